From an optimization exercise on the open Yosys and OpenROAD flow, aimed at small area, a short achievable clock period and few clock cycles; shortcuts taken in it are not production practice. Function was checked by simulation only, so behaviour that the tests miss may differ from the original. Order is by start time. A run may have started before the one above it ended, and the first run may already hold edits. Not every run is shown, and edits may drop behaviour that the tests do not exercise.

$ cat flow/config.mk
export PLATFORM = sky130hd
export DESIGN_NAME = MatrixMulEngine
export DESIGN_NICKNAME = MatrixMulEngine
export VERILOG_FILES = /design/flow/design.v
export SDC_FILE = /design/flow/constraint.sdc
export NUM_CORES = 4
export LEC_CHECK = 0
export CAP_MARGIN = 20
export CORE_MARGIN = 2
export CORE_UTILIZATION = 35
export SLEW_MARGIN = 20
$ cat flow/constraint.sdc
create_clock -name core_clock -period 33.0 [get_ports {clk}]
set_input_delay 6.6000 -clock core_clock [delete_from_list [all_inputs] [get_ports {clk}]]
set_output_delay 6.6000 -clock core_clock [all_outputs]
set_load 0.01 [all_outputs]
$ cat flow/design.v
module FullAdder(
    input augend_i,
    input addend_i,
    input carry_i,
    output sum_o,
    output carry_o);
    assign sum_o = augend_i ^ addend_i ^ carry_i;
    assign carry_o = (augend_i & addend_i) || (addend_i & carry_i) || (carry_i & augend_i);
endmodule
module Compressor32 #(
    parameter XLEN = 49
) (
    input [XLEN - 1 : 0] A_i,
    input [XLEN - 1 : 0] B_i,
    input [XLEN - 1 : 0] C_i,
    output [XLEN - 1 : 0] Sum_o,
    output [XLEN - 1 : 0] Carry_o
);
    generate
        genvar j;
        for(j = 0; j < XLEN; j = j+1)begin
            FullAdder FA(
                .augend_i(A_i[j]),
                .addend_i(B_i[j]),
                .carry_i(C_i[j]),
                .sum_o(Sum_o[j]),
                .carry_o(Carry_o[j])
            );
        end
    endgenerate
endmodule
module Compressor42 #(
    parameter XLEN = 49
) (
    input [XLEN - 1 : 0] A_i,
    input [XLEN - 1 : 0] B_i,
    input [XLEN - 1 : 0] C_i,
    input [XLEN - 1 : 0] D_i,
    output [XLEN - 1 : 0] Sum_o,
    output [XLEN - 1 : 0] Carry_o,
    output hidden_carry_msb);
    wire [XLEN - 1: 0] top_sum;
    wire [XLEN - 1: 0] top_carry;
    Compressor32 top32(
        .A_i(A_i),
        .B_i(B_i),
        .C_i(C_i),
        .Sum_o(top_sum),
        .Carry_o(top_carry)
    );
    Compressor32 down32(
        .A_i(top_sum),
        .B_i({top_carry<<1}),
        .C_i(D_i),
        .Sum_o(Sum_o),
        .Carry_o(Carry_o)
    );
    assign hidden_carry_msb = top_carry[XLEN - 1];
endmodule
module R4Booth #(
    parameter PARM_MANT = 23
) (
    input [PARM_MANT : 0] MantA_i,  
    input [PARM_MANT : 0] MantB_i,
    output [2*PARM_MANT + 2 : 0] pp_00_o,  
    output [2*PARM_MANT + 2 : 0] pp_01_o,
    output [2*PARM_MANT + 2 : 0] pp_02_o,
    output [2*PARM_MANT + 2 : 0] pp_03_o,
    output [2*PARM_MANT + 2 : 0] pp_04_o,
    output [2*PARM_MANT + 2 : 0] pp_05_o,
    output [2*PARM_MANT + 2 : 0] pp_06_o,
    output [2*PARM_MANT + 2 : 0] pp_07_o,
    output [2*PARM_MANT + 2 : 0] pp_08_o,
    output [2*PARM_MANT + 2 : 0] pp_09_o,
    output [2*PARM_MANT + 2 : 0] pp_10_o,
    output [2*PARM_MANT + 2 : 0] pp_11_o,
    output [2*PARM_MANT + 1 : 0] pp_12_o
);
    parameter PARM_PP = ((PARM_MANT+1)+1+1)/2;  
    wire [PARM_MANT + 3 : 0] mant_B_Padding = {2'd0, MantB_i, 1'd0};
    wire [PARM_PP - 1 : 0] mul1x;  
    wire [PARM_PP - 1 : 0] mul2x;  
    wire [PARM_PP - 1 : 0] mulsign;  
    generate
        genvar j;
        for (j = 0; j < 13; j = j+1) begin
            assign mul1x[j] =  mant_B_Padding[j*2] ^ mant_B_Padding[j*2 + 1];
            assign mul2x[j] =   ((~mant_B_Padding[j*2]) & (~mant_B_Padding[j*2 + 1]) & (mant_B_Padding[j*2 + 2])) ||
                                ((mant_B_Padding[j*2]) & (mant_B_Padding[j*2+1]) & (~mant_B_Padding[j*2+2]));
            assign mulsign[j] = mant_B_Padding[j*2 + 2];
        end
    endgenerate
    reg [PARM_MANT + 1 : 0] booth_PP_tmp [PARM_PP - 1: 0];
    wire [PARM_MANT + 1 : 0] booth_PP [PARM_PP - 1: 0];
    integer idx;
    always @(*) begin
        for (idx = 0; idx < PARM_PP; idx = idx + 1) begin
            if(mul1x[idx]) booth_PP_tmp[idx] = MantA_i;
            else if(mul2x[idx]) booth_PP_tmp[idx] = MantA_i << 1;
            else booth_PP_tmp[idx] = 0;
        end
    end
    generate
        genvar k;
        for(k = 0; k < PARM_PP; k = k + 1)begin
            assign booth_PP[k] = (mulsign[k])? ~booth_PP_tmp[k] : booth_PP_tmp[k];
        end
    endgenerate 
    assign pp_00_o = {21'd0, ~mulsign[ 0],{2{mulsign[0]}},booth_PP[0]}; 
    assign pp_01_o = {21'd1, ~mulsign[ 1], booth_PP[ 1], 1'b0, mulsign[ 0]};
    assign pp_02_o = {19'd1, ~mulsign[ 2], booth_PP[ 2], 1'b0, mulsign[ 1],  2'd0};
    assign pp_03_o = {17'd1, ~mulsign[ 3], booth_PP[ 3], 1'b0, mulsign[ 2],  4'd0};
    assign pp_04_o = {15'd1, ~mulsign[ 4], booth_PP[ 4], 1'b0, mulsign[ 3],  6'd0};
    assign pp_05_o = {13'd1, ~mulsign[ 5], booth_PP[ 5], 1'b0, mulsign[ 4],  8'd0};
    assign pp_06_o = {11'd1, ~mulsign[ 6], booth_PP[ 6], 1'b0, mulsign[ 5], 10'd0};
    assign pp_07_o = { 9'd1, ~mulsign[ 7], booth_PP[ 7], 1'b0, mulsign[ 6], 12'd0};
    assign pp_08_o = { 7'd1, ~mulsign[ 8], booth_PP[ 8], 1'b0, mulsign[ 7], 14'd0};
    assign pp_09_o = { 5'd1, ~mulsign[ 9], booth_PP[ 9], 1'b0, mulsign[ 8], 16'd0};
    assign pp_10_o = { 3'd1, ~mulsign[10], booth_PP[10], 1'b0, mulsign[ 9], 18'd0};
    assign pp_11_o = { 1'd1, ~mulsign[11], booth_PP[11], 1'b0, mulsign[10], 20'd0};
    assign pp_12_o = {booth_PP[12][PARM_MANT : 0], 1'b0, mulsign[11], 22'd0};  
endmodule
module WallaceTree #(
    parameter PARM_MANT = 23
) (
    input [2*PARM_MANT + 2 : 0] pp_00_i,
    input [2*PARM_MANT + 2 : 0] pp_01_i,
    input [2*PARM_MANT + 2 : 0] pp_02_i,
    input [2*PARM_MANT + 2 : 0] pp_03_i,
    input [2*PARM_MANT + 2 : 0] pp_04_i,
    input [2*PARM_MANT + 2 : 0] pp_05_i,
    input [2*PARM_MANT + 2 : 0] pp_06_i,
    input [2*PARM_MANT + 2 : 0] pp_07_i,
    input [2*PARM_MANT + 2 : 0] pp_08_i,
    input [2*PARM_MANT + 2 : 0] pp_09_i,
    input [2*PARM_MANT + 2 : 0] pp_10_i,
    input [2*PARM_MANT + 2 : 0] pp_11_i,
    input [2*PARM_MANT + 1 : 0] pp_12_i,
    output [2*PARM_MANT + 2 : 0] wallace_sum_o,
    output [2*PARM_MANT + 2 : 0] wallace_carry_o,
    output suppression_sign_extension_o);
    wire  [2*PARM_MANT + 2 : 0] csa_sum [9 - 1: 0];
    wire  [2*PARM_MANT + 2 : 0] csa_carry [9 - 1: 0];
    wire  [2*PARM_MANT + 2 : 0] csa_shcy [9 - 1: 0];
    wire  [9 : 3] sign_extension;
    generate
        genvar i;
        for(i = 3; i < 9; i = i+1)begin
            assign sign_extension[i] = csa_carry[i][2*PARM_MANT + 2];
        end
    endgenerate
    generate
        genvar j;
        for(j = 0; j < 9; j = j+1)begin
            assign csa_shcy[j] = csa_carry[j] << 1;
        end
    endgenerate
    Compressor32 #(2*PARM_MANT + 3) LV1_0 (.A_i(pp_00_i),.B_i(pp_01_i),.C_i(pp_02_i),.Sum_o(csa_sum[0]),.Carry_o(csa_carry[0]));
    Compressor32 #(2*PARM_MANT + 3) LV1_1 (.A_i(pp_03_i),.B_i(pp_04_i),.C_i(pp_05_i),.Sum_o(csa_sum[1]),.Carry_o(csa_carry[1]));
    Compressor32 #(2*PARM_MANT + 3) LV1_2 (.A_i(pp_06_i),.B_i(pp_07_i),.C_i(pp_08_i),.Sum_o(csa_sum[2]),.Carry_o(csa_carry[2]));
    Compressor32 #(2*PARM_MANT + 3) LV1_3 (.A_i(pp_09_i),.B_i(pp_10_i),.C_i(pp_11_i),.Sum_o(csa_sum[3]),.Carry_o(csa_carry[3]));
    Compressor32 #(2*PARM_MANT + 3) LV2_0 (.A_i(csa_sum[0] ),.B_i(csa_shcy[0]),.C_i(csa_sum[1] ),.Sum_o(csa_sum[4]),.Carry_o(csa_carry[4]));
    Compressor32 #(2*PARM_MANT + 3) LV2_1 (.A_i(csa_shcy[1]),.B_i(csa_sum[2] ),.C_i(csa_shcy[2]),.Sum_o(csa_sum[5]),.Carry_o(csa_carry[5]));
    Compressor32 #(2*PARM_MANT + 3) LV2_2 (.A_i(csa_sum[3] ),.B_i(csa_shcy[3]),.C_i({1'd0, pp_12_i}),.Sum_o(csa_sum[6]),.Carry_o(csa_carry[6]));
    Compressor32 #(2*PARM_MANT + 3) LV3_0 (.A_i(csa_sum[4] ),.B_i(csa_shcy[4]),.C_i(csa_sum[5] ),.Sum_o(csa_sum[7]),.Carry_o(csa_carry[7]));
    Compressor32 #(2*PARM_MANT + 3) LV3_1 (.A_i(csa_shcy[5]),.B_i(csa_sum[6] ),.C_i(csa_shcy[6]),.Sum_o(csa_sum[8]),.Carry_o(csa_carry[8]));
    Compressor42 #(2*PARM_MANT + 3)
        LV4_Final (
            .A_i(csa_sum[7]),
            .B_i(csa_shcy[7]),
            .C_i(csa_sum[8]),
            .D_i(csa_shcy[8]),
            .Sum_o(wallace_sum_o),
            .Carry_o(wallace_carry_o),
            .hidden_carry_msb(sign_extension[9])
        );
    assign suppression_sign_extension_o = |sign_extension;
endmodule
module SpecialCaseDetector #(
    parameter PARM_XLEN         = 32,
    parameter PARM_EXP          = 8,
    parameter PARM_MANT         = 23
) (
    input [PARM_XLEN - 1 : 0] A_i,
    input [PARM_XLEN - 1 : 0] B_i,
    input [PARM_XLEN - 1 : 0] C_i,
    input A_Leadingbit_i,
    input B_Leadingbit_i,
    input C_Leadingbit_i,
    output A_Inf_o,
    output B_Inf_o,
    output C_Inf_o,
    output A_Zero_o,
    output B_Zero_o,
    output C_Zero_o,
    output A_NaN_o,
    output B_NaN_o,
    output C_NaN_o,
    output A_DeN_o,
    output B_DeN_o,
    output C_DeN_o);
    wire [PARM_EXP - 1: 0] Exp_Fullone = {PARM_EXP{1'b1}};  
    wire A_ExpZero = ~A_Leadingbit_i;
    wire B_ExpZero = ~B_Leadingbit_i;
    wire C_ExpZero = ~C_Leadingbit_i;
    wire A_ExpFull = (A_i[PARM_XLEN - 2 : PARM_MANT] == Exp_Fullone);
    wire B_ExpFull = (B_i[PARM_XLEN - 2 : PARM_MANT] == Exp_Fullone);
    wire C_ExpFull = (C_i[PARM_XLEN - 2 : PARM_MANT] == Exp_Fullone);
    wire A_MantZero = (A_i[PARM_MANT - 1 : 0] == 0);
    wire B_MantZero = (B_i[PARM_MANT - 1 : 0] == 0);
    wire C_MantZero = (C_i[PARM_MANT - 1 : 0] == 0);
    assign A_Zero_o = A_ExpZero & A_MantZero;
    assign B_Zero_o = B_ExpZero & B_MantZero;
    assign C_Zero_o = C_ExpZero & C_MantZero;
    assign A_Inf_o = A_ExpFull & A_MantZero;
    assign B_Inf_o = B_ExpFull & B_MantZero;
    assign C_Inf_o = C_ExpFull & C_MantZero;
    assign A_NaN_o = A_ExpFull & (~A_MantZero);
    assign B_NaN_o = B_ExpFull & (~B_MantZero);
    assign C_NaN_o = C_ExpFull & (~C_MantZero);
    assign A_DeN_o  = A_ExpZero & (~A_MantZero);
    assign B_DeN_o  = B_ExpZero & (~B_MantZero);
    assign C_DeN_o  = C_ExpZero & (~C_MantZero);
endmodule
module PreNormalizer #(
    parameter PARM_EXP  = 8,
    parameter PARM_MANT = 23,
    parameter PARM_BIAS = 127
) (
    input A_sign_i,
    input B_sign_i,
    input C_sign_i,
    input Sub_Sign_i,
    input [PARM_EXP - 1 : 0] A_Exp_i,
    input [PARM_EXP - 1 : 0] B_Exp_i,
    input [PARM_EXP - 1 : 0] C_Exp_i,
    input [PARM_MANT : 0] A_Mant_i,
    input Sign_flip_i, 
    input Mv_halt_i,
    input [PARM_EXP + 1 : 0] Exp_mv_i,
    input Exp_mv_sign_i,
    output Sign_aligned_o,
    output [PARM_EXP + 1: 0] Exp_aligned_o,
    output reg [74 : 0] A_Mant_aligned_o,
    output reg Mant_sticky_sht_out_o
    );
    wire [73 : 0] A_Mant_aligned;
    wire [PARM_MANT : 0] Drop_bits;
    assign {A_Mant_aligned, Drop_bits} = {A_Mant_i, 74'd0} >> (Mv_halt_i ? 0 : Exp_mv_i);
    assign Sign_aligned_o = (Exp_mv_sign_i)? A_sign_i : B_sign_i ^ C_sign_i;
    assign Exp_aligned_o = (Exp_mv_sign_i)? A_Exp_i : (B_Exp_i + C_Exp_i - PARM_BIAS + 27);  
    always @(*) begin
        if(Exp_mv_sign_i)
            A_Mant_aligned_o = (A_Mant_i << 50);
        else if(~Mv_halt_i)
            A_Mant_aligned_o = {Sub_Sign_i, {74{Sub_Sign_i}}^A_Mant_aligned};
        else 
            A_Mant_aligned_o = 0;
    end
    wire [PARM_MANT : 0] A_Mant_2compelemnt = (~A_Mant_i) + 1;  
    wire [PARM_MANT : 0] Drop_bits_2complement = (~Drop_bits) + 1;  
    always @(*) begin
        if(Sub_Sign_i & (~Sign_flip_i))
            Mant_sticky_sht_out_o = (Mv_halt_i)? (|A_Mant_2compelemnt) : (|Drop_bits_2complement);
        else
            Mant_sticky_sht_out_o = (Mv_halt_i)? (|A_Mant_i) : (|Drop_bits);
    end
endmodule
module EACAdder #(
    parameter PARM_MANT = 23
) (
    input [2*PARM_MANT + 1 : 0] CSA_sum_i,
    input [2*PARM_MANT + 1 : 0] CSA_carry_i,
    input Carry_postcor_i,
    input Sub_Sign_i,
    input A_Zero_i,    
    output [2*PARM_MANT + 1 : 0] low_sum_o,
    output low_carry_o,
    output [2*PARM_MANT + 1 : 0] low_sum_inv_o,
    output low_carry_inv_o);
    wire end_round_carry = Sub_Sign_i & (~A_Zero_i);
    assign {low_carry_o, low_sum_o} =  CSA_sum_i + {Carry_postcor_i, CSA_carry_i[2*PARM_MANT : 0], end_round_carry};
    assign {low_carry_inv_o, low_sum_inv_o} = 2'b10 + {1'b1, ~CSA_sum_i} + {~Carry_postcor_i, ~CSA_carry_i[2*PARM_MANT : 0], ~end_round_carry};
endmodule
module MSBIncrementer #(
    parameter PARM_MANT = 23
) (
    input low_carry_i,
    input low_carry_inv_i,
    input [PARM_MANT + 3 : 0]   A_Mant_aligned_high_i, 
    output [PARM_MANT + 3 : 0]  high_sum_o,
    output [PARM_MANT + 3 : 0]  high_sum_inv_o
);
    wire high_carry;         
    wire high_carry_inv;     
    assign {high_carry, high_sum_o} = (low_carry_i)? A_Mant_aligned_high_i + 1 : A_Mant_aligned_high_i;
    assign {high_carry_inv, high_sum_inv_o} = (low_carry_inv_i)? ~A_Mant_aligned_high_i : ~A_Mant_aligned_high_i - 1;
endmodule
module ZeroDetector_Base #(
    parameter XLEN = 8
) (
    input [XLEN - 1: 0] base_data_i,
    output zero_o );
    assign zero_o = (base_data_i == 0);
endmodule
module ZeroDetector_Group #(
    parameter XLEN = 2
) (
    input [XLEN - 1 : 0] group_data_i,
    output group_zero_o );
    assign group_zero_o = &group_data_i;
endmodule
module LeadingOneDetector_Top #(
    parameter X_LEN = 74,
    parameter PARM_SHIFTZERO = $clog2(X_LEN)
) (
    input  [X_LEN - 1 : 0] data_i,
    output reg [PARM_SHIFTZERO - 1 : 0] shift_num_o,
    output allzero_o );
    wire [7:0] base_zeros;
    generate
        genvar i;
        for(i = 0; i < 8; i = i+1)begin
            ZeroDetector_Base #(8) lzd_base(
                .base_data_i(data_i[(72 - i*8) -: 8]),
                .zero_o(base_zeros[i])
            );
        end
    endgenerate
    wire [3:0] lv1_zeros;
    generate
        genvar j;
        for (j = 0; j < 4; j = j+1) begin
            ZeroDetector_Group #(2) lzd_grouplv1(
                .group_data_i(base_zeros[j*2 +:2]),
                .group_zero_o(lv1_zeros[j])
            );
        end
    endgenerate
    wire [1:0] lv2_zeros;
    ZeroDetector_Group #(2) lzd_grouplv2_0(
        .group_data_i(lv1_zeros[1:0]),
        .group_zero_o(lv2_zeros[0])
    );
    ZeroDetector_Group #(2) lzd_grouplv2_1(
        .group_data_i(lv1_zeros[3:2]),
        .group_zero_o(lv2_zeros[1])
    );
    wire lv3_zeros;
    ZeroDetector_Group #(2) lzd_grouplv3(
        .group_data_i(lv2_zeros),
        .group_zero_o(lv3_zeros)
    );
    wire left_zero = (data_i[8:0] == 9'd0);
    assign allzero_o = lv3_zeros & left_zero;
    always @(*) begin
        if(lv3_zeros)begin
            if(data_i[8])  shift_num_o = 64;
            else if(data_i[7]) shift_num_o = 65;
            else if(data_i[6]) shift_num_o = 66;
            else if(data_i[5]) shift_num_o = 67;
            else if(data_i[4]) shift_num_o = 68;
            else if(data_i[3]) shift_num_o = 69;
            else if(data_i[2]) shift_num_o = 70;
            else if(data_i[1]) shift_num_o = 71;
            else shift_num_o = 72;  
        end
        else begin  
            if(lv2_zeros[0])begin  
                if(lv1_zeros[2])begin  
                    if(base_zeros[6])begin  
                        if(data_i[16]) shift_num_o = 56;
                        else if(data_i[15]) shift_num_o = 57;
                        else if(data_i[14]) shift_num_o = 58;
                        else if(data_i[13]) shift_num_o = 59;
                        else if(data_i[12]) shift_num_o = 60;
                        else if(data_i[11]) shift_num_o = 61;
                        else if(data_i[10]) shift_num_o = 62;
                        else  shift_num_o = 63;  
                    end
                    else begin  
                        if(data_i[24]) shift_num_o = 48;
                        else if(data_i[23]) shift_num_o = 49;
                        else if(data_i[22]) shift_num_o = 50;
                        else if(data_i[21]) shift_num_o = 51;
                        else if(data_i[20]) shift_num_o = 52;
                        else if(data_i[19]) shift_num_o = 53;
                        else if(data_i[18]) shift_num_o = 54;
                        else  shift_num_o = 55;  
                    end
                end
                else begin  
                    if(base_zeros[4])begin  
                        if(data_i[32]) shift_num_o = 40;
                        else if(data_i[31]) shift_num_o = 41;
                        else if(data_i[30]) shift_num_o = 42;
                        else if(data_i[29]) shift_num_o = 43;
                        else if(data_i[28]) shift_num_o = 44;
                        else if(data_i[27]) shift_num_o = 45;
                        else if(data_i[26]) shift_num_o = 46;
                        else  shift_num_o = 47;  
                    end
                    else begin  
                        if(data_i[40]) shift_num_o = 32;
                        else if(data_i[39]) shift_num_o = 33;
                        else if(data_i[38]) shift_num_o = 34;
                        else if(data_i[37]) shift_num_o = 35;
                        else if(data_i[36]) shift_num_o = 36;
                        else if(data_i[35]) shift_num_o = 37;
                        else if(data_i[34]) shift_num_o = 38;
                        else  shift_num_o = 39;  
                    end
                end
            end
            else begin  
                if(lv1_zeros[0])begin   
                    if(base_zeros[2])begin  
                        if(data_i[48]) shift_num_o = 24;
                        else if(data_i[47]) shift_num_o = 25;
                        else if(data_i[46]) shift_num_o = 26;
                        else if(data_i[45]) shift_num_o = 27;
                        else if(data_i[44]) shift_num_o = 28;
                        else if(data_i[43]) shift_num_o = 29;
                        else if(data_i[42]) shift_num_o = 30;
                        else shift_num_o = 31;  
                    end
                    else begin  
                        if(data_i[56]) shift_num_o = 16;
                        else if(data_i[55]) shift_num_o = 17;
                        else if(data_i[54]) shift_num_o = 18;
                        else if(data_i[53]) shift_num_o = 19;
                        else if(data_i[52]) shift_num_o = 20;
                        else if(data_i[51]) shift_num_o = 21;
                        else if(data_i[50]) shift_num_o = 22;
                        else shift_num_o = 23;  
                    end
                end
                else begin  
                    if(base_zeros[0])begin  
                        if(data_i[64]) shift_num_o = 8;
                        else if(data_i[63]) shift_num_o = 9;
                        else if(data_i[62]) shift_num_o = 10;
                        else if(data_i[61]) shift_num_o = 11;
                        else if(data_i[60]) shift_num_o = 12;
                        else if(data_i[59]) shift_num_o = 13;
                        else if(data_i[58]) shift_num_o = 14;
                        else shift_num_o = 15;  
                    end
                    else begin  
                        if(data_i[72]) shift_num_o = 0;
                        else if(data_i[71]) shift_num_o = 1;
                        else if(data_i[70]) shift_num_o = 2;
                        else if(data_i[69]) shift_num_o = 3;
                        else if(data_i[68]) shift_num_o = 4;
                        else if(data_i[67]) shift_num_o = 5;
                        else if(data_i[66]) shift_num_o = 6;
                        else shift_num_o = 7;  
                    end
                end
            end
        end
    end
endmodule
module Normalizer#(
    parameter PARM_EXP              = 8,
    parameter PARM_MANT             = 23,
    parameter PARM_LEADONE_WIDTH    = 7
) (
    input [3*PARM_MANT + 4 : 0]Mant_i,
    input [PARM_EXP + 1 : 0]Exp_i,
    input [PARM_LEADONE_WIDTH - 1 : 0] Shift_num_i,
    input Exp_mv_sign_i,
    output [3*PARM_MANT + 4 : 0] Mant_norm_o,
    output reg [PARM_EXP + 1 : 0] Exp_norm_o,
    output [PARM_EXP + 1 : 0] Exp_norm_mone_o,
    output [PARM_EXP + 1 : 0] Exp_max_rs_o,
    output [3*PARM_MANT + 6 : 0] Rs_Mant_o
    );
    wire [PARM_LEADONE_WIDTH - 1 : 0] Shift_num = (Exp_mv_sign_i | Mant_i[3*PARM_MANT + 4])? 0 : Shift_num_i;  
    reg [PARM_EXP : 0] norm_amt;
    always @(*) begin
        if(Exp_i[PARM_EXP + 1]) 
            norm_amt = 0;  
        else if(Exp_i > Shift_num) 
            norm_amt = Shift_num;  
        else 
            norm_amt =  Exp_i[PARM_EXP : 0] - 1;  
    end
    assign Mant_norm_o = Mant_i << norm_amt;
    always @(*) begin
        if(Exp_i[PARM_EXP + 1]) 
            Exp_norm_o = 0;  
        else if(Exp_i > Shift_num) 
            Exp_norm_o = Exp_i - Shift_num;  
        else 
            Exp_norm_o = 1;  
    end
    assign Exp_norm_mone_o = Exp_i - Shift_num - 1;
    assign Exp_max_rs_o = Exp_i[PARM_EXP : 0] + 74;
    wire [PARM_EXP + 1 : 0] Rs_count = (~Exp_i + 1) + 1;  
    assign Rs_Mant_o = {Mant_i, 2'd0} >> Rs_count;
endmodule
module Rounder #(
    parameter PARM_EXP              = 8,
    parameter PARM_MANT             = 23
) (
    input [PARM_EXP + 1 : 0]Exp_i,
    input Sign_i,
    input Allzero_i,
    input Exp_mv_sign_i,
    input Sub_Sign_i,
    input [PARM_EXP - 1 : 0] A_Exp_raw_i,
    input [PARM_MANT : 0] A_Mant_i,
    input A_Sign_i,
    input B_Sign_i,
    input C_Sign_i,
    input A_DeN_i,
    input A_Inf_i,
    input B_Inf_i,
    input C_Inf_i,
    input A_Zero_i,
    input B_Zero_i,
    input C_Zero_i,
    input A_NaN_i,
    input B_NaN_i,
    input C_NaN_i,
    input Mant_sticky_sht_out_i,
    input Minus_sticky_bit_i,
    input [3*PARM_MANT + 4 : 0] Mant_norm_i,
    input [PARM_EXP + 1 : 0] Exp_norm_i,
    input [PARM_EXP + 1 : 0] Exp_norm_mone_i,
    input [PARM_EXP + 1 : 0] Exp_max_rs_i,
    input [3*PARM_MANT + 6 : 0] Rs_Mant_i,
    output reg Sign_result_o,
    output reg [PARM_EXP - 1 : 0] Exp_result_o,
    output reg [PARM_MANT - 1 : 0] Mant_result_o);
    reg [2*PARM_MANT + 1 : 0] Mant_sticky_changed;
    always @(*) begin
        if(Exp_norm_i[PARM_EXP + 1]) 
            Mant_sticky_changed = Rs_Mant_i [2*PARM_MANT + 3 : 2];
        else if(Exp_norm_i == 0) 
            Mant_sticky_changed = Mant_norm_i[2*PARM_MANT + 2 : 1];
        else if(Mant_norm_i[3*PARM_MANT + 4]) 
            Mant_sticky_changed = Mant_norm_i[2*PARM_MANT + 1 : 0];
        else 
            Mant_sticky_changed = {Mant_norm_i[2*PARM_MANT : 0], 1'b0};
    end
    wire Sticky_one = (|Mant_sticky_changed) || Mant_sticky_sht_out_i || Minus_sticky_bit_i;
    reg Mant_sticky;
    reg [PARM_MANT : 0] Mant_result_norm;  
    reg [PARM_EXP - 1 : 0] Exp_result_norm;  
    reg [1 : 0] Mant_lower;
    always @(*) begin
        Mant_result_norm = 0;
        Exp_result_norm = 0;
        Mant_lower = 2'b00;
        Sign_result_o = 1'b0;
        Mant_sticky = 1'b0;
        if(A_Inf_i | B_Inf_i | C_Inf_i)begin
            Exp_result_norm = 8'b1111_1111;
            if(A_Inf_i) Sign_result_o = A_Sign_i;
            else Sign_result_o = B_Sign_i ^ C_Sign_i; 
        end
        else if(B_Zero_i | C_Zero_i)begin 
            Mant_result_norm = A_Mant_i;
            Exp_result_norm = A_Exp_raw_i;
            Sign_result_o = A_Sign_i;
        end
        else if(Exp_mv_sign_i)begin
            Mant_result_norm = A_Mant_i;
            Exp_result_norm = A_Exp_raw_i;
            Sign_result_o = A_Sign_i;
            Mant_sticky = Sticky_one;
        end
        else if(Allzero_i)begin
            Sign_result_o = Sign_i;
        end
        else if(Exp_i[PARM_EXP + 1])begin 
            if(~Exp_max_rs_i[PARM_EXP + 1])begin
                Sign_result_o = Sign_i;
            end
            else begin 
                Mant_result_norm = {1'b0, Rs_Mant_i[3*PARM_MANT + 6 : 2*PARM_MANT + 6]};
                Mant_lower = Rs_Mant_i[2*PARM_MANT + 5 : 2*PARM_MANT + 4];
                Sign_result_o = Sign_i;
                Mant_sticky = Sticky_one;
            end
        end
        else if(Exp_norm_i[PARM_EXP - 1 : 0] == 8'b1111_1111)begin
            if(Mant_norm_i[3*PARM_MANT + 4] || (Mant_norm_i[3*PARM_MANT + 4 : 2*PARM_MANT + 4] == 0))begin 
                Sign_result_o = Sign_i;
            end
            else begin 
                Exp_result_norm = 8'b1111_1110;  
                Sign_result_o = Sign_i;
                Mant_result_norm  = Mant_norm_i [3*PARM_MANT + 2 : 2*PARM_MANT + 3];
                Mant_lower = Mant_norm_i[2*PARM_MANT + 2 : 2*PARM_MANT + 1];
                Mant_sticky = Sticky_one;
            end
        end
        else if(Exp_norm_i[PARM_EXP])begin 
            Sign_result_o = Sign_i;
        end
        else if(Exp_norm_i == 10'd0)begin 
            Mant_result_norm = {1'b0, Mant_norm_i[3*PARM_MANT + 4 : 2*PARM_MANT + 5]};
            Mant_lower = Mant_norm_i[2*PARM_MANT + 4 : 2*PARM_MANT + 3];
            Sign_result_o = Sign_i;
            Mant_sticky = Sticky_one;
        end
        else if(Exp_norm_i == 10'd1)begin
            if(Mant_norm_i[3*PARM_MANT + 4])begin 
                Mant_result_norm = Mant_norm_i[3*PARM_MANT + 4 : 2*PARM_MANT + 4];
                Exp_result_norm = 1;
                Mant_lower = Mant_norm_i[2*PARM_MANT + 3 : 2*PARM_MANT + 2];
                Sign_result_o = Sign_i;
                Mant_sticky = Sticky_one;
            end
            else begin 
                Mant_result_norm = Mant_norm_i[3*PARM_MANT + 4: 2*PARM_MANT + 4];
                Mant_lower = Mant_norm_i[2*PARM_MANT + 3 : 2*PARM_MANT + 2];
                Sign_result_o = Sign_i;
                Mant_sticky = Sticky_one;
            end
        end
        else if(~Mant_norm_i[3*PARM_MANT + 4])begin 
            Mant_result_norm = Mant_norm_i[3*PARM_MANT + 3 : 2*PARM_MANT + 3];
            Exp_result_norm = Exp_norm_mone_i[PARM_EXP - 1 : 0];
            Mant_lower = Mant_norm_i[2*PARM_MANT + 2 : 2*PARM_MANT + 1];
            Sign_result_o = Sign_i;
            Mant_sticky = Sticky_one;
        end
        else begin 
            Mant_result_norm = Mant_norm_i[3*PARM_MANT + 4 : 2*PARM_MANT + 4];
            Exp_result_norm = Exp_norm_i[PARM_EXP - 1 : 0];
            Mant_lower = Mant_norm_i[2*PARM_MANT + 3 : 2*PARM_MANT + 2];
            Sign_result_o = Sign_i;
            Mant_sticky = Sticky_one;
        end
    end
    wire GRSbits = (|Mant_lower) || Mant_sticky; 
    reg Mant_roundup;
    always @(*) begin
        Mant_roundup = GRSbits & (~Sign_i);  
    end
    wire [PARM_MANT + 1 : 0] Mant_upper_rounded = Mant_result_norm + Mant_roundup;
    wire Mant_renormalize = Mant_upper_rounded[PARM_MANT + 1];
    always @(*) begin
        if(Mant_renormalize)
            Mant_result_o = Mant_upper_rounded[PARM_MANT : 1];
        else 
            Mant_result_o = Mant_upper_rounded[PARM_MANT - 1 : 0];
    end
    always@(*)begin
        Exp_result_o = Exp_result_norm + Mant_renormalize;
    end
endmodule
module MAC32_top #(
    parameter PARM_XLEN     = 32,
    parameter PARM_EXP      = 8,
    parameter PARM_MANT     = 23,
    parameter PARM_BIAS     = 127
) (
    input clk,
    input rst_n,
    input [PARM_XLEN - 1 : 0] A_i,
    input [PARM_XLEN - 1 : 0] B_i,
    input [PARM_XLEN - 1 : 0] C_i,
    output reg [PARM_XLEN - 1 : 0] Result  
    );
    parameter PARM_LEADONE_WIDTH = 7;
    parameter PARM_EXP_ONE      = 8'h01; 
    wire A_Leadingbit = | A_i[PARM_XLEN - 2 : PARM_MANT]; 
    wire B_Leadingbit = | B_i[PARM_XLEN - 2 : PARM_MANT];
    wire C_Leadingbit = | C_i[PARM_XLEN - 2 : PARM_MANT];
    wire A_Inf, B_Inf, C_Inf;
    wire A_Zero, B_Zero, C_Zero;
    wire A_NaN, B_NaN, C_NaN;
    wire A_DeN, B_DeN, C_DeN;
    wire [PARM_XLEN - 1 : 0] Result_o;
    always @(posedge clk or negedge rst_n) begin
        if (!rst_n) begin
            Result <= 0;
        end else begin
            Result <= Result_o;
        end
    end
    SpecialCaseDetector #(
        .PARM_XLEN(PARM_XLEN),
        .PARM_EXP(PARM_EXP),
        .PARM_MANT(PARM_MANT)
    ) SpecialCaseDetector (
        .A_i(A_i),
        .B_i(B_i),
        .C_i(C_i),
        .A_Leadingbit_i(A_Leadingbit),
        .B_Leadingbit_i(B_Leadingbit),
        .C_Leadingbit_i(C_Leadingbit),
        .A_Inf_o(A_Inf),
        .B_Inf_o(B_Inf),
        .C_Inf_o(C_Inf),
        .A_Zero_o(A_Zero),
        .B_Zero_o(B_Zero),
        .C_Zero_o(C_Zero),
        .A_NaN_o(A_NaN),
        .B_NaN_o(B_NaN),
        .C_NaN_o(C_NaN),
        .A_DeN_o(A_DeN),
        .B_DeN_o(B_DeN),
        .C_DeN_o(C_DeN)
    );
    wire A_Sign = A_i[PARM_XLEN - 1];
    wire B_Sign = B_i[PARM_XLEN - 1];
    wire C_Sign = C_i[PARM_XLEN - 1];
    wire Sub_Sign = A_Sign ^ B_Sign ^ C_Sign;  
    wire [PARM_EXP - 1: 0] A_Exp = A_DeN ? PARM_EXP_ONE : A_i[PARM_XLEN - 2 : PARM_MANT];
    wire [PARM_EXP - 1: 0] B_Exp = B_DeN ? PARM_EXP_ONE : B_i[PARM_XLEN - 2 : PARM_MANT];
    wire [PARM_EXP - 1: 0] C_Exp = C_DeN ? PARM_EXP_ONE : C_i[PARM_XLEN - 2 : PARM_MANT];
    wire [PARM_MANT : 0] A_Mant = {A_Leadingbit, A_i[PARM_MANT - 1 : 0]};
    wire [PARM_MANT : 0] B_Mant = {B_Leadingbit, B_i[PARM_MANT - 1 : 0]};
    wire [PARM_MANT : 0] C_Mant = {C_Leadingbit, C_i[PARM_MANT - 1 : 0]};
    wire [2*PARM_MANT + 2 : 0] booth_PP [12 - 1: 0];
    wire [2*PARM_MANT + 1 : 0] booth_PP_13;
    R4Booth #(
        .PARM_MANT(PARM_MANT)
    ) R4Booth (
        .MantA_i(B_Mant),
        .MantB_i(C_Mant),
        .pp_00_o(booth_PP[ 0]),
        .pp_01_o(booth_PP[ 1]),
        .pp_02_o(booth_PP[ 2]),
        .pp_03_o(booth_PP[ 3]),
        .pp_04_o(booth_PP[ 4]),
        .pp_05_o(booth_PP[ 5]),
        .pp_06_o(booth_PP[ 6]),
        .pp_07_o(booth_PP[ 7]),
        .pp_08_o(booth_PP[ 8]),
        .pp_09_o(booth_PP[ 9]),
        .pp_10_o(booth_PP[10]),
        .pp_11_o(booth_PP[11]),
        .pp_12_o(booth_PP_13)
    );
    wire [2*PARM_MANT + 2 : 0] Wallace_sum;
    wire [2*PARM_MANT + 2 : 0] Wallace_carry;
    wire Wallace_suppression_sign_extension;
    WallaceTree #(
        .PARM_MANT(PARM_MANT)
    ) WallaceTree (
        .pp_00_i(booth_PP[ 0]),
        .pp_01_i(booth_PP[ 1]),
        .pp_02_i(booth_PP[ 2]),
        .pp_03_i(booth_PP[ 3]),
        .pp_04_i(booth_PP[ 4]),
        .pp_05_i(booth_PP[ 5]),
        .pp_06_i(booth_PP[ 6]),
        .pp_07_i(booth_PP[ 7]),
        .pp_08_i(booth_PP[ 8]),
        .pp_09_i(booth_PP[ 9]),
        .pp_10_i(booth_PP[10]),
        .pp_11_i(booth_PP[11]),
        .pp_12_i(booth_PP_13),
        .wallace_sum_o(Wallace_sum),
        .wallace_carry_o(Wallace_carry),
        .suppression_sign_extension_o(Wallace_suppression_sign_extension)
    );
    wire Sign_aligned;
    wire Exp_mv_sign;
    wire Mv_halt;
    wire [PARM_EXP + 1 : 0] Exp_mv = 27 - A_Exp + B_Exp + C_Exp - PARM_BIAS; 
    wire [PARM_EXP + 1 : 0] Exp_mv_neg = -27 + A_Exp - B_Exp - C_Exp + PARM_BIAS;
    assign Exp_mv_sign = Exp_mv[PARM_EXP + 1];
    assign Mv_halt = ((~Exp_mv_sign) & (Exp_mv[PARM_EXP : 0] > 73)) || A_Zero; 
    wire SignFlip_ADD_PRN;
    wire [3*PARM_MANT + 5 : 0] A_Mant_aligned;
    wire [PARM_MANT + 3 : 0] A_Mant_aligned_high = A_Mant_aligned[3*PARM_MANT + 5 : 2*PARM_MANT + 2];
    wire [2*PARM_MANT + 1 : 0] A_Mant_aligned_low = A_Mant_aligned[2*PARM_MANT + 1 : 0];
    wire signed [PARM_EXP + 1 : 0] Exp_aligned;
    wire Mant_sticky_sht_out;
    PreNormalizer #(
        .PARM_EXP(PARM_EXP),
        .PARM_MANT(PARM_MANT),
        .PARM_BIAS(PARM_BIAS)
    ) PreNormalizer (
        .A_sign_i(A_Sign),
        .B_sign_i(B_Sign),
        .C_sign_i(C_Sign),
        .Sub_Sign_i(Sub_Sign),
        .A_Exp_i(A_Exp),
        .B_Exp_i(B_Exp),
        .C_Exp_i(C_Exp),
        .A_Mant_i(A_Mant),
        .Sign_flip_i(SignFlip_ADD_PRN), 
        .Mv_halt_i(Mv_halt),
        .Exp_mv_i(Exp_mv),
        .Exp_mv_sign_i(Exp_mv_sign),
        .A_Mant_aligned_o(A_Mant_aligned),
        .Exp_aligned_o(Exp_aligned),
        .Sign_aligned_o(Sign_aligned),
        .Mant_sticky_sht_out_o(Mant_sticky_sht_out)
    );
    wire [2*PARM_MANT + 2 : 0] Wallace_sum_adjusted;
    wire [2*PARM_MANT + 2 : 0] Wallace_carry_adjusted;
    assign Wallace_sum_adjusted = (Exp_mv_sign) ? 0 : Wallace_sum;
    assign Wallace_carry_adjusted = (Exp_mv_sign) ? 0 : Wallace_carry;
    wire [2*PARM_MANT + 1 : 0] CSA_sum;
    wire [2*PARM_MANT + 1 : 0] CSA_carry;
    Compressor32 #(
        .XLEN(2*PARM_MANT + 2)
    ) CarrySaveAdder (
        .A_i(A_Mant_aligned_low),
        .B_i(Wallace_sum_adjusted[2*PARM_MANT + 1 : 0]),
        .C_i({Wallace_carry_adjusted[2*PARM_MANT : 0], 1'b0}),
        .Sum_o(CSA_sum),
        .Carry_o(CSA_carry)
    );
    reg [73 : 0] PosSum;
    wire Minus_sticky_bit;
    wire Adder_sign;
    wire wallace_msb_G = Wallace_sum_adjusted[2*PARM_MANT + 2] & Wallace_carry_adjusted[2*PARM_MANT + 1];
    wire adder_Correlated_sign = Wallace_suppression_sign_extension | Wallace_carry_adjusted[2*PARM_MANT + 2] | wallace_msb_G;
    wire Carry_postcor = (~Exp_mv_sign) & ((~adder_Correlated_sign) ^ CSA_carry[2*PARM_MANT + 1]);
    wire [2*PARM_MANT + 1 : 0] low_sum;
    wire low_carry;
    wire [2*PARM_MANT + 1 : 0] low_sum_inv;
    wire low_carry_inv;
    EACAdder #(
        .PARM_MANT(PARM_MANT)
    ) EACAdder (
        .CSA_sum_i(CSA_sum),
        .CSA_carry_i(CSA_carry),
        .Carry_postcor_i(Carry_postcor),
        .Sub_Sign_i(Sub_Sign),
        .A_Zero_i(A_Zero),
        .low_sum_o(low_sum),
        .low_carry_o(low_carry),
        .low_sum_inv_o(low_sum_inv),
        .low_carry_inv_o(low_carry_inv)
    );
    wire [PARM_MANT + 3 : 0] high_sum;
    wire [PARM_MANT + 3 : 0] high_sum_inv;
    MSBIncrementer #(
        .PARM_MANT(PARM_MANT)
    ) MSBIncrementer (
        .low_carry_i(low_carry),
        .low_carry_inv_i(low_carry_inv),
        .A_Mant_aligned_high_i(A_Mant_aligned_high), 
        .high_sum_o(high_sum),
        .high_sum_inv_o(high_sum_inv)
    );
    wire bc_not_strange = ~(B_Inf | C_Inf | B_Zero | C_Zero | B_NaN | C_NaN);
    wire [3*PARM_MANT + 4 : 0] sub_minus = {{A_Mant_aligned_high[PARM_MANT+2 : 0], 1'b0} - bc_not_strange, 47'd0};
    assign SignFlip_ADD_PRN = high_sum[PARM_MANT + 3];
    assign Adder_sign = Exp_mv_sign ? Sign_aligned : (SignFlip_ADD_PRN ^ Sign_aligned);
    always @(*) begin
        if (Mv_halt)
            PosSum = {{26'd0}, low_sum};  
        else if (Exp_mv_sign)
            PosSum = Sub_Sign ? sub_minus : {A_Mant_aligned_high[PARM_MANT+2 : 0], 48'd0};  
        else if (SignFlip_ADD_PRN)
            PosSum = {high_sum_inv[PARM_MANT + 2 : 0], low_sum_inv};  
        else
            PosSum = {high_sum[PARM_MANT + 2 : 0], low_sum};  
    end
    assign Minus_sticky_bit = Exp_mv_sign && (bc_not_strange);
    wire [PARM_LEADONE_WIDTH - 1 : 0] shift_num;
    wire allzero;
    LeadingOneDetector_Top #(
        .X_LEN(74)
    ) LeadingOneDetector (
        .data_i(PosSum),
        .shift_num_o(shift_num),
        .allzero_o(allzero)
    );
    wire [3*PARM_MANT + 4 : 0] Mant_norm;
    wire [PARM_EXP + 1 : 0] Exp_norm;
    wire [PARM_EXP + 1 : 0] Exp_norm_mone;
    wire [PARM_EXP + 1 : 0] Exp_max_rs;
    wire [3*PARM_MANT + 6 : 0] Rs_Mant;
    Normalizer #(
        .PARM_EXP(PARM_EXP),
        .PARM_MANT(PARM_MANT),
        .PARM_LEADONE_WIDTH(PARM_LEADONE_WIDTH)
    ) Normalizer (
        .Mant_i(PosSum),
        .Exp_i(Exp_aligned),
        .Shift_num_i(shift_num),
        .Exp_mv_sign_i(Exp_mv_sign),
        .Mant_norm_o(Mant_norm),
        .Exp_norm_o(Exp_norm),
        .Exp_norm_mone_o(Exp_norm_mone),
        .Exp_max_rs_o(Exp_max_rs),
        .Rs_Mant_o(Rs_Mant)
    );
    wire Sign_result;
    wire [PARM_EXP - 1 : 0] Exp_result;
    wire [PARM_MANT - 1 : 0] Mant_result;
    assign Result_o = {Sign_result, Exp_result, Mant_result};
    Rounder #(
        .PARM_EXP(PARM_EXP),          
        .PARM_MANT(PARM_MANT)
    ) Rounder (
        .Exp_i(Exp_aligned),
        .Sign_i(Adder_sign),
        .Allzero_i(allzero),
        .Exp_mv_sign_i(Exp_mv_sign),
        .Sub_Sign_i(Sub_Sign),
        .A_Exp_raw_i(A_i[PARM_XLEN - 2 : PARM_MANT]),
        .A_Mant_i(A_Mant),
        .A_Sign_i(A_Sign),
        .B_Sign_i(B_Sign),
        .C_Sign_i(C_Sign),
        .A_DeN_i(A_DeN),
        .A_Inf_i(A_Inf),
        .B_Inf_i(B_Inf),
        .C_Inf_i(C_Inf),
        .A_Zero_i(A_Zero),
        .B_Zero_i(B_Zero),
        .C_Zero_i(C_Zero),
        .A_NaN_i(A_NaN),
        .B_NaN_i(B_NaN),
        .C_NaN_i(C_NaN),
        .Mant_sticky_sht_out_i(Mant_sticky_sht_out),
        .Minus_sticky_bit_i(Minus_sticky_bit),
        .Mant_norm_i(Mant_norm),
        .Exp_norm_i(Exp_norm),
        .Exp_norm_mone_i(Exp_norm_mone),
        .Exp_max_rs_i(Exp_max_rs),
        .Rs_Mant_i(Rs_Mant),
        .Sign_result_o(Sign_result),
        .Exp_result_o(Exp_result),
        .Mant_result_o(Mant_result)
    );
endmodule
module DotProductEngine #(
    parameter DATA_WIDTH = 32,
    parameter ADDR_WIDTH = 10
)(
    input wire clk,
    input wire rst_n,
    input wire start,
    input wire [ADDR_WIDTH-1:0] vec_length,
    input wire [DATA_WIDTH-1:0] patch_data,
    input wire [DATA_WIDTH-1:0] filter_data,
    output reg done,
    output reg [DATA_WIDTH-1:0] result,
    output reg [ADDR_WIDTH-1:0] patch_addr,
    output reg [ADDR_WIDTH-1:0] filter_addr
);
    reg [1:0] state, next_state;
    parameter IDLE = 2'b00;
    parameter RUN  = 2'b01;
    parameter WAIT_RESULT = 2'b10;
    parameter DONE = 2'b11;
    reg [ADDR_WIDTH-1:0] counter;
    reg [DATA_WIDTH-1:0] acc;
    wire [DATA_WIDTH-1:0] mac_result;
    MAC32_top u_mac (
        .clk(clk),
        .rst_n(rst_n),
        .A_i(acc),
        .B_i(patch_data),
        .C_i(filter_data),
        .Result(mac_result)
    );
    always @(posedge clk or negedge rst_n) begin
        if (!rst_n)
            state <= IDLE;
        else
            state <= next_state;
    end
    always @(*) begin
        case (state)
            IDLE: next_state = (start) ? RUN : IDLE;
            RUN: next_state = WAIT_RESULT;
            WAIT_RESULT: next_state = (counter == vec_length) ? DONE : RUN;
            DONE: next_state = IDLE;
            default: next_state = IDLE;
        endcase
    end
    always @(posedge clk or negedge rst_n) begin
        if (!rst_n) begin
            counter <= 0;
            acc <= 0;
            patch_addr <= 0;
            filter_addr <= 0;
            done <= 0;
            result <= 0;
        end else begin
            case (state)
                IDLE: begin
                    counter <= 0;
                    acc <= 32'b0;
                    patch_addr <= 0;
                    filter_addr <= 0;
                    done <= 0;
                end
                RUN: begin
                    patch_addr <= patch_addr + 1;
                    filter_addr <= filter_addr + 1;
                    counter <= counter + 1;
                end
                WAIT_RESULT: begin
                    acc <= mac_result;   
                end
                DONE: begin
                    result <= acc;
                    done <= 1;
                end
            endcase
        end
    end
endmodule
`timescale 1ns/1ps
module MatrixMulEngine #(
    parameter MAX_M = 4,
    parameter MAX_K = 4,
    parameter MAX_N = 4,
    parameter ADDR_M_BITS = $clog2(MAX_M),
    parameter ADDR_K_BITS = $clog2(MAX_K),
    parameter ADDR_N_BITS = $clog2(MAX_N),
    parameter ADDR_A_BITS = $clog2(MAX_M * MAX_K),
    parameter ADDR_B_BITS = $clog2(MAX_K * MAX_N),
    parameter ADDR_C_BITS = $clog2(MAX_M * MAX_N),
    parameter ADDR_WIDTH = $clog2((MAX_M > MAX_K ? (MAX_M > MAX_N ? MAX_M : MAX_N) : (MAX_K > MAX_N ? MAX_K : MAX_N)))
)(
    input wire clk,
    input wire rst_n,
    input wire start,
    output reg done,
    input [ADDR_M_BITS:0] M_val,
    input [ADDR_K_BITS:0] K_val,
    input [ADDR_N_BITS:0] N_val,
    input  wire [32*MAX_M*MAX_K-1:0] matrix_A,
    input  wire [32*MAX_K*MAX_N-1:0] matrix_B,
    output reg  [32*MAX_M*MAX_N-1:0] matrix_C
);
    reg [1:0] state;
    localparam IDLE = 2'b00,
               WAIT_DPE = 2'b01,
               STORE = 2'b10;
    integer i;
    reg [ADDR_M_BITS-1:0] row_idx;
    reg [ADDR_N_BITS-1:0] col_idx;
    reg  dpe_start;
    wire dpe_done;
    wire [31:0] dpe_result;
    wire [ADDR_WIDTH-1:0] dpe_patch_addr, dpe_filter_addr;
    wire [31:0] dpe_patch_data, dpe_filter_data;
    wire [ADDR_A_BITS-1:0] a_index = row_idx * K_val + dpe_patch_addr;
    wire [ADDR_B_BITS-1:0] b_index = dpe_filter_addr * N_val + col_idx;
    wire [ADDR_C_BITS-1:0] c_index = row_idx * N_val + col_idx;
    wire [ADDR_WIDTH-1:0] vec_len_ext = K_val;
    DotProductEngine #(
        .ADDR_WIDTH(ADDR_WIDTH)
    ) dpe_inst (
        .clk(clk),
        .rst_n(rst_n),
        .start(dpe_start),
        .vec_length(vec_len_ext),
        .patch_data(dpe_patch_data),
        .filter_data(dpe_filter_data),
        .done(dpe_done),
        .result(dpe_result),
        .patch_addr(dpe_patch_addr),
        .filter_addr(dpe_filter_addr)
    );
    assign dpe_patch_data  = matrix_A[a_index*32 +: 32];
    assign dpe_filter_data = matrix_B[b_index*32 +: 32];
    always @(posedge clk) begin
        if (rst_n && state == STORE)
            matrix_C[c_index*32 +: 32] <= dpe_result;
    end
    always @(posedge clk or negedge rst_n) begin
        if (!rst_n) begin
            state <= IDLE;
            row_idx <= 0;
            col_idx <= 0;
            dpe_start <= 0;
            done <= 0;
        end else begin
            case (state)
                IDLE: begin
                    done <= 0;
                    if (start) begin
                        row_idx <= 0;
                        col_idx <= 0;
                        dpe_start <= 1;
                        state <= WAIT_DPE;
                    end
                end
                WAIT_DPE: begin
                    dpe_start <= 0;
                    if (dpe_done) begin
                        state <= STORE;
                    end
                end
                STORE: begin
                    if (col_idx < N_val - 1) begin
                        col_idx <= col_idx + 1;
                        dpe_start <= 1;
                        state <= WAIT_DPE;
                    end else if (row_idx < M_val - 1) begin
                        row_idx <= row_idx + 1;
                        col_idx <= 0;
                        dpe_start <= 1;
                        state <= WAIT_DPE;
                    end else begin
                        done <= 1;
                        state <= IDLE;
                    end
                end
            endcase
        end
    end
endmodule
$ cat flow/run.sh
#!/bin/bash
# synth_recipe.tcl (not shown) runs the flow's synth.tcl, then flattens the netlist and writes it again
# the make line also repeats each setting of config.mk as NAME=value (left out here)
make -C /OpenROAD-flow-scripts/flow DESIGN_CONFIG=/design/flow/config.mk WORK_HOME=/design/flow/orfs CLKGATE_MAP_FILE= SYNTH_SCRIPT=/design/flow/synth_recipe.tcl finish
==> summary.txt, run 1 <==
status=no timing/DRC/antenna violations; Post-CTS Hold Fix Bufs=0; Post-synth EDFFs=512; Die Y=488 um; Post-Syn Area per Cell=9.27 sq um; initial cell density of the core=35.2%; final WL=590,000 um; yosys warns=10; WS Path Type=input port to register; Seq/Total Area, Yosys=22.2%; H-Tree Depth=2; worst path required time=33.52 ns; Max Root-Sink Buffers=3; crit end category=register; Row Count=177; RSZ-0062 raised after global routing=no; Worst Max-Slew Pin Slew=1.32 ns; top sig layer=met5; crit path DAT=32.53 ns; first-pass GRT wire length=782,000 um; DRT antenna net count=0; Final setup viols=0; vias in the first global route=89,800; register bit total from synthesis=625; Max Slew Vio Count=0; Core ar.=0.233 sq mm; fillers=22,100; hpwl dp=496,000 um; DRT Pass-1 Iters=10; final worst-path cycle share=97.0%; CP max-delay cell=ha_4; Num CTS Buffers=53; Netlist Area Pre-Place=0.0819 sq mm; WL/cell=38.8 um; clk_skew=0.0508 ns; IO Port Bufs=1,548; die width=488 um; fmax=31.2 MHz; syn_nets=10,500; Total GRT Usage=47.8%; Sum Neg Setup Slack=0 ns; synthesized instance count=8,841; Cell variety after synth=147; Tmin final=32.01 ns; Slew Limit Headroom=11.8%; # DRC=0; Area Growth Syn to Fin=41.4%; Max Cap Violations=0; wire length on met2=243,000 um; endpoints failing hold=0; Clock Latency Late Sink=0.65 ns; Final Wtd Congestion=1.19; vias per cell=6.22; Initial DRC Count=13,100; largest net degree at the start of global routing=134; CTS tree=done; Via Count=94,800; Root Driver=clkbuf_16; Net count, final=13,200; clk sinks=625; full die area=0.238 sq mm; most used cell, CP=buf_4; gr ovfl total=0; CP Launch Type=input port; clk slew on worst S/H paths=0.07 ns; slowest stage delay, CP=0.72 ns; HP Class=register to register; Max FO, Critical Path=50; top_reg_cell synth=edfxtp_1; IO Pins=1,549; layout cell share with drive strength beyond 1=26.3%; antenna violations before repair=207; Async S/R FF share, synth=18.1%; met3 WL=66,500 um; wire length on met1=212,000 um
==> sequential cells by signal, indices dropped and copies added, names as in the netlist, 2 cells and up <==
signal	flops
matrix_C	512
dpe_inst.acc	32
dpe_inst.result	32
dpe_inst.u_mac.Result	32
col_idx	2
dpe_inst.counter	2
dpe_inst.filter_addr	2
dpe_inst.patch_addr	2
dpe_inst.state	2
row_idx	2
state	2
==> area by class of cell <==
cell class | instances | area, sq um | share of cell area [%]
antenna | 555 | 1390 | 1.20
clock buffer | 67 | 1420 | 1.22
clock inverter | 33 | 369 | 0.319
inverter | 510 | 1910 | 1.65
multi-input combinational | 6970 | 58900 | 50.8
sequential | 625 | 18200 | 15.7
tap | 3132 | 3920 | 3.38
timing repair buffer | 3343 | 29700 | 25.7
==> final timing paths <==
kind,from,end,slack [ns],cells after the start
max in group asynchronous,rst_n,dpe_inst.result[8]$_DFFE_PN0P_,25.68,2
min in group asynchronous,rst_n,dpe_start$_DFFE_PN0P_,6.04,1
worst min register to register,dpe_inst.u_mac.Result[1]$_DFF_PN0_,dpe_inst.acc[1]$_DFFE_PN0P_,0.42,2
worst min-delay path,dpe_inst.u_mac.Result[1]$_DFF_PN0_,dpe_inst.acc[1]$_DFFE_PN0P_,0.42,2
worst max register to register,row_idx[1]$_DFFE_PN0P_,dpe_inst.u_mac.Result[29]$_DFF_PN0_,6.95,109
worst max-delay path,K_val[0],dpe_inst.u_mac.Result[29]$_DFF_PN0_,0.99,110
==> through the flow <==
stage	cell area [sq um]	cells	setup slack [ns]	utilization (%)	hold WS [ns]
2_1_floorplan	81900	8841	3.60	-	0.428
3_3_place_gp	113000	14600	0.209	48.3	0.436
3_5_place_dp	113000	14600	0.299	48.3	0.446
4_1_cts	114000	14700	0.782	49.1	0.415
5_1_grt	116000	15100	0.0127	49.7	0.480
6_report	116000	15200	0.990	49.8	0.418
==> cells in the final DEF, fill, tap and decap left out, drive strengths merged, types with 84 or more instances in the layout <==
cell type	n
a211oi	94
a21o	98
a21oi	449
a22oi	323
a31oi	84
and2	95
buf	1796
clkdlybuf4s50	1547
dfrtp	113
diode	555
edfxtp	512
fa	319
ha	311
inv	503
mux2	606
mux2i	164
mux4	320
nand2	773
nand2b	113
nand3	192
nand4	90
nor2	614
nor3	179
o211ai	128
o21ai	384
o22ai	104
xnor2	430
==> critical path: cells and delay by family <==
family,cells,cell delay (ns)
buffers and inverters,23,4.29
XOR/XNOR,3,0.46
AO/OA/AOI/OAI,36,8.54
multiplexers,3,1.45
AND/OR/NAND/NOR,31,6.28
adder cells (fa/ha/maj),14,4.70
==> logic make-up after synthesis <==
group	synth area share (%)
flops	22.2
xor+xnor	5.57
buf+inv	6.33
simple gates	14.3
mux	19.1
compound gates	19.9
fa+ha+maj	12.6
==> layer usage <==
layer  global-route usage [%]  up-vias
met1                     56.0    47100
li1                         -    39000
met2                     67.4     7087
met3                     14.9     1591
met4                     48.3       50
met5                     1.31        -
==> Yosys cell counts (all sizes together), types with 84 or more instances <==
master	instances	area, sq um
inv	500	1880
o21ai	384	1960
dfrtp	113	2830
a211oi	94	731
nor2	614	2350
ha	311	3890
nand2	773	2930
fa	319	6390
mux2	606	6830
mux2i	164	1650
xnor2	430	3830
mux4	320	7210
nand4	90	576
nand2b	113	707
and2	95	594
a21oi	449	2280
a22oi	323	2430
nor3	179	968
clkbuf	430	1620
o22ai	104	657
edfxtp	512	15400
buf	306	1650
o211ai	128	998
a21o	98	736
a31oi	84	541
nand3	192	983
==> what timing repair did <==
action	CTS	global route
gates resized for setup	0	5
setup buffers	0	7
endpoints found under the setup margin	0	17
Testbench counts, summed over its fixed seeds: cycles 10,704.
Power of run 1 is left out: the tool's default activity adds up to more than one toggle a clock period on the data nets, which glitch-free logic cannot reach.
==> inputs of run 2 (changes only) <==
--- a/flow/design.v
+++ b/flow/design.v
@@ -931,4 +931,196 @@
     );
 endmodule
+module FMAPipe (
+    input clk,
+    input [31:0] b_i,           
+    input [31:0] c_i,           
+    input acc_zero_i,           
+    output [31:0] result_o      
+);
+    localparam PARM_XLEN = 32, PARM_EXP = 8, PARM_MANT = 23, PARM_BIAS = 127;
+    localparam PARM_EXP_ONE = 8'h01;
+    reg [31:0] B_i, C_i;
+    always @(posedge clk) begin
+        B_i <= b_i;
+        C_i <= c_i;
+    end
+    wire B_Leadingbit = | B_i[PARM_XLEN - 2 : PARM_MANT];
+    wire C_Leadingbit = | C_i[PARM_XLEN - 2 : PARM_MANT];
+    wire B_ExpFull = (B_i[30:23] == 8'hff);
+    wire C_ExpFull = (C_i[30:23] == 8'hff);
+    wire B_MantZero = (B_i[22:0] == 0);
+    wire C_MantZero = (C_i[22:0] == 0);
+    wire B_Zero = ~B_Leadingbit & B_MantZero;
+    wire C_Zero = ~C_Leadingbit & C_MantZero;
+    wire B_Inf = B_ExpFull & B_MantZero;
+    wire C_Inf = C_ExpFull & C_MantZero;
+    wire B_NaN = B_ExpFull & ~B_MantZero;
+    wire C_NaN = C_ExpFull & ~C_MantZero;
+    wire B_DeN = ~B_Leadingbit & ~B_MantZero;
+    wire C_DeN = ~C_Leadingbit & ~C_MantZero;
+    wire [PARM_EXP - 1: 0] B_Exp = B_DeN ? PARM_EXP_ONE : B_i[PARM_XLEN - 2 : PARM_MANT];
+    wire [PARM_EXP - 1: 0] C_Exp = C_DeN ? PARM_EXP_ONE : C_i[PARM_XLEN - 2 : PARM_MANT];
+    wire [PARM_MANT : 0] B_Mant = {B_Leadingbit, B_i[PARM_MANT - 1 : 0]};
+    wire [PARM_MANT : 0] C_Mant = {C_Leadingbit, C_i[PARM_MANT - 1 : 0]};
+    wire [2*PARM_MANT + 2 : 0] booth_PP [12 - 1: 0];
+    wire [2*PARM_MANT + 1 : 0] booth_PP_13;
+    R4Booth #(.PARM_MANT(PARM_MANT)) R4Booth (
+        .MantA_i(B_Mant), .MantB_i(C_Mant),
+        .pp_00_o(booth_PP[ 0]), .pp_01_o(booth_PP[ 1]), .pp_02_o(booth_PP[ 2]),
+        .pp_03_o(booth_PP[ 3]), .pp_04_o(booth_PP[ 4]), .pp_05_o(booth_PP[ 5]),
+        .pp_06_o(booth_PP[ 6]), .pp_07_o(booth_PP[ 7]), .pp_08_o(booth_PP[ 8]),
+        .pp_09_o(booth_PP[ 9]), .pp_10_o(booth_PP[10]), .pp_11_o(booth_PP[11]),
+        .pp_12_o(booth_PP_13)
+    );
+    wire [2*PARM_MANT + 2 : 0] Wallace_sum_d, Wallace_carry_d;
+    wire Wallace_supp_d;
+    WallaceTree #(.PARM_MANT(PARM_MANT)) WallaceTree (
+        .pp_00_i(booth_PP[ 0]), .pp_01_i(booth_PP[ 1]), .pp_02_i(booth_PP[ 2]),
+        .pp_03_i(booth_PP[ 3]), .pp_04_i(booth_PP[ 4]), .pp_05_i(booth_PP[ 5]),
+        .pp_06_i(booth_PP[ 6]), .pp_07_i(booth_PP[ 7]), .pp_08_i(booth_PP[ 8]),
+        .pp_09_i(booth_PP[ 9]), .pp_10_i(booth_PP[10]), .pp_11_i(booth_PP[11]),
+        .pp_12_i(booth_PP_13),
+        .wallace_sum_o(Wallace_sum_d), .wallace_carry_o(Wallace_carry_d),
+        .suppression_sign_extension_o(Wallace_supp_d)
+    );
+    wire [PARM_EXP + 1 : 0] BC_Exp_d = B_Exp + C_Exp - PARM_BIAS + 27;
+    reg [2*PARM_MANT + 2 : 0] Wallace_sum, Wallace_carry;
+    reg Wallace_suppression_sign_extension;
+    reg [PARM_EXP + 1 : 0] BC_Exp;
+    reg BC_Sign, BC_Inf, BC_Zero, bc_not_strange;
+    always @(posedge clk) begin
+        Wallace_sum <= Wallace_sum_d;
+        Wallace_carry <= Wallace_carry_d;
+        Wallace_suppression_sign_extension <= Wallace_supp_d;
+        BC_Exp <= BC_Exp_d;
+        BC_Sign <= B_i[31] ^ C_i[31];
+        BC_Inf <= B_Inf | C_Inf;
+        BC_Zero <= B_Zero | C_Zero;
+        bc_not_strange <= ~(B_Inf | C_Inf | B_Zero | C_Zero | B_NaN | C_NaN);
+    end
+    reg [31:0] acc_q;
+    wire [31:0] A_i = acc_zero_i ? 32'd0 : acc_q;
+    wire A_Leadingbit = | A_i[PARM_XLEN - 2 : PARM_MANT];
+    wire A_ExpFull = (A_i[30:23] == 8'hff);
+    wire A_MantZero = (A_i[22:0] == 0);
+    wire A_Zero = ~A_Leadingbit & A_MantZero;
+    wire A_Inf = A_ExpFull & A_MantZero;
+    wire A_DeN = ~A_Leadingbit & ~A_MantZero;
+    wire A_Sign = A_i[PARM_XLEN - 1];
+    wire Sub_Sign = A_Sign ^ BC_Sign;
+    wire [PARM_EXP - 1: 0] A_Exp = A_DeN ? PARM_EXP_ONE : A_i[PARM_XLEN - 2 : PARM_MANT];
+    wire [PARM_MANT : 0] A_Mant = {A_Leadingbit, A_i[PARM_MANT - 1 : 0]};
+    wire [PARM_EXP + 1 : 0] Exp_mv = BC_Exp - A_Exp;
+    wire Exp_mv_sign = Exp_mv[PARM_EXP + 1];
+    wire Mv_halt = ((~Exp_mv_sign) & (Exp_mv[PARM_EXP : 0] > 73)) || A_Zero;
+    wire SignFlip_ADD_PRN;
+    wire Sign_aligned;
+    wire [3*PARM_MANT + 5 : 0] A_Mant_aligned;
+    wire [PARM_MANT + 3 : 0] A_Mant_aligned_high = A_Mant_aligned[3*PARM_MANT + 5 : 2*PARM_MANT + 2];
+    wire [2*PARM_MANT + 1 : 0] A_Mant_aligned_low = A_Mant_aligned[2*PARM_MANT + 1 : 0];
+    wire [PARM_EXP + 1 : 0] Exp_aligned_pn;
+    wire Mant_sticky_sht_out;
+    PreNormalizer #(.PARM_EXP(PARM_EXP), .PARM_MANT(PARM_MANT), .PARM_BIAS(PARM_BIAS)) PreNormalizer (
+        .A_sign_i(A_Sign), .B_sign_i(BC_Sign), .C_sign_i(1'b0), .Sub_Sign_i(Sub_Sign),
+        .A_Exp_i(A_Exp), .B_Exp_i(8'd0), .C_Exp_i(8'd0), .A_Mant_i(A_Mant),
+        .Sign_flip_i(SignFlip_ADD_PRN), .Mv_halt_i(Mv_halt), .Exp_mv_i(Exp_mv), .Exp_mv_sign_i(Exp_mv_sign),
+        .A_Mant_aligned_o(A_Mant_aligned), .Exp_aligned_o(Exp_aligned_pn),
+        .Sign_aligned_o(Sign_aligned), .Mant_sticky_sht_out_o(Mant_sticky_sht_out)
+    );
+    wire [PARM_EXP + 1 : 0] Exp_aligned = Exp_mv_sign ? {2'b00, A_Exp} : BC_Exp;
+    wire [2*PARM_MANT + 2 : 0] Wallace_sum_adjusted = Exp_mv_sign ? 0 : Wallace_sum;
+    wire [2*PARM_MANT + 2 : 0] Wallace_carry_adjusted = Exp_mv_sign ? 0 : Wallace_carry;
+    wire [2*PARM_MANT + 1 : 0] CSA_sum, CSA_carry;
+    Compressor32 #(.XLEN(2*PARM_MANT + 2)) CarrySaveAdder (
+        .A_i(A_Mant_aligned_low),
+        .B_i(Wallace_sum_adjusted[2*PARM_MANT + 1 : 0]),
+        .C_i({Wallace_carry_adjusted[2*PARM_MANT : 0], 1'b0}),
+        .Sum_o(CSA_sum), .Carry_o(CSA_carry)
+    );
+    wire wallace_msb_G = Wallace_sum_adjusted[2*PARM_MANT + 2] & Wallace_carry_adjusted[2*PARM_MANT + 1];
+    wire adder_Correlated_sign = Wallace_suppression_sign_extension | Wallace_carry_adjusted[2*PARM_MANT + 2] | wallace_msb_G;
+    wire Carry_postcor = (~Exp_mv_sign) & ((~adder_Correlated_sign) ^ CSA_carry[2*PARM_MANT + 1]);
+    wire [2*PARM_MANT + 1 : 0] low_sum, low_sum_inv;
+    wire low_carry, low_carry_inv;
+    EACAdder #(.PARM_MANT(PARM_MANT)) EACAdder (
+        .CSA_sum_i(CSA_sum), .CSA_carry_i(CSA_carry), .Carry_postcor_i(Carry_postcor),
+        .Sub_Sign_i(Sub_Sign), .A_Zero_i(A_Zero),
+        .low_sum_o(low_sum), .low_carry_o(low_carry),
+        .low_sum_inv_o(low_sum_inv), .low_carry_inv_o(low_carry_inv)
+    );
+    wire [PARM_MANT + 3 : 0] high_sum, high_sum_inv;
+    MSBIncrementer #(.PARM_MANT(PARM_MANT)) MSBIncrementer (
+        .low_carry_i(low_carry), .low_carry_inv_i(low_carry_inv),
+        .A_Mant_aligned_high_i(A_Mant_aligned_high),
+        .high_sum_o(high_sum), .high_sum_inv_o(high_sum_inv)
+    );
+    wire [3*PARM_MANT + 4 : 0] sub_minus = {{A_Mant_aligned_high[PARM_MANT+2 : 0], 1'b0} - bc_not_strange, 47'd0};
+    assign SignFlip_ADD_PRN = high_sum[PARM_MANT + 3];
+    wire Adder_sign = Exp_mv_sign ? Sign_aligned : (SignFlip_ADD_PRN ^ Sign_aligned);
+    reg [73 : 0] PosSum_d;
+    always @(*) begin
+        if (Mv_halt)
+            PosSum_d = {{26'd0}, low_sum};
+        else if (Exp_mv_sign)
+            PosSum_d = Sub_Sign ? sub_minus : {A_Mant_aligned_high[PARM_MANT+2 : 0], 48'd0};
+        else if (SignFlip_ADD_PRN)
+            PosSum_d = {high_sum_inv[PARM_MANT + 2 : 0], low_sum_inv};
+        else
+            PosSum_d = {high_sum[PARM_MANT + 2 : 0], low_sum};
+    end
+    wire Minus_sticky_bit_d = Exp_mv_sign && bc_not_strange;
+    reg [73:0] PosSum;
+    reg [PARM_EXP + 1 : 0] Exp_aligned_q;
+    reg Adder_sign_q, Exp_mv_sign_q, A_Sign_q, A_Inf_q, BC_Inf_q, BC_Zero_q, BC_Sign_q;
+    reg Mant_sticky_sht_out_q, Minus_sticky_bit_q;
+    reg [PARM_EXP - 1 : 0] A_Exp_raw_q;
+    reg [PARM_MANT : 0] A_Mant_q;
+    always @(posedge clk) begin
+        PosSum <= PosSum_d;
+        Exp_aligned_q <= Exp_aligned;
+        Adder_sign_q <= Adder_sign;
+        Exp_mv_sign_q <= Exp_mv_sign;
+        A_Sign_q <= A_Sign;
+        A_Inf_q <= A_Inf;
+        BC_Inf_q <= BC_Inf;
+        BC_Zero_q <= BC_Zero;
+        BC_Sign_q <= BC_Sign;
+        Mant_sticky_sht_out_q <= Mant_sticky_sht_out;
+        Minus_sticky_bit_q <= Minus_sticky_bit_d;
+        A_Exp_raw_q <= A_i[PARM_XLEN - 2 : PARM_MANT];
+        A_Mant_q <= A_Mant;
+    end
+    wire [6 : 0] shift_num;
+    wire allzero;
+    LeadingOneDetector_Top #(.X_LEN(74)) LeadingOneDetector (
+        .data_i(PosSum), .shift_num_o(shift_num), .allzero_o(allzero)
+    );
+    wire [3*PARM_MANT + 4 : 0] Mant_norm;
+    wire [PARM_EXP + 1 : 0] Exp_norm, Exp_norm_mone, Exp_max_rs;
+    wire [3*PARM_MANT + 6 : 0] Rs_Mant;
+    Normalizer #(.PARM_EXP(PARM_EXP), .PARM_MANT(PARM_MANT), .PARM_LEADONE_WIDTH(7)) Normalizer (
+        .Mant_i(PosSum), .Exp_i(Exp_aligned_q), .Shift_num_i(shift_num), .Exp_mv_sign_i(Exp_mv_sign_q),
+        .Mant_norm_o(Mant_norm), .Exp_norm_o(Exp_norm), .Exp_norm_mone_o(Exp_norm_mone),
+        .Exp_max_rs_o(Exp_max_rs), .Rs_Mant_o(Rs_Mant)
+    );
+    wire Sign_result;
+    wire [PARM_EXP - 1 : 0] Exp_result;
+    wire [PARM_MANT - 1 : 0] Mant_result;
+    Rounder #(.PARM_EXP(PARM_EXP), .PARM_MANT(PARM_MANT)) Rounder (
+        .Exp_i(Exp_aligned_q), .Sign_i(Adder_sign_q), .Allzero_i(allzero), .Exp_mv_sign_i(Exp_mv_sign_q),
+        .Sub_Sign_i(1'b0), .A_Exp_raw_i(A_Exp_raw_q), .A_Mant_i(A_Mant_q),
+        .A_Sign_i(A_Sign_q), .B_Sign_i(BC_Sign_q), .C_Sign_i(1'b0),
+        .A_DeN_i(1'b0), .A_Inf_i(A_Inf_q), .B_Inf_i(BC_Inf_q), .C_Inf_i(1'b0),
+        .A_Zero_i(1'b0), .B_Zero_i(BC_Zero_q), .C_Zero_i(1'b0),
+        .A_NaN_i(1'b0), .B_NaN_i(1'b0), .C_NaN_i(1'b0),
+        .Mant_sticky_sht_out_i(Mant_sticky_sht_out_q), .Minus_sticky_bit_i(Minus_sticky_bit_q),
+        .Mant_norm_i(Mant_norm), .Exp_norm_i(Exp_norm), .Exp_norm_mone_i(Exp_norm_mone),
+        .Exp_max_rs_i(Exp_max_rs), .Rs_Mant_i(Rs_Mant),
+        .Sign_result_o(Sign_result), .Exp_result_o(Exp_result), .Mant_result_o(Mant_result)
+    );
+    assign result_o = {Sign_result, Exp_result, Mant_result};
+    always @(posedge clk)
+        acc_q <= result_o;
+endmodule
 module DotProductEngine #(
     parameter DATA_WIDTH = 32,
@@ -1014,12 +1206,5 @@
     parameter MAX_M = 4,
     parameter MAX_K = 4,
-    parameter MAX_N = 4,
-    parameter ADDR_M_BITS = $clog2(MAX_M),
-    parameter ADDR_K_BITS = $clog2(MAX_K),
-    parameter ADDR_N_BITS = $clog2(MAX_N),
-    parameter ADDR_A_BITS = $clog2(MAX_M * MAX_K),
-    parameter ADDR_B_BITS = $clog2(MAX_K * MAX_N),
-    parameter ADDR_C_BITS = $clog2(MAX_M * MAX_N),
-    parameter ADDR_WIDTH = $clog2((MAX_M > MAX_K ? (MAX_M > MAX_N ? MAX_M : MAX_N) : (MAX_K > MAX_N ? MAX_K : MAX_N)))
+    parameter MAX_N = 4
 )(
     input wire clk,
@@ -1027,88 +1212,101 @@
     input wire start,
     output reg done,
-    input [ADDR_M_BITS:0] M_val,
-    input [ADDR_K_BITS:0] K_val,
-    input [ADDR_N_BITS:0] N_val,
+    input [2:0] M_val,
+    input [2:0] K_val,
+    input [2:0] N_val,
     input  wire [32*MAX_M*MAX_K-1:0] matrix_A,
     input  wire [32*MAX_K*MAX_N-1:0] matrix_B,
     output reg  [32*MAX_M*MAX_N-1:0] matrix_C
 );
-    reg [1:0] state;
-    localparam IDLE = 2'b00,
-               WAIT_DPE = 2'b01,
-               STORE = 2'b10;
-    integer i;
-    reg [ADDR_M_BITS-1:0] row_idx;
-    reg [ADDR_N_BITS-1:0] col_idx;
-    reg  dpe_start;
-    wire dpe_done;
-    wire [31:0] dpe_result;
-    wire [ADDR_WIDTH-1:0] dpe_patch_addr, dpe_filter_addr;
-    wire [31:0] dpe_patch_data, dpe_filter_data;
-    wire [ADDR_A_BITS-1:0] a_index = row_idx * K_val + dpe_patch_addr;
-    wire [ADDR_B_BITS-1:0] b_index = dpe_filter_addr * N_val + col_idx;
-    wire [ADDR_C_BITS-1:0] c_index = row_idx * N_val + col_idx;
-    wire [ADDR_WIDTH-1:0] vec_len_ext = K_val;
-    DotProductEngine #(
-        .ADDR_WIDTH(ADDR_WIDTH)
-    ) dpe_inst (
-        .clk(clk),
-        .rst_n(rst_n),
-        .start(dpe_start),
-        .vec_length(vec_len_ext),
-        .patch_data(dpe_patch_data),
-        .filter_data(dpe_filter_data),
-        .done(dpe_done),
-        .result(dpe_result),
-        .patch_addr(dpe_patch_addr),
-        .filter_addr(dpe_filter_addr)
-    );
-    assign dpe_patch_data  = matrix_A[a_index*32 +: 32];
-    assign dpe_filter_data = matrix_B[b_index*32 +: 32];
-    always @(posedge clk) begin
-        if (rst_n && state == STORE)
-            matrix_C[c_index*32 +: 32] <= dpe_result;
-    end
+    reg       busy;
+    reg       slot;               
+    reg [1:0] k;
+    reg [3:0] kN;                 
+    reg [1:0] i0, j0, i1, j1;     
+    reg [3:0] e0;                 
+    wire issue = start | busy;
+    wire [4:0] E = M_val * N_val;
+    wire last_k = ({1'b0, k} == K_val - 3'd1);
+    wire last_pair = ({1'b0, e0} + 5'd2 >= E);
+    wire [1:0] ic = slot ? i1 : i0;
+    wire [1:0] jc = slot ? j1 : j0;
+    wire       n0_wrap = ({1'b0, j0} == N_val - 3'd1);
+    wire [1:0] n0_i = n0_wrap ? i0 + 2'd1 : i0;
+    wire [1:0] n0_j = n0_wrap ? 2'd0 : j0 + 2'd1;
+    wire       n1_wrap = ({1'b0, j1} == N_val - 3'd1);
+    wire [1:0] n1_i = n1_wrap ? i1 + 2'd1 : i1;
+    wire [1:0] n1_j = n1_wrap ? 2'd0 : j1 + 2'd1;
+    wire [3:0] a_idx = ic * K_val[2:0] + k;
+    wire [3:0] b_idx = kN + jc;
     always @(posedge clk or negedge rst_n) begin
         if (!rst_n) begin
-            state <= IDLE;
-            row_idx <= 0;
-            col_idx <= 0;
-            dpe_start <= 0;
-            done <= 0;
-        end else begin
-            case (state)
-                IDLE: begin
-                    done <= 0;
-                    if (start) begin
-                        row_idx <= 0;
-                        col_idx <= 0;
-                        dpe_start <= 1;
-                        state <= WAIT_DPE;
-                    end
-                end
-                WAIT_DPE: begin
-                    dpe_start <= 0;
-                    if (dpe_done) begin
-                        state <= STORE;
-                    end
-                end
-                STORE: begin
-                    if (col_idx < N_val - 1) begin
-                        col_idx <= col_idx + 1;
-                        dpe_start <= 1;
-                        state <= WAIT_DPE;
-                    end else if (row_idx < M_val - 1) begin
-                        row_idx <= row_idx + 1;
-                        col_idx <= 0;
-                        dpe_start <= 1;
-                        state <= WAIT_DPE;
+            busy <= 1'b0;
+            slot <= 1'b0;
+            k <= 2'd0;
+            kN <= 4'd0;
+            i0 <= 2'd0; j0 <= 2'd0;
+            i1 <= 2'd0; j1 <= 2'd0;
+            e0 <= 4'd0;
+        end else if (issue) begin
+            busy <= 1'b1;
+            if (!slot) begin
+                slot <= 1'b1;
+                i1 <= n0_i;
+                j1 <= n0_j;
+            end else begin
+                slot <= 1'b0;
+                if (!last_k) begin
+                    k <= k + 2'd1;
+                    kN <= kN + {1'b0, N_val};
+                end else begin
+                    k <= 2'd0;
+                    kN <= 4'd0;
+                    if (last_pair) begin
+                        busy <= 1'b0;
+                        i0 <= 2'd0; j0 <= 2'd0;
+                        e0 <= 4'd0;
                     end else begin
-                        done <= 1;
-                        state <= IDLE;
+                        i0 <= n1_i;
+                        j0 <= n1_j;
+                        e0 <= e0 + 4'd2;
                     end
                 end
-            endcase
+            end
         end
     end
+    reg       v0, v1, v2;
+    reg       f0, f1;
+    reg       l0, l1, l2;
+    reg [3:0] x0, x1, x2;
+    always @(posedge clk or negedge rst_n) begin
+        if (!rst_n) begin
+            v0 <= 1'b0; v1 <= 1'b0; v2 <= 1'b0;
+            l0 <= 1'b0; l1 <= 1'b0; l2 <= 1'b0;
+            done <= 1'b0;
+        end else begin
+            v0 <= issue;
+            l0 <= issue & slot & last_k & last_pair;
+            v1 <= v0; l1 <= l0;
+            v2 <= v1; l2 <= l1;
+            done <= v2 & l2;
+        end
+    end
+    always @(posedge clk) begin
+        f0 <= (k == 2'd0);
+        x0 <= e0 + {3'd0, slot};
+        f1 <= f0; x1 <= x0;
+        x2 <= x1;
+    end
+    wire [31:0] result;
+    FMAPipe u_fma (
+        .clk(clk),
+        .b_i(matrix_A[a_idx*32 +: 32]),
+        .c_i(matrix_B[b_idx*32 +: 32]),
+        .acc_zero_i(f1),
+        .result_o(result)
+    );
+    always @(posedge clk) begin
+        if (v2)
+            matrix_C[x2*32 +: 32] <= result;
+    end
 endmodule
==> summary.txt, run 2 <==
Final Wtd Congestion=1.15 (-3.8%); Netlist Area Pre-Place=0.0811 sq mm (-0.95%); initial cell density of the core=35.2% (about the same); hpwl dp=447,000 um (-9.8%); endpoints failing hold=0 (unchanged); worst path required time=33.57 ns (+0.05 ns); Via Count=86,500 (-8.7%); most numerous cell in the Yosys netlist=nand2_1; Cell variety after synth=128 (-13%); final worst-path cycle share=49.4% (-48 points); largest family of logic cells by synthesized area=compound AO/OA/AOI/OAI gates; full die area=0.236 sq mm (-0.94%); IO Pins=1,549 (unchanged); DRT Pass-1 Iters=8 (-2); top flop regs=matrix_C: 512 flops, u_fma.PosSum: 74 flops, u_fma.Wallace_sum: 49 flops; gr ovfl total=0 (unchanged); Most flops, register=matrix_C; syn_nets=10,600 (+0.73%); Post-CTS Setup Bufs=0 (unchanged); CP max-delay cell=o32ai_1; largest net degree at the start of global routing=150 (+12%); Placed Area=0.100 sq mm (-11%); top cells by count, synth=1,237 x nand2_1, 643 x o21ai_0, 597 x clkbuf_1; Total GRT Usage=45.3% (-2.5 points); post-CTS sizing=0 (unchanged); Fin Hold WS=0.326 ns (-0.0925 ns); CTS tree=done; Die Y=486 um (-0.47%); Sum Neg Setup Slack=0 ns (unchanged); Post-Synth XOR/XNOR Area=5.51% (-0.055 points); most used cell, CP=buf_4; Tmin final=16.31 ns (-15.70 ns); Core ar.=0.230 sq mm (-1.0%); # DRC=0 (unchanged); H-Tree Depth=3 (+1); Async S/R FF share, synth=2.95% (-15 points); antenna violations before repair=191 (-7.7%); vias per cell=6.40 (+3.0%); Synth area leader=edfxtp_1; RSZ-0062 raised after global routing=no; first-pass GRT wire length=734,000 um (-6.1%); yosys warns=9 (-1); Root Driver=clkbuf_16; WS Path Type=register to register; Adder-Cell Fraction of Synth Area=12.4% (-0.19 points); post-synthesis compound-gate area fraction=19.2% (-0.72 points); Post-synth EDFFs=512 (unchanged); fmax=61.3 MHz (+96%); register bit total from synthesis=881 (+41%); top cells by area, synth=edfxtp_1 19%, mux4_2 9.8%, dfxtp_1 8.5%, fa_1 7.7%, nand2_1 5.7%; synthesized instance count=8,931 (+1.0%); clk slew on worst S/H paths=0.06 ns (about the same); DRT antenna net count=0 (unchanged); Max Root-Sink Buffers=3 (unchanged); simple-gate share of the synthesized area=14.9% (+0.64 points); Num CTS Buffers=104 (+96%); clk_skew=0.0910 ns (+0.0403 ns); IO Port Bufs=1,548 (unchanged); Largest register FFs=512 (unchanged); WL/cell=41.0 um (+5.8%); Max Slew Vio Count=0 (unchanged); Net count, final=11,800 (-10%); top_reg_cell synth=edfxtp_1; mux contribution to synthesized area=13.8% (-5.4 points); vias in the first global route=81,800 (-9.0%); Post-CTS Hold Fix Bufs=0 (unchanged); Worst Max-Slew Pin Slew=1.31 ns (-0.0116 ns); status=no timing/DRC/antenna violations; clk sinks=881 (+41%); final instance area=0.105 sq mm (-9.6%); HP Class=register to register; Max Cap Violations=0 (unchanged); Row Count=176 (-0.56%); Seq/Total Area, Yosys=28.2% (+6.0 points); crit path DAT=16.88 ns (-15.65 ns); Post-Syn Area per Cell=9.09 sq um (-1.9%); die width=486 um (-0.47%); Final setup viols=0 (unchanged); final WL=554,000 um (-6.1%); commonest non-fill, non-tap cell in the layout=clkdlybuf4s50_1; Max FO, Critical Path=39 (-22%); fillers=22,200 (+0.25%); commonest cells after routing, fill and taps aside=1,548 x clkdlybuf4s50_1, 1,219 x nand2_1, 636 x o21ai_0, 512 x edfxtp_1, 497 x inv_1; Area Growth Syn to Fin=29.0%; top cell type's share of synthesized area=18.9% (+0.18 points); layout cell share with drive strength beyond 1=11.4% (-15 points); CP Launch Type=register; crit end category=register; Clock Latency Late Sink=0.86 ns (+0.21 ns); Initial DRC Count=12,500 (-4.9%); Slew Limit Headroom=12.5% (+0.72 points); slowest stage delay, CP=1.15 ns (+0.43 ns)
run 2: final timing paths:
path                                         start                       end  slack [ns]  cells after the start
setup / recovery           u_fma.acc_q[17]$_DFF_P_  u_fma.PosSum[25]$_DFF_P_       16.69                     46
hold / removal                       x1[0]$_DFF_P_             x2[0]$_DFF_P_        0.33                      0
setup reg to reg           u_fma.acc_q[17]$_DFF_P_  u_fma.PosSum[25]$_DFF_P_       16.69                     46
hold reg to reg                      x1[0]$_DFF_P_             x2[0]$_DFF_P_        0.33                      0
max in group asynchronous                    rst_n              v2$_DFF_PN0_       26.18                      2
min in group asynchronous                    rst_n            done$_DFF_PN0_        6.32                      2
run 2: through the flow:
stage	setup slack (ns)	util (%)	std cells
floorplan	21.41	-	8931
global placement	16.90	43.6	13100
detailed placement	17.43	43.6	13100
CTS	17.38	45.1	13300
global route	16.55	45.3	13400
finish	16.69	45.4	13500
run 2: final cells by class:
class / count / area (sq um) / area share, %
clock inverter: 52 / 619 / 0.592
antenna: 258 / 646 / 0.617
tap: 3026 / 3790 / 3.62
inverter: 509 / 1910 / 1.83
timing repair buffer: 1849 / 17800 / 17.0
multi-input combinational: 6798 / 54100 / 51.7
sequential: 881 / 22900 / 21.9
clock buffer: 141 / 2880 / 2.76
run 2: logic make-up after synthesis:
| group | Yosys count |
|---|---|
| simple gates | 2627 |
| compound gates | 2384 |
| flops | 881 |
| xor+xnor | 510 |
| buf+inv | 1252 |
| fa+ha+maj | 617 |
| mux | 660 |
run 2: metal layers:
layer | vias up | wire, um | global-route usage (%)
met5 | - | 560 | 0.0408
met4 | 70 | 60300 | 41.9
met3 | 1686 | 60500 | 14.4
met2 | 6395 | 244000 | 68.8
met1 | 43000 | 189000 | 50.6
li1 | 35300 | - | -
run 2: critical path: cells and delay by family (launching register included):
| family | cells | cell delay (ns) |
|---|---|---|
| simple gates | 12 | 2.21 |
| mux | 1 | 0.51 |
| flops | 1 | 0.32 |
| compound gates | 20 | 7.72 |
| xor+xnor | 3 | 1.85 |
| fa+ha+maj | 4 | 1.61 |
| buf+inv | 6 | 1.74 |
Testbench counts for the RTL of run 2, summed over its fixed seeds: cycles 3,684.
Power of run 2 is left out for the same reason.
==> inputs of run 3 (changes only) <==
--- a/flow/design.v
+++ b/flow/design.v
@@ -933,32 +933,32 @@
 module FMAPipe (
     input clk,
+    input [31:0] a_i,           
     input [31:0] b_i,           
     input [31:0] c_i,           
-    input acc_zero_i,           
     output [31:0] result_o      
 );
     localparam PARM_XLEN = 32, PARM_EXP = 8, PARM_MANT = 23, PARM_BIAS = 127;
     localparam PARM_EXP_ONE = 8'h01;
-    reg [31:0] B_i, C_i;
-    always @(posedge clk) begin
-        B_i <= b_i;
-        C_i <= c_i;
-    end
+    wire [31:0] A_i = a_i, B_i = b_i, C_i = c_i;
+    wire A_Leadingbit = | A_i[PARM_XLEN - 2 : PARM_MANT];
     wire B_Leadingbit = | B_i[PARM_XLEN - 2 : PARM_MANT];
     wire C_Leadingbit = | C_i[PARM_XLEN - 2 : PARM_MANT];
-    wire B_ExpFull = (B_i[30:23] == 8'hff);
-    wire C_ExpFull = (C_i[30:23] == 8'hff);
-    wire B_MantZero = (B_i[22:0] == 0);
-    wire C_MantZero = (C_i[22:0] == 0);
-    wire B_Zero = ~B_Leadingbit & B_MantZero;
-    wire C_Zero = ~C_Leadingbit & C_MantZero;
-    wire B_Inf = B_ExpFull & B_MantZero;
-    wire C_Inf = C_ExpFull & C_MantZero;
-    wire B_NaN = B_ExpFull & ~B_MantZero;
-    wire C_NaN = C_ExpFull & ~C_MantZero;
-    wire B_DeN = ~B_Leadingbit & ~B_MantZero;
-    wire C_DeN = ~C_Leadingbit & ~C_MantZero;
+    wire A_Inf, B_Inf, C_Inf, A_Zero, B_Zero, C_Zero, A_NaN, B_NaN, C_NaN, A_DeN, B_DeN, C_DeN;
+    SpecialCaseDetector #(.PARM_XLEN(PARM_XLEN), .PARM_EXP(PARM_EXP), .PARM_MANT(PARM_MANT)) SpecialCaseDetector (
+        .A_i(A_i), .B_i(B_i), .C_i(C_i),
+        .A_Leadingbit_i(A_Leadingbit), .B_Leadingbit_i(B_Leadingbit), .C_Leadingbit_i(C_Leadingbit),
+        .A_Inf_o(A_Inf), .B_Inf_o(B_Inf), .C_Inf_o(C_Inf),
+        .A_Zero_o(A_Zero), .B_Zero_o(B_Zero), .C_Zero_o(C_Zero),
+        .A_NaN_o(A_NaN), .B_NaN_o(B_NaN), .C_NaN_o(C_NaN),
+        .A_DeN_o(A_DeN), .B_DeN_o(B_DeN), .C_DeN_o(C_DeN)
+    );
+    wire A_Sign = A_i[PARM_XLEN - 1];
+    wire B_Sign = B_i[PARM_XLEN - 1];
+    wire C_Sign = C_i[PARM_XLEN - 1];
+    wire Sub_Sign = A_Sign ^ B_Sign ^ C_Sign;
+    wire [PARM_EXP - 1: 0] A_Exp = A_DeN ? PARM_EXP_ONE : A_i[PARM_XLEN - 2 : PARM_MANT];
     wire [PARM_EXP - 1: 0] B_Exp = B_DeN ? PARM_EXP_ONE : B_i[PARM_XLEN - 2 : PARM_MANT];
     wire [PARM_EXP - 1: 0] C_Exp = C_DeN ? PARM_EXP_ONE : C_i[PARM_XLEN - 2 : PARM_MANT];
+    wire [PARM_MANT : 0] A_Mant = {A_Leadingbit, A_i[PARM_MANT - 1 : 0]};
     wire [PARM_MANT : 0] B_Mant = {B_Leadingbit, B_i[PARM_MANT - 1 : 0]};
     wire [PARM_MANT : 0] C_Mant = {C_Leadingbit, C_i[PARM_MANT - 1 : 0]};
@@ -973,6 +973,6 @@
         .pp_12_o(booth_PP_13)
     );
-    wire [2*PARM_MANT + 2 : 0] Wallace_sum_d, Wallace_carry_d;
-    wire Wallace_supp_d;
+    wire [2*PARM_MANT + 2 : 0] Wallace_sum, Wallace_carry;
+    wire Wallace_suppression_sign_extension;
     WallaceTree #(.PARM_MANT(PARM_MANT)) WallaceTree (
         .pp_00_i(booth_PP[ 0]), .pp_01_i(booth_PP[ 1]), .pp_02_i(booth_PP[ 2]),
@@ -981,52 +981,27 @@
         .pp_09_i(booth_PP[ 9]), .pp_10_i(booth_PP[10]), .pp_11_i(booth_PP[11]),
         .pp_12_i(booth_PP_13),
-        .wallace_sum_o(Wallace_sum_d), .wallace_carry_o(Wallace_carry_d),
-        .suppression_sign_extension_o(Wallace_supp_d)
+        .wallace_sum_o(Wallace_sum), .wallace_carry_o(Wallace_carry),
+        .suppression_sign_extension_o(Wallace_suppression_sign_extension)
     );
-    wire [PARM_EXP + 1 : 0] BC_Exp_d = B_Exp + C_Exp - PARM_BIAS + 27;
-    reg [2*PARM_MANT + 2 : 0] Wallace_sum, Wallace_carry;
-    reg Wallace_suppression_sign_extension;
-    reg [PARM_EXP + 1 : 0] BC_Exp;
-    reg BC_Sign, BC_Inf, BC_Zero, bc_not_strange;
-    always @(posedge clk) begin
-        Wallace_sum <= Wallace_sum_d;
-        Wallace_carry <= Wallace_carry_d;
-        Wallace_suppression_sign_extension <= Wallace_supp_d;
-        BC_Exp <= BC_Exp_d;
-        BC_Sign <= B_i[31] ^ C_i[31];
-        BC_Inf <= B_Inf | C_Inf;
-        BC_Zero <= B_Zero | C_Zero;
-        bc_not_strange <= ~(B_Inf | C_Inf | B_Zero | C_Zero | B_NaN | C_NaN);
-    end
-    reg [31:0] acc_q;
-    wire [31:0] A_i = acc_zero_i ? 32'd0 : acc_q;
-    wire A_Leadingbit = | A_i[PARM_XLEN - 2 : PARM_MANT];
-    wire A_ExpFull = (A_i[30:23] == 8'hff);
-    wire A_MantZero = (A_i[22:0] == 0);
-    wire A_Zero = ~A_Leadingbit & A_MantZero;
-    wire A_Inf = A_ExpFull & A_MantZero;
-    wire A_DeN = ~A_Leadingbit & ~A_MantZero;
-    wire A_Sign = A_i[PARM_XLEN - 1];
-    wire Sub_Sign = A_Sign ^ BC_Sign;
-    wire [PARM_EXP - 1: 0] A_Exp = A_DeN ? PARM_EXP_ONE : A_i[PARM_XLEN - 2 : PARM_MANT];
-    wire [PARM_MANT : 0] A_Mant = {A_Leadingbit, A_i[PARM_MANT - 1 : 0]};
-    wire [PARM_EXP + 1 : 0] Exp_mv = BC_Exp - A_Exp;
+    wire [PARM_EXP + 1 : 0] Exp_mv = 27 - A_Exp + B_Exp + C_Exp - PARM_BIAS;
     wire Exp_mv_sign = Exp_mv[PARM_EXP + 1];
     wire Mv_halt = ((~Exp_mv_sign) & (Exp_mv[PARM_EXP : 0] > 73)) || A_Zero;
-    wire SignFlip_ADD_PRN;
-    wire Sign_aligned;
-    wire [3*PARM_MANT + 5 : 0] A_Mant_aligned;
+    wire [97 : 0] A_Mant_shifted = {A_Mant, 74'd0} >> Exp_mv[6:0];
+    wire [73 : 0] A_Mant_shifted_high = A_Mant_shifted[97 : PARM_MANT + 1];
+    wire [PARM_MANT : 0] Drop_bits = A_Mant_shifted[PARM_MANT : 0];
+    wire Sign_aligned = Exp_mv_sign ? A_Sign : B_Sign ^ C_Sign;
+    wire [PARM_EXP + 1 : 0] Exp_aligned = Exp_mv_sign ? {2'b00, A_Exp} : (B_Exp + C_Exp - PARM_BIAS + 27);
+    reg [3*PARM_MANT + 5 : 0] A_Mant_aligned;
+    always @(*) begin
+        if (Exp_mv_sign)
+            A_Mant_aligned = A_Mant << 50;
+        else if (~Mv_halt)
+            A_Mant_aligned = {Sub_Sign, {74{Sub_Sign}} ^ A_Mant_shifted_high};
+        else
+            A_Mant_aligned = 0;
+    end
+    wire Mant_sticky_sht_out = Mv_halt ? (|A_Mant) : (~Exp_mv_sign & (|Drop_bits));
     wire [PARM_MANT + 3 : 0] A_Mant_aligned_high = A_Mant_aligned[3*PARM_MANT + 5 : 2*PARM_MANT + 2];
     wire [2*PARM_MANT + 1 : 0] A_Mant_aligned_low = A_Mant_aligned[2*PARM_MANT + 1 : 0];
-    wire [PARM_EXP + 1 : 0] Exp_aligned_pn;
-    wire Mant_sticky_sht_out;
-    PreNormalizer #(.PARM_EXP(PARM_EXP), .PARM_MANT(PARM_MANT), .PARM_BIAS(PARM_BIAS)) PreNormalizer (
-        .A_sign_i(A_Sign), .B_sign_i(BC_Sign), .C_sign_i(1'b0), .Sub_Sign_i(Sub_Sign),
-        .A_Exp_i(A_Exp), .B_Exp_i(8'd0), .C_Exp_i(8'd0), .A_Mant_i(A_Mant),
-        .Sign_flip_i(SignFlip_ADD_PRN), .Mv_halt_i(Mv_halt), .Exp_mv_i(Exp_mv), .Exp_mv_sign_i(Exp_mv_sign),
-        .A_Mant_aligned_o(A_Mant_aligned), .Exp_aligned_o(Exp_aligned_pn),
-        .Sign_aligned_o(Sign_aligned), .Mant_sticky_sht_out_o(Mant_sticky_sht_out)
-    );
-    wire [PARM_EXP + 1 : 0] Exp_aligned = Exp_mv_sign ? {2'b00, A_Exp} : BC_Exp;
     wire [2*PARM_MANT + 2 : 0] Wallace_sum_adjusted = Exp_mv_sign ? 0 : Wallace_sum;
     wire [2*PARM_MANT + 2 : 0] Wallace_carry_adjusted = Exp_mv_sign ? 0 : Wallace_carry;
@@ -1041,9 +1016,38 @@
     wire adder_Correlated_sign = Wallace_suppression_sign_extension | Wallace_carry_adjusted[2*PARM_MANT + 2] | wallace_msb_G;
     wire Carry_postcor = (~Exp_mv_sign) & ((~adder_Correlated_sign) ^ CSA_carry[2*PARM_MANT + 1]);
+    wire bc_not_strange = ~(B_Inf | C_Inf | B_Zero | C_Zero | B_NaN | C_NaN);
+    reg [2*PARM_MANT + 1 : 0] p1_CSA_sum;
+    reg [2*PARM_MANT : 0]     p1_CSA_carry;
+    reg p1_Carry_postcor, p1_Sub_Sign, p1_A_Zero;
+    reg [PARM_MANT + 3 : 0] p1_A_Mant_aligned_high;
+    reg p1_bc_not_strange, p1_Mv_halt, p1_Exp_mv_sign, p1_Sign_aligned;
+    reg [PARM_EXP + 1 : 0] p1_Exp_aligned;
+    reg p1_Mant_sticky_sht_out;
+    reg [31:0] p1_A;
+    reg p1_A_Inf, p1_BC_Inf, p1_BC_Zero, p1_BC_Sign;
+    always @(posedge clk) begin
+        p1_CSA_sum <= CSA_sum;
+        p1_CSA_carry <= CSA_carry[2*PARM_MANT : 0];
+        p1_Carry_postcor <= Carry_postcor;
+        p1_Sub_Sign <= Sub_Sign;
+        p1_A_Zero <= A_Zero;
+        p1_A_Mant_aligned_high <= A_Mant_aligned_high;
+        p1_bc_not_strange <= bc_not_strange;
+        p1_Mv_halt <= Mv_halt;
+        p1_Exp_mv_sign <= Exp_mv_sign;
+        p1_Sign_aligned <= Sign_aligned;
+        p1_Exp_aligned <= Exp_aligned;
+        p1_Mant_sticky_sht_out <= Mant_sticky_sht_out;
+        p1_A <= A_i;
+        p1_A_Inf <= A_Inf;
+        p1_BC_Inf <= B_Inf | C_Inf;
+        p1_BC_Zero <= B_Zero | C_Zero;
+        p1_BC_Sign <= B_Sign ^ C_Sign;
+    end
     wire [2*PARM_MANT + 1 : 0] low_sum, low_sum_inv;
     wire low_carry, low_carry_inv;
     EACAdder #(.PARM_MANT(PARM_MANT)) EACAdder (
-        .CSA_sum_i(CSA_sum), .CSA_carry_i(CSA_carry), .Carry_postcor_i(Carry_postcor),
-        .Sub_Sign_i(Sub_Sign), .A_Zero_i(A_Zero),
+        .CSA_sum_i(p1_CSA_sum), .CSA_carry_i({1'b0, p1_CSA_carry}), .Carry_postcor_i(p1_Carry_postcor),
+        .Sub_Sign_i(p1_Sub_Sign), .A_Zero_i(p1_A_Zero),
         .low_sum_o(low_sum), .low_carry_o(low_carry),
         .low_sum_inv_o(low_sum_inv), .low_carry_inv_o(low_carry_inv)
@@ -1052,74 +1056,113 @@
     MSBIncrementer #(.PARM_MANT(PARM_MANT)) MSBIncrementer (
         .low_carry_i(low_carry), .low_carry_inv_i(low_carry_inv),
-        .A_Mant_aligned_high_i(A_Mant_aligned_high),
+        .A_Mant_aligned_high_i(p1_A_Mant_aligned_high),
         .high_sum_o(high_sum), .high_sum_inv_o(high_sum_inv)
     );
-    wire [3*PARM_MANT + 4 : 0] sub_minus = {{A_Mant_aligned_high[PARM_MANT+2 : 0], 1'b0} - bc_not_strange, 47'd0};
-    assign SignFlip_ADD_PRN = high_sum[PARM_MANT + 3];
-    wire Adder_sign = Exp_mv_sign ? Sign_aligned : (SignFlip_ADD_PRN ^ Sign_aligned);
-    reg [73 : 0] PosSum_d;
+    wire [3*PARM_MANT + 4 : 0] sub_minus = {{p1_A_Mant_aligned_high[PARM_MANT+2 : 0], 1'b0} - p1_bc_not_strange, 47'd0};
+    wire SignFlip_ADD_PRN = high_sum[PARM_MANT + 3];
+    wire Adder_sign = p1_Exp_mv_sign ? p1_Sign_aligned : (SignFlip_ADD_PRN ^ p1_Sign_aligned);
+    reg [73 : 0] PosSum;
     always @(*) begin
-        if (Mv_halt)
-            PosSum_d = {{26'd0}, low_sum};
-        else if (Exp_mv_sign)
-            PosSum_d = Sub_Sign ? sub_minus : {A_Mant_aligned_high[PARM_MANT+2 : 0], 48'd0};
+        if (p1_Mv_halt)
+            PosSum = {{26'd0}, low_sum};
+        else if (p1_Exp_mv_sign)
+            PosSum = p1_Sub_Sign ? sub_minus : {p1_A_Mant_aligned_high[PARM_MANT+2 : 0], 48'd0};
         else if (SignFlip_ADD_PRN)
-            PosSum_d = {high_sum_inv[PARM_MANT + 2 : 0], low_sum_inv};
+            PosSum = {high_sum_inv[PARM_MANT + 2 : 0], low_sum_inv};
         else
-            PosSum_d = {high_sum[PARM_MANT + 2 : 0], low_sum};
+            PosSum = {high_sum[PARM_MANT + 2 : 0], low_sum};
     end
-    wire Minus_sticky_bit_d = Exp_mv_sign && bc_not_strange;
-    reg [73:0] PosSum;
-    reg [PARM_EXP + 1 : 0] Exp_aligned_q;
-    reg Adder_sign_q, Exp_mv_sign_q, A_Sign_q, A_Inf_q, BC_Inf_q, BC_Zero_q, BC_Sign_q;
-    reg Mant_sticky_sht_out_q, Minus_sticky_bit_q;
-    reg [PARM_EXP - 1 : 0] A_Exp_raw_q;
-    reg [PARM_MANT : 0] A_Mant_q;
+    wire Minus_sticky_bit = p1_Exp_mv_sign && p1_bc_not_strange;
+    reg [73:0] p2_PosSum;
+    reg [PARM_EXP + 1 : 0] p2_Exp_aligned;
+    reg p2_Adder_sign, p2_Exp_mv_sign, p2_Mant_sticky_sht_out, p2_Minus_sticky_bit;
+    reg [31:0] p2_A;
+    reg p2_A_Inf, p2_BC_Inf, p2_BC_Zero, p2_BC_Sign;
     always @(posedge clk) begin
-        PosSum <= PosSum_d;
-        Exp_aligned_q <= Exp_aligned;
-        Adder_sign_q <= Adder_sign;
-        Exp_mv_sign_q <= Exp_mv_sign;
-        A_Sign_q <= A_Sign;
-        A_Inf_q <= A_Inf;
-        BC_Inf_q <= BC_Inf;
-        BC_Zero_q <= BC_Zero;
-        BC_Sign_q <= BC_Sign;
-        Mant_sticky_sht_out_q <= Mant_sticky_sht_out;
-        Minus_sticky_bit_q <= Minus_sticky_bit_d;
-        A_Exp_raw_q <= A_i[PARM_XLEN - 2 : PARM_MANT];
-        A_Mant_q <= A_Mant;
+        p2_PosSum <= PosSum;
+        p2_Exp_aligned <= p1_Exp_aligned;
+        p2_Adder_sign <= Adder_sign;
+        p2_Exp_mv_sign <= p1_Exp_mv_sign;
+        p2_Mant_sticky_sht_out <= p1_Mant_sticky_sht_out;
+        p2_Minus_sticky_bit <= Minus_sticky_bit;
+        p2_A <= p1_A;
+        p2_A_Inf <= p1_A_Inf;
+        p2_BC_Inf <= p1_BC_Inf;
+        p2_BC_Zero <= p1_BC_Zero;
+        p2_BC_Sign <= p1_BC_Sign;
     end
     wire [6 : 0] shift_num;
     wire allzero;
     LeadingOneDetector_Top #(.X_LEN(74)) LeadingOneDetector (
-        .data_i(PosSum), .shift_num_o(shift_num), .allzero_o(allzero)
-    );
-    wire [3*PARM_MANT + 4 : 0] Mant_norm;
-    wire [PARM_EXP + 1 : 0] Exp_norm, Exp_norm_mone, Exp_max_rs;
-    wire [3*PARM_MANT + 6 : 0] Rs_Mant;
-    Normalizer #(.PARM_EXP(PARM_EXP), .PARM_MANT(PARM_MANT), .PARM_LEADONE_WIDTH(7)) Normalizer (
-        .Mant_i(PosSum), .Exp_i(Exp_aligned_q), .Shift_num_i(shift_num), .Exp_mv_sign_i(Exp_mv_sign_q),
-        .Mant_norm_o(Mant_norm), .Exp_norm_o(Exp_norm), .Exp_norm_mone_o(Exp_norm_mone),
-        .Exp_max_rs_o(Exp_max_rs), .Rs_Mant_o(Rs_Mant)
+        .data_i(p2_PosSum), .shift_num_o(shift_num), .allzero_o(allzero)
     );
+    wire [73 : 0] Mant_i = p2_PosSum;
+    wire [PARM_EXP + 1 : 0] Exp_i = p2_Exp_aligned;
+    wire [6 : 0] Shift_num = (p2_Exp_mv_sign | Mant_i[73]) ? 7'd0 : shift_num;
+    wire norm_gt = (Exp_i > {3'd0, Shift_num});
+    wire [6 : 0] norm_amt = Exp_i[PARM_EXP + 1] ? 7'd0 : (norm_gt ? Shift_num : Exp_i[6:0] - 7'd1);
+    wire [73 : 0] Mant_norm = (Exp_i == 10'd0) ? 74'd0 : (Mant_i << norm_amt);
+    reg [PARM_EXP + 1 : 0] Exp_norm;
+    always @(*) begin
+        if (Exp_i[PARM_EXP + 1])
+            Exp_norm = 0;
+        else if (norm_gt)
+            Exp_norm = Exp_i - Shift_num;
+        else
+            Exp_norm = 1;
+    end
+    wire [PARM_EXP + 1 : 0] Exp_norm_mone = Exp_i - Shift_num - 1;
+    wire [PARM_EXP + 1 : 0] Exp_max_rs = Exp_i[PARM_EXP : 0] + 74;
+    wire [PARM_EXP + 1 : 0] Rs_count = (~Exp_i + 1) + 1;
+    wire [3*PARM_MANT + 6 : 0] Rs_Mant = {Mant_i, 2'd0} >> Rs_count;
+    reg [3*PARM_MANT + 4 : 2*PARM_MANT + 1] p3_Mant_norm_high;    
+    reg p3_or_46_1, p3_b0;
+    reg [PARM_EXP : 0] p3_Exp_norm;
+    reg [PARM_EXP - 1 : 0] p3_Exp_norm_mone;
+    reg p3_Exp_max_rs_sign, p3_Exp_sign;
+    reg [3*PARM_MANT + 6 : 2*PARM_MANT + 5] p3_Rs_Mant_high;      
+    reg p3_allzero, p3_Adder_sign, p3_Exp_mv_sign, p3_Mant_sticky_sht_out, p3_Minus_sticky_bit;
+    reg [31:0] p3_A;
+    reg p3_A_Inf, p3_BC_Inf, p3_BC_Zero, p3_BC_Sign;
+    always @(posedge clk) begin
+        p3_Mant_norm_high <= Mant_norm[3*PARM_MANT + 4 : 2*PARM_MANT + 1];
+        p3_or_46_1 <= |Mant_norm[2*PARM_MANT : 1];
+        p3_b0 <= Mant_norm[0];
+        p3_Exp_norm <= Exp_norm[PARM_EXP : 0];
+        p3_Exp_norm_mone <= Exp_norm_mone[PARM_EXP - 1 : 0];
+        p3_Exp_max_rs_sign <= Exp_max_rs[PARM_EXP + 1];
+        p3_Exp_sign <= p2_Exp_aligned[PARM_EXP + 1];
+        p3_Rs_Mant_high <= Rs_Mant[3*PARM_MANT + 6 : 2*PARM_MANT + 5];
+        p3_allzero <= allzero;
+        p3_Adder_sign <= p2_Adder_sign;
+        p3_Exp_mv_sign <= p2_Exp_mv_sign;
+        p3_Mant_sticky_sht_out <= p2_Mant_sticky_sht_out;
+        p3_Minus_sticky_bit <= p2_Minus_sticky_bit;
+        p3_A <= p2_A;
+        p3_A_Inf <= p2_A_Inf;
+        p3_BC_Inf <= p2_BC_Inf;
+        p3_BC_Zero <= p2_BC_Zero;
+        p3_BC_Sign <= p2_BC_Sign;
+    end
+    wire [3*PARM_MANT + 4 : 0] Mant_norm_r = {p3_Mant_norm_high, 45'd0, p3_or_46_1, p3_b0};
+    wire [3*PARM_MANT + 6 : 0] Rs_Mant_r = {p3_Rs_Mant_high, 51'd0};
+    wire A_Leadingbit_r = | p3_A[PARM_XLEN - 2 : PARM_MANT];
     wire Sign_result;
     wire [PARM_EXP - 1 : 0] Exp_result;
     wire [PARM_MANT - 1 : 0] Mant_result;
     Rounder #(.PARM_EXP(PARM_EXP), .PARM_MANT(PARM_MANT)) Rounder (
-        .Exp_i(Exp_aligned_q), .Sign_i(Adder_sign_q), .Allzero_i(allzero), .Exp_mv_sign_i(Exp_mv_sign_q),
-        .Sub_Sign_i(1'b0), .A_Exp_raw_i(A_Exp_raw_q), .A_Mant_i(A_Mant_q),
-        .A_Sign_i(A_Sign_q), .B_Sign_i(BC_Sign_q), .C_Sign_i(1'b0),
-        .A_DeN_i(1'b0), .A_Inf_i(A_Inf_q), .B_Inf_i(BC_Inf_q), .C_Inf_i(1'b0),
-        .A_Zero_i(1'b0), .B_Zero_i(BC_Zero_q), .C_Zero_i(1'b0),
+        .Exp_i({p3_Exp_sign, 9'd0}), .Sign_i(p3_Adder_sign), .Allzero_i(p3_allzero), .Exp_mv_sign_i(p3_Exp_mv_sign),
+        .Sub_Sign_i(1'b0), .A_Exp_raw_i(p3_A[PARM_XLEN - 2 : PARM_MANT]),
+        .A_Mant_i({A_Leadingbit_r, p3_A[PARM_MANT - 1 : 0]}),
+        .A_Sign_i(p3_A[PARM_XLEN - 1]), .B_Sign_i(p3_BC_Sign), .C_Sign_i(1'b0),
+        .A_DeN_i(1'b0), .A_Inf_i(p3_A_Inf), .B_Inf_i(p3_BC_Inf), .C_Inf_i(1'b0),
+        .A_Zero_i(1'b0), .B_Zero_i(p3_BC_Zero), .C_Zero_i(1'b0),
         .A_NaN_i(1'b0), .B_NaN_i(1'b0), .C_NaN_i(1'b0),
-        .Mant_sticky_sht_out_i(Mant_sticky_sht_out_q), .Minus_sticky_bit_i(Minus_sticky_bit_q),
-        .Mant_norm_i(Mant_norm), .Exp_norm_i(Exp_norm), .Exp_norm_mone_i(Exp_norm_mone),
-        .Exp_max_rs_i(Exp_max_rs), .Rs_Mant_i(Rs_Mant),
+        .Mant_sticky_sht_out_i(p3_Mant_sticky_sht_out), .Minus_sticky_bit_i(p3_Minus_sticky_bit),
+        .Mant_norm_i(Mant_norm_r), .Exp_norm_i({1'b0, p3_Exp_norm}), .Exp_norm_mone_i({2'b00, p3_Exp_norm_mone}),
+        .Exp_max_rs_i({p3_Exp_max_rs_sign, 9'd0}), .Rs_Mant_i(Rs_Mant_r),
         .Sign_result_o(Sign_result), .Exp_result_o(Exp_result), .Mant_result_o(Mant_result)
     );
     assign result_o = {Sign_result, Exp_result, Mant_result};
-    always @(posedge clk)
-        acc_q <= result_o;
 endmodule
 module DotProductEngine #(
@@ -1220,93 +1263,118 @@
 );
     reg       busy;
-    reg       slot;               
+    reg [1:0] slot;               
     reg [1:0] k;
     reg [3:0] kN;                 
-    reg [1:0] i0, j0, i1, j1;     
+    reg [1:0] ic, jc;             
+    reg [1:0] ig, jg;             
     reg [3:0] e0;                 
+    reg [3:0] a_idx, b_idx;       
+    reg [2:0] Kq, Nq;
+    reg [4:0] Eq;                 
     wire issue = start | busy;
-    wire [4:0] E = M_val * N_val;
-    wire last_k = ({1'b0, k} == K_val - 3'd1);
-    wire last_pair = ({1'b0, e0} + 5'd2 >= E);
-    wire [1:0] ic = slot ? i1 : i0;
-    wire [1:0] jc = slot ? j1 : j0;
-    wire       n0_wrap = ({1'b0, j0} == N_val - 3'd1);
-    wire [1:0] n0_i = n0_wrap ? i0 + 2'd1 : i0;
-    wire [1:0] n0_j = n0_wrap ? 2'd0 : j0 + 2'd1;
-    wire       n1_wrap = ({1'b0, j1} == N_val - 3'd1);
-    wire [1:0] n1_i = n1_wrap ? i1 + 2'd1 : i1;
-    wire [1:0] n1_j = n1_wrap ? 2'd0 : j1 + 2'd1;
-    wire [3:0] a_idx = ic * K_val[2:0] + k;
-    wire [3:0] b_idx = kN + jc;
+    wire last_k = ({1'b0, k} == Kq - 3'd1);
+    wire last_group = ({1'b0, e0} + 5'd4 >= Eq);
+    wire       n_wrap = ({1'b0, jc} == Nq - 3'd1);
+    wire [1:0] n_i = n_wrap ? ic + 2'd1 : ic;
+    wire [1:0] n_j = n_wrap ? 2'd0 : jc + 2'd1;
+    function [3:0] a_index(input [1:0] i, input [2:0] kk, input [2:0] K);
+        a_index = i * K + {1'b0, kk};
+    endfunction
     always @(posedge clk or negedge rst_n) begin
         if (!rst_n) begin
             busy <= 1'b0;
-            slot <= 1'b0;
+            slot <= 2'd0;
             k <= 2'd0;
             kN <= 4'd0;
-            i0 <= 2'd0; j0 <= 2'd0;
-            i1 <= 2'd0; j1 <= 2'd0;
+            ic <= 2'd0; jc <= 2'd0;
+            ig <= 2'd0; jg <= 2'd0;
             e0 <= 4'd0;
-        end else if (issue) begin
+            a_idx <= 4'd0; b_idx <= 4'd0;
+            Kq <= 3'd1; Nq <= 3'd1; Eq <= 5'd1;
+        end else if (start) begin
             busy <= 1'b1;
-            if (!slot) begin
-                slot <= 1'b1;
-                i1 <= n0_i;
-                j1 <= n0_j;
+            slot <= 2'd1;
+            Kq <= K_val; Nq <= N_val; Eq <= M_val * N_val;
+            if (N_val == 3'd1) begin
+                ic <= 2'd1; jc <= 2'd0;
+                a_idx <= {1'b0, K_val}; b_idx <= 4'd0;
             end else begin
-                slot <= 1'b0;
-                if (!last_k) begin
-                    k <= k + 2'd1;
-                    kN <= kN + {1'b0, N_val};
+                ic <= 2'd0; jc <= 2'd1;
+                a_idx <= 4'd0; b_idx <= 4'd1;
+            end
+        end else if (busy) begin
+            slot <= slot + 2'd1;
+            if (slot != 2'd3) begin
+                ic <= n_i;
+                jc <= n_j;
+                a_idx <= a_index(n_i, {1'b0, k}, Kq);
+                b_idx <= kN + {2'd0, n_j};
+            end else if (!last_k) begin
+                k <= k + 2'd1;
+                kN <= kN + {1'b0, Nq};
+                ic <= ig;
+                jc <= jg;
+                a_idx <= a_index(ig, {1'b0, k} + 3'd1, Kq);
+                b_idx <= kN + {1'b0, Nq} + {2'd0, jg};
+            end else begin
+                k <= 2'd0;
+                kN <= 4'd0;
+                if (last_group) begin
+                    busy <= 1'b0;
+                    ic <= 2'd0; jc <= 2'd0;
+                    ig <= 2'd0; jg <= 2'd0;
+                    e0 <= 4'd0;
+                    a_idx <= 4'd0; b_idx <= 4'd0;
                 end else begin
-                    k <= 2'd0;
-                    kN <= 4'd0;
-                    if (last_pair) begin
-                        busy <= 1'b0;
-                        i0 <= 2'd0; j0 <= 2'd0;
-                        e0 <= 4'd0;
-                    end else begin
-                        i0 <= n1_i;
-                        j0 <= n1_j;
-                        e0 <= e0 + 4'd2;
-                    end
+                    ic <= n_i; jc <= n_j;
+                    ig <= n_i; jg <= n_j;
+                    e0 <= e0 + 4'd4;
+                    a_idx <= a_index(n_i, 3'd0, Kq);
+                    b_idx <= {2'd0, n_j};
                 end
             end
         end
     end
-    reg       v0, v1, v2;
-    reg       f0, f1;
-    reg       l0, l1, l2;
-    reg [3:0] x0, x1, x2;
+    reg       v0, v1, v2, v3;
+    reg       l0, l1, l2, l3;
+    reg       f0;
+    reg [3:0] x0, x1, x2, x3;
     always @(posedge clk or negedge rst_n) begin
         if (!rst_n) begin
-            v0 <= 1'b0; v1 <= 1'b0; v2 <= 1'b0;
-            l0 <= 1'b0; l1 <= 1'b0; l2 <= 1'b0;
+            v0 <= 1'b0; v1 <= 1'b0; v2 <= 1'b0; v3 <= 1'b0;
+            l0 <= 1'b0; l1 <= 1'b0; l2 <= 1'b0; l3 <= 1'b0;
             done <= 1'b0;
         end else begin
             v0 <= issue;
-            l0 <= issue & slot & last_k & last_pair;
+            l0 <= issue & (slot == 2'd3) & last_k & last_group;
             v1 <= v0; l1 <= l0;
             v2 <= v1; l2 <= l1;
-            done <= v2 & l2;
+            v3 <= v2; l3 <= l2;
+            done <= v3 & l3;
         end
     end
     always @(posedge clk) begin
         f0 <= (k == 2'd0);
-        x0 <= e0 + {3'd0, slot};
-        f1 <= f0; x1 <= x0;
-        x2 <= x1;
+        x0 <= e0 + {2'd0, slot};
+        x1 <= x0; x2 <= x1; x3 <= x2;
     end
+    reg  [31:0] op_a, op_b;       
     wire [31:0] result;
+    reg  [31:0] acc;              
+    always @(posedge clk) begin
+        op_a <= matrix_A[a_idx*32 +: 32];
+        op_b <= matrix_B[b_idx*32 +: 32];
+        acc <= result;
+    end
     FMAPipe u_fma (
         .clk(clk),
-        .b_i(matrix_A[a_idx*32 +: 32]),
-        .c_i(matrix_B[b_idx*32 +: 32]),
-        .acc_zero_i(f1),
+        .a_i(f0 ? 32'd0 : acc),
+        .b_i(op_a),
+        .c_i(op_b),
         .result_o(result)
     );
     always @(posedge clk) begin
-        if (v2)
-            matrix_C[x2*32 +: 32] <= result;
+        if (v3)
+            matrix_C[x3*32 +: 32] <= result;
     end
 endmodule
==> summary.txt, run 3 <==
status=no timing/DRC/antenna violations; Seq/Total Area, Yosys=33.5% (+5.3 points); Max FO, Critical Path=72 (+85%); Largest register FFs=512 (unchanged); commonest non-fill, non-tap cell in the layout=clkdlybuf4s50_1; Tmin final=9.11 ns (-7.21 ns); area of the multi-input gates=0.0495 sq mm (-8.4%); Most flops, register=matrix_C; Clock Latency Late Sink=0.83 ns (-0.03 ns); DRT Pass-1 Iters=7 (-1); fillers=21,800 (-1.5%); family with the most delay on the worst path=compound AO/OA/AOI/OAI gates; fmax=110 MHz (+79%); Async S/R FF share, synth=4.33% (+1.4 points); vias in the first global route=72,500 (-11%); Post-Syn Area per Cell=9.93 sq um (+9.3%); register bit total from synthesis=1,086 (+23%); vias per cell=5.92 (-7.5%); reg2reg start=u_fma.p2_PosSum[33]$_DFF_P_; CP max-delay cell=a222oi_1; Root Driver=clkbuf_16; Post-CTS Setup Bufs=0 (unchanged); Area Growth Syn to Fin=29.3%; WS Path Type=register to register; die width=485 um (-0.11%); Final Wtd Congestion=1.08 (-6.1%); Num CTS Buffers=132 (+27%); path length in cells of the critical path=24 (-48%); Initial DRC Count=8,864 (-29%); Total GRT Usage=37.2% (-8.1 points); Final Instance Count excl. Fillers=12,700 (-6.2%); flop-to-flop setup slack=23.89 ns (+7.21 ns); clk slew on worst S/H paths=0.06 ns (about the same); # DRC=0 (unchanged); most numerous cell in the Yosys netlist=nand2_1; dpl cells=12,300 (-6.1%); H-Tree Depth=4 (+1); IO Port Bufs=1,548 (unchanged); Worst Max-Slew Pin Slew=1.26 ns (-0.0503 ns); layout cell share with drive strength beyond 1=10.3% (-1.0 points); clk sinks=1,086 (+23%); synthesized instance count=8,152 (-8.7%); top cells by count, synth=847 x nand2_1, 602 x inv_1, 527 x dfxtp_1; WP buf/inv=4 (-2); Netlist Area Pre-Place=0.0810 sq mm (-0.22%); worst flop-to-flop path endpoint=u_fma.p3_or_46_1$_DFF_P_; slowest stage delay, CP=0.94 ns (-0.21 ns); hpwl dp=369,000 um (-18%); largest net degree at the start of global routing=170 (+13%); antenna violations before repair=140 (-27%); yosys warns=7 (-2); Post-CTS Hold Fix Bufs=0 (unchanged); Row Count=176 (unchanged); WL/cell=35.7 um (-13%); Reg2Reg Depth=24 (-48%); CTS tree=done; syn_nets=9,836 (-7.1%); Max Slew Vio Count=0 (unchanged); initial cell density of the core=35.2% (about the same); clk_skew=0.0781 ns (-0.0129 ns); HP Class=register to register; Max Cap Violations=0 (unchanged); Storage cell area=0.0271 sq mm (+19%); CP cell instances=nor4_1 > nand2_1 > o41ai_1 > a31oi_1 > or3_1 > inv_1 > ha_1 > inv_1 > fa_1 > a21oi_1 > o2111ai_1 > nand3_1 > buf_4 > mux2i_1 > a211o_2 > buf_4 > mux2_2 > a222oi_1 > nand3_1 > a211oi_1 > a22oi_1 > nor4_1 > nand4_1 > and3_1; endpoints failing hold=0 (unchanged); Synth area leader=edfxtp_1; worst path required time=33.69 ns (+0.12 ns); first-pass GRT wire length=612,000 um (-17%); Die Y=485 um (-0.11%); final WL=452,000 um (-18%); top flop regs=matrix_C: 512 flops, u_fma.p2_PosSum: 74 flops, u_fma.p1_CSA_sum: 48 flops; gr ovfl total=0 (unchanged); top_reg_cell synth=dfxtp_1; Post-synth EDFFs=512 (unchanged); worst setup path end=u_fma.p3_or_46_1$_DFF_P_; Slew Limit Headroom=15.9% (+3.4 points); IO Pins=1,549 (unchanged); Core ar.=0.230 sq mm (-0.19%); Net count, final=11,100 (-6.3%); Final setup viols=0 (unchanged); full die area=0.235 sq mm (-0.22%); crit end category=register; Via Count=75,100 (-13%); top cell type's share of synthesized area=19.0% (+0.041 points); Max Root-Sink Buffers=3 (unchanged); final worst-path cycle share=27.6% (-22 points); Fin Hold WS=0.316 ns (-0.00952 ns); CP Launch Type=register; commonest cells after routing, fill and taps aside=1,546 x clkdlybuf4s50_1, 837 x nand2_1, 602 x inv_1, 517 x dfxtp_1, 512 x edfxtp_1; post-CTS sizing=0 (unchanged); RSZ-0062 raised after global routing=no; crit path DAT=9.80 ns (-7.08 ns); Critical Path Start=u_fma.p2_PosSum[33]$_DFF_P_; DRT antenna net count=0 (unchanged); Cell variety after synth=97 (-24%); Sum Neg Setup Slack=0 ns (unchanged); top cells by area, synth=edfxtp_1 19%, dfxtp_1 13%, mux4_2 9.2%, fa_1 8.0%, ha_1 5.0%
==> run 3: cell families (layout without fill, tap and decap cells) <==
group | after synthesis | in the layout | synth area share [%]
AOI/OAI and AO/OA | 1977 | 1977 | 16.9
xor gates and xnor gates | 577 | 577 | 6.24
adders and majority gates | 648 | 648 | 13.0
buffers and inverters | 1260 | 2590 | 5.93
DFF | 1086 | 1086 | 33.5
muxes | 672 | 672 | 13.6
other | 0 | 169 | 0
and+or+nand+nor | 1932 | 1932 | 10.9
==> run 3: per-stage QoR <==
stage	util [%]	setup WS (ns)	area, sq um
5_1_grt	45.5	23.43	105000
3_3_place_gp	43.3	24.01	99600
2_1_floorplan	-	21.41	81000
6_report	45.5	23.89	105000
3_5_place_dp	43.4	23.99	99700
4_1_cts	45.3	24.16	104000
==> run 3: worst min-delay path by stage <==
stage / start / to / slack (ns) / cells after the start
4_1_cts: u_fma.p2_A[6]$_DFF_P_ / u_fma.p3_A[6]$_DFF_P_ / 0.31 / 0
3_3_place_gp: u_fma.p1_Exp_aligned[9]$_SDFF_PN0_ / u_fma.p2_Exp_aligned[9]$_DFF_P_ / 0.31 / 0
3_5_place_dp: u_fma.p1_A[6]$_DFF_P_ / u_fma.p2_A[6]$_DFF_P_ / 0.31 / 0
5_1_grt: x2[1]$_DFF_P_ / x3[1]$_DFF_P_ / 0.32 / 0
2_1_floorplan: u_fma.p1_A[0]$_DFF_P_ / u_fma.p2_A[0]$_DFF_P_ / 0.31 / 0
6_report: u_fma.p1_Exp_aligned[4]$_DFF_P_ / u_fma.p2_Exp_aligned[4]$_DFF_P_ / 0.32 / 0
==> run 3: per-layer routing <==
metal	track usage [%]	vias up	part of all wire, %
met3	7.48	837	8.0
met5	0	-	0.065
met2	59.1	4200	46
met1	45.7	37900	38
li1	-	32100	-
met4	25.0	44	7.9
==> run 3: cell type report <==
cell class | count | share of cell area (%)
Inverter | 614 | 2.20
Multi-Input combinational cell | 5806 | 47.3
Antenna cell | 169 | 0.404
Clock inverter | 73 | 0.936
Tap cell | 3026 | 3.62
Sequential cell | 1086 | 25.9
Clock buffer | 170 | 3.42
Timing Repair Buffer | 1733 | 16.2
Testbench counts for the RTL of run 3, summed over its fixed seeds: cycles 3,772.
Power of run 3 is left out for the same reason.
==> inputs of run 4 (changes only) <==
--- a/flow/design.v
+++ b/flow/design.v
@@ -1116,4 +1116,16 @@
     wire [PARM_EXP + 1 : 0] Rs_count = (~Exp_i + 1) + 1;
     wire [3*PARM_MANT + 6 : 0] Rs_Mant = {Mant_i, 2'd0} >> Rs_count;
+    wire [73 : 0] prefix;
+    genvar gp;
+    generate
+        for (gp = 0; gp < 74; gp = gp + 1) begin : g_prefix
+            assign prefix[gp] = |Mant_i[gp : 0];
+        end
+    endgenerate
+    wire [6 : 0] sticky_pos = 7'd46 - norm_amt;
+    wire or_46_1 = (Exp_i == 10'd0) ? 1'b0 :
+                   (norm_amt == 7'd0) ? (|Mant_i[46 : 1]) :
+                   (norm_amt <= 7'd46) ? prefix[sticky_pos] : 1'b0;
+    wire b0 = (Exp_i != 10'd0) & (norm_amt == 7'd0) & Mant_i[0];
     reg [3*PARM_MANT + 4 : 2*PARM_MANT + 1] p3_Mant_norm_high;    
     reg p3_or_46_1, p3_b0;
@@ -1127,6 +1139,6 @@
     always @(posedge clk) begin
         p3_Mant_norm_high <= Mant_norm[3*PARM_MANT + 4 : 2*PARM_MANT + 1];
-        p3_or_46_1 <= |Mant_norm[2*PARM_MANT : 1];
-        p3_b0 <= Mant_norm[0];
+        p3_or_46_1 <= or_46_1;
+        p3_b0 <= b0;
         p3_Exp_norm <= Exp_norm[PARM_EXP : 0];
         p3_Exp_norm_mone <= Exp_norm_mone[PARM_EXP - 1 : 0];
@@ -1270,6 +1282,6 @@
     reg [3:0] e0;                 
     reg [3:0] a_idx, b_idx;       
-    reg [2:0] Kq, Nq;
-    reg [4:0] Eq;                 
+    reg [2:0] Mq, Kq, Nq;
+    wire [4:0] Eq = Mq * Nq;
     wire issue = start | busy;
     wire last_k = ({1'b0, k} == Kq - 3'd1);
@@ -1291,9 +1303,9 @@
             e0 <= 4'd0;
             a_idx <= 4'd0; b_idx <= 4'd0;
-            Kq <= 3'd1; Nq <= 3'd1; Eq <= 5'd1;
+            Mq <= 3'd1; Kq <= 3'd1; Nq <= 3'd1;
         end else if (start) begin
             busy <= 1'b1;
             slot <= 2'd1;
-            Kq <= K_val; Nq <= N_val; Eq <= M_val * N_val;
+            Mq <= M_val; Kq <= K_val; Nq <= N_val;
             if (N_val == 3'd1) begin
                 ic <= 2'd1; jc <= 2'd0;
@@ -1336,12 +1348,12 @@
         end
     end
-    reg       v0, v1, v2, v3;
-    reg       l0, l1, l2, l3;
+    reg       v0, v1, v2, v3, v4;
+    reg       l0, l1, l2, l3, l4;
     reg       f0;
-    reg [3:0] x0, x1, x2, x3;
+    reg [3:0] x0, x1, x2, x3, x4;
     always @(posedge clk or negedge rst_n) begin
         if (!rst_n) begin
-            v0 <= 1'b0; v1 <= 1'b0; v2 <= 1'b0; v3 <= 1'b0;
-            l0 <= 1'b0; l1 <= 1'b0; l2 <= 1'b0; l3 <= 1'b0;
+            v0 <= 1'b0; v1 <= 1'b0; v2 <= 1'b0; v3 <= 1'b0; v4 <= 1'b0;
+            l0 <= 1'b0; l1 <= 1'b0; l2 <= 1'b0; l3 <= 1'b0; l4 <= 1'b0;
             done <= 1'b0;
         end else begin
@@ -1351,5 +1363,6 @@
             v2 <= v1; l2 <= l1;
             v3 <= v2; l3 <= l2;
-            done <= v3 & l3;
+            v4 <= v3; l4 <= l3;
+            done <= v4 & l4;
         end
     end
@@ -1357,5 +1370,5 @@
         f0 <= (k == 2'd0);
         x0 <= e0 + {2'd0, slot};
-        x1 <= x0; x2 <= x1; x3 <= x2;
+        x1 <= x0; x2 <= x1; x3 <= x2; x4 <= x3;
     end
     reg  [31:0] op_a, op_b;       
@@ -1375,6 +1388,6 @@
     );
     always @(posedge clk) begin
-        if (v3)
-            matrix_C[x3*32 +: 32] <= result;
+        if (v4)
+            matrix_C[x4*32 +: 32] <= acc;
     end
 endmodule
==> flow/flow/run.sh (new file) <==
#!/bin/bash
# Layout flow: the standard flow (standard.sh, synthesis unchanged) with two
# settings changed for the steps after synthesis:
#  - BUFFER_PORTS_ARGS: the port buffers are sky130_fd_sc_hd__buf_1, the
#    smallest buffer (timing repair upsizes the ones on critical paths).
# Each tool's output is in orfs/logs/ (one log per step); standard.sh's own
# output is in standard.log.
export SETUP_SLACK_MARGIN=25
export BUFFER_PORTS_ARGS="-buffer_cell sky130_fd_sc_hd__buf_1"
bash standard.sh > standard.log 2>&1
status=$?
cp standard.sh standard_sh.txt 2>/dev/null
exit $status
==> flow/standard.sh (new file) <==
#!/bin/bash
# synth_recipe.tcl (not shown) runs the flow's synth.tcl, then flattens the netlist and writes it again
# the make line also repeats each setting of config.mk as NAME=value (left out here)
make -C /OpenROAD-flow-scripts/flow DESIGN_CONFIG=/design/flow/config.mk WORK_HOME=/design/flow/orfs CLKGATE_MAP_FILE= SYNTH_SCRIPT=/design/flow/synth_recipe.tcl "${@:-finish}"
removed: flow/run.sh
==> summary.txt, run 4 <==
vias in the first global route=70,200 (-3.2%); syn_nets=9,583 (-2.6%); DRT Pass-1 Iters=6 (-1); met2 track demand over resource=54.9% (-4.2 points); Worst Max-Slew Pin Slew=1.29 ns (+0.0309 ns); fillers=22,600 (+3.5%); RSZ-0062 raised after global routing=yes; initial cell density of the core=35.2% (about the same); fmax=123 MHz (+12%); WL/cell=35.4 um (-0.73%); Cell variety after synth=100 (+3.1%); clk slew on worst S/H paths=0.06 ns (about the same); synthesized instance count=7,902 (-3.1%); WS Path Type=register to primary output; Seq/Total Area, Yosys=33.2% (-0.27 points); IO Pins=1,549 (unchanged); CP max-delay cell=edfxtp_1; commonest cells after routing, fill and taps aside=1,087 x buf_1, 646 x nand2_1, 559 x inv_1, 551 x mux2_2, 524 x dfxtp_1; layout cell share with drive strength beyond 1=21.7% (+11 points); Max Cap Violations=0 (unchanged); most numerous cell in the Yosys netlist=nand2_1; Tmin final=8.10 ns (-1.01 ns); Netlist Area Pre-Place=0.0819 sq mm (+1.1%); Clock Latency Late Sink=0.86 ns (+0.03 ns); Core ar.=0.233 sq mm (+1.1%); Post-Syn Area per Cell=10.4 sq um (+4.3%); HP Class=register to register; Net count, final=11,000 (-0.43%); final worst-path cycle share=24.5% (-3.1 points); worst path required time=26.40 ns (-7.29 ns); crit path DAT=1.50 ns (-8.30 ns); DRT antenna net count=0 (unchanged); die width=488 um (+0.55%); crit end category=primary output; Final setup viols=0 (unchanged); antenna violations before repair=218 (+56%); Slew Limit Headroom=14.1% (-1.8 points); Initial DRC Count=8,668 (-2.2%); simple-gate share of the synthesized area=10.0% (-0.87 points); Num CTS Buffers=134 (+1.5%); Row Count=177 (+0.57%); top_reg_cell synth=dfxtp_1; largest net degree at the start of global routing=90 (-47%); top flop regs=matrix_C: 512 flops, u_fma.p2_PosSum: 74 flops, u_fma.p1_CSA_sum: 48 flops; Root Driver=clkbuf_16; Adder-Cell Fraction of Synth Area=12.8% (-0.19 points); hpwl dp=368,000 um (-0.27%); final worst setup slack=24.90 ns (+1.01 ns); register bit total from synthesis=1,090 (+0.37%); Area Growth Syn to Fin=21.8%; commonest non-fill, non-tap cell in the layout=buf_1; Final Wtd Congestion=1.09 (+1.2%); IO Port Bufs=1,548 (unchanged); top cells by area, synth=edfxtp_1 19%, dfxtp_1 13%, mux4_2 9.4%, fa_1 7.9%, mux2_2 7.6%; top cell type's share of synthesized area=18.8% (-0.21 points); vias per cell=5.80 (-2.1%); WP buf/inv=1 (-3); status=no timing/DRC/antenna violations; H-Tree Depth=4 (unchanged); final WL=459,000 um (+1.5%); first-pass GRT wire length=604,000 um (-1.4%); clk sinks=1,090 (+0.37%); family with the most delay on the worst path=flip-flops; slowest stage delay, CP=0.47 ns (-0.47 ns); largest family of logic cells by synthesized area=multiplexers; Sum Neg Setup Slack=0 ns (unchanged); endpoints failing hold=0 (unchanged); Max Slew Vio Count=0 (unchanged); gr ovfl total=0 (unchanged); Async S/R FF share, synth=4.31% (-0.016 points); Largest register FFs=512 (unchanged); Storage cell area=0.0272 sq mm (+0.30%); Max Root-Sink Buffers=3 (unchanged); Total GRT Usage=37.0% (-0.22 points); Most flops, register=matrix_C; clk_skew=0.0558 ns (-0.0223 ns); CTS tree=done; GR peak layer=met2; Via Count=75,200 (+0.12%); Synth area leader=edfxtp_1; Max FO, Critical Path=2 (-97%); worst slack at placement=24.43 ns (+0.443 ns); yosys warns=7 (unchanged); area of the multi-input gates=0.0502 sq mm (+1.4%); full die area=0.238 sq mm (+1.1%); Post-Synth XOR/XNOR Area=6.02% (-0.22 points); mux contribution to synthesized area=20.1% (+6.5 points); # DRC=0 (unchanged); post-synthesis compound-gate area fraction=12.1% (-4.8 points); top cells by count, synth=652 x nand2_1, 559 x inv_1, 551 x mux2_2; Die Y=488 um (+0.55%); met3 usage=12.7% (+5.2 points); CP cell instances=buf_6; Post-synth EDFFs=512 (unchanged); CP Launch Type=register; met1 usage=43.4% (-2.3 points)
[run 4: path summary, 6_finish.rpt]
path                            cells past startpoint  slack [ns]                                endpoint                            from
worst max-delay path                                1       24.90                           matrix_C[158]         matrix_C[158]$_DFFE_PP_
worst min-delay path                                0        0.30                           x4[1]$_DFF_P_                   x3[1]$_DFF_P_
worst max register to register                     21       25.37  u_fma.p3_Mant_norm_high[61]$_SDFF_PP0_  u_fma.p2_PosSum[64]$_SDFF_PP0_
worst min register to register                      0        0.30                           x4[1]$_DFF_P_                   x3[1]$_DFF_P_
max in group asynchronous                           2       26.22                            v4$_DFF_PN0_                           rst_n
min in group asynchronous                           2        6.01                    a_idx[3]$_DFFE_PN0N_                           rst_n
[run 4: cell type report]
cell class / count / area share (%)
Antenna cell: 485 / 1.22
Clock buffer: 169 / 3.61
Clock inverter: 74 / 1.08
Inverter: 575 / 2.17
Multi-Input combinational cell: 5593 / 50.4
Sequential cell: 1090 / 27.3
Tap cell: 3043 / 3.82
Timing Repair Buffer: 1935 / 10.4
[run 4: cell families after synthesis]
family | after synthesis
muxes | 1151
xor gates and xnor gates | 563
adders and majority gates | 645
buffers and inverters | 1219
AOI/OAI and AO/OA | 1489
and+or+nand+nor | 1745
DFF | 1090
[run 4: what timing repair did]
action,4_1_cts,5_1_grt
setup buffers,109,81
gates resized for setup,451,302
hold buffers,0,0
endpoints found under the setup margin,409,492
[run 4: metal layers]
layer | part of all wire, % | vias up
li1 | - | 31900
met1 | 37 | 37500
met2 | 44 | 4778
met3 | 11 | 1002
met4 | 8.7 | 76
met5 | 0.14 | -
[run 4: through the flow]
step                      std cells  hold WS [ns]  cell area, sq um  util (%)
after global placement        12000         0.311             90600      39.0
final                         13000         0.295             99700      42.9
after CTS                     12400         0.288             97200      41.8
after detailed placement      12000         0.312             90700      39.0
after global routing          12900         0.292             99500      42.8
after floorplan                7902         0.310             81900         -
Testbench counts for the RTL of run 4, summed over its fixed seeds: cycles 3,844.
Power of run 4 is left out for the same reason.
==> inputs of run 5 (changes only) <==
--- a/flow/design.v
+++ b/flow/design.v
@@ -1281,5 +1281,5 @@
     reg [1:0] ig, jg;             
     reg [3:0] e0;                 
-    reg [3:0] a_idx, b_idx;       
+    reg [15:0] a_sel, b_sel;      
     reg [2:0] Mq, Kq, Nq;
     wire [4:0] Eq = Mq * Nq;
@@ -1293,4 +1293,7 @@
         a_index = i * K + {1'b0, kk};
     endfunction
+    function [15:0] onehot(input [3:0] idx);
+        onehot = 16'd1 << idx;
+    endfunction
     always @(posedge clk or negedge rst_n) begin
         if (!rst_n) begin
@@ -1302,5 +1305,5 @@
             ig <= 2'd0; jg <= 2'd0;
             e0 <= 4'd0;
-            a_idx <= 4'd0; b_idx <= 4'd0;
+            a_sel <= 16'd1; b_sel <= 16'd1;
             Mq <= 3'd1; Kq <= 3'd1; Nq <= 3'd1;
         end else if (start) begin
@@ -1310,8 +1313,8 @@
             if (N_val == 3'd1) begin
                 ic <= 2'd1; jc <= 2'd0;
-                a_idx <= {1'b0, K_val}; b_idx <= 4'd0;
+                a_sel <= onehot({1'b0, K_val}); b_sel <= 16'd1;
             end else begin
                 ic <= 2'd0; jc <= 2'd1;
-                a_idx <= 4'd0; b_idx <= 4'd1;
+                a_sel <= 16'd1; b_sel <= 16'd2;
             end
         end else if (busy) begin
@@ -1320,6 +1323,6 @@
                 ic <= n_i;
                 jc <= n_j;
-                a_idx <= a_index(n_i, {1'b0, k}, Kq);
-                b_idx <= kN + {2'd0, n_j};
+                a_sel <= onehot(a_index(n_i, {1'b0, k}, Kq));
+                b_sel <= onehot(kN + {2'd0, n_j});
             end else if (!last_k) begin
                 k <= k + 2'd1;
@@ -1327,6 +1330,6 @@
                 ic <= ig;
                 jc <= jg;
-                a_idx <= a_index(ig, {1'b0, k} + 3'd1, Kq);
-                b_idx <= kN + {1'b0, Nq} + {2'd0, jg};
+                a_sel <= onehot(a_index(ig, {1'b0, k} + 3'd1, Kq));
+                b_sel <= onehot(kN + {1'b0, Nq} + {2'd0, jg});
             end else begin
                 k <= 2'd0;
@@ -1337,23 +1340,23 @@
                     ig <= 2'd0; jg <= 2'd0;
                     e0 <= 4'd0;
-                    a_idx <= 4'd0; b_idx <= 4'd0;
+                    a_sel <= 16'd1; b_sel <= 16'd1;
                 end else begin
                     ic <= n_i; jc <= n_j;
                     ig <= n_i; jg <= n_j;
                     e0 <= e0 + 4'd4;
-                    a_idx <= a_index(n_i, 3'd0, Kq);
-                    b_idx <= {2'd0, n_j};
+                    a_sel <= onehot(a_index(n_i, 3'd0, Kq));
+                    b_sel <= onehot({2'd0, n_j});
                 end
             end
         end
     end
-    reg       v0, v1, v2, v3, v4;
-    reg       l0, l1, l2, l3, l4;
+    reg       v0, v1, v2, v3;
+    reg       l0, l1, l2, l3;
     reg       f0;
-    reg [3:0] x0, x1, x2, x3, x4;
+    reg [3:0] x0, x1, x2, x3;
     always @(posedge clk or negedge rst_n) begin
         if (!rst_n) begin
-            v0 <= 1'b0; v1 <= 1'b0; v2 <= 1'b0; v3 <= 1'b0; v4 <= 1'b0;
-            l0 <= 1'b0; l1 <= 1'b0; l2 <= 1'b0; l3 <= 1'b0; l4 <= 1'b0;
+            v0 <= 1'b0; v1 <= 1'b0; v2 <= 1'b0; v3 <= 1'b0;
+            l0 <= 1'b0; l1 <= 1'b0; l2 <= 1'b0; l3 <= 1'b0;
             done <= 1'b0;
         end else begin
@@ -1363,6 +1366,5 @@
             v2 <= v1; l2 <= l1;
             v3 <= v2; l3 <= l2;
-            v4 <= v3; l4 <= l3;
-            done <= v4 & l4;
+            done <= v3 & l3;
         end
     end
@@ -1370,12 +1372,22 @@
         f0 <= (k == 2'd0);
         x0 <= e0 + {2'd0, slot};
-        x1 <= x0; x2 <= x1; x3 <= x2; x4 <= x3;
+        x1 <= x0; x2 <= x1; x3 <= x2;
     end
     reg  [31:0] op_a, op_b;       
     wire [31:0] result;
     reg  [31:0] acc;              
+    reg  [31:0] op_a_d, op_b_d;
+    integer e;
+    always @(*) begin
+        op_a_d = 32'd0;
+        op_b_d = 32'd0;
+        for (e = 0; e < 16; e = e + 1) begin
+            op_a_d = op_a_d | (matrix_A[32*e +: 32] & {32{a_sel[e]}});
+            op_b_d = op_b_d | (matrix_B[32*e +: 32] & {32{b_sel[e]}});
+        end
+    end
     always @(posedge clk) begin
-        op_a <= matrix_A[a_idx*32 +: 32];
-        op_b <= matrix_B[b_idx*32 +: 32];
+        op_a <= op_a_d;
+        op_b <= op_b_d;
         acc <= result;
     end
@@ -1388,6 +1400,6 @@
     );
     always @(posedge clk) begin
-        if (v4)
-            matrix_C[x4*32 +: 32] <= acc;
+        if (v3)
+            matrix_C[x3*32 +: 32] <= result;
     end
 endmodule
--- a/flow/config.mk
+++ b/flow/config.mk
@@ -8,4 +8,4 @@
 export CAP_MARGIN = 20
 export CORE_MARGIN = 2
-export CORE_UTILIZATION = 35
+export CORE_UTILIZATION = 42
 export SLEW_MARGIN = 20
==> summary.txt, run 5 <==
DRT antenna net count=1 (+1); Root Driver=clkbuf_16; Net count, final=12,000 (+8.5%); IO Port Bufs=1,548 (unchanged); final instance area=0.0954 sq mm (-4.3%); antenna violations before repair=143 (-34%); final worst setup slack=24.93 ns (+0.0281 ns); Most flops, register=matrix_C; CP max-delay cell=edfxtp_1; WP buf/inv=1 (unchanged); path length in cells of the critical path=1 (unchanged); full die area=0.195 sq mm (-18%); CP cell instances=clkbuf_2; clk sinks=1,108 (+1.7%); clk slew on worst S/H paths=0.07 ns (about the same); DRT Pass-1 Iters=12 (+6); WL/cell=39.1 um (+10%); Via Count=84,000 (+12%); RSZ-0062 raised after global routing=yes; Netlist Area Pre-Place=0.0803 sq mm (-1.9%); Core ar.=0.190 sq mm (-18%); worst path required time=26.40 ns (about the same); worst slack at placement=24.31 ns (-0.121 ns); Final setup viols=0 (unchanged); gr ovfl total=0 (unchanged); CP Launch Type=register; register bit total from synthesis=1,108 (+1.7%); Async S/R FF share, synth=6.23% (+1.9 points); WS Path Type=register to primary output; CTS tree=done; status=complete, but fails checks; Synth area leader=edfxtp_1; yosys warns=7 (unchanged); Worst Max-Slew Pin Slew=1.38 ns (+0.0904 ns); most numerous cell in the Yosys netlist=nand2_1; initial cell density of the core=42.2% (+7.0 points); slowest stage delay, CP=0.45 ns (-0.02 ns); top cells by area, synth=edfxtp_1 19%, dfxtp_1 13%, fa_1 8.0%, nand2_1 5.1%, ha_1 5.1%; family with the most delay on the worst path=flip-flops; Layout Check Fails=antenna rules; top_reg_cell synth=dfxtp_1; Seq/Total Area, Yosys=34.4% (+1.2 points); largest net degree at the start of global routing=88 (-2.2%); Row Count=160 (-9.6%); hpwl dp=406,000 um (+10%); Initial DRC Count=11,600 (+34%); Cell variety after synth=97 (-3.0%); Final Wtd Congestion=1.17 (+7.1%); Sum Neg Setup Slack=0 ns (unchanged); crit end category=primary output; Largest register FFs=512 (unchanged); crit path DAT=1.47 ns (-0.03 ns); Num CTS Buffers=117 (-13%); vias per cell=6.47 (+12%); Post-synth EDFFs=512 (unchanged); Tmin final=8.07 ns (-0.0281 ns); # DRC=0 (unchanged); fillers=17,800 (-21%); die width=441 um (-9.5%); commonest non-fill, non-tap cell in the layout=buf_1; IO Pins=1,549 (unchanged); top cell type's share of synthesized area=19.1% (+0.36 points); Hold Path Depth=0 (unchanged); fmax=124 MHz (+0.35%); Max Cap Violations=0 (unchanged); Max Root-Sink Buffers=3 (unchanged); Clock Latency Late Sink=0.85 ns (about the same); Area Growth Syn to Fin=18.8%; vias in the first global route=76,700 (+9.3%); layout cell share with drive strength beyond 1=11.3% (-10 points); Max FO, Critical Path=2 (unchanged); Die Y=441 um (-9.5%); Placed Area=0.0885 sq mm (-2.5%); Post-Syn Area per Cell=9.02 sq um (-13%); commonest cells after routing, fill and taps aside=1,297 x buf_1, 1,074 x nand2_1, 619 x inv_1, 535 x o21ai_0, 525 x dfxtp_1; Max Slew Vio Count=0 (unchanged); syn_nets=10,600 (+11%); top cells by count, synth=1,091 x nand2_1, 620 x clkbuf_1, 620 x inv_1; top flop regs=matrix_C: 512 flops, u_fma.p2_PosSum: 74 flops, u_fma.p1_CSA_sum: 48 flops; clk_skew=0.0755 ns (+0.0197 ns); HP Class=register to register; endpoints failing hold=0 (unchanged); H-Tree Depth=3 (-1); Reg2Reg Depth=21 (unchanged); synthesized instance count=8,905 (+13%); Total GRT Usage=49.7% (+13 points); final WL=508,000 um (+11%); final worst-path cycle share=24.5% (-0.085 points); first-pass GRT wire length=661,000 um (+9.6%); Slew Limit Headroom=8.11% (-6.0 points)
==> run 5: cell families after synthesis <==
group                      Yosys count  synth area share (%)
AOI/OAI and AO/OA                 2494                  21.2
and+or+nand+nor                   2306                  13.0
buffers and inverters             1371                  6.55
DFF                               1108                  34.4
adders and majority gates          649                  13.1
xor gates and xnor gates           591                  6.44
muxes                              386                  5.24
==> run 5: metrics by stage <==
step / std cells / hold slack, ns / utilization (%)
after floorplan: 8905 / 0.310 / -
after global placement: 12400 / 0.313 / 46.5
after detailed placement: 12400 / 0.312 / 46.5
after CTS: 12800 / 0.297 / 49.4
after global routing: 12900 / 0.291 / 50.1
final: 13000 / 0.289 / 50.2
==> run 5: area by class of cell <==
cell class              instances  area [sq um]  share of cell area, %
multi-input cells            6426         47900                   50.2
diodes                        105           263                  0.275
repair buffers               1975         10000                   10.5
clock buffers                 143          3170                   3.33
flip-flops and latches       1108         27700                   29.0
well taps                    2511          3140                   3.29
clock inverters                79           823                  0.863
inverters                     638          2400                   2.51
==> run 5: per-layer routing <==
metal  part of all wire (%)  vias up  routed length [um]  track usage (%)
met2                     42     6413              215000             72.2
met1                     32    40900              164000             52.2
li1                       -    34700                   -                -
met3                     11     1857               56600             17.2
met4                     14       76               71200             58.7
met5                   0.21        -                1080             2.64
==> run 5: repair_timing <==
| action | CTS | global route |
|---|---|---|
| hold endpoints to repair | 0 | 0 |
| endpoints found under the setup margin | 294 | 322 |
| resized for setup | 290 | 155 |
| hold buffers | 0 | 0 |
| cloned | 0 | 0 |
| setup buffers | 117 | 93 |
| pin swaps | 0 | 0 |
==> run 5: path summary, 6_finish.rpt <==
| kind | start | endpoint | slack, ns |
|---|---|---|---|
| setup / recovery | matrix_C[283]$_DFFE_PP_ | matrix_C[283] | 24.93 |
| setup reg to reg | f0$_DFF_P_ | u_fma.p1_CSA_sum[13]$_DFF_P_ | 25.25 |
| hold / removal | u_fma.p1_A[20]$_DFF_P_ | u_fma.p2_A[20]$_DFF_P_ | 0.29 |
| max in group asynchronous | rst_n | a_sel[0]$_DFFE_PN1N_ | 26.60 |
| hold reg to reg | u_fma.p1_A[20]$_DFF_P_ | u_fma.p2_A[20]$_DFF_P_ | 0.29 |
| min in group asynchronous | rst_n | kN[3]$_DFFE_PN0P_ | 5.74 |
Testbench counts for the RTL of run 5, summed over its fixed seeds: cycles 3,772.
Power of run 5 is left out for the same reason.
==> inputs of run 6 (changes only) <==
--- a/flow/design.v
+++ b/flow/design.v
@@ -1280,14 +1280,12 @@
     reg [1:0] ic, jc;             
     reg [1:0] ig, jg;             
-    reg [3:0] e0;                 
+    reg [3:0] cnt;                
     reg [15:0] a_sel, b_sel;      
+    wire [15:0] b_sel1 = {b_sel[14:0], 1'b0};    
     reg [2:0] Mq, Kq, Nq;
-    wire [4:0] Eq = Mq * Nq;
+    wire [4:0] E0 = Mq * ((Nq + 3'd1) >> 1);    
     wire issue = start | busy;
     wire last_k = ({1'b0, k} == Kq - 3'd1);
-    wire last_group = ({1'b0, e0} + 5'd4 >= Eq);
-    wire       n_wrap = ({1'b0, jc} == Nq - 3'd1);
-    wire [1:0] n_i = n_wrap ? ic + 2'd1 : ic;
-    wire [1:0] n_j = n_wrap ? 2'd0 : jc + 2'd1;
+    wire last_group = ({1'b0, cnt} + 5'd4 >= E0);
     function [3:0] a_index(input [1:0] i, input [2:0] kk, input [2:0] K);
         a_index = i * K + {1'b0, kk};
@@ -1296,4 +1294,6 @@
         onehot = 16'd1 << idx;
     endfunction
+    wire [1:0] n_i = ({1'b0, jc} + 3'd2 < Nq) ? ic : ic + 2'd1;
+    wire [1:0] n_j = ({1'b0, jc} + 3'd2 < Nq) ? jc + 2'd2 : 2'd0;
     always @(posedge clk or negedge rst_n) begin
         if (!rst_n) begin
@@ -1304,5 +1304,5 @@
             ic <= 2'd0; jc <= 2'd0;
             ig <= 2'd0; jg <= 2'd0;
-            e0 <= 4'd0;
+            cnt <= 4'd0;
             a_sel <= 16'd1; b_sel <= 16'd1;
             Mq <= 3'd1; Kq <= 3'd1; Nq <= 3'd1;
@@ -1311,10 +1311,10 @@
             slot <= 2'd1;
             Mq <= M_val; Kq <= K_val; Nq <= N_val;
-            if (N_val == 3'd1) begin
+            if (N_val <= 3'd2) begin
                 ic <= 2'd1; jc <= 2'd0;
                 a_sel <= onehot({1'b0, K_val}); b_sel <= 16'd1;
             end else begin
-                ic <= 2'd0; jc <= 2'd1;
-                a_sel <= 16'd1; b_sel <= 16'd2;
+                ic <= 2'd0; jc <= 2'd2;
+                a_sel <= 16'd1; b_sel <= 16'd4;
             end
         end else if (busy) begin
@@ -1339,10 +1339,10 @@
                     ic <= 2'd0; jc <= 2'd0;
                     ig <= 2'd0; jg <= 2'd0;
-                    e0 <= 4'd0;
+                    cnt <= 4'd0;
                     a_sel <= 16'd1; b_sel <= 16'd1;
                 end else begin
                     ic <= n_i; jc <= n_j;
                     ig <= n_i; jg <= n_j;
-                    e0 <= e0 + 4'd4;
+                    cnt <= cnt + 4'd4;
                     a_sel <= onehot(a_index(n_i, 3'd0, Kq));
                     b_sel <= onehot({2'd0, n_j});
@@ -1354,4 +1354,5 @@
     reg       l0, l1, l2, l3;
     reg       f0;
+    reg       w0, w1, w2, w3;
     reg [3:0] x0, x1, x2, x3;
     always @(posedge clk or negedge rst_n) begin
@@ -1366,23 +1367,27 @@
             v2 <= v1; l2 <= l1;
             v3 <= v2; l3 <= l2;
-            done <= v3 & l3;
+            done <= l3;
         end
     end
     always @(posedge clk) begin
         f0 <= (k == 2'd0);
-        x0 <= e0 + {2'd0, slot};
+        x0 <= ic * Nq + {2'd0, jc};
+        w0 <= start ? (N_val > 3'd1) : ({1'b0, jc} + 3'd1 < Nq);
         x1 <= x0; x2 <= x1; x3 <= x2;
+        w1 <= w0; w2 <= w1; w3 <= w2;
     end
-    reg  [31:0] op_a, op_b;       
-    wire [31:0] result;
-    reg  [31:0] acc;              
-    reg  [31:0] op_a_d, op_b_d;
+    reg  [31:0] op_a, op_b, op_b1;    
+    wire [31:0] result, result1;
+    reg  [31:0] acc, acc1;            
+    reg  [31:0] op_a_d, op_b_d, op_b1_d;
     integer e;
     always @(*) begin
         op_a_d = 32'd0;
         op_b_d = 32'd0;
+        op_b1_d = 32'd0;
         for (e = 0; e < 16; e = e + 1) begin
             op_a_d = op_a_d | (matrix_A[32*e +: 32] & {32{a_sel[e]}});
             op_b_d = op_b_d | (matrix_B[32*e +: 32] & {32{b_sel[e]}});
+            op_b1_d = op_b1_d | (matrix_B[32*e +: 32] & {32{b_sel1[e]}});
         end
     end
@@ -1390,5 +1395,7 @@
         op_a <= op_a_d;
         op_b <= op_b_d;
+        op_b1 <= op_b1_d;
         acc <= result;
+        acc1 <= result1;
     end
     FMAPipe u_fma (
@@ -1399,7 +1406,26 @@
         .result_o(result)
     );
-    always @(posedge clk) begin
-        if (v3)
-            matrix_C[x3*32 +: 32] <= result;
-    end
+    FMAPipe u_fma1 (
+        .clk(clk),
+        .a_i(f0 ? 32'd0 : acc1),
+        .b_i(op_a),
+        .c_i(op_b1),
+        .result_o(result1)
+    );
+    localparam [15:0] U0_WORDS = 16'b0101_1111_0111_1111;   
+    localparam [15:0] U1_WORDS = 16'b1010_1110_1011_1010;   
+    wire [3:0] x3n = x3 + 4'd1;
+    genvar gw;
+    generate
+        for (gw = 0; gw < 16; gw = gw + 1) begin : g_c
+            wire wr0 = U0_WORDS[gw] & v3 & (x3 == gw);
+            wire wr1 = U1_WORDS[gw] & v3 & w3 & (x3n == gw);
+            always @(posedge clk) begin
+                if (wr0)
+                    matrix_C[gw*32 +: 32] <= result;
+                else if (wr1)
+                    matrix_C[gw*32 +: 32] <= result1;
+            end
+        end
+    endgenerate
 endmodule
==> summary.txt, run 6 <==
RSZ-0062 raised after global routing=yes; vias in the first global route=116,000 (+51%); Worst Max-Slew Pin Slew=1.38 ns (-0.000695 ns); Most flops, register=matrix_C; Area Growth Syn to Fin=13.8%; top cells by area, synth=dfxtp_1 16%, edfxtp_1 12%, fa_1 9.9%, xnor2_1 6.1%, ha_1 6.1%; first-pass GRT wire length=938,000 um (+42%); antenna violations before repair=272 (+90%); Net count, final=17,900 (+50%); Sum Neg Setup Slack=0 ns (unchanged); Netlist Area Pre-Place=0.129 sq mm (+60%); endpoints failing hold=0 (unchanged); Num CTS Buffers=182 (+56%); Max Slew Vio Count=0 (unchanged); clk sinks=1,590 (+44%); WS Path Type=register to primary output; top cell type's share of synthesized area=15.7% (-3.4 points); synthesized instance count=14,600 (+64%); WL/cell=34.3 um (-12%); largest net degree at the start of global routing=95 (+8.0%); Seq/Total Area, Yosys=29.0% (-5.4 points); Final setup viols=0 (unchanged); final instance area=0.146 sq mm (+53%); met2 track demand over resource=62.2% (-10 points); layout cell share with drive strength beyond 1=9.60% (-1.7 points); CP Launch Type=register; IO Port Bufs=1,548 (unchanged); HP Class=register to register; Max Cap Violations=0 (unchanged); fillers=30,000 (+69%); gr ovfl total=0 (unchanged); commonest non-fill, non-tap cell in the layout=nand2_1; vias per cell=6.21 (-3.9%); syn_nets=16,900 (+60%); Initial DRC Count=16,600 (+43%); register bit total from synthesis=1,590 (+44%); slowest stage delay, CP=0.59 ns (+0.14 ns); Max FO, Critical Path=1 (-1); yosys warns=7 (unchanged); Die Y=557 um (+26%); Clock Latency Late Sink=0.91 ns (+0.06 ns); full die area=0.311 sq mm (+60%); path length in cells of the critical path=1 (unchanged); DRT antenna net count=0 (-1); crit path DAT=1.72 ns (+0.25 ns); Placed Area=0.138 sq mm (+56%); Core ar.=0.305 sq mm (+61%); crit end category=primary output; Row Count=203 (+27%); family with the most delay on the worst path=flip-flops; flop-to-flop setup slack=25.33 ns (+0.08 ns); H-Tree Depth=4 (+1); commonest cells after routing, fill and taps aside=1,436 x nand2_1, 1,168 x inv_1, 1,076 x buf_1, 981 x dfxtp_1, 889 x xnor2_1; GR peak layer=met2; WP buf/inv=1 (unchanged); Post-synth EDFFs=512 (unchanged); Post-Syn Area per Cell=8.80 sq um (-2.5%); IO Pins=1,549 (unchanged); Via Count=125,000 (+49%); hpwl dp=545,000 um (+34%); CTS tree=done; Total GRT Usage=42.5% (-7.2 points); CP cell instances=buf_2; Largest register FFs=512 (unchanged); fmax=120 MHz (-3.0%); die width=557 um (+26%); most numerous cell in the Yosys netlist=nand2_1; final worst-path cycle share=25.2% (+0.76 points); met3 usage=12.4% (-4.8 points); DRT Pass-1 Iters=10 (-2); status=no timing/DRC/antenna violations; top cells by count, synth=1,444 x nand2_1, 1,169 x inv_1, 1,009 x dfxtp_1; Final Wtd Congestion=1.12 (-4.1%); initial cell density of the core=42.1% (-0.11 points); # DRC=0 (unchanged); top_reg_cell synth=dfxtp_1; clk slew on worst S/H paths=0.06 ns (about the same); met1 usage=52.5% (+0.32 points); Max Root-Sink Buffers=4 (+1); worst setup path end=matrix_C[442]; top flop regs=matrix_C: 512 flops, u_fma.p2_PosSum: 74 flops, u_fma1.p2_PosSum: 74 flops; Root Driver=clkbuf_16; clk_skew=0.0808 ns (+0.00521 ns); Slew Limit Headroom=8.15% (+0.046 points); Cell variety after synth=110 (+13%); worst flop-to-flop path endpoint=u_fma.p1_Carry_postcor$_DFF_P_; worst path required time=26.40 ns (about the same); CP max-delay cell=edfxtp_1; Reg2Reg Depth=27 (+29%); Synth area leader=dfxtp_1; Tmin final=8.32 ns (+0.252 ns); final WL=688,000 um (+36%); Critical Path Start=matrix_C[442]$_DFFE_PP_; reg2reg start=op_b[24]$_DFF_P_; Async S/R FF share, synth=4.34% (-1.9 points)
-- run 6: cell types whose count changed after synthesis, moves of 353 or more --
cell,before,now
a22oi_1,291,769
xnor2_1,465,902
inv_1,620,1169
nor2_1,487,876
dfxtp_1,527,1009
nand2_1,1091,1444
-- run 6: per-stage QoR --
step	hold WS (ns)	utilization, %	setup slack [ns]	std cells
final	0.285	47.9	24.68	20100
after CTS	0.274	47.4	24.60	19800
after global routing	0.278	47.9	24.65	20000
after global placement	0.310	45.3	24.31	19500
after detailed placement	0.312	45.3	24.29	19500
after floorplan	0.310	-	25.04	14600
-- run 6: worst min path at each step --
stage	cells past startpoint	startpoint	end
after floorplan	0	u_fma.p1_A[0]$_DFF_P_	u_fma.p2_A[0]$_DFF_P_
after global placement	0	u_fma1.p1_Exp_aligned[1]$_DFF_P_	u_fma1.p2_Exp_aligned[1]$_DFF_P_
after detailed placement	0	u_fma.p1_A[16]$_DFF_P_	u_fma.p2_A[16]$_DFF_P_
after CTS	0	u_fma.p2_Mant_sticky_sht_out$_DFF_P_	u_fma.p3_Mant_sticky_sht_out$_DFF_P_
after global routing	0	u_fma.p2_Mant_sticky_sht_out$_DFF_P_	u_fma.p3_Mant_sticky_sht_out$_DFF_P_
final	0	u_fma.p2_Mant_sticky_sht_out$_DFF_P_	u_fma.p3_Mant_sticky_sht_out$_DFF_P_
-- run 6: cell families after synthesis --
| logic type | Yosys count | synth area share [%] |
|---|---|---|
| buffers and inverters | 2303 | 6.84 |
| adder cells (fa/ha/maj) | 1266 | 16.0 |
| AO/OA/AOI/OAI | 3790 | 20.7 |
| XOR/XNOR | 1106 | 7.55 |
| AND/OR/NAND/NOR | 3851 | 14.0 |
| multiplexers | 715 | 5.84 |
| flip-flops | 1590 | 29.0 |
-- run 6: cell type report --
cell class	count	area, sq um	share of cell area (%)
clock inverters	99	1290	0.882
flip-flops and latches	1590	37400	25.5
clock buffers	233	5080	3.47
multi-input cells	10700	83300	56.9
diodes	281	703	0.481
repair buffers	1866	8960	6.13
inverters	1197	4500	3.07
well taps	4100	5130	3.51
-- run 6: repair_timing --
action	4_1_cts	5_1_grt
buffers inserted	0	1
gates resized for setup	94	452
endpoints found under the setup margin	513	592
hold buffers	0	0
pin swaps	0	2
-- run 6: routing by layer --
metal  vias to the layer above  wire length, um
li1                      54300                -
met1                     60500           266000
met2                      8088           290000
met3                      1913            70700
met4                        62            61800
met5                         -              542
Testbench counts for the RTL of run 6, summed over its fixed seeds: cycles 2,112.
Power of run 6 is left out for the same reason.
==> inputs of run 7 (changes only) <==
--- a/flow/design.v
+++ b/flow/design.v
@@ -1288,4 +1288,8 @@
     wire last_k = ({1'b0, k} == Kq - 3'd1);
     wire last_group = ({1'b0, cnt} + 5'd4 >= E0);
+    wire [4:0] rem = E0 - {1'b0, cnt};
+    wire [1:0] last_slot = (rem >= 5'd4) ? 2'd3 : rem[1:0] - 2'd1;
+    wire end_now = last_k & last_group & (slot == last_slot);
+    wire end_start = (K_val == 3'd1) & (M_val == 3'd1) & (N_val <= 3'd2);
     function [3:0] a_index(input [1:0] i, input [2:0] kk, input [2:0] K);
         a_index = i * K + {1'b0, kk};
@@ -1308,8 +1312,11 @@
             Mq <= 3'd1; Kq <= 3'd1; Nq <= 3'd1;
         end else if (start) begin
-            busy <= 1'b1;
-            slot <= 2'd1;
+            busy <= ~end_start;
+            slot <= end_start ? 2'd0 : 2'd1;
             Mq <= M_val; Kq <= K_val; Nq <= N_val;
-            if (N_val <= 3'd2) begin
+            if (end_start) begin
+                ic <= 2'd0; jc <= 2'd0;
+                a_sel <= 16'd1; b_sel <= 16'd1;
+            end else if (N_val <= 3'd2) begin
                 ic <= 2'd1; jc <= 2'd0;
                 a_sel <= onehot({1'b0, K_val}); b_sel <= 16'd1;
@@ -1320,5 +1327,14 @@
         end else if (busy) begin
             slot <= slot + 2'd1;
-            if (slot != 2'd3) begin
+            if (end_now) begin
+                busy <= 1'b0;
+                slot <= 2'd0;
+                k <= 2'd0;
+                kN <= 4'd0;
+                ic <= 2'd0; jc <= 2'd0;
+                ig <= 2'd0; jg <= 2'd0;
+                cnt <= 4'd0;
+                a_sel <= 16'd1; b_sel <= 16'd1;
+            end else if (slot != 2'd3) begin
                 ic <= n_i;
                 jc <= n_j;
@@ -1335,11 +1351,5 @@
                 k <= 2'd0;
                 kN <= 4'd0;
-                if (last_group) begin
-                    busy <= 1'b0;
-                    ic <= 2'd0; jc <= 2'd0;
-                    ig <= 2'd0; jg <= 2'd0;
-                    cnt <= 4'd0;
-                    a_sel <= 16'd1; b_sel <= 16'd1;
-                end else begin
+                begin
                     ic <= n_i; jc <= n_j;
                     ig <= n_i; jg <= n_j;
@@ -1363,5 +1373,5 @@
         end else begin
             v0 <= issue;
-            l0 <= issue & (slot == 2'd3) & last_k & last_group;
+            l0 <= start ? end_start : (busy & end_now);
             v1 <= v0; l1 <= l0;
             v2 <= v1; l2 <= l1;
==> flow/flow/run.sh (replaced) <==
#!/bin/bash
# Layout flow: the standard flow (standard.sh, synthesis unchanged) with these
# settings changed for the steps after synthesis:
#  - BUFFER_PORTS_ARGS: the port buffers are sky130_fd_sc_hd__buf_1, the
#    smallest buffer (timing repair upsizes the ones on critical paths);
#  - up to 10 (not 5) rounds of antenna repair after global and detailed routing.
# Each tool's output is in orfs/logs/ (one log per step); standard.sh's own
# output is in standard.log.
export SETUP_SLACK_MARGIN=25
export BUFFER_PORTS_ARGS="-buffer_cell sky130_fd_sc_hd__buf_1"
export MAX_REPAIR_ANTENNAS_ITER_GRT=10
export MAX_REPAIR_ANTENNAS_ITER_DRT=10
bash standard.sh > standard.log 2>&1
status=$?
cp standard.sh standard_sh.txt 2>/dev/null
exit $status
==> summary.txt, run 7 <==
status=no timing/DRC/antenna violations; Die Y=556 um (-0.29%); clk_skew=0.0801 ns (-0.000664 ns); Via Count=127,000 (+2.0%); Max Slew Vio Count=0 (unchanged); crit path DAT=1.78 ns (+0.06 ns); WP buf/inv=1 (unchanged); Slew Limit Headroom=13.0% (+4.9 points); largest net degree at the start of global routing=90 (-5.3%); Tmin final=8.38 ns (+0.0566 ns); # DRC=0 (unchanged); Root Driver=clkbuf_16; Area Growth Syn to Fin=14.4%; Cell variety after synth=98 (-11%); Sum Neg Setup Slack=0 ns (unchanged); clk slew on worst S/H paths=0.06 ns (about the same); Max Root-Sink Buffers=4 (unchanged); endpoints failing hold=0 (unchanged); Post-synth EDFFs=512 (unchanged); CTS tree=done; wire length on met1=256,000 um (-3.5%); DRT antenna net count=0 (unchanged); CP Launch Type=register; IO Pins=1,549 (unchanged); final worst-path cycle share=25.4% (+0.17 points); top sig layer=met5; Worst Max-Slew Pin Slew=1.30 ns (-0.0775 ns); vias in the first global route=116,000 (+0.44%); Final Wtd Congestion=1.12 (+0.20%); gr ovfl total=0 (unchanged); fillers=29,700 (-0.92%); Netlist Area Pre-Place=0.128 sq mm (-0.57%); Most flops, register=matrix_C; most numerous cell in the Yosys netlist=nand2_1; CP max-delay cell=edfxtp_1; H-Tree Depth=4 (unchanged); Fin Hold WS=0.289 ns (+0.00394 ns); vias per cell=6.33 (+1.8%); synthesized instance count=14,400 (-1.4%); top_reg_cell synth=dfxtp_1; met3 WL=87,700 um (+24%); Largest register FFs=512 (unchanged); family with the most delay on the worst path=flip-flops; Row Count=202 (-0.49%); Seq/Total Area, Yosys=29.2% (+0.17 points); Max Cap Violations=0 (unchanged); antenna violations before repair=362 (+33%); top cells by count, synth=1,416 x nand2_1, 1,161 x inv_1, 1,009 x dfxtp_1; full die area=0.309 sq mm (-0.57%); IO Port Bufs=1,548 (unchanged); wire length on met2=317,000 um (+9.4%); Final setup viols=0 (unchanged); commonest non-fill, non-tap cell in the layout=nand2_1; Net count, final=17,700 (-0.94%); HP Class=register to register; WS Path Type=register to primary output; final WL=742,000 um (+7.8%); commonest cells after routing, fill and taps aside=1,408 x nand2_1, 1,182 x buf_1, 1,161 x inv_1, 981 x dfxtp_1, 889 x xnor2_1; Async S/R FF share, synth=4.34% (unchanged); Post-Syn Area per Cell=8.87 sq um (+0.84%); yosys warns=7 (unchanged); Synth area leader=dfxtp_1; die width=556 um (-0.29%); top cell type's share of synthesized area=15.8% (+0.091 points); fmax=119 MHz (-0.68%); Initial DRC Count=17,600 (+6.2%); Clock Latency Late Sink=0.91 ns (about the same); Core ar.=0.303 sq mm (-0.82%); RSZ-0062 raised after global routing=yes; hpwl dp=595,000 um (+9.1%); DRT Pass-1 Iters=7 (-3); first-pass GRT wire length=999,000 um (+6.5%); WL/cell=36.9 um (+7.6%); top flop regs=matrix_C: 512 flops, u_fma.p2_PosSum: 74 flops, u_fma1.p2_PosSum: 74 flops; Storage cell area=0.0374 sq mm (unchanged); area of the multi-input gates=0.0826 sq mm (-0.78%); top cells by area, synth=dfxtp_1 16%, edfxtp_1 12%, fa_1 10%, xnor2_1 6.2%, ha_1 6.2%; register bit total from synthesis=1,590 (unchanged); Num CTS Buffers=180 (-1.1%); syn_nets=16,700 (-1.2%); Total GRT Usage=46.6% (+4.1 points); Max FO, Critical Path=1 (unchanged); clk sinks=1,590 (unchanged); slowest stage delay, CP=0.69 ns (+0.10 ns); initial cell density of the core=42.2% (+0.11 points); layout cell share with drive strength beyond 1=9.04% (-0.57 points); worst path required time=26.40 ns (about the same); crit end category=primary output; fin util=48.3% (+0.38 points); CP cell instances=buf_6
==> run 7: cell count changes after synthesis, sizes merged, moves of 24 or more <==
cell	change
a211oi	+55
a21o	+24
a21oi	+47
a22oi	-54
and3	+41
buf	-24
mux2	-48
mux2i	+71
nand2	-29
nand2b	-24
nand3	-81
o211ai	-29
o21ai	-102
xor2	+26
==> run 7: cell type report <==
class | count | area share (%)
Sequential cell | 1590 | 25.6
Inverter | 1196 | 3.08
Antenna cell | 618 | 1.06
Clock buffer | 225 | 3.39
Tap cell | 3978 | 3.40
Multi-Input combinational cell | 10500 | 56.5
Timing Repair Buffer | 1879 | 6.14
Clock inverter | 102 | 0.878
==> run 7: worst paths after layout <==
| check | startpoint | to | slack (ns) | depth (start not counted) |
|---|---|---|---|---|
| setup / recovery | matrix_C[343]$_DFFE_PP_ | matrix_C[343] | 24.62 | 1 |
| setup reg to reg | u_fma1.p2_PosSum[27]$_DFF_P_ | u_fma1.p3_or_46_1$_SDFF_PP0_ | 24.97 | 25 |
| min in group asynchronous | rst_n | cnt[3]$_DFFE_PN0P_ | 5.85 | 1 |
| hold / removal | u_fma.p2_A[29]$_DFF_P_ | u_fma.p3_A[29]$_DFF_P_ | 0.29 | 0 |
| max in group asynchronous | rst_n | b_sel[10]$_DFFE_PN0P_ | 26.39 | 1 |
| hold reg to reg | u_fma.p2_A[29]$_DFF_P_ | u_fma.p3_A[29]$_DFF_P_ | 0.29 | 0 |
==> run 7: layer usage <==
| metal | global-route usage, % | vias to the layer above |
|---|---|---|
| met2 | 67.5 | 8981 |
| met5 | 3.09 | - |
| met3 | 18.2 | 2457 |
| li1 | - | 54000 |
| met1 | 51.8 | 61800 |
| met4 | 44.5 | 108 |
==> run 7: timing repair <==
item / 4_1_cts / 5_1_grt
gates cloned: 2 / 0
setup buffers: 0 / 3
resized for setup: 134 / 318
hold buffers: 0 / 0
hold endpoints to repair: 0 / 0
endpoints found under the setup margin: 396 / 607
pin swaps: 2 / 2
==> run 7: per-stage QoR <==
stage	area (sq um)	std cells	setup WS, ns
floorplan	128000	14400	25.24
detailed placement	138000	19200	23.91
global route	146000	19900	24.60
finish	146000	20100	24.62
global placement	137000	19200	23.97
CTS	144000	19500	24.63
==> run 7: kinds of logic (layout without fill, tap and decap cells) <==
| group | after synthesis | in the layout | share of synthesized area [%] |
|---|---|---|---|
| compound gates | 3681 | 3682 | 20.2 |
| xor+xnor | 1137 | 1137 | 7.79 |
| fa+ha+maj | 1270 | 1270 | 16.2 |
| buf+inv | 2282 | 3402 | 6.84 |
| flops | 1590 | 1590 | 29.2 |
| mux | 761 | 761 | 6.40 |
| other cells | 1 | 619 | 0.00293 |
| simple gates | 3694 | 3695 | 13.4 |
Testbench counts for the RTL of run 7, summed over its fixed seeds: cycles 2,089.
Power of run 7 is left out for the same reason.

==> port drivers added, routing unchanged <==
In the flow no input, the clock included, has a driving cell. The finished layouts below were timed again as built, in two steps.
Step 1, drivers: a clkbuf_16 drives clk and a buf_2 each remaining input, both assumed.
Step 2 moves the port delays by t, midway between the first and last clock arrival at a register: inputs arrive t later, outputs are due t later. That takes back most of the time a late clock gives input paths.
a / b / c = ideal / step 1 / step 2; a / b = the first two.
run	shift t [ns]	setup slack, ns	worst register clock-pin slew, ns	worst slew at a driven data input, ns
run 1	0.720	0.990 / 1.042 / 0.322	0.07 / 0.07	0.58
run 2	0.935	16.686 / 16.686 / 16.686	0.07 / 0.07	0.63
run 3	0.898	23.894 / 23.894 / 23.894	0.07 / 0.07	0.48
run 4	0.938	24.902 / 24.792 / 24.341	0.07 / 0.07	0.59
run 5	0.914	24.930 / 24.825 / 24.181	0.07 / 0.07	0.33
run 6	0.984	24.678 / 24.562 / 24.252	0.08 / 0.08	0.62
run 7	0.996	24.621 / 24.492 / 24.335	0.08 / 0.08	0.80
For run 5, which loses most, drivers alone change the setup slack by -0.105 ns; drivers and shift together by -0.749 ns.
